Context: an optimization exercise on an open-source flow, tuned for small area and a short achievable clock period. The choices shown serve that exercise and are no tape-out recipe.
RTL that was checked went through simulation tests only; none was proved equivalent to the original.
Runs are listed by start time; runs that overlapped did not see each other's results, and the first one shown may already differ from the original design.
Not every run is shown, and edits may drop behaviour that the tests do not exercise.
Only the layout flow was run in runs 1 and 3; the RTL was not checked for function there.
No activity file was given, so power comes from the tool's default toggle rates.

File: flow/design.v
module cpu (
    input clk,
    input reset,
    output reg [15:0] mem_addr,
    output reg [7:0] mem_data_write,
    input [7:0] mem_data_read,
    output reg mem_do_write,
    input [4:0] interrupts_enabled,
    input [4:0] interrupts_request,
    output reg [4:0] interrupts_ack,
    output cpu_is_halted,
    output [15:0] dbg_pc,
    output [15:0] dbg_sp,
    output [15:0] dbg_AF,
    output [15:0] dbg_BC,
    output [15:0] dbg_DE,
    output [15:0] dbg_HL,
    output dbg_instruction_retired,
    output reg [7:0] dbg_last_opcode
);
localparam RESET       = 0,
           HALTED      = 1,
           FETCH       = 2,
           DECODE      = 3,
           DECODE_CB1  = 4,
           DECODE_CB2  = 5,
           DECODE_CB3  = 6,
           DECODE_CB4  = 7,
           DECODE_IMM1 = 8,
           DECODE_IMM2 = 9,
           DECODE_IMM3 = 10,
           DECODE_IMM4 = 11,
           DECODE_IMM5 = 12,
           DECODE_IMM6 = 13,
           DECODE_IMM7 = 14,
           DECODE_IMM8 = 15,
           LOAD_MEM1   = 16,
           LOAD_MEM2   = 17,
           LOAD_MEM3   = 18,
           LOAD_MEM4   = 19,
           LOAD_MEM5   = 20,
           LOAD_MEM6   = 21,
           LOAD_MEM7   = 22,
           LOAD_MEM8   = 23,
           EXECUTE     = 24,
           STORE_MEM1  = 25,
           STORE_MEM2  = 26,
           STORE_MEM3  = 27,
           STORE_MEM4  = 28,
           STORE_MEM5  = 29,
           STORE_MEM6  = 30,
           STORE_MEM7  = 31,
           STORE_MEM8  = 32,
           STALL1      = 33,
           STALL2      = 34,
           STALL3      = 35,
           STALL4      = 36,
           STALL5      = 37,
           STALL6      = 38,
           STALL7      = 39,
           STALL8      = 40,
           WRITEBACK   = 41;
localparam ALU_NOP  = 0,
           ALU_ADD  = 1,
           ALU_ADC  = 2,
           ALU_SUB  = 3,
           ALU_SBC  = 4,
           ALU_AND  = 5,
           ALU_XOR  = 6,
           ALU_OR   = 7,
           ALU_RLC  = 8,
           ALU_RRC  = 9,
           ALU_RL   = 10,
           ALU_RR   = 11,
           ALU_SLA  = 12,
           ALU_SRA  = 13,
           ALU_SWAP = 14,
           ALU_SRL  = 15,
           ALU_DAA  = 16;
localparam DE_NONE   = 0,
           DE_CONST  = 1,
           DE_IMM8   = 2,
           DE_IMM16  = 3,
           DE_PC     = 4,
           DE_SP     = 5,
           DE_REG_A  = 6,
           DE_REG_B  = 7,
           DE_REG_C  = 8,
           DE_REG_D  = 9,
           DE_REG_E  = 10,
           DE_REG_H  = 11,
           DE_REG_L  = 12,
           DE_REG_AF = 13,
           DE_REG_BC = 14,
           DE_REG_DE = 15,
           DE_REG_HL = 16,
           DE_HLMEM  = 17,  
           DE_IO_C   = 18,
           DE_IO_IMM = 19;
localparam SP_OP_NONE = 0,
           SP_OP_INC2 = 1,
           SP_OP_DEC2 = 2;
localparam HL_OP_NONE = 0,
           HL_OP_INC  = 1,
           HL_OP_DEC  = 2;
reg [5:0] stage, next_stage;
reg halted;
reg interrupts_master_enabled;
wire has_pending_intr;
reg [15:0] pc, sp;
reg Z, N, H, C;
reg [7:0] reg_A, reg_B, reg_C, reg_D, reg_E, reg_H, reg_L;
wire [7:0] reg_F;
wire [3:0] reg_Fh;
reg decode_halt;
reg decode_instruction_not_implemented;
reg decode_16bit;
reg [4:0] decode_alu_op;
reg [4:0] decode_oper1, decode_oper2;
reg [15:0] decode_oper1_constval, decode_oper2_constval;
reg [1:0] decode_instr_length;
reg [4:0] decode_dest;
reg [7:0] decode_opcode, opc;
reg [3:0] decode_flags_mask;
reg [3:0] decode_flags_override_set, decode_flags_override_reset;
reg [1:0] decode_HL_op, decode_SP_op;
reg decode_cond;
reg decode_load_mem8, decode_load_mem16;
reg decode_store_mem8, decode_store_mem16;
reg [4:0] decode_store_addr_oper, decode_store_data_oper;
reg [15:0] decode_store_addr_constval, decode_store_data_constval;
reg decode_cb_prefix;
reg decode_intm_disable, decode_intm_enable;
reg [4:0] decode_intack;
reg decode_branch_taken;
reg decode_ret;
reg decode_push;
reg decode_arith16;
reg decode_stall_more;
reg [7:0] decode_cb_opcode;
reg [4:0] decode_cb_alu_op;
reg [4:0] decode_cb_oper1;
reg [4:0] decode_cb_oper2;
reg [7:0] decode_cb_oper2_constval;
reg [4:0] decode_cb_dest;
reg [3:0] decode_cb_flags_mask;
reg decode_cb_instruction_not_implemented;
reg decode_has_imm_operand, decode_has_imm16_operand;
reg decode_imm_operand_is_store_addr;
reg decode_imm_operand_is_oper2;
reg load_mem, load_mem16;
reg load_use_oper2;
reg load_from_iospace;
reg [15:0] load_mem_addr;
reg store_mem, store_mem16;
reg [15:0] store_mem_addr, store_mem_data;
reg store_mem_execout;
reg alu_16bit;
reg [4:0] alu_op;
reg [15:0] exec_oper1, exec_oper2;
reg [16:0] alu_out;  
wire alu_out_Z, alu_out_N, alu_out_H;
reg alu_out_C;
wire [7:0] alu_daa_add;
reg do_stall, do_stall8;
reg [4:0] wb_dest;
reg [15:0] wb_data;
reg [15:0] wb_pc;
reg [3:0] wb_flags, wb_flags_mask, wb_flags_override_set, wb_flags_override_reset;
reg [1:0] wb_HL_op, wb_SP_op;
reg wb_intm_disable, wb_intm_enable;
reg [4:0] wb_intack;
assign cpu_is_halted = halted;
assign dbg_pc = pc;
assign dbg_sp = sp;
assign dbg_AF = {reg_A, reg_F};
assign dbg_BC = {reg_B, reg_C};
assign dbg_DE = {reg_D, reg_E};
assign dbg_HL = {reg_H, reg_L};
assign dbg_instruction_retired = stage == WRITEBACK;
assign reg_Fh = {Z, N, H, C};
assign reg_F = {reg_Fh, 4'h0};
assign has_pending_intr = interrupts_master_enabled &
    |(interrupts_request & interrupts_enabled);
function [15:0] sext(input [7:0] val);
    sext = {{8{val[7]}}, val};
endfunction
always @(*)
    if (reset)
        next_stage = RESET;
    else
        case (stage)
            RESET:       next_stage = FETCH;
            HALTED:      next_stage = has_pending_intr ? FETCH :
                                      halted ? HALTED : FETCH;
            FETCH:       next_stage = DECODE;
            DECODE:      next_stage = decode_cb_prefix ? DECODE_CB1 :
                                      decode_has_imm_operand ? DECODE_IMM1 :
                                      load_mem ? LOAD_MEM1 : EXECUTE;
            DECODE_CB1:  next_stage = DECODE_CB2;
            DECODE_CB2:  next_stage = DECODE_CB3;
            DECODE_CB3:  next_stage = DECODE_CB4;
            DECODE_CB4:  next_stage = decode_has_imm_operand ? DECODE_IMM1 :
                                      load_mem ? LOAD_MEM1 : EXECUTE;
            DECODE_IMM1: next_stage = DECODE_IMM2;
            DECODE_IMM2: next_stage = DECODE_IMM3;
            DECODE_IMM3: next_stage = DECODE_IMM4;
            DECODE_IMM4: next_stage = decode_has_imm16_operand ? DECODE_IMM5 :
                                      (load_mem ? LOAD_MEM1 : EXECUTE);
            DECODE_IMM5: next_stage = DECODE_IMM6;
            DECODE_IMM6: next_stage = DECODE_IMM7;
            DECODE_IMM7: next_stage = DECODE_IMM8;
            DECODE_IMM8: next_stage = load_mem ? LOAD_MEM1 : EXECUTE;
            LOAD_MEM1:   next_stage = LOAD_MEM2;
            LOAD_MEM2:   next_stage = LOAD_MEM3;
            LOAD_MEM3:   next_stage = LOAD_MEM4;
            LOAD_MEM4:   next_stage = load_mem16 ? LOAD_MEM5 : EXECUTE;
            LOAD_MEM5:   next_stage = LOAD_MEM6;
            LOAD_MEM6:   next_stage = LOAD_MEM7;
            LOAD_MEM7:   next_stage = LOAD_MEM8;
            LOAD_MEM8:   next_stage = EXECUTE;
            EXECUTE:     next_stage = store_mem ? STORE_MEM1 :
                                      do_stall ? STALL1 : WRITEBACK;
            STORE_MEM1:  next_stage = STORE_MEM2;
            STORE_MEM2:  next_stage = STORE_MEM3;
            STORE_MEM3:  next_stage = STORE_MEM4;
            STORE_MEM4:  next_stage = store_mem16 ? STORE_MEM5 :
                                      do_stall ? STALL1 : WRITEBACK;
            STORE_MEM5:  next_stage = STORE_MEM6;
            STORE_MEM6:  next_stage = STORE_MEM7;
            STORE_MEM7:  next_stage = STORE_MEM8;
            STORE_MEM8:  next_stage = do_stall ? STALL1 : WRITEBACK;
            STALL1:      next_stage = STALL2;
            STALL2:      next_stage = STALL3;
            STALL3:      next_stage = STALL4;
            STALL4:      next_stage = do_stall8 ? STALL5 : WRITEBACK;
            STALL5:      next_stage = STALL6;
            STALL6:      next_stage = STALL7;
            STALL7:      next_stage = STALL8;
            STALL8:      next_stage = WRITEBACK;
            WRITEBACK:   next_stage = has_pending_intr ? FETCH :
                                      halted ? HALTED : FETCH;
            default:     next_stage = HALTED;
        endcase
function [4:0] decode_operand_reg8(input [2:0] operand_bits);
    case (operand_bits)
        3'b000: decode_operand_reg8 = DE_REG_B;
        3'b001: decode_operand_reg8 = DE_REG_C;
        3'b010: decode_operand_reg8 = DE_REG_D;
        3'b011: decode_operand_reg8 = DE_REG_E;
        3'b100: decode_operand_reg8 = DE_REG_H;
        3'b101: decode_operand_reg8 = DE_REG_L;
        3'b110: decode_operand_reg8 = DE_HLMEM;
        3'b111: decode_operand_reg8 = DE_REG_A;
    endcase
endfunction
function [4:0] decode_operand_reg16(input [1:0] operand_bits, input allow_AF);
    case (operand_bits)
        2'b00: decode_operand_reg16 = DE_REG_BC;
        2'b01: decode_operand_reg16 = DE_REG_DE;
        2'b10: decode_operand_reg16 = DE_REG_HL;
        2'b11: decode_operand_reg16 = allow_AF ? DE_REG_AF : DE_SP;
    endcase
endfunction
function decode_operand_cond(input [1:0] operand_bits);
    case (operand_bits)
        2'b00: decode_operand_cond = ~Z;
        2'b01: decode_operand_cond = Z;
        2'b10: decode_operand_cond = ~C;
        2'b11: decode_operand_cond = C;
    endcase
endfunction
function [2:0] get_pending_intr();
    casez (interrupts_request & interrupts_enabled)
        5'b????1: get_pending_intr = 0;
        5'b???10: get_pending_intr = 1;
        5'b??100: get_pending_intr = 2;
        5'b?1000: get_pending_intr = 3;
        5'b10000: get_pending_intr = 4;
        default: get_pending_intr = 0;
    endcase
endfunction
/*verilator lint_off LATCH*/
always @(*) begin
    decode_cb_prefix = 0;
    decode_alu_op = ALU_NOP;
    decode_oper1 = DE_REG_A;
    decode_oper2 = DE_NONE;
    decode_oper1_constval = 'hffff;
    decode_oper2_constval = 16'h0001;
    decode_dest = DE_NONE;
    decode_halt = 0;
    decode_instruction_not_implemented = 0;
    decode_flags_mask = 4'h0;
    decode_flags_override_reset = 4'h0;
    decode_flags_override_set = 4'h0;
    decode_16bit = 0;
    decode_HL_op = HL_OP_NONE;
    decode_SP_op = SP_OP_NONE;
    decode_load_mem8 = 0;
    decode_load_mem16 = 0;
    decode_store_mem8 = 0;
    decode_store_mem16 = 0;
    decode_store_addr_oper = DE_CONST;
    decode_store_data_oper = DE_CONST;
    decode_store_addr_constval = 16'hffff;
    decode_store_data_constval = 16'hffff;
    decode_intm_disable = 0;
    decode_intm_enable = 0;
    decode_intack = 0;
    decode_branch_taken = 0;
    decode_ret = 0;
    decode_push = 0;
    decode_arith16 = 0;
    decode_stall_more = 0;
    decode_cond = 0;
    decode_opcode = mem_data_read;
    opc = decode_opcode;
    if (has_pending_intr) begin
        decode_store_mem16 = 1;
        decode_store_addr_constval = sp - 2;
        decode_store_data_constval = pc;
        decode_SP_op = SP_OP_DEC2;
        decode_oper1 = DE_CONST;
        decode_oper1_constval = {8'h0, 2'b01, get_pending_intr(), 3'b0};
        decode_dest = DE_PC;
        decode_intack = 5'b1 << get_pending_intr();
    end else if (opc == 'h00) begin                  
        ;
    end else if (opc == 'h76) begin                  
        decode_halt = 1;
    end else if (opc == 'hf3) begin                  
        decode_intm_disable = 1;
    end else if (opc == 'hfb) begin                  
        decode_intm_enable = 1;
    end else if (opc == 'h37) begin                  
        decode_flags_override_set   = 4'b0001;
        decode_flags_override_reset = 4'b0110;
    end else if (opc == 'h3f) begin                  
        decode_flags_override_set   = C ? 4'b0000 : 4'b0001;
        decode_flags_override_reset = C ? 4'b0111 : 4'b0110;
    end else if ((opc & 'hcf) == 'h01) begin         
        decode_dest = decode_operand_reg16(opc[5:4], 0);
        decode_oper1 = DE_IMM16;
    end else if ((opc & 'hc7) == 'h06) begin         
        decode_oper1 = DE_IMM8;
        decode_dest = decode_operand_reg8(opc[5:3]);
    end else if ((opc & 'hc0) == 'h40) begin         
        decode_oper1 = decode_operand_reg8(opc[2:0]);
        decode_dest = decode_operand_reg8(opc[5:3]);
    end else if (opc == 'hf9) begin                  
        decode_oper1 = DE_REG_HL;
        decode_dest = DE_SP;
        decode_arith16 = 1;
    end else if ((opc & 'hef) == 'h0a) begin         
        decode_load_mem8 = 1;
        decode_oper1 = decode_operand_reg16(opc[5:4], 0);
        decode_dest = DE_REG_A;
    end else if (opc == 'h2a) begin                  
        decode_load_mem8 = 1;
        decode_oper1 = DE_REG_HL;
        decode_dest = DE_REG_A;
        decode_HL_op = HL_OP_INC;
    end else if (opc == 'h3a) begin                  
        decode_load_mem8 = 1;
        decode_oper1 = DE_REG_HL;
        decode_dest = DE_REG_A;
        decode_HL_op = HL_OP_DEC;
    end else if (opc == 'hf0) begin                  
        decode_load_mem8 = 1;
        decode_oper1 = DE_IO_IMM;
        decode_dest = DE_REG_A;
    end else if (opc == 'hf2) begin                  
        decode_load_mem8 = 1;
        decode_oper1 = DE_IO_C;
        decode_dest = DE_REG_A;
    end else if (opc == 'hfa) begin                  
        decode_load_mem8 = 1;
        decode_oper1 = DE_IMM16;
        decode_dest = DE_REG_A;
    end else if ((opc & 'hef) == 'h02) begin         
        decode_store_mem8 = 1;
        decode_store_addr_oper = decode_operand_reg16(opc[5:4], 0);
        decode_store_data_oper = DE_REG_A;
    end else if (opc == 'h22) begin                  
        decode_store_mem8 = 1;
        decode_store_addr_oper = DE_REG_HL;
        decode_store_data_oper = DE_REG_A;
        decode_HL_op = HL_OP_INC;
    end else if (opc == 'h32) begin                  
        decode_store_mem8 = 1;
        decode_store_addr_oper = DE_REG_HL;
        decode_store_data_oper = DE_REG_A;
        decode_HL_op = HL_OP_DEC;
    end else if (opc == 'hea) begin                  
        decode_store_mem8 = 1;
        decode_store_addr_oper = DE_IMM16;
        decode_store_data_oper = DE_REG_A;
    end else if (opc == 'he2) begin                  
        decode_store_mem8 = 1;
        decode_store_addr_oper = DE_IO_C;
        decode_store_data_oper = DE_REG_A;
    end else if (opc == 'he0) begin                  
        decode_store_mem8 = 1;
        decode_store_addr_oper = DE_IO_IMM;
        decode_store_data_oper = DE_REG_A;
    end else if (opc == 'h08) begin                  
        decode_store_mem16 = 1;
        decode_store_addr_oper = DE_IMM16;
        decode_store_data_oper = DE_SP;
    end else if ((opc & 'hcf) == 'hc5) begin         
        decode_store_mem16 = 1;
        decode_store_addr_constval = sp - 2;
        decode_store_data_oper = decode_operand_reg16(opc[5:4], 1);
        decode_SP_op = SP_OP_DEC2;
        decode_push = 1;
    end else if ((opc & 'hcf) == 'hc1) begin         
        decode_load_mem16 = 1;
        decode_oper1 = DE_SP;
        decode_dest = decode_operand_reg16(opc[5:4], 1);
        decode_SP_op = SP_OP_INC2;
    end else if (opc == 'hcd) begin                  
        decode_store_mem16 = 1;
        decode_store_addr_constval = sp - 2;
        decode_store_data_constval = pc + 3;
        decode_SP_op = SP_OP_DEC2;
        decode_oper1 = DE_IMM16;
        decode_dest = DE_PC;
        decode_branch_taken = 1;
    end else if ((opc & 'he7) == 'hc4) begin         
        decode_cond = decode_operand_cond(opc[4:3]);
        decode_store_mem16 = decode_cond;
        decode_store_addr_constval = sp - 2;
        decode_store_data_constval = pc + 3;
        decode_SP_op = decode_cond ? SP_OP_DEC2 : SP_OP_NONE;
        decode_oper1 = DE_IMM16;
        decode_dest = decode_cond ? DE_PC : DE_NONE;
        decode_branch_taken = decode_cond;
    end else if (opc == 'hc9) begin                  
        decode_load_mem16 = 1;
        decode_oper1 = DE_SP;
        decode_dest = DE_PC;
        decode_SP_op = SP_OP_INC2;
        decode_ret = 1;
    end else if ((opc & 'he7) == 'hc0) begin         
        decode_cond = decode_operand_cond(opc[4:3]);
        decode_load_mem16 = decode_cond;
        decode_oper1 = DE_SP;
        decode_dest = decode_cond ? DE_PC : DE_NONE;
        decode_SP_op = decode_cond ? SP_OP_INC2 : SP_OP_NONE;
        decode_ret = 1;
        decode_branch_taken = decode_cond;
    end else if (opc == 'hd9) begin                  
        decode_load_mem16 = 1;
        decode_oper1 = DE_SP;
        decode_dest = DE_PC;
        decode_SP_op = SP_OP_INC2;
        decode_intm_enable = 1;
        decode_branch_taken = 1;
    end else if ((opc & 'hc7) == 'hc7) begin         
        decode_store_mem16 = 1;
        decode_store_addr_constval = sp - 2;
        decode_store_data_constval = pc + 1;
        decode_SP_op = SP_OP_DEC2;
        decode_oper1 = DE_CONST;
        decode_oper1_constval = {10'h0, opc[5:3], 3'b000};
        decode_dest = DE_PC;
        decode_branch_taken = 1;
    end else if (opc == 'hc3) begin                  
        decode_oper1 = DE_IMM16;
        decode_dest = DE_PC;
        decode_branch_taken = 1;
    end else if (opc == 'he9) begin                  
        decode_oper1 = DE_REG_HL;
        decode_dest = DE_PC;
    end else if (opc == 'h18) begin                  
        decode_alu_op = ALU_ADD;
        decode_oper1 = DE_IMM8;
        decode_oper2 = DE_PC;
        decode_dest = DE_PC;
        decode_branch_taken = 1;
    end else if ((opc & 'he7) == 'hc2) begin         
        decode_oper1 = DE_IMM16;
        decode_cond = decode_operand_cond(opc[4:3]);
        decode_dest = decode_cond ? DE_PC : DE_NONE;
        decode_branch_taken = decode_cond;
    end else if ((opc & 'he7) == 'h20) begin         
        decode_alu_op = ALU_ADD;
        decode_oper1 = DE_IMM8;
        decode_oper2 = DE_PC;
        decode_cond = decode_operand_cond(opc[4:3]);
        decode_dest = decode_cond ? DE_PC : DE_NONE;
        decode_branch_taken = decode_cond;
    end else if (opc == 'h07) begin                  
        decode_alu_op = ALU_RLC;
        decode_oper1 = DE_REG_A;
        decode_dest = DE_REG_A;
        decode_flags_mask = 4'b1111;
        decode_flags_override_reset = 4'b1000;
    end else if (opc == 'h0f) begin                  
        decode_alu_op = ALU_RRC;
        decode_oper1 = DE_REG_A;
        decode_dest = DE_REG_A;
        decode_flags_mask = 4'b1111;
        decode_flags_override_reset = 4'b1000;
    end else if (opc == 'h17) begin                  
        decode_alu_op = ALU_RL;
        decode_oper1 = DE_REG_A;
        decode_dest = DE_REG_A;
        decode_flags_mask = 4'b1111;
        decode_flags_override_reset = 4'b1000;
    end else if (opc == 'h1f) begin                  
        decode_alu_op = ALU_RR;
        decode_oper1 = DE_REG_A;
        decode_dest = DE_REG_A;
        decode_flags_mask = 4'b1111;
        decode_flags_override_reset = 4'b1000;
    end else if (opc == 'h27) begin                  
        decode_alu_op = ALU_DAA;
        decode_oper1 = DE_REG_A;
        decode_dest = DE_REG_A;
        decode_flags_mask = 4'b1011;
        decode_flags_override_reset = 4'b0010;
    end else if (opc == 'h2f) begin                  
        decode_alu_op = ALU_XOR;
        decode_oper1 = DE_REG_A;
        decode_oper2 = DE_CONST;
        decode_oper2_constval = 'hff;
        decode_dest = DE_REG_A;
        decode_flags_mask = 4'b0110;
        decode_flags_override_set = 4'b0110;
    end else if ((opc & 'hc7) == 'h04) begin         
        decode_alu_op = ALU_ADD;
        decode_oper1 = decode_operand_reg8(opc[5:3]);
        decode_oper2 = DE_CONST;
        decode_dest = decode_operand_reg8(opc[5:3]);
        decode_flags_mask = 4'b1110;
    end else if ((opc & 'hc7) == 'h05) begin         
        decode_alu_op = ALU_SUB;
        decode_oper1 = decode_operand_reg8(opc[5:3]);
        decode_oper2 = DE_CONST;
        decode_dest = decode_operand_reg8(opc[5:3]);
        decode_flags_mask = 4'b1110;
    end else if ((opc & 'hf8) == 'h80) begin         
        decode_alu_op = ALU_ADD;
        decode_oper2 = decode_operand_reg8(opc[2:0]);
        decode_dest = DE_REG_A;
        decode_flags_mask = 4'b1111;
    end else if ((opc & 'hf8) == 'h88) begin         
        decode_alu_op = ALU_ADC;
        decode_oper2 = decode_operand_reg8(opc[2:0]);
        decode_dest = DE_REG_A;
        decode_flags_mask = 4'b1111;
    end else if ((opc & 'hf8) == 'h90) begin         
        decode_alu_op = ALU_SUB;
        decode_oper2 = decode_operand_reg8(opc[2:0]);
        decode_dest = DE_REG_A;
        decode_flags_mask = 4'b1111;
    end else if ((opc & 'hf8) == 'h98) begin         
        decode_alu_op = ALU_SBC;
        decode_oper2 = decode_operand_reg8(opc[2:0]);
        decode_dest = DE_REG_A;
        decode_flags_mask = 4'b1111;
    end else if ((opc & 'hf8) == 'ha0) begin         
        decode_alu_op = ALU_AND;
        decode_oper2 = decode_operand_reg8(opc[2:0]);
        decode_dest = DE_REG_A;
        decode_flags_mask = 4'b1111;
    end else if ((opc & 'hf8) == 'ha8) begin         
        decode_alu_op = ALU_XOR;
        decode_oper2 = decode_operand_reg8(opc[2:0]);
        decode_dest = DE_REG_A;
        decode_flags_mask = 4'b1111;
    end else if ((opc & 'hf8) == 'hb0) begin         
        decode_alu_op = ALU_OR;
        decode_oper2 = decode_operand_reg8(opc[2:0]);
        decode_dest = DE_REG_A;
        decode_flags_mask = 4'b1111;
    end else if ((opc & 'hf8) == 'hb8) begin         
        decode_alu_op = ALU_SUB;
        decode_oper2 = decode_operand_reg8(opc[2:0]);
        decode_flags_mask = 4'b1111;
    end else if (opc == 'hc6) begin                  
        decode_alu_op = ALU_ADD;
        decode_oper2 = DE_IMM8;
        decode_dest = DE_REG_A;
        decode_flags_mask = 4'b1111;
    end else if (opc == 'hd6) begin                  
        decode_alu_op = ALU_SUB;
        decode_oper2 = DE_IMM8;
        decode_dest = DE_REG_A;
        decode_flags_mask = 4'b1111;
    end else if (opc == 'he6) begin                  
        decode_alu_op = ALU_AND;
        decode_oper2 = DE_IMM8;
        decode_dest = DE_REG_A;
        decode_flags_mask = 4'b1111;
    end else if (opc == 'hf6) begin                  
        decode_alu_op = ALU_OR;
        decode_oper2 = DE_IMM8;
        decode_dest = DE_REG_A;
        decode_flags_mask = 4'b1111;
    end else if (opc == 'hce) begin                  
        decode_alu_op = ALU_ADC;
        decode_oper2 = DE_IMM8;
        decode_dest = DE_REG_A;
        decode_flags_mask = 4'b1111;
    end else if (opc == 'hde) begin                  
        decode_alu_op = ALU_SBC;
        decode_oper2 = DE_IMM8;
        decode_dest = DE_REG_A;
        decode_flags_mask = 4'b1111;
    end else if (opc == 'hee) begin                  
        decode_alu_op = ALU_XOR;
        decode_oper2 = DE_IMM8;
        decode_dest = DE_REG_A;
        decode_flags_mask = 4'b1111;
    end else if (opc == 'hfe) begin                  
        decode_alu_op = ALU_SUB;
        decode_oper2 = DE_IMM8;
        decode_flags_mask = 4'b1111;
    end else if ((opc & 'hcf) == 'h03) begin         
        decode_alu_op = ALU_ADD;
        decode_oper1 = decode_operand_reg16(opc[5:4], 0);
        decode_oper2 = DE_CONST;
        decode_dest = decode_operand_reg16(opc[5:4], 0);
        decode_arith16 = 1;
    end else if ((opc & 'hcf) == 'h0b) begin         
        decode_alu_op = ALU_SUB;
        decode_oper1 = decode_operand_reg16(opc[5:4], 0);
        decode_oper2 = DE_CONST;
        decode_dest = decode_operand_reg16(opc[5:4], 0);
        decode_arith16 = 1;
    end else if ((opc & 'hcf) == 'h09) begin         
        decode_alu_op = ALU_ADD;
        decode_16bit = 1;
        decode_oper1 = DE_REG_HL;
        decode_oper2 = decode_operand_reg16(opc[5:4], 0);
        decode_dest = DE_REG_HL;
        decode_flags_mask = 4'b0111;
        decode_arith16 = 1;
    end else if (opc == 'he8) begin                  
        decode_alu_op = ALU_ADD;
        decode_oper1 = DE_SP;
        decode_oper2 = DE_IMM8;
        decode_dest = DE_SP;
        decode_flags_mask = 4'b0111;
        decode_flags_override_reset = 4'b1000;
        decode_arith16 = 1;
        decode_stall_more = 1;  
    end else if (opc == 'hf8) begin                  
        decode_alu_op = ALU_ADD;
        decode_oper1 = DE_SP;
        decode_oper2 = DE_IMM8;
        decode_dest = DE_REG_HL;
        decode_flags_mask = 4'b0111;
        decode_flags_override_reset = 4'b1000;
        decode_arith16 = 1;
    end else if (opc == 'hcb) begin                  
        decode_cb_prefix = 1;
    end else
        decode_instruction_not_implemented = 1;
    decode_instr_length = (decode_oper1 == DE_IMM16 ||
                           decode_store_addr_oper == DE_IMM16) ? 3 : (
                          (decode_oper1 == DE_IMM8 ||
                           decode_oper2 == DE_IMM8 ||
                           decode_oper1 == DE_IO_IMM ||
                           decode_store_addr_oper == DE_IMM8 ||
                           decode_store_addr_oper == DE_IO_IMM ||
                           decode_cb_prefix) ? 2 :
                                               1);
end
always @(*) begin
    decode_cb_opcode = mem_data_read;
    decode_cb_alu_op = ALU_NOP;
    decode_cb_oper2 = DE_NONE;
    decode_cb_oper2_constval = 8'h01;
    decode_cb_instruction_not_implemented = 0;
    decode_cb_oper1 = decode_operand_reg8(decode_cb_opcode[2:0]);
    decode_cb_dest = decode_operand_reg8(decode_cb_opcode[2:0]);
    decode_cb_flags_mask = 4'b1111;
    if ((decode_cb_opcode & 'hf8) == 'h00) begin             
        decode_cb_alu_op = ALU_RLC;
    end else if ((decode_cb_opcode & 'hf8) == 'h08) begin    
        decode_cb_alu_op = ALU_RRC;
    end else if ((decode_cb_opcode & 'hf8) == 'h10) begin    
        decode_cb_alu_op = ALU_RL;
    end else if ((decode_cb_opcode & 'hf8) == 'h18) begin    
        decode_cb_alu_op = ALU_RR;
    end else if ((decode_cb_opcode & 'hf8) == 'h20) begin    
        decode_cb_alu_op = ALU_SLA;
    end else if ((decode_cb_opcode & 'hf8) == 'h28) begin    
        decode_cb_alu_op = ALU_SRA;
    end else if ((decode_cb_opcode & 'hf8) == 'h30) begin    
        decode_cb_alu_op = ALU_SWAP;
    end else if ((decode_cb_opcode & 'hf8) == 'h38) begin    
        decode_cb_alu_op = ALU_SRL;
    end else if ((decode_cb_opcode & 'hc0) == 'h40) begin    
        decode_cb_alu_op = ALU_AND;
        decode_cb_oper2 = DE_CONST;
        decode_cb_oper2_constval = 8'b1 << decode_cb_opcode[5:3];
        decode_cb_dest = DE_NONE;
        decode_cb_flags_mask = 4'b1110;
    end else if ((decode_cb_opcode & 'hc0) == 'h80) begin    
        decode_cb_alu_op = ALU_AND;
        decode_cb_oper2 = DE_CONST;
        decode_cb_oper2_constval = ~(8'b1 << decode_cb_opcode[5:3]);
        decode_cb_flags_mask = 4'b0000;
    end else if ((decode_cb_opcode & 'hc0) == 'hc0) begin    
        decode_cb_alu_op = ALU_OR;
        decode_cb_oper2 = DE_CONST;
        decode_cb_oper2_constval = 8'b1 << decode_cb_opcode[5:3];
        decode_cb_flags_mask = 4'b0000;
    end else
        decode_cb_instruction_not_implemented = 1;
end
function automatic [15:0] operand_mux(input [4:0] operand, input [15:0] const_value);
    case (operand)
        DE_NONE:   operand_mux = 'hffff;
        DE_CONST:  operand_mux = const_value;
        DE_IMM8:   operand_mux = 'hffff;  
        DE_IMM16:  operand_mux = 'hffff;  
        DE_PC:     operand_mux = pc + {14'b0, decode_instr_length};
        DE_SP:     operand_mux = sp;
        DE_REG_A:  operand_mux = sext(reg_A);
        DE_REG_B:  operand_mux = sext(reg_B);
        DE_REG_C:  operand_mux = sext(reg_C);
        DE_REG_D:  operand_mux = sext(reg_D);
        DE_REG_E:  operand_mux = sext(reg_E);
        DE_REG_H:  operand_mux = sext(reg_H);
        DE_REG_L:  operand_mux = sext(reg_L);
        DE_REG_AF: operand_mux = {reg_A, reg_F};
        DE_REG_BC: operand_mux = {reg_B, reg_C};
        DE_REG_DE: operand_mux = {reg_D, reg_E};
        DE_REG_HL: operand_mux = {reg_H, reg_L};
        DE_HLMEM:  operand_mux = {reg_H, reg_L};  
        DE_IO_C:   operand_mux = {8'hff, reg_C};
        DE_IO_IMM: operand_mux = 16'hff00;  
        default: begin
            operand_mux = 'hffff;
        end
    endcase
endfunction
always @(*)
    case (alu_op)
        ALU_NOP:  begin alu_out = {1'b0, exec_oper1}; end
        ALU_ADD:  begin alu_out = {1'b0, exec_oper1} + {1'b0, exec_oper2}; end
        ALU_ADC:  begin alu_out = {1'b0, exec_oper1} + {1'b0, exec_oper2} + {16'b0, C}; end
        ALU_SUB:  begin alu_out = {1'b0, exec_oper1} - {1'b0, exec_oper2}; end
        ALU_SBC:  begin alu_out = {1'b0, exec_oper1} - {1'b0, exec_oper2} - {16'b0, C}; end
        ALU_AND:  begin alu_out = {1'b0, exec_oper1} & {1'b0, exec_oper2}; end
        ALU_XOR:  begin alu_out = {1'b0, exec_oper1} ^ {1'b0, exec_oper2}; end
        ALU_OR:   begin alu_out = {1'b0, exec_oper1} | {1'b0, exec_oper2}; end
        ALU_RLC:  begin alu_out = {9'b0, exec_oper1[6:0], exec_oper1[7]}; end
        ALU_RRC:  begin alu_out = {9'b0, exec_oper1[0], exec_oper1[7:1]}; end
        ALU_RL:   begin alu_out = {9'b0, exec_oper1[6:0], C}; end
        ALU_RR:   begin alu_out = {9'b0, C, exec_oper1[7:1]}; end
        ALU_SLA:  begin alu_out = {9'b0, exec_oper1[6:0], 1'b0}; end
        ALU_SRA:  begin alu_out = {9'b0, exec_oper1[7], exec_oper1[7:1]}; end
        ALU_SWAP: begin alu_out = {9'b0, exec_oper1[3:0], exec_oper1[7:4]}; end
        ALU_SRL:  begin alu_out = {9'b0, 1'b0, exec_oper1[7:1]}; end
        ALU_DAA:  begin alu_out = {9'b0, exec_oper1[7:0] + (N ? -alu_daa_add : alu_daa_add)}; end
        default:  alu_out = 17'hFFFF;
    endcase
assign alu_daa_add = ((H || (!N && (exec_oper1 & 'h0f) > 'h09)) ? 8'h06 : 0) |
                     ((C || (!N && (exec_oper1 & 'hff) > 'h99)) ? 8'h60 : 0);
assign alu_out_Z = alu_16bit ? (alu_out[15:0] == 16'h0000) :
                               (alu_out[7:0] == 8'h00);
assign alu_out_N = alu_op == ALU_SUB || alu_op == ALU_SBC;
assign alu_out_H = alu_op == ALU_AND ||
                   ((alu_op == ALU_ADD || alu_op == ALU_ADC ||
                     alu_op == ALU_SUB || alu_op == ALU_SBC) &&
                    (alu_16bit ? exec_oper1[12] ^ exec_oper2[12] ^ alu_out[12]
                               : exec_oper1[4] ^ exec_oper2[4] ^ alu_out[4]));
always @(*)
    case (alu_op)
        ALU_ADD, ALU_ADC, ALU_SUB, ALU_SBC:
            alu_out_C = alu_16bit ? alu_out[16] :
                            (exec_oper1[8] ^ exec_oper2[8] ^ alu_out[8]);
        ALU_RLC, ALU_RL,
        ALU_SLA:
            alu_out_C = exec_oper1[7];
        ALU_RRC, ALU_RR,
        ALU_SRA, ALU_SRL:
            alu_out_C = exec_oper1[0];
        ALU_DAA:
            alu_out_C = C || (!N && (exec_oper1 & 'hff) > 'h99);
        default:
            alu_out_C = 0;
    endcase
always @(posedge clk) begin
    interrupts_ack <= 0;
    if (reset) begin
        stage <= RESET;
        halted <= 0;
            pc <= 16'h0000;
        sp <= 16'h0000;
        reg_A <= 8'h00;
        reg_B <= 8'h00;
        reg_C <= 8'h00;
        reg_D <= 8'h00;
        reg_E <= 8'h00;
        reg_H <= 8'h00;
        reg_L <= 8'h00;
        {Z, N, H, C} <= 4'h0;
        mem_do_write <= 0;
        mem_addr <= 0;
        interrupts_master_enabled <= 0;
    end else begin
        case (next_stage)
        FETCH: begin
            halted <= 0;
            mem_addr <= pc;
        end
        DECODE: begin
            if (decode_instruction_not_implemented) begin
                halted <= 1;
            end
            if (decode_halt)
                halted <= 1;
            dbg_last_opcode <= decode_opcode;
            alu_op <= decode_alu_op;
            alu_16bit <= decode_16bit;
            exec_oper1 <= operand_mux(decode_oper1, decode_oper1_constval);
            exec_oper2 <= operand_mux(decode_oper2, decode_oper2_constval);
            decode_has_imm_operand <= decode_oper1 == DE_IMM8 ||
                                      decode_oper1 == DE_IMM16 ||
                                      decode_oper1 == DE_IO_IMM ||
                                      decode_oper2 == DE_IMM8 ||
                                      decode_oper2 == DE_IMM16 ||
                                      decode_store_addr_oper == DE_IMM8 ||
                                      decode_store_addr_oper == DE_IMM16 ||
                                      decode_store_addr_oper == DE_IO_IMM;
            decode_has_imm16_operand <= decode_oper1 == DE_IMM16 ||
                                        decode_oper2 == DE_IMM16 ||
                                        decode_store_addr_oper == DE_IMM16;
            decode_imm_operand_is_store_addr <= decode_store_addr_oper == DE_IMM8 ||
                                                decode_store_addr_oper == DE_IMM16 ||
                                                decode_store_addr_oper == DE_IO_IMM;
            decode_imm_operand_is_oper2 <= decode_oper2 == DE_IMM8 ||
                                           decode_oper2 == DE_IMM16;
            load_mem <= decode_load_mem8 || decode_load_mem16 ||
                        decode_oper1 == DE_HLMEM || decode_oper2 == DE_HLMEM ||
                        decode_oper1 == DE_IO_IMM;
            load_mem16 <= decode_load_mem16;
            load_use_oper2 <= decode_oper2 == DE_HLMEM;
            load_from_iospace <= decode_oper1 == DE_IO_IMM;
            store_mem <= decode_store_mem8 || decode_store_mem16 ||
                         decode_dest == DE_HLMEM;
            store_mem16 <= decode_store_mem16;
            store_mem_addr <= operand_mux(decode_dest == DE_HLMEM ? DE_HLMEM : decode_store_addr_oper, decode_store_addr_constval);
            store_mem_data <= operand_mux(decode_store_data_oper, decode_store_data_constval);
            store_mem_execout <= decode_dest == DE_HLMEM;
            do_stall <= decode_branch_taken || decode_ret || decode_arith16 || decode_push;
            do_stall8 <= (decode_ret && decode_branch_taken) || decode_stall_more;
            wb_dest <= decode_dest;
            wb_pc <= pc + {14'b0, decode_instr_length};
            wb_flags_mask <= decode_flags_mask;
            wb_flags_override_set <= decode_flags_override_set;
            wb_flags_override_reset <= decode_flags_override_reset;
            wb_HL_op <= decode_HL_op;
            wb_SP_op <= decode_SP_op;
            wb_intm_disable <= decode_intm_disable;
            wb_intm_enable <= decode_intm_enable;
            wb_intack <= decode_intack;
        end
        DECODE_CB1: begin
            mem_addr <= pc + 16'h1;
        end
        DECODE_CB3: begin
            if (decode_cb_instruction_not_implemented) begin
                halted <= 1;
            end
            alu_op <= decode_cb_alu_op;
            exec_oper1 <= operand_mux(decode_cb_oper1, 16'hdead);
            exec_oper2 <= operand_mux(decode_cb_oper2, {8'h00, decode_cb_oper2_constval});
            wb_dest <= decode_cb_dest;
            wb_flags_mask <= decode_cb_flags_mask;
            load_mem <= decode_cb_oper1 == DE_HLMEM;
            load_mem16 <= 0;
            load_use_oper2 <= 0;
            load_from_iospace <= 0;
            store_mem <= decode_cb_dest == DE_HLMEM;
            store_mem_addr <= operand_mux(DE_HLMEM, 0);
            store_mem_execout <= 1;
        end
        DECODE_IMM1: begin
            mem_addr <= pc + 16'h1;
        end
        DECODE_IMM3: begin
            if (decode_imm_operand_is_store_addr)
                store_mem_addr[7:0] <= mem_data_read;
            else if (decode_imm_operand_is_oper2)
                exec_oper2 <= sext(mem_data_read);
            else
                exec_oper1 <= sext(mem_data_read);
        end
        DECODE_IMM5: begin
            mem_addr <= pc + 16'h2;
        end
        DECODE_IMM7: begin
            if (decode_imm_operand_is_store_addr)
                store_mem_addr[15:8] <= mem_data_read;
            else if (decode_imm_operand_is_oper2)
                exec_oper2[15:8] <= mem_data_read;
            else
                exec_oper1[15:8] <= mem_data_read;
        end
        LOAD_MEM1: begin
            if (load_use_oper2)
                mem_addr <= load_from_iospace ? {8'hff, exec_oper2[7:0]} : exec_oper2;
            else
                mem_addr <= load_from_iospace ? {8'hff, exec_oper1[7:0]} : exec_oper1;
        end
        LOAD_MEM3: begin
            load_mem_addr <= mem_addr;
            if (load_use_oper2)
                exec_oper2 <= sext(mem_data_read);
            else
                exec_oper1 <= sext(mem_data_read);
        end
        LOAD_MEM5: begin
            mem_addr <= load_mem_addr + 16'h1;
        end
        LOAD_MEM7: begin
            if (load_use_oper2)
                exec_oper2[15:8] <= mem_data_read;
            else
                exec_oper1[15:8] <= mem_data_read;
        end
        EXECUTE: begin
            wb_data <= alu_out[15:0];
            wb_flags <= {alu_out_Z, alu_out_N, alu_out_H, alu_out_C};
            if (store_mem_execout)
                store_mem_data <= alu_out[15:0];
        end
        STORE_MEM1: begin
            mem_addr <= store_mem_addr;
            mem_data_write <= store_mem_data[7:0];
            mem_do_write <= 1;
        end
        STORE_MEM2: begin
            mem_do_write <= 0;
        end
        STORE_MEM5: begin
            mem_addr <= store_mem_addr + 16'h1;
            mem_data_write <= store_mem_data[15:8];
            mem_do_write <= 1;
        end
        STORE_MEM6: begin
            mem_do_write <= 0;
        end
        WRITEBACK: begin
            pc <= wb_dest == DE_PC ? wb_data : wb_pc;
            mem_addr <= wb_dest == DE_PC ? wb_data : wb_pc;  
            {Z, N, H, C} <= ((reg_Fh & ~wb_flags_mask) |
                             (wb_flags & wb_flags_mask))
                            & ~wb_flags_override_reset
                            | wb_flags_override_set;
            interrupts_master_enabled <= wb_intm_disable ? 0 :
                                         wb_intm_enable  ? 1 :
                                         interrupts_master_enabled;
            interrupts_ack <= wb_intack;
            case (wb_dest)
                DE_SP:     sp <= wb_data;
                DE_REG_A:  reg_A <= wb_data[7:0];
                DE_REG_B:  reg_B <= wb_data[7:0];
                DE_REG_C:  reg_C <= wb_data[7:0];
                DE_REG_D:  reg_D <= wb_data[7:0];
                DE_REG_E:  reg_E <= wb_data[7:0];
                DE_REG_H:  reg_H <= wb_data[7:0];
                DE_REG_L:  reg_L <= wb_data[7:0];
                DE_REG_AF: {reg_A, Z, N, H, C} <= wb_data[15:4];
                DE_REG_BC: {reg_B, reg_C} <= wb_data;
                DE_REG_DE: {reg_D, reg_E} <= wb_data;
                DE_REG_HL: {reg_H, reg_L} <= wb_data;
            endcase
            case (wb_HL_op)
                HL_OP_INC: {reg_H, reg_L} <= {reg_H, reg_L} + 16'h0001;
                HL_OP_DEC: {reg_H, reg_L} <= {reg_H, reg_L} - 16'h0001;
            endcase
            case (wb_SP_op)
                SP_OP_INC2: sp <= sp + 16'h0002;
                SP_OP_DEC2: sp <= sp - 16'h0002;
            endcase
        end
        endcase  
        stage <= next_stage;
    end
end
endmodule
File: flow/run.sh
#!/bin/bash
# synth_recipe.tcl (not shown) runs the flow's synth.tcl, then flattens the netlist and writes it again
# the make line also repeats each setting of config.mk as NAME=value (left out here)
make -C /OpenROAD-flow-scripts/flow DESIGN_CONFIG=/design/flow/config.mk WORK_HOME=/design/flow/orfs CLKGATE_MAP_FILE= SYNTH_SCRIPT=/design/flow/synth_recipe.tcl finish
File: flow/config.mk
export PLATFORM = sky130hd
export DESIGN_NAME = cpu
export DESIGN_NICKNAME = cpu
export VERILOG_FILES = /design/flow/design.v
export SDC_FILE = /design/flow/constraint.sdc
export NUM_CORES = 4
export LEC_CHECK = 0
export CAP_MARGIN = 20
export CORE_MARGIN = 2
export CORE_UTILIZATION = 40
export SLEW_MARGIN = 20
File: flow/constraint.sdc
create_clock -name core_clock -period 12.0 [get_ports {clk}]
set_input_delay 2.4000 -clock core_clock [delete_from_list [all_inputs] [get_ports {clk}]]
set_output_delay 2.4000 -clock core_clock [all_outputs]
set_load 0.01 [all_outputs]
==> flow_summary.yaml, run 1 <==
critical_path:
  path_delay_family: "simple AND/OR/NAND/NOR gates"
  timing.rr.start: "interrupts_master_enabled"
  worstPathRequired_ps: 12310
  cp.buffers_inverters: 2
  crit_slowest_cell: "clkdlybuf4s50_1"
  cp.arrival_ps: 9710
  crit_path_end_kind: "register"
  crit_fanout: 15
  start_kind: "input pin"
  timing.rr.end: "exec_oper2[5]"
  crit_type: "input pin to register"
  reg2reg_depth: 18
  reg2reg_slack_ps: 5910
  path_cells: "clkdlybuf4s50_1 > inv_1 > ha_1 > nand2b_1 > o22ai_1 > or4_1 > nor3_4 > and3_1 > nand2_1 > o21ai_0 > a41oi_1 > ha_1 > fa_1 > nand2_1 > xnor2_1 > a32o_1 > a2111oi_0 > nand4_1 > a221o_1"
  critPathMaxStageDelay_ps: 900
status:
  status: "complete, no violations"
cells_and_area:
  stdcell_area_mm2: 0.03195
  drive_above_1_share_pct: 7.250
  instances_no_fill: 4637
  areaGrowthSynthToFinish_pct: 11.67
  fin_nets: 3763
  multiInputGateArea_mm2: 0.01909
  seq_area_mm2: 0.007757
  num-fill-cells: 7209
clock_tree:
  worst_skew_pair.late_latency_ps: 570
  root_buffer: "clkbuf_16"
  cts_buffers: 36
  cts.clk_slew.worst_paths_ps: 60
  cts.repair.resized: 0
  cts_hold_buf: 0
  tritoncts: "done"
  ctsLongestPathBuffers: 3
  cts_setup_buffers: 0
  htree_levels: 2
  cts_sinks: 299
sta:
  max_freq_mhz: 106.3
  whs_ps: 440.3
  rsz0062_at_grt: "false"
  finalCritPeriodShare_pct: 78.37
  finalClockSkew_ps: 30.19
  relSlewSlack_pct: 13.06
  fin_tns_setup_ps: 0
  setup_violations: 0
  period_needed_ps: 9404
  finalHoldViolations: 0
  final_max_slew_viol_count: 0
  worst-slew-pin-transition_ps: 1294
min_path:
  min_path_type: "register to register"
  hold_depth: 1
  hold-path-endpoint: "interrupts_ack[4]"
  hp-start: "wb_intack[4]"
grt:
  grt_max_degree: 75
  grt_overflow_total: 0
  first_global_vias: 30640
  grt_pass1_wl_mm: 230.1
  antenna_found_initial: 7
  grt_usage_pct: 42.78
route:
  drtPass1Iterations: 11
  ant_nets: 0
  vias: 33330
  drt_wl_total_mm: 163.7
  avgViaCountPerCell: 7.188
  wire_per_inst_um: 35.31
  drtIter0Drc: 5461
  drc: 0
pwr:
  total_power_w: 0.004666
  ir_drop_mv: 0.08517
  p_leak_nw: 11.18
  p_per_area_mw_per_mm2: 146.0
place:
  dp.cells: 4566
  dp_hpwl_mm: 120.2
  port_buffers: 151
  gp_congestion: 1.081
  placed_area_mm2: 0.03072
yosys:
  ys_seq_area_share_pct: 27.12
  synth_area_leaders: "edfxtp_1 (19%), dfxtp_1 (8.5%), nand2_1 (5.1%)"
  synthCells: 3703
  synth_seq_cells: 299
  synth.avg_cell_area_um2: 7.726
  yosys_warnings: 1
  netlist_area_mm2: 0.02861
  dominantRegCellSynth: "edfxtp_1"
  synth_edf_count: 177
  synth_top_area_cell: "edfxtp_1"
  yosysUniqueCellTypes: 123
  ys_async_sr_fraction_pct: 0
  synth_top_area_share_pct: 18.58
die:
  rows: 98
  die_w_um: 271.4
  start_util_pct: 40.23
  num_io_pins: 156
  core_area_mm2: 0.07112
  fp.dieH_um: 271.4
  die_area_mm2: 0.07368
job:
  cap_viol_max_count: 0
==> logic make-up (layout without fill, tap and decap cells) <==
family	count (synthesis)	in the layout	share of synthesized area, %
buf+inv	462	439	6.692
fa+ha+maj	89	89	3.989
mux	122	122	4.299
flops	299	299	27.12
compound gates	1206	1206	29.81
other cells	1	8	0.01311
xor+xnor	122	122	3.735
simple gates	1402	1402	24.35
==> cells in the final DEF, fill, tap and decap left out, drive strengths merged, types with 48 or more instances in the layout <==
master,count
mux2i,115
and2,49
nor3,113
clkdlybuf4s50,145
a222oi,80
a211oi,78
a22oi,62
and3,61
edfxtp,177
xnor2,75
nand2,389
buf,109
o21ai,194
dfxtp,122
ha,84
o211ai,50
nor2,384
a31oi,67
clkbuf,48
nand3,101
a21oi,274
a221oi,55
inv,118
==> cells in the mapped netlist (35+ instances only) <==
cell / count
a22oi_1: 62
a31oi_1: 66
xor2_1: 47
a211oi_1: 78
nand3_1: 101
o211ai_1: 50
a222oi_1: 80
nor3_1: 100
and3_1: 61
ha_1: 84
xnor2_1: 75
or3_1: 35
nand2_1: 387
nor2_1: 380
nand4_1: 45
nor4_1: 37
mux2i_1: 115
a21oi_1: 271
edfxtp_1: 177
and2_1: 45
inv_1: 114
clkbuf_1: 257
buf_2: 37
o21ai_0: 182
dfxtp_1: 122
a221oi_1: 55
nor2b_1: 35
==> per-stage QoR <==
step / worst slack [ps] / utilization [%]
3_3_place_gp: 2469 / 43.19
5_1_grt: 2422 / 44.91
4_1_cts: 2971 / 44.88
6_report: 2596 / 44.92
3_5_place_dp: 2417 / 43.19
2_1_floorplan: 1480 / -
==> report_power, final <==
group          switching (W)  leakage (nW)  internal [W]
clock network       0.000486         0.591      0.000657
registers           0.000181          2.57       0.00129
logic                0.00138          8.02      0.000663
total                0.00205          11.2       0.00262
==> worst max-delay path by stage <==
stage	from	end	cells after the start
after detailed placement	mem_data_read[1]	exec_oper1[6]	19
after floorplan	mem_data_read[0]	exec_oper1[10]	15
after global placement	mem_data_read[1]	exec_oper1[6]	19
after global routing	mem_data_read[1]	exec_oper1[6]	19
final	mem_data_read[1]	exec_oper1[6]	19
after CTS	mem_data_read[1]	exec_oper1[6]	19
==> layout make-up <==
class / count / share of cell area [%]
antenna: 4 / 0.03133
clock buffer: 48 / 3.258
clock inverter: 18 / 0.4974
inverter: 119 / 1.406
multi-input combinational: 2945 / 59.74
sequential: 299 / 24.28
tap: 950 / 3.721
timing repair buffer: 254 / 7.065
==> layer usage <==
| metal | up-vias | share of wire (%) | track usage, % |
|---|---|---|---|
| met5 | - | 0.063 | 0.7702 |
| li1 | 13940 | - | - |
| met3 | 695 | 13 | 13.50 |
| met2 | 2651 | 42 | 63.99 |
| met1 | 16030 | 37 | 53.04 |
| met4 | 9 | 8.0 | 27.49 |
==> run 2: changes to the inputs <==
==> flow/design.v (replaced) <==
module cpu (
    input clk,
    input reset,
    output reg [15:0] mem_addr,
    output reg [7:0] mem_data_write,
    input [7:0] mem_data_read,
    output reg mem_do_write,
    input [4:0] interrupts_enabled,
    input [4:0] interrupts_request,
    output reg [4:0] interrupts_ack,
    output cpu_is_halted,
    output [15:0] dbg_pc,
    output [15:0] dbg_sp,
    output [15:0] dbg_AF,
    output [15:0] dbg_BC,
    output [15:0] dbg_DE,
    output [15:0] dbg_HL,
    output dbg_instruction_retired,
    output reg [7:0] dbg_last_opcode
);
localparam S_IDLE = 4'd0,   
           S_FET  = 4'd1,
           S_DEC  = 4'd2,
           S_CB   = 4'd3,
           S_IML  = 4'd4,
           S_IMH  = 4'd5,
           S_LDL  = 4'd6,
           S_LDH  = 4'd7,
           S_EX   = 4'd8,
           S_STL  = 4'd9,
           S_STH  = 4'd10,
           S_PDL  = 4'd11,
           S_PDH  = 4'd12,
           S_WB   = 4'd13;
reg [3:0] st, nst;
reg [1:0] ph;
reg halted;
reg ime;
reg [15:0] pc, sp;
reg [7:0] rA, rB, rC, rD, rE, rH, rL;
reg fZ, fN, fH, fC;
reg [15:0] t;           
reg [4:0] ih;           
reg cbm;                
wire [7:0] op = dbg_last_opcode;
wire [7:0] cbop = t[15:8];
wire intr = |ih;
assign cpu_is_halted = halted;
assign dbg_pc = pc;
assign dbg_sp = sp;
assign dbg_AF = {rA, fZ, fN, fH, fC, 4'b0};
assign dbg_BC = {rB, rC};
assign dbg_DE = {rD, rE};
assign dbg_HL = {rH, rL};
assign dbg_instruction_retired = st == S_WB;
wire [4:0] irq = interrupts_request & interrupts_enabled;
wire pending = ime & |irq;
wire [4:0] irq_first = irq & (~irq + 5'd1);
wire op_halts = mem_data_read == 8'h76 || mem_data_read == 8'h10 ||
                mem_data_read == 8'hd3 || mem_data_read == 8'hdb ||
                mem_data_read == 8'hdd || mem_data_read == 8'he3 ||
                mem_data_read == 8'he4 || mem_data_read == 8'heb ||
                mem_data_read == 8'hec || mem_data_read == 8'hed ||
                mem_data_read == 8'hf4 || mem_data_read == 8'hfc ||
                mem_data_read == 8'hfd;
wire nrm = ~intr & ~cbm;
wire cbx = cbm;                  
wire intd = intr & ~cbm;         
reg cond;
always @(*)
    case (op[4:3])
        2'd0: cond = ~fZ;
        2'd1: cond = fZ;
        2'd2: cond = ~fC;
        default: cond = fC;
    endcase
wire o_ldrr_imm = (op & 8'hcf) == 8'h01;
wire o_st_a_rr  = (op & 8'hcf) == 8'h02;    
wire o_ld_a_rr  = (op & 8'hcf) == 8'h0a;    
wire o_inc16    = (op & 8'hcf) == 8'h03;
wire o_dec16    = (op & 8'hcf) == 8'h0b;
wire o_inc8     = (op & 8'hc7) == 8'h04;
wire o_dec8     = (op & 8'hc7) == 8'h05;
wire o_ld8_imm  = (op & 8'hc7) == 8'h06;
wire o_rota     = (op & 8'he7) == 8'h07;    
wire o_ldnnsp   = op == 8'h08;
wire o_addhl    = (op & 8'hcf) == 8'h09;
wire o_jr       = op == 8'h18;
wire o_jrcc     = (op & 8'he7) == 8'h20;
wire o_daa      = op == 8'h27;
wire o_cpl      = op == 8'h2f;
wire o_scf      = op == 8'h37;
wire o_ccf      = op == 8'h3f;
wire o_ldrr8    = op[7:6] == 2'b01 && op != 8'h76;
wire o_alu      = op[7:6] == 2'b10;
wire o_alui     = (op & 8'hc7) == 8'hc6;
wire o_retcc    = (op & 8'he7) == 8'hc0;
wire o_pop      = (op & 8'hcf) == 8'hc1;
wire o_jpcc     = (op & 8'he7) == 8'hc2;
wire o_jp       = op == 8'hc3;
wire o_callcc   = (op & 8'he7) == 8'hc4;
wire o_push     = (op & 8'hcf) == 8'hc5;
wire o_rst      = (op & 8'hc7) == 8'hc7;
wire o_ret      = op == 8'hc9;
wire o_reti     = op == 8'hd9;
wire o_call     = op == 8'hcd;
wire o_ldh_st   = op == 8'he0;
wire o_ldc_st   = op == 8'he2;
wire o_addsp    = op == 8'he8;
wire o_jphl     = op == 8'he9;
wire o_ldnn_st  = op == 8'hea;
wire o_ldh_ld   = op == 8'hf0;
wire o_ldc_ld   = op == 8'hf2;
wire o_di       = op == 8'hf3;
wire o_ldhlsp   = op == 8'hf8;
wire o_ldsphl   = op == 8'hf9;
wire o_ldnn_ld  = op == 8'hfa;
wire o_ei       = op == 8'hfb;
wire alu_imm_or_reg = o_alu | o_alui;
wire [2:0] alu_kind = op[5:3];    
wire call_t  = o_call | (o_callcc & cond);
wire ret_t   = o_ret | o_reti | (o_retcc & cond);
wire jp_t    = o_jp | (o_jpcc & cond);
wire jr_t    = o_jr | (o_jrcc & cond);
wire hl_src  = (o_ldrr8 | o_alu) & (op[2:0] == 3'd6) |
               (o_inc8 | o_dec8) & (op[5:3] == 3'd6);
wire hl_dst  = (o_ldrr8 | o_inc8 | o_dec8 | o_ld8_imm) & (op[5:3] == 3'd6);
wire n_imm16 = o_ldrr_imm | o_ldnnsp | o_jpcc | o_jp | o_callcc | o_call |
               o_ldnn_st | o_ldnn_ld;
wire n_imm   = n_imm16 | o_ld8_imm | o_jr | o_jrcc | o_alui | o_ldh_st |
               o_addsp | o_ldh_ld | o_ldhlsp;
wire n_ld16  = o_pop | ret_t;
wire n_ld    = n_ld16 | o_ld_a_rr | o_ldh_ld | o_ldc_ld | o_ldnn_ld | hl_src;
wire n_st16  = o_ldnnsp | o_push | call_t | o_rst;
wire n_st    = n_st16 | o_st_a_rr | o_ldh_st | o_ldc_st | o_ldnn_st | hl_dst;
wire n_pad   = call_t | o_retcc | o_ret | o_reti | o_rst | jp_t | jr_t |
               o_ldsphl | o_inc16 | o_dec16 | o_addhl | o_addsp | o_ldhlsp | o_push;
wire n_pad8  = (o_retcc & cond) | o_addsp;
wire cb_hl   = cbop[2:0] == 3'd6;
wire cb_bit  = cbop[7:6] == 2'b01;
wire d_imm   = nrm & n_imm;
wire d_imm16 = nrm & n_imm16;
wire d_ld    = nrm ? n_ld : (cbx & cb_hl);
wire d_ld16  = nrm & n_ld16;
wire d_st    = nrm ? n_st : intd | (cbx & cb_hl & ~cb_bit);
wire d_st16  = nrm ? n_st16 : intr;
wire d_pad   = nrm & n_pad;
wire d_pad8  = nrm & n_pad8;
reg [1:0] n_len;
always @(*)
    if (n_imm16) n_len = 2'd3;
    else if (n_imm | op == 8'hcb) n_len = 2'd2;
    else n_len = 2'd1;
wire [1:0] pc_inc = intr ? (cbm ? 2'd1 : 2'd0) : (cbm ? 2'd2 : n_len);
wire [15:0] pcn = pc + {14'b0, pc_inc};
reg [2:0] sidx;
always @(*)
    if (cbm) sidx = cbop[2:0];
    else if (o_inc8 | o_dec8) sidx = op[5:3];
    else sidx = op[2:0];
wire s_useT = sidx == 3'd6 | (nrm & (o_ld8_imm | o_alui | o_ld_a_rr | o_ldh_ld | o_ldc_ld | o_ldnn_ld));
reg [7:0] sv;
always @(*)
    if (s_useT) sv = t[7:0];
    else case (sidx)
        3'd0: sv = rB;
        3'd1: sv = rC;
        3'd2: sv = rD;
        3'd3: sv = rE;
        3'd4: sv = rH;
        3'd5: sv = rL;
        default: sv = rA;
    endcase
reg [15:0] rr;      
always @(*)
    case (op[5:4])
        2'd0: rr = {rB, rC};
        2'd1: rr = {rD, rE};
        2'd2: rr = {rH, rL};
        default: rr = sp;
    endcase
wire [7:0] daa_add = ((fH | (~fN & (rA[3:0] > 4'h9))) ? 8'h06 : 8'h00) |
                     ((fC | (~fN & (rA > 8'h99))) ? 8'h60 : 8'h00);
wire sub8 = (alu_imm_or_reg & (alu_kind == 3'd2 | alu_kind == 3'd3 | alu_kind == 3'd7)) | o_dec8;
wire [15:0] sext_t = {{8{t[7]}}, t[7:0]};
reg [15:0] ax, ay;
reg acin;
always @(*) begin
    ax = sp;
    ay = 16'hfffe;
    acin = 1'b0;
    if (nrm) begin
        if (o_inc16) begin ax = rr; ay = 16'h0001; end
        else if (o_dec16) begin ax = rr; ay = 16'hffff; end
        else if (o_addhl) begin ax = rr; ay = {rH, rL}; end
        else if (o_st_a_rr | o_ld_a_rr) begin
            ax = {rH, rL}; ay = op[4] ? 16'hffff : 16'h0001;
        end
        else if (o_pop | o_ret | o_reti | o_retcc) begin ax = sp; ay = 16'h0002; end
        else if (o_addsp | o_ldhlsp) begin ax = sp; ay = sext_t; end
        else if (o_jr | o_jrcc) begin ax = mem_addr; ay = sext_t; acin = 1'b1; end
        else if (alu_imm_or_reg) begin
            ax = {8'h00, rA};
            ay = {8'h00, sub8 ? ~sv : sv};
            acin = sub8 ^ (alu_kind[0] & ~alu_kind[2] & fC);
        end
        else if (o_inc8) begin ax = {8'h00, sv}; ay = 16'h0001; end
        else if (o_dec8) begin ax = {8'h00, sv}; ay = 16'h00ff; end
        else if (o_daa) begin
            ax = {8'h00, rA}; ay = {8'h00, fN ? ~daa_add : daa_add}; acin = fN;
        end
    end
end
wire [16:0] asum = {1'b0, ax} + {1'b0, ay} + {16'b0, acin};
wire c4  = ax[4] ^ ay[4] ^ asum[4];
wire c8  = ax[8] ^ ay[8] ^ asum[8];
wire c12 = ax[12] ^ ay[12] ^ asum[12];
wire c16 = asum[16];
wire [7:0] bmask = 8'b1 << cbop[5:3];
wire [7:0] sh_in = (nrm & o_rota) ? rA : sv;
wire [2:0] sh_kind = (nrm & o_rota) ? {1'b0, op[4:3]} : cbop[5:3];
reg [7:0] sh_out;
reg sh_c;
always @(*)
    case (sh_kind)
        3'd0: begin sh_out = {sh_in[6:0], sh_in[7]}; sh_c = sh_in[7]; end    
        3'd1: begin sh_out = {sh_in[0], sh_in[7:1]}; sh_c = sh_in[0]; end    
        3'd2: begin sh_out = {sh_in[6:0], fC}; sh_c = sh_in[7]; end          
        3'd3: begin sh_out = {fC, sh_in[7:1]}; sh_c = sh_in[0]; end          
        3'd4: begin sh_out = {sh_in[6:0], 1'b0}; sh_c = sh_in[7]; end        
        3'd5: begin sh_out = {sh_in[7], sh_in[7:1]}; sh_c = sh_in[0]; end    
        3'd6: begin sh_out = {sh_in[3:0], sh_in[7:4]}; sh_c = 1'b0; end      
        default: begin sh_out = {1'b0, sh_in[7:1]}; sh_c = sh_in[0]; end     
    endcase
reg [7:0] w8;
always @(*)
    if (cbm) begin
        case (cbop[7:6])
            2'b00: w8 = sh_out;
            2'b01: w8 = sv & bmask;
            2'b10: w8 = sv & ~bmask;
            default: w8 = sv | bmask;
        endcase
    end else if (o_rota) w8 = sh_out;
    else if (o_cpl) w8 = ~rA;
    else if (alu_imm_or_reg & alu_kind == 3'd4) w8 = rA & sv;
    else if (alu_imm_or_reg & alu_kind == 3'd5) w8 = rA ^ sv;
    else if (alu_imm_or_reg & alu_kind == 3'd6) w8 = rA | sv;
    else if (alu_imm_or_reg | o_inc8 | o_dec8 | o_daa) w8 = asum[7:0];
    else w8 = sv;
wire z8 = w8 == 8'h00;
reg [2:0] didx;
reg w8_en;
always @(*) begin
    didx = 3'd7;
    w8_en = 1'b0;
    if (cbm) begin
        didx = cbop[2:0];
        w8_en = ~cb_bit;
    end else if (nrm) begin
        if (o_ldrr8 | o_ld8_imm | o_inc8 | o_dec8) begin didx = op[5:3]; w8_en = 1'b1; end
        else if ((alu_imm_or_reg & alu_kind != 3'd7) | o_rota | o_daa | o_cpl |
                 o_ld_a_rr | o_ldh_ld | o_ldc_ld | o_ldnn_ld) w8_en = 1'b1;
    end
end
wire w16_T  = nrm & (o_ldrr_imm | o_pop);           
wire w16_ad = nrm & (o_inc16 | o_dec16);            
wire hl_ad  = nrm & (o_addhl | o_ldhlsp | ((o_st_a_rr | o_ld_a_rr) & op[5]));
wire sp_ad  = intr | (nrm & (o_push | call_t | o_rst | o_pop | ret_t | o_addsp));
wire sp_hl  = nrm & o_ldsphl;
reg [3:0] fnew;
always @(*) begin
    fnew = {fZ, fN, fH, fC};
    if (cbm) begin
        case (cbop[7:6])
            2'b00: fnew = {z8, 1'b0, 1'b0, sh_c};
            2'b01: fnew = {z8, 1'b0, 1'b1, fC};
            default: ;
        endcase
    end else if (nrm) begin
        if (alu_imm_or_reg) begin
            case (alu_kind)
                3'd4: fnew = {z8, 1'b0, 1'b1, 1'b0};
                3'd5, 3'd6: fnew = {z8, 1'b0, 1'b0, 1'b0};
                default: fnew = {z8, sub8, c4 ^ sub8, c8 ^ sub8};
            endcase
        end
        else if (o_inc8 | o_dec8) fnew = {z8, sub8, c4 ^ sub8, fC};
        else if (o_daa) fnew = {z8, fN, 1'b0, fC | (~fN & (rA > 8'h99))};
        else if (o_cpl) fnew = {fZ, 1'b1, 1'b1, fC};
        else if (o_scf) fnew = {fZ, 1'b0, 1'b0, 1'b1};
        else if (o_ccf) fnew = {fZ, 1'b0, 1'b0, ~fC};
        else if (o_rota) fnew = {1'b0, 1'b0, 1'b0, sh_c};
        else if (o_addhl) fnew = {fZ, 1'b0, c12, c16};
        else if (o_addsp | o_ldhlsp) fnew = {1'b0, 1'b0, c4, c8};
        else if (o_pop & op[5:4] == 2'd3) fnew = t[7:4];
    end
end
reg [15:0] npc;
always @(*)
    if (intd) npc = {9'b0, 1'b1, ih[4], ih[3] | ih[2], ih[3] | ih[1], 3'b0};
    else if (nrm & (jp_t | call_t | ret_t)) npc = t;
    else if (nrm & o_jphl) npc = {rH, rL};
    else if (nrm & jr_t) npc = asum[15:0];
    else if (nrm & o_rst) npc = {10'b0, op[5:3], 3'b0};
    else npc = pcn;
reg [15:0] addr_ls;
always @(*)
    if (cbm) addr_ls = {rH, rL};
    else if (intr) addr_ls = asum[15:0];    
    else if (hl_src | hl_dst | ((o_st_a_rr | o_ld_a_rr) & op[5])) addr_ls = {rH, rL};
    else if (o_st_a_rr | o_ld_a_rr) addr_ls = op[4] ? {rD, rE} : {rB, rC};
    else if (o_ldh_st | o_ldh_ld) addr_ls = {8'hff, t[7:0]};
    else if (o_ldc_st | o_ldc_ld) addr_ls = {8'hff, rC};
    else if (o_ldnn_st | o_ldnn_ld | o_ldnnsp) addr_ls = t;
    else if (o_pop | o_ret | o_reti | o_retcc) addr_ls = sp;
    else addr_ls = asum[15:0];    
reg [15:0] sdat;
always @(*)
    if (intr) sdat = cbm ? {cbop[7:6] == 2'b11 ? {8{t[7]}} : 8'h00, w8} : pcn;
    else if (cbm | hl_dst) sdat = {8'h00, w8};
    else if (o_ldnnsp) sdat = sp;
    else if (o_push) sdat = (op[5:4] == 2'd3) ? {rA, fZ, fN, fH, fC, 4'b0} : rr;
    else if (call_t | o_rst) sdat = pcn;
    else sdat = {8'h00, rA};
wire grp = st == S_CB || st == S_IML || st == S_IMH || st == S_LDL ||
           st == S_LDH || st == S_STL || st == S_STH || st == S_PDL || st == S_PDH;
wire ph3 = ph == 2'd3;
wire cb_go = op == 8'hcb && !pending;
always @(*) begin
    nst = st;
    case (st)
        S_IDLE: nst = (pending | ~halted) ? S_FET : S_IDLE;
        S_FET:  nst = S_DEC;
        S_DEC:  nst = cb_go ? S_CB : d_imm ? S_IML : d_ld ? S_LDL : S_EX;
        S_CB:   if (ph3) nst = d_ld ? S_LDL : S_EX;
        S_IML:  if (ph3) nst = d_imm16 ? S_IMH : d_ld ? S_LDL : S_EX;
        S_IMH:  if (ph3) nst = d_ld ? S_LDL : S_EX;
        S_LDL:  if (ph3) nst = d_ld16 ? S_LDH : S_EX;
        S_LDH:  if (ph3) nst = S_EX;
        S_EX:   nst = d_st ? S_STL : d_pad ? S_PDL : S_WB;
        S_STL:  if (ph3) nst = d_st16 ? S_STH : d_pad ? S_PDL : S_WB;
        S_STH:  if (ph3) nst = d_pad ? S_PDL : S_WB;
        S_PDL:  if (ph3) nst = d_pad8 ? S_PDH : S_WB;
        S_PDH:  if (ph3) nst = S_WB;
        S_WB:   nst = (pending | ~halted) ? S_FET : S_IDLE;
        default: nst = S_IDLE;
    endcase
end
wire to_wb  = nst == S_WB;
wire to_inc = (nst != st) && (nst == S_CB || nst == S_IML || nst == S_IMH ||
                              nst == S_LDH || nst == S_STH);
wire to_ldl = nst == S_LDL && st != S_LDL;
wire to_stl = nst == S_STL && st != S_STL;
wire to_sth = nst == S_STH && st != S_STH;
always @(posedge clk) begin
    interrupts_ack <= 5'b0;
    if (reset) begin
        st <= S_IDLE;
        ph <= 2'd0;
        halted <= 1'b0;
        pc <= 16'h0000;
        sp <= 16'h0000;
        rA <= 8'h00; rB <= 8'h00; rC <= 8'h00; rD <= 8'h00;
        rE <= 8'h00; rH <= 8'h00; rL <= 8'h00;
        {fZ, fN, fH, fC} <= 4'h0;
        mem_do_write <= 1'b0;
        mem_addr <= 16'h0000;
        ime <= 1'b0;
    end else begin
        st <= nst;
        ph <= grp ? ph + 2'd1 : 2'd0;
        mem_do_write <= to_stl | to_sth;
        if (st == S_FET) begin
            dbg_last_opcode <= mem_data_read;
            halted <= op_halts & ~pending;
            ih <= pending ? irq_first : 5'b0;
            cbm <= 1'b0;
        end
        if (nst == S_FET) halted <= 1'b0;
        if (st == S_DEC) cbm <= cb_go;
        if (ph == 2'd1 && (st == S_IML || st == S_LDL)) t[7:0] <= mem_data_read;
        if (ph == 2'd1 && (st == S_CB || st == S_IMH || st == S_LDH)) t[15:8] <= mem_data_read;
        if (to_inc) mem_addr <= mem_addr + 16'd1;
        if (to_ldl | to_stl) mem_addr <= addr_ls;
        if (to_stl) mem_data_write <= sdat[7:0];
        if (to_sth) mem_data_write <= sdat[15:8];
        if (to_wb) begin
            pc <= npc;
            mem_addr <= npc;
            interrupts_ack <= ih;
            {fZ, fN, fH, fC} <= fnew;
            if (nrm & o_di) ime <= 1'b0;
            if (nrm & (o_ei | o_reti)) ime <= 1'b1;
            if (w8_en) case (didx)
                3'd0: rB <= w8;
                3'd1: rC <= w8;
                3'd2: rD <= w8;
                3'd3: rE <= w8;
                3'd4: rH <= w8;
                3'd5: rL <= w8;
                3'd7: rA <= w8;
                default: ;
            endcase
            if (w16_T | w16_ad) case (op[5:4])
                2'd0: {rB, rC} <= w16_T ? t : asum[15:0];
                2'd1: {rD, rE} <= w16_T ? t : asum[15:0];
                2'd2: {rH, rL} <= w16_T ? t : asum[15:0];
                default: if (o_pop) rA <= t[15:8]; else sp <= w16_T ? t : asum[15:0];
            endcase
            if (hl_ad) {rH, rL} <= asum[15:0];
            if (sp_ad) sp <= asum[15:0];
            if (sp_hl) sp <= {rH, rL};
        end
    end
end
endmodule
==> flow_summary.yaml, run 2 <==
sta:
  worst-slew-pin-transition_ps: 1273
  relSlewSlack_pct: 14.23
  whs_ps: 451.2
  period_needed_ps: 9030
  finalClockSkew_ps: 20.00
  final_max_slew_viol_count: 0
  fin_tns_setup_ps: 0
  finalHoldViolations: 0
  rsz0062_at_grt: "false"
  max_freq_mhz: 110.7
  setup_violations: 0
  finalCritPeriodShare_pct: 75.25
yosys:
  synth_top_area_cell: "dfxtp_1"
  dominantRegCellSynth: "dfxtp_1"
  yosysUniqueCellTypes: 110
  ys_seq_area_share_pct: 20.89
  yosysMostFrequentCell: "nand2_1"
  synth_edf_count: 38
  synthCells: 2458
  synth_area_leaders: "dfxtp_1 (14%), a21oi_1 (6.7%), edfxtp_1 (6.7%)"
  synth_top_area_share_pct: 14.24
  synth_seq_cells: 160
  synth_common_cells: "nand2_1 (269), nor2_1 (267), a21oi_1 (228)"
  synth.avg_cell_area_um2: 6.979
  ys_async_sr_fraction_pct: 0
  netlist_area_mm2: 0.01715
  yosys_warnings: 1
critical_path:
  crit_path_end_kind: "register"
  worstPathRequired_ps: 12440
  crit_fanout: 27
  path_cells: "nor4b_4 > mux2i_2 > nand2_1 > o32ai_1 > a32oi_1 > a22oi_2 > a211oi_1 > o221ai_1 > a21oi_1 > o21a_1 > fa_1 > a211oi_1 > o21ai_0 > a2111oi_0 > nor2_1 > a41o_1 > o21ai_0 > nand2_1 > o21ai_0 > a21oi_1 > nor2_1 > a21oi_1 > a211oi_1"
  crit_type: "register to register"
  start_kind: "register"
  cp.arrival_ps: 9470
  crit_slowest_cell: "nor4b_4"
  critPathMaxStageDelay_ps: 1080
die:
  start_util_pct: 40.71
  die_w_um: 211.1
  die_area_mm2: 0.04456
  fp.dieH_um: 211.1
  core_area_mm2: 0.04213
  num_io_pins: 156
  rows: 75
grt:
  grt_max_degree: 72
  grt_usage_pct: 48.51
  grt_pass1_wl_mm: 153.1
  grt_overflow_total: 0
  first_global_vias: 20270
  antenna_found_initial: 8
route:
  drc: 0
  drt_wl_total_mm: 110.3
  drtPass1Iterations: 8
  drtIter0Drc: 3908
  avgViaCountPerCell: 7.391
  vias: 22540
  ant_nets: 0
  wire_per_inst_um: 36.15
clock_tree:
  cts.repair.resized: 0
  cts_hold_buf: 0
  cts.clk_slew.worst_paths_ps: 70
  cts_sinks: 160
  htree_levels: 4
  cts_buffers: 17
  ctsLongestPathBuffers: 2
  root_buffer: "clkbuf_16"
  worst_skew_pair.late_latency_ps: 530
  tritoncts: "done"
  cts_setup_buffers: 0
pwr:
  pwr-share-clk_pct: 23.4
  swShare_pct: 49.13
  ir_drop_mv: 0.08815
  p_per_area_mw_per_mm2: 125.8
  p_leak_nw: 6.786
  p_seq_share_pct: 26.6
  p_int_w: 0.001261
  switchingPower_w: 0.001218
  p_comb_share_pct: 50.0
cells_and_area:
  multiInputGateArea_mm2: 0.01252
  seq_area_mm2: 0.003583
  layout.cells.most_common: "nand2_1"
  drive_above_1_share_pct: 7.898
  num-fill-cells: 4336
  postLayoutCoreUtil_pct: 46.76
  fin_nets: 2558
  areaGrowthSynthToFinish_pct: 14.87
  most-common-layout-cells: "nand2_1 (269), nor2_1 (264), a21oi_1 (225)"
status:
  status: "complete, no violations"
place:
  port_buffers: 151
  dp_hpwl_mm: 81.61
  gp_congestion: 1.117
job:
  cap_viol_max_count: 0
min_path:
  min_path_type: "register to register"
## run 2: cell types whose count changed in the layout (fill, tap and decap cells not counted), moves of 34 or more
cell      delta
inv_1       -62
nand2_1    -118
a21oi_1     -46
mux2i_1     -67
a22oi_1     -47
nor2_1     -112
a222oi_1    -76
edfxtp_1   -139
ha_1        -43
xnor2_1     -34
## run 2: kinds of logic (layout without fill, tap and decap cells)
| group | Yosys count | after routing | synth area share (%) |
|---|---|---|---|
| multiplexers | 68 | 68 | 4.128 |
| XOR/XNOR | 64 | 64 | 3.268 |
| AO/OA/AOI/OAI | 974 | 974 | 37.67 |
| adder cells (fa/ha/maj) | 43 | 43 | 3.224 |
| AND/OR/NAND/NOR | 874 | 874 | 24.09 |
| flip-flops | 160 | 160 | 20.89 |
| buffers and inverters | 274 | 320 | 6.710 |
| other | 1 | 8 | 0.02186 |
## run 2: path summary, 6_finish.rpt
| kind | from | to | slack [ps] | cells past startpoint |
|---|---|---|---|---|
| worst max register to register | dbg_last_opcode[6] | sp[14] | 2970 | 23 |
| worst min register to register | ph[0] | ph[0] | 450 | 1 |
| worst max-delay path | dbg_last_opcode[6] | sp[14] | 2970 | 23 |
| worst min-delay path | ph[0] | ph[0] | 450 | 1 |
## run 2: critical path, delay by kind of cell, from the launching register on
| kind | cells | cell delay (ps) |
|---|---|---|
| muxes | 1 | 400 |
| and+or+nand+nor | 5 | 2050 |
| DFF | 1 | 770 |
| AOI/OAI and AO/OA | 16 | 5260 |
| adders and majority gates | 1 | 450 |
## run 2: cell type report
| class | count | share of cell area, % |
|---|---|---|
| Multi-Input combinational cell | 2027 | 63.53 |
| Sequential cell | 160 | 18.19 |
| Timing Repair Buffer | 233 | 10.82 |
| Tap cell | 539 | 3.423 |
| Clock buffer | 19 | 2.299 |
| Inverter | 56 | 1.067 |
| Clock inverter | 12 | 0.6287 |
| Antenna cell | 4 | 0.05080 |
## run 2: per-stage QoR
step           cells  setup WS [ps]  total power, W  area, um2
3_5_place_dp    3015           3403        0.001814      19100
5_1_grt         3047           2568        0.002523      19700
3_3_place_gp    3014           3552        0.001805      19070
2_1_floorplan   2461           5713        0.001348      17170
6_report        3050           2970        0.002478      19700
4_1_cts         3046           3335        0.002392      19680
## run 2: metal layers
layer	up-vias	wire length (um)	track usage [%]
met5	-	30	0
met4	4	8753	32.25
met3	460	16040	17.77
met2	1984	43650	67.67
met1	10750	41780	62.15
li1	9349	-	-
## run 2: power groups by stage
stage / clock network (W) / logic [W] / registers [W]
3_5_place_dp: 0 / 0.00115 / 0.000665
3_3_place_gp: 0 / 0.00114 / 0.000664
6_report: 0.000581 / 0.00124 / 0.000658
2_1_floorplan: 0 / 0.000716 / 0.000632
5_1_grt: 0.000600 / 0.00126 / 0.000660
4_1_cts: 0.000584 / 0.00115 / 0.000653
==> run 3: changes to the inputs <==
==> flow/design.v (replaced) <==
module cpu (
    input clk,
    input reset,
    output reg [15:0] mem_addr,
    output reg [7:0] mem_data_write,
    input [7:0] mem_data_read,
    output reg mem_do_write,
    input [4:0] interrupts_enabled,
    input [4:0] interrupts_request,
    output reg [4:0] interrupts_ack,
    output cpu_is_halted,
    output [15:0] dbg_pc,
    output [15:0] dbg_sp,
    output [15:0] dbg_AF,
    output [15:0] dbg_BC,
    output [15:0] dbg_DE,
    output [15:0] dbg_HL,
    output dbg_instruction_retired,
    output reg [7:0] dbg_last_opcode
);
localparam S_IDLE = 4'd0,   
           S_FET  = 4'd1,
           S_DEC  = 4'd2,
           S_CB   = 4'd3,
           S_IML  = 4'd4,
           S_IMH  = 4'd5,
           S_LDL  = 4'd6,
           S_LDH  = 4'd7,
           S_EX   = 4'd8,
           S_STL  = 4'd9,
           S_STH  = 4'd10,
           S_PDL  = 4'd11,
           S_PDH  = 4'd12,
           S_WB   = 4'd13;
reg [3:0] st, nst;
reg [1:0] ph;
reg halted;
reg ime;
reg [15:0] pc, sp;
reg [7:0] rA, rB, rC, rD, rE, rH, rL;
reg fZ, fN, fH, fC;
reg [15:0] t;           
reg [4:0] ih;           
reg cbm;                
wire [7:0] op = dbg_last_opcode;
wire [7:0] cbop = t[15:8];
wire intr = |ih;
assign cpu_is_halted = halted;
assign dbg_pc = pc;
assign dbg_sp = sp;
assign dbg_AF = {rA, fZ, fN, fH, fC, 4'b0};
assign dbg_BC = {rB, rC};
assign dbg_DE = {rD, rE};
assign dbg_HL = {rH, rL};
wire [4:0] irq = interrupts_request & interrupts_enabled;
wire pending = ime & |irq;
wire [4:0] irq_first = irq & (~irq + 5'd1);
wire op_halts = mem_data_read == 8'h76 || mem_data_read == 8'h10 ||
                mem_data_read == 8'hd3 || mem_data_read == 8'hdb ||
                mem_data_read == 8'hdd || mem_data_read == 8'he3 ||
                mem_data_read == 8'he4 || mem_data_read == 8'heb ||
                mem_data_read == 8'hec || mem_data_read == 8'hed ||
                mem_data_read == 8'hf4 || mem_data_read == 8'hfc ||
                mem_data_read == 8'hfd;
wire nrm = ~intr & ~cbm;
wire cbx = cbm;                  
wire intd = intr & ~cbm;         
reg cond;
always @(*)
    case (op[4:3])
        2'd0: cond = ~fZ;
        2'd1: cond = fZ;
        2'd2: cond = ~fC;
        default: cond = fC;
    endcase
wire o_ldrr_imm = (op & 8'hcf) == 8'h01;
wire o_st_a_rr  = (op & 8'hcf) == 8'h02;    
wire o_ld_a_rr  = (op & 8'hcf) == 8'h0a;    
wire o_inc16    = (op & 8'hcf) == 8'h03;
wire o_dec16    = (op & 8'hcf) == 8'h0b;
wire o_inc8     = (op & 8'hc7) == 8'h04;
wire o_dec8     = (op & 8'hc7) == 8'h05;
wire o_ld8_imm  = (op & 8'hc7) == 8'h06;
wire o_rota     = (op & 8'he7) == 8'h07;    
wire o_ldnnsp   = op == 8'h08;
wire o_addhl    = (op & 8'hcf) == 8'h09;
wire o_jr       = op == 8'h18;
wire o_jrcc     = (op & 8'he7) == 8'h20;
wire o_daa      = op == 8'h27;
wire o_cpl      = op == 8'h2f;
wire o_scf      = op == 8'h37;
wire o_ccf      = op == 8'h3f;
wire o_ldrr8    = op[7:6] == 2'b01 && op != 8'h76;
wire o_alu      = op[7:6] == 2'b10;
wire o_alui     = (op & 8'hc7) == 8'hc6;
wire o_retcc    = (op & 8'he7) == 8'hc0;
wire o_pop      = (op & 8'hcf) == 8'hc1;
wire o_jpcc     = (op & 8'he7) == 8'hc2;
wire o_jp       = op == 8'hc3;
wire o_callcc   = (op & 8'he7) == 8'hc4;
wire o_push     = (op & 8'hcf) == 8'hc5;
wire o_rst      = (op & 8'hc7) == 8'hc7;
wire o_ret      = op == 8'hc9;
wire o_reti     = op == 8'hd9;
wire o_call     = op == 8'hcd;
wire o_ldh_st   = op == 8'he0;
wire o_ldc_st   = op == 8'he2;
wire o_addsp    = op == 8'he8;
wire o_jphl     = op == 8'he9;
wire o_ldnn_st  = op == 8'hea;
wire o_ldh_ld   = op == 8'hf0;
wire o_ldc_ld   = op == 8'hf2;
wire o_di       = op == 8'hf3;
wire o_ldhlsp   = op == 8'hf8;
wire o_ldsphl   = op == 8'hf9;
wire o_ldnn_ld  = op == 8'hfa;
wire o_ei       = op == 8'hfb;
wire call_t  = o_call | (o_callcc & cond);
wire ret_t   = o_ret | o_reti | (o_retcc & cond);
wire jp_t    = o_jp | (o_jpcc & cond);
wire jr_t    = o_jr | (o_jrcc & cond);
wire hl_src  = (o_ldrr8 | o_alu) & (op[2:0] == 3'd6) |
               (o_inc8 | o_dec8) & (op[5:3] == 3'd6);
wire hl_dst  = (o_ldrr8 | o_inc8 | o_dec8 | o_ld8_imm) & (op[5:3] == 3'd6);
wire n_imm16 = o_ldrr_imm | o_ldnnsp | o_jpcc | o_jp | o_callcc | o_call |
               o_ldnn_st | o_ldnn_ld;
wire n_imm   = n_imm16 | o_ld8_imm | o_jr | o_jrcc | o_alui | o_ldh_st |
               o_addsp | o_ldh_ld | o_ldhlsp;
wire n_ld16  = o_pop | ret_t;
wire n_ld    = n_ld16 | o_ld_a_rr | o_ldh_ld | o_ldc_ld | o_ldnn_ld | hl_src;
wire n_st16  = o_ldnnsp | o_push | call_t | o_rst;
wire n_st    = n_st16 | o_st_a_rr | o_ldh_st | o_ldc_st | o_ldnn_st | hl_dst;
wire n_pad   = call_t | o_retcc | o_ret | o_reti | o_rst | jp_t | jr_t |
               o_ldsphl | o_inc16 | o_dec16 | o_addhl | o_addsp | o_ldhlsp | o_push;
wire n_pad8  = (o_retcc & cond) | o_addsp;
wire cb_hl   = cbop[2:0] == 3'd6;
wire cb_bit  = cbop[7:6] == 2'b01;
wire d_imm   = nrm & n_imm;
wire d_imm16 = nrm & n_imm16;
wire d_ld    = nrm ? n_ld : (cbx & cb_hl);
wire d_ld16  = nrm & n_ld16;
wire d_st    = nrm ? n_st : intd | (cbx & cb_hl & ~cb_bit);
wire d_st16  = nrm ? n_st16 : intr;
wire d_pad   = nrm & n_pad;
wire d_pad8  = nrm & n_pad8;
reg [1:0] n_len;
always @(*)
    if (n_imm16) n_len = 2'd3;
    else if (n_imm | op == 8'hcb) n_len = 2'd2;
    else n_len = 2'd1;
wire [1:0] pc_inc = intr ? (cbm ? 2'd1 : 2'd0) : (cbm ? 2'd2 : n_len);
reg [1:0] c_pcinc;
always @(posedge clk) c_pcinc <= pc_inc;
wire [15:0] pcn = pc + {14'b0, c_pcinc};
wire hlpm = (o_st_a_rr | o_ld_a_rr) & op[5];           
wire o_popret = o_pop | o_ret | o_reti | o_retcc;
wire alu8 = o_alu | o_alui;
wire [2:0] alu_kind = op[5:3];    
wire sub8 = (alu8 & (alu_kind == 3'd2 | alu_kind == 3'd3 | alu_kind == 3'd7)) | o_dec8;
reg [2:0] k_sidx;
always @(*)
    if (cbm) k_sidx = cbop[2:0];
    else if (o_inc8 | o_dec8) k_sidx = op[5:3];
    else k_sidx = op[2:0];
wire k_useT = k_sidx == 3'd6 | (nrm & (o_ld_a_rr | o_ldh_ld | o_ldc_ld | o_ldnn_ld));
wire k_xP  = nrm & (o_inc16 | o_dec16 | hlpm | o_addhl | o_addsp | o_ldhlsp | o_ldsphl | o_jphl);
wire k_xM  = nrm & (o_jr | o_jrcc);
wire k_xA  = nrm & (alu8 | o_daa);
wire k_x01 = nrm & o_inc8;
wire k_xFF = nrm & o_dec8;
wire k_xT  = nrm & (o_ldrr_imm | o_pop | jp_t | call_t | ret_t);
wire k_y01 = nrm & (o_inc16 | (hlpm & ~op[4]));
wire k_yM1 = nrm & (o_dec16 | (hlpm & op[4]));
wire k_yHL = nrm & o_addhl;
wire k_ySx = nrm & (o_addsp | o_ldhlsp | o_jr | o_jrcc);
wire k_ySv = nrm & (alu8 | o_inc8 | o_dec8);
wire k_yInv = nrm & ((alu8 & sub8) | (o_daa & fN));
wire k_daa6  = nrm & o_daa & (fH | (~fN & (rA[3:0] > 4'h9)));
wire k_daa60 = nrm & o_daa & (fC | (~fN & (rA > 8'h99)));
wire k_cin = nrm & ((o_jr | o_jrcc) | (o_daa & fN) |
                    (alu8 & (alu_kind == 3'd2 | alu_kind == 3'd7)) |
                    (alu8 & alu_kind == 3'd1 & fC) | (alu8 & alu_kind == 3'd3 & ~fC));
wire k_wSh   = (cbm & cbop[7:6] == 2'b00) | (nrm & o_rota);
wire k_wBand = cbm & cbop[7:6] == 2'b01;
wire k_wBres = cbm & cbop[7:6] == 2'b10;
wire k_wBset = cbm & cbop[7:6] == 2'b11;
wire k_wCpl  = nrm & o_cpl;
wire k_wAnd  = nrm & alu8 & alu_kind == 3'd4;
wire k_wXor  = nrm & alu8 & alu_kind == 3'd5;
wire k_wOr   = nrm & alu8 & alu_kind == 3'd6;
wire k_wSum  = nrm & ((alu8 & (alu_kind[2] == 1'b0 | alu_kind == 3'd7)) | o_inc8 | o_dec8 | o_daa);
wire [2:0] k_shk = cbm ? cbop[5:3] : {1'b0, op[4:3]};
reg [2:0] k_didx;
reg k_w8;
always @(*) begin
    k_didx = 3'd7;
    k_w8 = 1'b0;
    if (cbm) begin
        k_didx = cbop[2:0];
        k_w8 = ~cb_bit;
    end else if (nrm) begin
        if (o_ldrr8 | o_ld8_imm | o_inc8 | o_dec8) begin k_didx = op[5:3]; k_w8 = 1'b1; end
        else if ((alu8 & alu_kind != 3'd7) | o_rota | o_daa | o_cpl |
                 o_ld_a_rr | o_ldh_ld | o_ldc_ld | o_ldnn_ld) k_w8 = 1'b1;
    end
end
wire k_w16 = nrm & (o_ldrr_imm | o_pop | o_inc16 | o_dec16 | o_addhl | o_ldhlsp | hlpm |
                    o_addsp | o_ldsphl);
wire [1:0] k_w16i = (o_addhl | o_ldhlsp | hlpm) ? 2'd2 : (o_addsp | o_ldsphl) ? 2'd3 : op[5:4];
wire k_popaf = nrm & o_pop & op[5:4] == 2'd3;
wire k_weA  = (k_w8 & k_didx == 3'd7) | k_popaf;
wire k_weB  = (k_w8 & k_didx == 3'd0) | (k_w16 & k_w16i == 2'd0);
wire k_weC  = (k_w8 & k_didx == 3'd1) | (k_w16 & k_w16i == 2'd0);
wire k_weD  = (k_w8 & k_didx == 3'd2) | (k_w16 & k_w16i == 2'd1);
wire k_weE  = (k_w8 & k_didx == 3'd3) | (k_w16 & k_w16i == 2'd1);
wire k_weH  = (k_w8 & k_didx == 3'd4) | (k_w16 & k_w16i == 2'd2);
wire k_weL  = (k_w8 & k_didx == 3'd5) | (k_w16 & k_w16i == 2'd2);
wire k_weSP = k_w16 & k_w16i == 2'd3 & ~o_pop;
wire k_spst = intr | (nrm & (o_push | call_t | o_rst | o_pop | ret_t));
wire k_rb8  = k_w8 & ~hlpm;    
wire k_aw8  = k_w8;            
reg k_zZ8, k_zA, k_nA, k_hC4, k_hC12, k_hA, k_cC8, k_cSh, k_cC16, k_cA, k_hInv, k_cInv;
reg [3:0] k_fk;    
always @(*) begin
    k_zZ8 = 0; k_zA = 0; k_nA = 0; k_hC4 = 0; k_hC12 = 0; k_hA = 0;
    k_cC8 = 0; k_cSh = 0; k_cC16 = 0; k_cA = 0; k_hInv = 0; k_cInv = 0;
    k_fk = {fZ, fN, fH, fC};
    if (cbm) begin
        case (cbop[7:6])
            2'b00: begin k_zZ8 = 1; k_fk[2:1] = 2'b00; k_cSh = 1; end
            2'b01: begin k_zZ8 = 1; k_fk[2:1] = 2'b01; end
            default: ;
        endcase
    end else if (nrm) begin
        if (alu8) begin
            k_zZ8 = 1;
            case (alu_kind)
                3'd4: k_fk[2:0] = 3'b010;
                3'd5, 3'd6: k_fk[2:0] = 3'b000;
                default: begin k_fk[2] = sub8; k_hC4 = 1; k_hInv = sub8; k_cC8 = 1; k_cInv = sub8; end
            endcase
        end
        else if (o_inc8 | o_dec8) begin k_zZ8 = 1; k_fk[2] = sub8; k_hC4 = 1; k_hInv = sub8; end
        else if (o_daa) begin k_zZ8 = 1; k_fk[1] = 1'b0; k_fk[0] = fC | (~fN & (rA > 8'h99)); end
        else if (o_cpl) k_fk[2:1] = 2'b11;
        else if (o_scf) k_fk[2:0] = 3'b001;
        else if (o_ccf) k_fk[2:0] = {2'b00, ~fC};
        else if (o_rota) begin k_fk[3:1] = 3'b000; k_cSh = 1; end
        else if (o_addhl) begin k_fk[2] = 1'b0; k_hC12 = 1; k_cC16 = 1; end
        else if (o_addsp | o_ldhlsp) begin k_fk[3:2] = 2'b00; k_hC4 = 1; k_cC8 = 1; end
        else if (o_pop & op[5:4] == 2'd3) begin k_zA = 1; k_nA = 1; k_hA = 1; k_cA = 1; end
    end
end
wire k_npcS = nrm & (jp_t | call_t | ret_t | jr_t | o_jphl);
wire k_npcV = intd | (nrm & o_rst);
wire [7:0] k_vec = intd ? {1'b0, 1'b1, ih[4], ih[3] | ih[2], ih[3] | ih[1], 3'b0}
                        : {2'b00, op[5:3], 3'b0};
reg [2:0] c_sidx, c_shk;
reg c_useT, c_xP, c_xM, c_xA, c_x01, c_xFF, c_xT, c_y01, c_yM1, c_yHL, c_ySx, c_ySv, c_yInv,
    c_daa6, c_daa60, c_cin, c_wSh, c_wBand, c_wBres, c_wBset, c_wCpl, c_wAnd, c_wXor, c_wOr,
    c_wSum, c_weA, c_weB, c_weC, c_weD, c_weE, c_weH, c_weL, c_weSP, c_spst, c_rb8, c_aw8,
    c_zZ8, c_zA, c_nA, c_hC4, c_hC12, c_hA, c_cC8, c_cSh, c_cC16, c_cA, c_hInv, c_cInv,
    c_npcS, c_npcV;
reg [3:0] c_fk;
reg [7:0] c_vec;
always @(posedge clk) begin
    c_sidx <= k_sidx; c_shk <= k_shk; c_useT <= k_useT;
    c_xP <= k_xP; c_xM <= k_xM; c_xA <= k_xA; c_x01 <= k_x01; c_xFF <= k_xFF; c_xT <= k_xT;
    c_y01 <= k_y01; c_yM1 <= k_yM1; c_yHL <= k_yHL; c_ySx <= k_ySx; c_ySv <= k_ySv;
    c_yInv <= k_yInv; c_daa6 <= k_daa6; c_daa60 <= k_daa60; c_cin <= k_cin;
    c_wSh <= k_wSh; c_wBand <= k_wBand; c_wBres <= k_wBres; c_wBset <= k_wBset;
    c_wCpl <= k_wCpl; c_wAnd <= k_wAnd; c_wXor <= k_wXor; c_wOr <= k_wOr; c_wSum <= k_wSum;
    c_weA <= k_weA; c_weB <= k_weB; c_weC <= k_weC; c_weD <= k_weD; c_weE <= k_weE;
    c_weH <= k_weH; c_weL <= k_weL; c_weSP <= k_weSP; c_spst <= k_spst; c_rb8 <= k_rb8;
    c_aw8 <= k_aw8;
    c_zZ8 <= k_zZ8; c_zA <= k_zA; c_nA <= k_nA; c_hC4 <= k_hC4; c_hC12 <= k_hC12; c_hA <= k_hA;
    c_cC8 <= k_cC8; c_cSh <= k_cSh; c_cC16 <= k_cC16; c_cA <= k_cA; c_hInv <= k_hInv;
    c_cInv <= k_cInv; c_fk <= k_fk;
    c_npcS <= k_npcS; c_npcV <= k_npcV; c_vec <= k_vec;
end
reg [7:0] sv;
always @(*)
    if (c_useT) sv = t[7:0];
    else case (c_sidx)
        3'd0: sv = rB;
        3'd1: sv = rC;
        3'd2: sv = rD;
        3'd3: sv = rE;
        3'd4: sv = rH;
        3'd5: sv = rL;
        default: sv = rA;
    endcase
function [1:0] psel_of(input [7:0] x);
    if ((x & 8'hcf) == 8'hc1 || (x & 8'he7) == 8'hc0 || x == 8'hc9 || x == 8'hd9 ||
        x == 8'h08 || x == 8'he8 || x == 8'hf8)
        psel_of = 2'd3;
    else if ((x & 8'hcf) == 8'hc5 || (x & 8'hc7) == 8'h03 || (x & 8'hcf) == 8'h09 ||
             (x & 8'he7) == 8'h02)
        psel_of = x[5:4];
    else
        psel_of = 2'd2;
endfunction
reg [1:0] psel;
always @(posedge clk)
    if (st == S_FET) psel <= psel_of(mem_data_read);
reg [15:0] P;
always @(*)
    case (psel)
        2'd0: P = {rB, rC};
        2'd1: P = {rD, rE};
        2'd2: P = {rH, rL};
        default: P = sp;
    endcase
reg sp_dn;
always @(posedge clk) sp_dn <= intr | o_push | call_t | o_rst;
wire [15:0] spn = {sp[15:1] + (sp_dn ? 15'h7fff : 15'h0001), sp[0]};
wire [15:0] sext_t = {{8{t[7]}}, t[7:0]};
wire [7:0] daa_v = {1'b0, c_daa60, c_daa60, 2'b00, c_daa6, c_daa6, 1'b0};
wire [15:0] ax = ({16{c_xP}} & P) | ({16{c_xT}} & t) | ({16{c_xM}} & mem_addr) |
                 ({16{c_xA}} & {8'h00, rA}) | {8'h00, {7{c_xFF}}, c_xFF | c_x01};
wire [7:0] ay_lo8 = ({8{c_ySv}} & sv) | daa_v;
wire [15:0] ay = ({16{c_y01}} & 16'h0001) | {16{c_yM1}} | ({16{c_yHL}} & {rH, rL}) |
                 ({16{c_ySx}} & sext_t) | {8'h00, ay_lo8 ^ {8{c_yInv}}};
wire [16:0] asum = {1'b0, ax} + {1'b0, ay} + {16'b0, c_cin};
wire c4  = ax[4] ^ ay[4] ^ asum[4];
wire c8  = ax[8] ^ ay[8] ^ asum[8];
wire c12 = ax[12] ^ ay[12] ^ asum[12];
wire c16 = asum[16];
wire [7:0] bmask = 8'b1 << cbop[5:3];
reg [7:0] sh_out;
reg sh_c;
always @(*)
    case (c_shk)
        3'd0: begin sh_out = {sv[6:0], sv[7]}; sh_c = sv[7]; end    
        3'd1: begin sh_out = {sv[0], sv[7:1]}; sh_c = sv[0]; end    
        3'd2: begin sh_out = {sv[6:0], fC}; sh_c = sv[7]; end       
        3'd3: begin sh_out = {fC, sv[7:1]}; sh_c = sv[0]; end       
        3'd4: begin sh_out = {sv[6:0], 1'b0}; sh_c = sv[7]; end     
        3'd5: begin sh_out = {sv[7], sv[7:1]}; sh_c = sv[0]; end    
        3'd6: begin sh_out = {sv[3:0], sv[7:4]}; sh_c = 1'b0; end   
        default: begin sh_out = {1'b0, sv[7:1]}; sh_c = sv[0]; end  
    endcase
wire w8_other = ~(c_wSh | c_wBand | c_wBres | c_wBset | c_wCpl | c_wAnd | c_wXor | c_wOr | c_wSum);
wire [7:0] w8 = ({8{c_wSh}} & sh_out) | ({8{c_wBand}} & sv & bmask) |
                ({8{c_wBres}} & sv & ~bmask) | ({8{c_wBset}} & (sv | bmask)) |
                ({8{c_wCpl}} & ~rA) | ({8{c_wAnd}} & rA & sv) | ({8{c_wXor}} & (rA ^ sv)) |
                ({8{c_wOr}} & (rA | sv)) | ({8{c_wSum}} & asum[7:0]) | ({8{w8_other}} & sv);
wire z8 = w8 == 8'h00;
wire [15:0] rb = c_rb8 ? {w8, w8} : asum[15:0];
wire [3:0] fnew = {
    c_zZ8 ? z8 : c_zA ? asum[7] : c_fk[3],
    c_nA ? asum[6] : c_fk[2],
    c_hC4 ? c4 ^ c_hInv : c_hC12 ? c12 : c_hA ? asum[5] : c_fk[1],
    c_cC8 ? c8 ^ c_cInv : c_cSh ? sh_c : c_cC16 ? c16 : c_cA ? asum[4] : c_fk[0]};
wire [15:0] npc = c_npcS ? asum[15:0] : c_npcV ? {8'h00, c_vec} : pcn;
reg [15:0] am;
always @(*)
    if (cbm) am = P;
    else if (intr | o_push | call_t | o_rst) am = spn;
    else if (o_ldh_st | o_ldh_ld) am = {8'hff, t[7:0]};
    else if (o_ldc_st | o_ldc_ld) am = {8'hff, rC};
    else if (o_ldnn_st | o_ldnn_ld | o_ldnnsp) am = t;
    else am = P;
reg [15:0] sdat;
always @(*)
    if (intr) sdat = cbm ? {cbop[7:6] == 2'b11 ? {8{t[7]}} : 8'h00, w8} : pcn;
    else if (cbm | hl_dst) sdat = {8'h00, w8};
    else if (o_push & op[5:4] == 2'd3) sdat = {rA, fZ, fN, fH, fC, 4'b0};
    else if (o_push | o_ldnnsp) sdat = P;
    else if (call_t | o_rst) sdat = pcn;
    else sdat = {8'h00, rA};
wire cb_go = op == 8'hcb && !pending;
wire ph3 = ph == 2'd3;
reg c_ld, c_ld16, c_st, c_st16, c_pad, c_pad8, c_imm16;
always @(posedge clk) begin
    c_ld <= d_ld; c_ld16 <= d_ld16; c_st <= d_st; c_st16 <= d_st16;
    c_pad <= d_pad; c_pad8 <= d_pad8; c_imm16 <= d_imm16;
end
wire s_idle = st == S_IDLE, s_fet = st == S_FET, s_dec = st == S_DEC, s_cb = st == S_CB,
     s_iml = st == S_IML, s_imh = st == S_IMH, s_ldl = st == S_LDL, s_ldh = st == S_LDH,
     s_ex = st == S_EX, s_stl = st == S_STL, s_sth = st == S_STH, s_pdl = st == S_PDL,
     s_pdh = st == S_PDH, s_wb = st == S_WB;
wire grp = ~(s_idle | s_fet | s_dec | s_ex | s_wb);
wire go_fet = (s_idle | s_wb) & (pending | ~halted);
wire go_cb  = s_dec & cb_go;
wire go_iml = s_dec & d_imm;
wire go_ldl = (s_dec & ~d_imm & d_ld) |
              (ph3 & c_ld & (s_cb | (s_iml & ~c_imm16) | s_imh));
wire go_imh = ph3 & s_iml & c_imm16;
wire go_ldh = ph3 & s_ldl & c_ld16;
wire go_ex  = (s_dec & ~cb_go & ~d_imm & ~d_ld) |
              (ph3 & ((s_cb & ~c_ld) | (s_iml & ~c_imm16 & ~c_ld) | (s_imh & ~c_ld) |
                      (s_ldl & ~c_ld16) | s_ldh));
wire go_stl = s_ex & c_st;
wire go_sth = ph3 & s_stl & c_st16;
wire go_pdl = (s_ex & ~c_st & c_pad) | (ph3 & c_pad & ((s_stl & ~c_st16) | s_sth));
wire go_pdh = ph3 & s_pdl & c_pad8;
wire go_wb  = (s_ex & ~c_st & ~c_pad) |
              (ph3 & (((s_stl & ~c_st16) | s_sth) & ~c_pad | (s_pdl & ~c_pad8) | s_pdh));
wire go_idle = (s_idle | s_wb) & ~(pending | ~halted);
always @(*) begin
    nst = st;
    if (go_fet) nst = S_FET;
    if (s_fet) nst = S_DEC;
    if (go_cb) nst = S_CB;
    if (go_iml) nst = S_IML;
    if (go_imh) nst = S_IMH;
    if (go_ldl) nst = S_LDL;
    if (go_ldh) nst = S_LDH;
    if (go_ex) nst = S_EX;
    if (go_stl) nst = S_STL;
    if (go_sth) nst = S_STH;
    if (go_pdl) nst = S_PDL;
    if (go_pdh) nst = S_PDH;
    if (go_wb) nst = S_WB;
    if (go_idle) nst = S_IDLE;
end
wire to_wb  = go_wb;
wire to_inc = go_cb | go_iml | go_imh | go_ldh | go_sth;
wire to_ldl = go_ldl;
wire to_stl = go_stl;
wire to_sth = go_sth;
reg in_wb;
assign dbg_instruction_retired = in_wb;
always @(posedge clk) begin
    interrupts_ack <= 5'b0;
    if (reset) begin
        st <= S_IDLE;
        in_wb <= 1'b0;
        ph <= 2'd0;
        halted <= 1'b0;
        pc <= 16'h0000;
        sp <= 16'h0000;
        rA <= 8'h00; rB <= 8'h00; rC <= 8'h00; rD <= 8'h00;
        rE <= 8'h00; rH <= 8'h00; rL <= 8'h00;
        {fZ, fN, fH, fC} <= 4'h0;
        mem_do_write <= 1'b0;
        mem_addr <= 16'h0000;
        ime <= 1'b0;
    end else begin
        st <= nst;
        in_wb <= to_wb;
        ph <= grp ? ph + 2'd1 : 2'd0;
        mem_do_write <= to_stl | to_sth;
        if (st == S_FET) begin
            dbg_last_opcode <= mem_data_read;
            halted <= op_halts & ~pending;
            ih <= pending ? irq_first : 5'b0;
            cbm <= 1'b0;
        end
        if (nst == S_FET) halted <= 1'b0;
        if (st == S_DEC) cbm <= cb_go;
        if (ph == 2'd1 && (st == S_IML || st == S_LDL)) t[7:0] <= mem_data_read;
        if (ph == 2'd1 && (st == S_CB || st == S_IMH || st == S_LDH)) t[15:8] <= mem_data_read;
        if (to_inc) mem_addr <= mem_addr + 16'd1;
        if (to_ldl | to_stl) mem_addr <= am;
        if (to_stl) mem_data_write <= sdat[7:0];
        if (to_sth) mem_data_write <= sdat[15:8];
        if (to_wb) begin
            pc <= npc;
            mem_addr <= npc;
            interrupts_ack <= ih;
            {fZ, fN, fH, fC} <= fnew;
            if (nrm & o_di) ime <= 1'b0;
            if (nrm & (o_ei | o_reti)) ime <= 1'b1;
            if (c_weA) rA <= c_aw8 ? w8 : rb[15:8];
            if (c_weB) rB <= rb[15:8];
            if (c_weC) rC <= rb[7:0];
            if (c_weD) rD <= rb[15:8];
            if (c_weE) rE <= rb[7:0];
            if (c_weH) rH <= rb[15:8];
            if (c_weL) rL <= rb[7:0];
            if (c_weSP) sp <= rb;
            if (c_spst) sp <= spn;
        end
    end
end
endmodule
==> flow_summary.yaml, run 3 <==
status:
  status: "complete, no violations"
yosys:
  yosysUniqueCellTypes: 103
  synth_top_area_share_pct: 24.33
  synth.avg_cell_area_um2: 8.013
  yosysMostFrequentCell: "nand2_1"
  synth_area_leaders: "dfxtp_1 (24%), edfxtp_1 (7.6%), nand2_1 (5.8%)"
  yosys_warnings: 1
  synth_seq_cells: 233
  synth_common_cells: "nand2_1 (245), dfxtp_1 (193), nor2_1 (188)"
  synth_edf_count: 40
  synth_top_area_cell: "dfxtp_1"
  ys_seq_area_share_pct: 31.89
  synthCells: 1982
  netlist_area_mm2: 0.01588
  dominantRegCellSynth: "dfxtp_1"
  ys_async_sr_fraction_pct: 0
cells_and_area:
  most-common-layout-cells: "nand2_1 (245), dfxtp_1 (193), nor2_1 (187)"
  fin_nets: 2124
  drive_above_1_share_pct: 7.400
  antenna_cells: 0
  layout.cells.most_common: "nand2_1"
  postLayoutCoreUtil_pct: 48.09
  areaGrowthSynthToFinish_pct: 17.84
die:
  core_area_mm2: 0.03892
  start_util_pct: 40.81
  die_w_um: 203.3
  rows: 72
  num_io_pins: 156
  die_area_mm2: 0.04131
  fp.dieH_um: 203.3
critical_path:
  crit_path_end_kind: "register"
  crit_fanout: 21
  worstPathRequired_ps: 12520
  start_kind: "register"
  crit_type: "register to register"
  cp.arrival_ps: 6350
grt:
  grt_usage_pct: 37.69
  grt_max_degree: 60
  antenna_found_initial: 1
  grt_pass1_wl_mm: 114.2
  first_global_vias: 16200
  grt_overflow_total: 0
clock_tree:
  ctsLongestPathBuffers: 3
  cts_buffers: 28
  root_buffer: "clkbuf_16"
  cts.repair.resized: 0
  tritoncts: "done"
  cts_hold_buf: 0
  cts.clk_slew.worst_paths_ps: 60
  htree_levels: 1
  worst_skew_pair.late_latency_ps: 590
  cts_sinks: 233
  cts_setup_buffers: 0
sta:
  finalHoldViolations: 0
  finalCritPeriodShare_pct: 48.62
  relSlewSlack_pct: 25.10
  fin_tns_setup_ps: 0
  setup_violations: 0
  period_needed_ps: 5835
  finalClockSkew_ps: 23.04
  rsz0062_at_grt: "false"
  worst-slew-pin-transition_ps: 1123
  max_freq_mhz: 171.4
  final_max_slew_viol_count: 0
job:
  cap_viol_max_count: 0
pwr:
  ir_drop_mv: 0.09687
  p_per_area_mw_per_mm2: 148.3
  p_leak_nw: 6.839
place:
  dp_hpwl_mm: 60.45
  port_buffers: 151
  gp_congestion: 1.030
route:
  drtIter0Drc: 2031
  ant_nets: 0
  avgViaCountPerCell: 6.641
  wire_per_inst_um: 30.45
  drtPass1Iterations: 9
  drc: 0
  drt_wl_total_mm: 79.13
  vias: 17260
min_path:
  min_path_type: "register to register"
[run 3: changes by cell type after synthesis, moves of 34 or more]
cell / change
o22ai_1: -49
clkbuf_1: -83
a21oi_1: -78
nor2_1: -79
a211oi_1: -34
o21ai_0: -117
dfxtp_1: +71
[run 3: final cells by class]
class                           count  area [um2]
Fill cell                        3916       20200
Multi-Input combinational cell   1538        9960
Sequential cell                   233        5065
Timing Repair Buffer              183        1757
Clock buffer                       35       778.2
Tap cell                          518       648.1
Inverter                           75       281.5
Clock inverter                     17       225.2
[run 3: logic make-up after synthesis]
logic type,share of synthesized area [%]
simple gates,21.66
compound gates,27.57
flops,31.89
buf+inv,5.680
xor+xnor,3.853
mux,5.594
fa+ha+maj,3.734
other cells,0.02361
[run 3: metrics by stage]
stage               area [um2]  total power (W)  setup slack (ps)  cells  hold WS, ps
finish                   18710         0.002776              6165   2599        455.9
global route             18710         0.002881              5880   2599        477.3
CTS                      18700         0.002755              6269   2598        466.7
detailed placement       17690         0.001833              6276   2546        452.7
global placement         17680         0.001830              5748   2545        434.3
floorplan                15890         0.001502              7581   1985        421.5
[run 3: worst paths after layout]
| path | from | to | slack, ps | depth (start not counted) |
|---|---|---|---|---|
| worst max-delay path | c_sidx[0] | sp[5] | 6170 | 17 |
| worst min-delay path | ph[0] | ph[0] | 460 | 1 |
| worst max register to register | c_sidx[0] | sp[5] | 6170 | 17 |
| worst min register to register | ph[0] | ph[0] | 460 | 1 |
[run 3: critical path: stages, from the launching register on]
cell      delay (ps)
dfxtp_1          940
mux4_2           410
nor3b_1          170
a311oi_4         480
inv_1             80
a21oi_1          180
xnor2_1           80
a2111o_1         390
ha_1             300
a21o_1           180
a21oi_1          280
o21bai_1         100
a21oi_1          180
xnor2_1          410
a221oi_2         280
a21oi_1          950
a222oi_1         260
inv_1             90
[run 3: report_power, final]
part / internal, W / switching, W
combinational: 0.000321 / 0.000553
clock: 0.000551 / 0.000373
sequential: 0.000854 / 0.000125
[run 3: metal layers]
layer | routed length [um] | vias up | global-route usage (%)
met5 | 11 | - | 0
met4 | 5955 | 2 | 23.23
met3 | 8353 | 310 | 7.510
met1 | 30700 | 8244 | 48.43
li1 | - | 7495 | -
met2 | 34110 | 1209 | 58.25
==> run 4: changes to the inputs <==
--- a/flow/design.v
+++ b/flow/design.v
@@ -255,8 +255,8 @@
 wire k_npcV = intd | (nrm & o_rst);
 wire [7:0] k_vec = intd ? {1'b0, 1'b1, ih[4], ih[3] | ih[2], ih[3] | ih[1], 3'b0}
                         : {2'b00, op[5:3], 3'b0};
-reg [2:0] c_sidx, c_shk;
-reg c_useT, c_xP, c_xM, c_xA, c_x01, c_xFF, c_xT, c_y01, c_yM1, c_yHL, c_ySx, c_ySv, c_yInv,
+reg [2:0] c_shk;
+reg c_xP, c_xM, c_xA, c_x01, c_xFF, c_xT, c_y01, c_yM1, c_yHL, c_ySx, c_ySv, c_yInv,
     c_daa6, c_daa60, c_cin, c_wSh, c_wBand, c_wBres, c_wBset, c_wCpl, c_wAnd, c_wXor, c_wOr,
     c_wSum, c_weA, c_weB, c_weC, c_weD, c_weE, c_weH, c_weL, c_weSP, c_spst, c_rb8, c_aw8,
     c_zZ8, c_zA, c_nA, c_hC4, c_hC12, c_hA, c_cC8, c_cSh, c_cC16, c_cA, c_hInv, c_cInv,
@@ -264,7 +264,7 @@
 reg [3:0] c_fk;
 reg [7:0] c_vec;
 always @(posedge clk) begin
-    c_sidx <= k_sidx; c_shk <= k_shk; c_useT <= k_useT;
+    c_shk <= k_shk;
     c_xP <= k_xP; c_xM <= k_xM; c_xA <= k_xA; c_x01 <= k_x01; c_xFF <= k_xFF; c_xT <= k_xT;
     c_y01 <= k_y01; c_yM1 <= k_yM1; c_yHL <= k_yHL; c_ySx <= k_ySx; c_ySv <= k_ySv;
     c_yInv <= k_yInv; c_daa6 <= k_daa6; c_daa60 <= k_daa60; c_cin <= k_cin;
@@ -278,18 +278,19 @@
     c_cInv <= k_cInv; c_fk <= k_fk;
     c_npcS <= k_npcS; c_npcV <= k_npcV; c_vec <= k_vec;
 end
-reg [7:0] sv;
+reg [7:0] sv_c, sv;
 always @(*)
-    if (c_useT) sv = t[7:0];
-    else case (c_sidx)
-        3'd0: sv = rB;
-        3'd1: sv = rC;
-        3'd2: sv = rD;
-        3'd3: sv = rE;
-        3'd4: sv = rH;
-        3'd5: sv = rL;
-        default: sv = rA;
+    if (k_useT) sv_c = t[7:0];
+    else case (k_sidx)
+        3'd0: sv_c = rB;
+        3'd1: sv_c = rC;
+        3'd2: sv_c = rD;
+        3'd3: sv_c = rE;
+        3'd4: sv_c = rH;
+        3'd5: sv_c = rL;
+        default: sv_c = rA;
     endcase
+always @(posedge clk) sv <= sv_c;
 function [1:0] psel_of(input [7:0] x);
     if ((x & 8'hcf) == 8'hc1 || (x & 8'he7) == 8'hc0 || x == 8'hc9 || x == 8'hd9 ||
         x == 8'h08 || x == 8'he8 || x == 8'hf8)
==> flow/flow/run.sh (new file) <==
#!/bin/bash
# The standard layout (standard.sh, unchanged synthesis), with the
# resizer's setup repair aiming at a larger slack than the ORFS default, so
# that it sizes and buffers the critical paths although the 12 ns clock is met.
set -euo pipefail
bash standard.sh SETUP_SLACK_MARGIN=8 finish > orfs_make.log 2>&1
==> flow/standard.sh (new file) <==
#!/bin/bash
# synth_recipe.tcl (not shown) runs the flow's synth.tcl, then flattens the netlist and writes it again
# the make line also repeats each setting of config.mk as NAME=value (left out here)
make -C /OpenROAD-flow-scripts/flow DESIGN_CONFIG=/design/flow/config.mk WORK_HOME=/design/flow/orfs CLKGATE_MAP_FILE= SYNTH_SCRIPT=/design/flow/synth_recipe.tcl "${@:-finish}"
--- a/flow/config.mk
+++ b/flow/config.mk
@@ -8,4 +8,6 @@
 export CAP_MARGIN = 20
 export CORE_MARGIN = 2
 export CORE_UTILIZATION = 40
+export CTS_CLUSTER_DIAMETER = 100
+export CTS_CLUSTER_SIZE = 30
 export SLEW_MARGIN = 20
removed: flow/run.sh
==> flow_summary.yaml, run 4 <==
status:
  status: "complete, no violations"
cells_and_area:
  seq_area_mm2: 0.005281
  multiInputGateArea_mm2: 0.01057
  drive_above_1_share_pct: 14.65
  layout.cells.most_common: "nor2_1"
  areaGrowthSynthToFinish_pct: 20.56
  postLayoutCoreUtil_pct: 48.86
  fin_nets: 2230
  most-common-layout-cells: "nor2_1 (223), nand2_1 (208), a21oi_1 (161)"
  num-fill-cells: 3926
yosys:
  synth_top_area_share_pct: 24.49
  netlist_area_mm2: 0.01610
  yosysUniqueCellTypes: 90
  synthCells: 2062
  synth_area_leaders: "dfxtp_1 (24%), edfxtp_1 (7.5%), a21oi_1 (5.3%)"
  yosys_warnings: 1
  synth_edf_count: 40
  ys_async_sr_fraction_pct: 0
  yosysMostFrequentCell: "nor2_1"
  ys_seq_area_share_pct: 31.95
  synth_top_area_cell: "dfxtp_1"
  dominantRegCellSynth: "dfxtp_1"
  synth_seq_cells: 237
  synth.avg_cell_area_um2: 7.809
  synth_common_cells: "nor2_1 (225), nand2_1 (209), dfxtp_1 (197)"
pwr:
  ir_drop_mv: 0.1119
  p_per_area_mw_per_mm2: 145.3
  p_leak_nw: 7.110
  total_power_w: 0.002821
route:
  drc: 0
  drtPass1Iterations: 8
  avgViaCountPerCell: 6.688
  drtIter0Drc: 2653
  drt_wl_total_mm: 82.27
  ant_nets: 0
  vias: 18040
  wire_per_inst_um: 30.51
critical_path:
  critPathMaxStageDelay_ps: 600
  crit_path_end_kind: "output port"
  path_cells: "clkdlybuf4s50_1"
  crit_type: "register to output port"
  cp.buffers_inverters: 1
  crit_slowest_cell: "clkdlybuf4s50_1"
  path_delay_family: "buffers and inverters"
  cp.arrival_ps: 1620
  crit_fanout: 4
  worstPathRequired_ps: 9600
  start_kind: "register"
die:
  core_area_mm2: 0.03973
  rows: 73
  die_w_um: 204.6
  start_util_pct: 40.53
  num_io_pins: 156
  die_area_mm2: 0.04188
  fp.dieH_um: 204.6
clock_tree:
  cts_sinks: 237
  htree_levels: 1
  ctsLongestPathBuffers: 3
  root_buffer: "clkbuf_16"
  tritoncts: "done"
  cts.clk_slew.worst_paths_ps: 110
  cts_buffers: 12
  cts_hold_buf: 0
  worst_skew_pair.late_latency_ps: 530
sta:
  relSlewSlack_pct: 22.57
  finalHoldViolations: 0
  fin_tns_setup_ps: 0
  finalCritPeriodShare_pct: 33.54
  worst_slack_ps: 7976
  setup_violations: 0
  whs_ps: 463.9
  worst-slew-pin-transition_ps: 1151
  final_max_slew_viol_count: 0
  max_freq_mhz: 248.5
  finalClockSkew_ps: 26.89
  rsz0062_at_grt: "true"
  period_needed_ps: 4024
place:
  gp_congestion: 1.058
  port_buffers: 151
  dp_hpwl_mm: 61.48
  pre_cts_ws_ps: 6717
grt:
  grt_pass1_wl_mm: 116.3
  grt_usage_pct: 38.02
  antenna_found_initial: 1
  grt_overflow_total: 0
  first_global_vias: 16730
  grt_max_degree: 70
min_path:
  min_path_type: "register to register"
job:
  cap_viol_max_count: 0
-- run 4: logic make-up (layout without fill, tap and decap cells) --
| group | Yosys count | in the layout | synth area share, % |
|---|---|---|---|
| compound gates | 669 | 669 | 27.49 |
| xor+xnor | 53 | 53 | 2.883 |
| fa+ha+maj | 45 | 45 | 3.683 |
| buf+inv | 225 | 330 | 5.734 |
| flops | 237 | 237 | 31.95 |
| mux | 69 | 69 | 5.820 |
| other cells | 1 | 5 | 0.02329 |
| simple gates | 763 | 764 | 22.42 |
-- run 4: final timing paths --
path | end | from | cells after the start | slack (ps)
max | dbg_sp[8] | sp[8] | 1 | 7980
min | ph[0] | ph[0] | 1 | 460
max reg2reg | mem_addr[14] | psel[1] | 13 | 7980
min reg2reg | ph[0] | ph[0] | 1 | 460
-- run 4: layer usage --
| metal | track usage, % | up-vias | share of wire (%) |
|---|---|---|---|
| li1 | - | 7846 | - |
| met1 | 51.83 | 8691 | 40 |
| met2 | 56.41 | 1246 | 42 |
| met3 | 8.670 | 255 | 12 |
| met4 | 18.48 | 0 | 5.9 |
| met5 | 0 | - | 0 |
-- run 4: layout make-up --
class	instances	area share, %
diodes	1	0.01289
clock buffers	17	1.856
clock inverters	3	0.1353
inverters	80	1.547
multi-input cells	1604	54.46
flip-flops and latches	237	27.20
well taps	525	3.384
repair buffers	230	11.40
-- run 4: metrics by stage --
step / std cells / area (um2)
after floorplan: 2065 / 16140
after global placement: 2629 / 17940
after detailed placement: 2629 / 17940
after CTS: 2678 / 18940
after global routing: 2696 / 19410
final: 2697 / 19410
-- run 4: power by group --
part / internal, W / switching, W / total (W)
sequential: 0.000903 / 0.000175 / 0.00108
combinational: 0.000466 / 0.000770 / 0.00124
clock: 0.000216 / 0.000290 / 0.000507
-- run 4: repair_timing --
action / 4_1_cts / 5_1_grt
endpoints found under the setup margin: 186 / 130
setup buffers: 27 / 17
hold endpoints to repair: 0 / 0
gates resized for setup: 147 / 90
gates cloned: 2 / 1
pin swaps: 12 / 30
==> run 5: changes to the inputs <==
--- a/flow/design.v
+++ b/flow/design.v
@@ -165,7 +165,7 @@
 wire k_useT = k_sidx == 3'd6 | (nrm & (o_ld_a_rr | o_ldh_ld | o_ldc_ld | o_ldnn_ld));
 wire k_xP  = nrm & (o_inc16 | o_dec16 | hlpm | o_addhl | o_addsp | o_ldhlsp | o_ldsphl | o_jphl);
 wire k_xM  = nrm & (o_jr | o_jrcc);
-wire k_xA  = nrm & (alu8 | o_daa);
+wire k_xA  = nrm & (alu8 | o_daa | o_cpl);
 wire k_x01 = nrm & o_inc8;
 wire k_xFF = nrm & o_dec8;
 wire k_xT  = nrm & (o_ldrr_imm | o_pop | jp_t | call_t | ret_t);
@@ -173,7 +173,7 @@
 wire k_yM1 = nrm & (o_dec16 | (hlpm & op[4]));
 wire k_yHL = nrm & o_addhl;
 wire k_ySx = nrm & (o_addsp | o_ldhlsp | o_jr | o_jrcc);
-wire k_ySv = nrm & (alu8 | o_inc8 | o_dec8);
+wire k_yZ  = nrm & (o_ldrr_imm | o_pop | jp_t | call_t | ret_t | o_ldsphl | o_jphl);
 wire k_yInv = nrm & ((alu8 & sub8) | (o_daa & fN));
 wire k_daa6  = nrm & o_daa & (fH | (~fN & (rA[3:0] > 4'h9)));
 wire k_daa60 = nrm & o_daa & (fC | (~fN & (rA > 8'h99)));
@@ -189,6 +189,7 @@
 wire k_wXor  = nrm & alu8 & alu_kind == 3'd5;
 wire k_wOr   = nrm & alu8 & alu_kind == 3'd6;
 wire k_wSum  = nrm & ((alu8 & (alu_kind[2] == 1'b0 | alu_kind == 3'd7)) | o_inc8 | o_dec8 | o_daa);
+wire k_wT    = nrm & o_ld_a_rr & op[5];    
 wire [2:0] k_shk = cbm ? cbop[5:3] : {1'b0, op[4:3]};
 reg [2:0] k_didx;
 reg k_w8;
@@ -256,18 +257,13 @@
 wire [7:0] k_vec = intd ? {1'b0, 1'b1, ih[4], ih[3] | ih[2], ih[3] | ih[1], 3'b0}
                         : {2'b00, op[5:3], 3'b0};
 reg [2:0] c_shk;
-reg c_xP, c_xM, c_xA, c_x01, c_xFF, c_xT, c_y01, c_yM1, c_yHL, c_ySx, c_ySv, c_yInv,
-    c_daa6, c_daa60, c_cin, c_wSh, c_wBand, c_wBres, c_wBset, c_wCpl, c_wAnd, c_wXor, c_wOr,
+reg c_cin, c_wT, c_wSh, c_wBand, c_wBres, c_wBset, c_wCpl, c_wAnd, c_wXor, c_wOr,
     c_wSum, c_weA, c_weB, c_weC, c_weD, c_weE, c_weH, c_weL, c_weSP, c_spst, c_rb8, c_aw8,
     c_zZ8, c_zA, c_nA, c_hC4, c_hC12, c_hA, c_cC8, c_cSh, c_cC16, c_cA, c_hInv, c_cInv,
     c_npcS, c_npcV;
-reg [3:0] c_fk;
-reg [7:0] c_vec;
 always @(posedge clk) begin
     c_shk <= k_shk;
-    c_xP <= k_xP; c_xM <= k_xM; c_xA <= k_xA; c_x01 <= k_x01; c_xFF <= k_xFF; c_xT <= k_xT;
-    c_y01 <= k_y01; c_yM1 <= k_yM1; c_yHL <= k_yHL; c_ySx <= k_ySx; c_ySv <= k_ySv;
-    c_yInv <= k_yInv; c_daa6 <= k_daa6; c_daa60 <= k_daa60; c_cin <= k_cin;
+    c_cin <= k_cin; c_wT <= k_wT;
     c_wSh <= k_wSh; c_wBand <= k_wBand; c_wBres <= k_wBres; c_wBset <= k_wBset;
     c_wCpl <= k_wCpl; c_wAnd <= k_wAnd; c_wXor <= k_wXor; c_wOr <= k_wOr; c_wSum <= k_wSum;
     c_weA <= k_weA; c_weB <= k_weB; c_weC <= k_weC; c_weD <= k_weD; c_weE <= k_weE;
@@ -275,10 +271,10 @@
     c_aw8 <= k_aw8;
     c_zZ8 <= k_zZ8; c_zA <= k_zA; c_nA <= k_nA; c_hC4 <= k_hC4; c_hC12 <= k_hC12; c_hA <= k_hA;
     c_cC8 <= k_cC8; c_cSh <= k_cSh; c_cC16 <= k_cC16; c_cA <= k_cA; c_hInv <= k_hInv;
-    c_cInv <= k_cInv; c_fk <= k_fk;
-    c_npcS <= k_npcS; c_npcV <= k_npcV; c_vec <= k_vec;
+    c_cInv <= k_cInv;
+    c_npcS <= k_npcS; c_npcV <= k_npcV;
 end
-reg [7:0] sv_c, sv;
+reg [7:0] sv_c;
 always @(*)
     if (k_useT) sv_c = t[7:0];
     else case (k_sidx)
@@ -290,7 +286,6 @@
         3'd5: sv_c = rL;
         default: sv_c = rA;
     endcase
-always @(posedge clk) sv <= sv_c;
 function [1:0] psel_of(input [7:0] x);
     if ((x & 8'hcf) == 8'hc1 || (x & 8'he7) == 8'hc0 || x == 8'hc9 || x == 8'hd9 ||
         x == 8'h08 || x == 8'he8 || x == 8'hf8)
@@ -316,12 +311,24 @@
 always @(posedge clk) sp_dn <= intr | o_push | call_t | o_rst;
 wire [15:0] spn = {sp[15:1] + (sp_dn ? 15'h7fff : 15'h0001), sp[0]};
 wire [15:0] sext_t = {{8{t[7]}}, t[7:0]};
-wire [7:0] daa_v = {1'b0, c_daa60, c_daa60, 2'b00, c_daa6, c_daa6, 1'b0};
-wire [15:0] ax = ({16{c_xP}} & P) | ({16{c_xT}} & t) | ({16{c_xM}} & mem_addr) |
-                 ({16{c_xA}} & {8'h00, rA}) | {8'h00, {7{c_xFF}}, c_xFF | c_x01};
-wire [7:0] ay_lo8 = ({8{c_ySv}} & sv) | daa_v;
-wire [15:0] ay = ({16{c_y01}} & 16'h0001) | {16{c_yM1}} | ({16{c_yHL}} & {rH, rL}) |
-                 ({16{c_ySx}} & sext_t) | {8'h00, ay_lo8 ^ {8{c_yInv}}};
+wire [7:0] daa_v = {1'b0, k_daa60, k_daa60, 2'b00, k_daa6, k_daa6, 1'b0};
+wire [15:0] ax_c = ({16{k_xP}} & P) | ({16{k_xT}} & t) | ({16{k_xM}} & mem_addr) |
+                   ({16{k_xA}} & {8'h00, rA}) | {8'h00, {7{k_xFF}}, k_xFF | k_x01};
+reg [15:0] ay_c;
+always @(*)
+    if (k_y01) ay_c = 16'h0001;
+    else if (k_yM1) ay_c = 16'hffff;
+    else if (k_yHL) ay_c = {rH, rL};
+    else if (k_ySx) ay_c = sext_t;
+    else if (k_yZ) ay_c = 16'h0000;
+    else ay_c = {8'h00, (o_daa & nrm ? daa_v : sv_c) ^ {8{k_yInv}}};
+reg [15:0] ax, ay;
+always @(posedge clk) begin
+    ax <= ax_c;
+    ay <= ay_c;
+end
+wire [7:0] sv = ay[7:0];
+wire [7:0] av = ax[7:0];
 wire [16:0] asum = {1'b0, ax} + {1'b0, ay} + {16'b0, c_cin};
 wire c4  = ax[4] ^ ay[4] ^ asum[4];
 wire c8  = ax[8] ^ ay[8] ^ asum[8];
@@ -341,19 +348,19 @@
         3'd6: begin sh_out = {sv[3:0], sv[7:4]}; sh_c = 1'b0; end   
         default: begin sh_out = {1'b0, sv[7:1]}; sh_c = sv[0]; end  
     endcase
-wire w8_other = ~(c_wSh | c_wBand | c_wBres | c_wBset | c_wCpl | c_wAnd | c_wXor | c_wOr | c_wSum);
-wire [7:0] w8 = ({8{c_wSh}} & sh_out) | ({8{c_wBand}} & sv & bmask) |
+wire w8_other = ~(c_wT | c_wSh | c_wBand | c_wBres | c_wBset | c_wCpl | c_wAnd | c_wXor | c_wOr | c_wSum);
+wire [7:0] w8 = ({8{c_wT}} & t[7:0]) | ({8{c_wSh}} & sh_out) | ({8{c_wBand}} & sv & bmask) |
                 ({8{c_wBres}} & sv & ~bmask) | ({8{c_wBset}} & (sv | bmask)) |
-                ({8{c_wCpl}} & ~rA) | ({8{c_wAnd}} & rA & sv) | ({8{c_wXor}} & (rA ^ sv)) |
-                ({8{c_wOr}} & (rA | sv)) | ({8{c_wSum}} & asum[7:0]) | ({8{w8_other}} & sv);
+                ({8{c_wCpl}} & ~av) | ({8{c_wAnd}} & av & sv) | ({8{c_wXor}} & (av ^ sv)) |
+                ({8{c_wOr}} & (av | sv)) | ({8{c_wSum}} & asum[7:0]) | ({8{w8_other}} & sv);
 wire z8 = w8 == 8'h00;
 wire [15:0] rb = c_rb8 ? {w8, w8} : asum[15:0];
 wire [3:0] fnew = {
-    c_zZ8 ? z8 : c_zA ? asum[7] : c_fk[3],
-    c_nA ? asum[6] : c_fk[2],
-    c_hC4 ? c4 ^ c_hInv : c_hC12 ? c12 : c_hA ? asum[5] : c_fk[1],
-    c_cC8 ? c8 ^ c_cInv : c_cSh ? sh_c : c_cC16 ? c16 : c_cA ? asum[4] : c_fk[0]};
-wire [15:0] npc = c_npcS ? asum[15:0] : c_npcV ? {8'h00, c_vec} : pcn;
+    c_zZ8 ? z8 : c_zA ? asum[7] : k_fk[3],
+    c_nA ? asum[6] : k_fk[2],
+    c_hC4 ? c4 ^ c_hInv : c_hC12 ? c12 : c_hA ? asum[5] : k_fk[1],
+    c_cC8 ? c8 ^ c_cInv : c_cSh ? sh_c : c_cC16 ? c16 : c_cA ? asum[4] : k_fk[0]};
+wire [15:0] npc = c_npcS ? asum[15:0] : c_npcV ? {8'h00, k_vec} : pcn;
 reg [15:0] am;
 always @(*)
     if (cbm) am = P;
==> flow/flow/run.sh (replaced) <==
#!/bin/bash
# The standard layout (standard.sh: unchanged synthesis, placement, CTS,
# routing), with two settings changed:
#  - the resizer's setup repair aims at a larger slack than the ORFS default,
#    so that it sizes and buffers the critical paths although 12 ns is met;
#  - the port buffers are buf_2 cells (ORFS otherwise picks a 10 um2 delay
#    buffer); every input and output port is still buffered.
# make's output goes to orfs_make.log; each ORFS step logs to orfs/logs/.
set -euo pipefail
bash standard.sh SETUP_SLACK_MARGIN=8.3 \
    "BUFFER_PORTS_ARGS=-buffer_cell sky130_fd_sc_hd__buf_2" \
    finish > orfs_make.log 2>&1
--- a/flow/config.mk
+++ b/flow/config.mk
@@ -7,7 +7,7 @@
 export LEC_CHECK = 0
 export CAP_MARGIN = 20
 export CORE_MARGIN = 2
-export CORE_UTILIZATION = 40
-export CTS_CLUSTER_DIAMETER = 100
-export CTS_CLUSTER_SIZE = 30
+export CORE_UTILIZATION = 55
+export CTS_CLUSTER_DIAMETER = 60
+export CTS_CLUSTER_SIZE = 20
 export SLEW_MARGIN = 20
==> flow_summary.yaml, run 5 <==
cells_and_area:
  stdcell_area_mm2: 0.01863
  drive_above_1_share_pct: 18.29
  most-common-layout-cells: "nand2_1 (220), nor2_1 (215), dfxtp_1 (185)"
  layout.cells.most_common: "nand2_1"
  fin_nets: 2197
  areaGrowthSynthToFinish_pct: 15.53
die:
  die_w_um: 175.2
  num_io_pins: 156
  fp.dieH_um: 175.2
  start_util_pct: 56.04
  die_area_mm2: 0.03071
  rows: 62
  core_area_mm2: 0.02878
route:
  drtPass1Iterations: 12
  avgViaCountPerCell: 7.112
  wire_per_inst_um: 28.09
  ant_nets: 0
  drtIter0Drc: 3025
  vias: 18030
  drt_wl_total_mm: 71.20
  drc: 0
clock_tree:
  worst_skew_pair.late_latency_ps: 560
  ctsLongestPathBuffers: 3
  tritoncts: "done"
  cts_sinks: 240
  cts_hold_buf: 0
  cts.clk_slew.worst_paths_ps: 70
  htree_levels: 1
  root_buffer: "clkbuf_16"
  cts_buffers: 24
sta:
  finalHoldViolations: 0
  setup_violations: 0
  fin_tns_setup_ps: 0
  final_max_slew_viol_count: 0
  relSlewSlack_pct: 21.02
  finalCritPeriodShare_pct: 31.86
  max_freq_mhz: 261.6
  rsz0062_at_grt: "true"
  worst-slew-pin-transition_ps: 1185
  finalClockSkew_ps: 18.65
  period_needed_ps: 3823
grt:
  grt_max_degree: 64
  top_usage_layer: "met2"
  first_global_vias: 16010
  grtUsageMet1_pct: 60.09
  grt_use_met2_pct: 66.17
  grt_pass1_wl_mm: 103.7
  grt_overflow_total: 0
  grt_usage_pct: 44.68
  grt_use_met3_pct: 12.12
  antenna_found_initial: 3
yosys:
  synth_edf_count: 40
  synth.avg_cell_area_um2: 8.020
  ys_async_sr_fraction_pct: 0
  synthAdderAreaFrac_pct: 3.739
  synth_xor_area_share_pct: 3.413
  synth_top_area_share_pct: 24.83
  ys_seq_area_share_pct: 32.27
  netlist_area_mm2: 0.01613
  synth_area_leaders: "dfxtp_1 (25%), edfxtp_1 (7.4%), nand2_1 (5.3%)"
  synth_top_area_cell: "dfxtp_1"
  synth_common_cells: "nand2_1 (226), nor2_1 (220), dfxtp_1 (200)"
  yosys.area_share.simple_pct: 21.38
  yosysMostFrequentCell: "nand2_1"
  dominantRegCellSynth: "dfxtp_1"
  yosysUniqueCellTypes: 103
  synth_top_family_by_area: "compound AO/OA/AOI/OAI gates"
  yosys_warnings: 1
  synth_seq_cells: 240
  synthCells: 2011
  synth_compound_area_share_pct: 27.70
  synth_mux_area_share_pct: 5.919
place:
  port_buffers: 151
  gp_congestion: 1.090
  dp_hpwl_mm: 52.22
  placed_area_mm2: 0.01706
critical_path:
  worstPathRequired_ps: 12410
  crit_type: "input pin to register"
  crit_fanout: 5
  cp.arrival_ps: 4240
  start_kind: "input pin"
  crit_path_end_kind: "register"
pwr:
  p_per_area_mw_per_mm2: 154.3
  ir_drop_mv: 0.1217
  p_leak_nw: 7.313
job:
  cap_viol_max_count: 0
min_path:
  min_path_type: "register to register"
status:
  status: "complete, no violations"
[run 5: kinds of logic (layout without fill, tap and decap cells)]
family / count (synthesis) / count (layout)
adder cells (fa/ha/maj): 46 / 46
flip-flops: 240 / 240
multiplexers: 73 / 73
AO/OA/AOI/OAI: 649 / 649
XOR/XNOR: 62 / 62
AND/OR/NAND/NOR: 736 / 736
other: 1 / 6
buffers and inverters: 204 / 339
[run 5: critical path, stage by stage]
cell       delay, ps
buf_6             70
a222oi_1          80
buf_4            150
a31o_4           220
nor2b_4          130
nand2_2          110
nand2_2           70
a2111oi_4        440
buf_6            220
buf_4            130
a21oi_2           30
a22oi_2          120
nor2_1            60
[run 5: area by class of cell]
type | count | area, um2
Inverter | 68 | 259.0
Multi-Input combinational cell | 1570 | 10290
Clock buffer | 27 | 633.1
Tap cell | 384 | 480.5
Antenna cell | 2 | 5.005
Fill cell | 2539 | 10150
Clock inverter | 16 | 211.5
Timing Repair Buffer | 228 | 1531
Sequential cell | 240 | 5224
[run 5: what timing repair did]
item | CTS | global route
resized for setup | 34 | 43
gates cloned | 5 | 1
endpoints found under the setup margin | 67 | 66
buffers inserted | 26 | 14
pin swaps | 6 | 13
[run 5: per-stage QoR]
step	hold WS (ps)	setup slack (ps)	cells	utilization, %	power [W]
global route	482.0	8089	2533	64.72	0.002957
detailed placement	446.5	7337	2444	59.27	0.001937
CTS	463.6	8259	2518	63.69	0.002772
global placement	432.6	7417	2444	59.27	0.001923
finish	459.0	8177	2535	64.74	0.002875
floorplan	421.5	8067	2014	-	0.001604
[run 5: layer usage]
layer	part of all wire, %	up-vias
met5	0.015	-
met4	6.8	2
met1	37	8454
li1	-	7730
met2	42	1488
met3	14	355
[run 5: path summary, 6_finish.rpt]
path	startpoint	end	slack [ps]	depth (start not counted)
max	interrupts_enabled[0]	mem_addr[1]	8180	13
min	ph[0]	ph[0]	460	1
max reg2reg	dbg_last_opcode[1]	mem_addr[12]	8340	10
min reg2reg	ph[0]	ph[0]	460	1
[run 5: power by group]
group / switching, W / leakage, nW / internal [W] / total, W
Clock: 0.000398 / 0.411 / 0.000414 / 0.000812
Combinational: 0.000698 / 4.91 / 0.000380 / 0.00108
Sequential: 0.000109 / 1.99 / 0.000877 / 0.000986
==> run 6: changes to the inputs <==
--- a/flow/design.v
+++ b/flow/design.v
@@ -377,7 +377,8 @@
     else if (o_push | o_ldnnsp) sdat = P;
     else if (call_t | o_rst) sdat = pcn;
     else sdat = {8'h00, rA};
-wire cb_go = op == 8'hcb && !pending;
+reg opcb;    
+wire cb_go = opcb & ~pending;
 wire ph3 = ph == 2'd3;
 reg c_ld, c_ld16, c_st, c_st16, c_pad, c_pad8, c_imm16;
 always @(posedge clk) begin
@@ -389,14 +390,12 @@
      s_ex = st == S_EX, s_stl = st == S_STL, s_sth = st == S_STH, s_pdl = st == S_PDL,
      s_pdh = st == S_PDH, s_wb = st == S_WB;
 wire grp = ~(s_idle | s_fet | s_dec | s_ex | s_wb);
-wire go_fet = (s_idle | s_wb) & (pending | ~halted);
-wire go_cb  = s_dec & cb_go;
 wire go_iml = s_dec & d_imm;
 wire go_ldl = (s_dec & ~d_imm & d_ld) |
               (ph3 & c_ld & (s_cb | (s_iml & ~c_imm16) | s_imh));
 wire go_imh = ph3 & s_iml & c_imm16;
 wire go_ldh = ph3 & s_ldl & c_ld16;
-wire go_ex  = (s_dec & ~cb_go & ~d_imm & ~d_ld) |
+wire go_ex  = (s_dec & ~opcb & ~d_imm & ~d_ld) |
               (ph3 & ((s_cb & ~c_ld) | (s_iml & ~c_imm16 & ~c_ld) | (s_imh & ~c_ld) |
                       (s_ldl & ~c_ld16) | s_ldh));
 wire go_stl = s_ex & c_st;
@@ -405,12 +404,9 @@
 wire go_pdh = ph3 & s_pdl & c_pad8;
 wire go_wb  = (s_ex & ~c_st & ~c_pad) |
               (ph3 & (((s_stl & ~c_st16) | s_sth) & ~c_pad | (s_pdl & ~c_pad8) | s_pdh));
-wire go_idle = (s_idle | s_wb) & ~(pending | ~halted);
 always @(*) begin
     nst = st;
-    if (go_fet) nst = S_FET;
     if (s_fet) nst = S_DEC;
-    if (go_cb) nst = S_CB;
     if (go_iml) nst = S_IML;
     if (go_imh) nst = S_IMH;
     if (go_ldl) nst = S_LDL;
@@ -421,10 +417,11 @@
     if (go_pdl) nst = S_PDL;
     if (go_pdh) nst = S_PDH;
     if (go_wb) nst = S_WB;
-    if (go_idle) nst = S_IDLE;
+    if (s_idle | s_wb) nst = (pending | ~halted) ? S_FET : S_IDLE;
+    if (s_dec & opcb) nst = pending ? S_EX : S_CB;
 end
 wire to_wb  = go_wb;
-wire to_inc = go_cb | go_iml | go_imh | go_ldh | go_sth;
+wire to_inc = go_iml | go_imh | go_ldh | go_sth;    
 wire to_ldl = go_ldl;
 wire to_stl = go_stl;
 wire to_sth = go_sth;
@@ -454,13 +451,14 @@
             dbg_last_opcode <= mem_data_read;
             halted <= op_halts & ~pending;
             ih <= pending ? irq_first : 5'b0;
+            opcb <= mem_data_read == 8'hcb;
             cbm <= 1'b0;
         end
-        if (nst == S_FET) halted <= 1'b0;
+        if (s_idle | s_wb) halted <= halted & ~pending;
         if (st == S_DEC) cbm <= cb_go;
         if (ph == 2'd1 && (st == S_IML || st == S_LDL)) t[7:0] <= mem_data_read;
         if (ph == 2'd1 && (st == S_CB || st == S_IMH || st == S_LDH)) t[15:8] <= mem_data_read;
-        if (to_inc) mem_addr <= mem_addr + 16'd1;
+        if (to_inc | (s_dec & opcb & ~pending)) mem_addr <= mem_addr + 16'd1;
         if (to_ldl | to_stl) mem_addr <= am;
         if (to_stl) mem_data_write <= sdat[7:0];
         if (to_sth) mem_data_write <= sdat[15:8];
==> flow_summary.yaml, run 6 <==
status:
  status: "complete, no violations"
pwr:
  p_comb_share_pct: 40.5
  ir_drop_mv: 0.1474
  swShare_pct: 43.28
  switchingPower_w: 0.001333
  pwr-share-clk_pct: 25.7
  p_seq_share_pct: 33.8
  p_leak_nw: 7.390
  p_per_area_mw_per_mm2: 166.6
  p_int_w: 0.001747
clock_tree:
  root_buffer: "clkbuf_16"
  htree_levels: 1
  worst_skew_pair.late_latency_ps: 560
  cts_sinks: 241
  cts.clk_slew.worst_paths_ps: 80
  cts_hold_buf: 0
  cts_buffers: 23
  ctsLongestPathBuffers: 3
  tritoncts: "done"
die:
  die_w_um: 174.3
  fp.dieH_um: 174.3
  rows: 62
  core_area_mm2: 0.02863
  num_io_pins: 156
  die_area_mm2: 0.03037
  start_util_pct: 55.70
route:
  avgViaCountPerCell: 7.211
  vias: 17990
  drc: 0
  drtIter0Drc: 3063
  drt_wl_total_mm: 71.70
  ant_nets: 0
  wire_per_inst_um: 28.74
  drtPass1Iterations: 7
critical_path:
  crit_path_end_kind: "register"
  crit_slowest_cell: "o41ai_1"
  worstPathRequired_ps: 12430
  cp.arrival_ps: 4130
  path_cells: "buf_12 > buf_4 > buf_4 > o41ai_1 > o21a_2 > mux2_2 > a22oi_1 > a21oi_1 > a21oi_1 > a21oi_1 > mux2i_1 > a21oi_1"
  crit_top_cell: "a21oi_1"
  start_kind: "register"
  critPathMaxStageDelay_ps: 670
  crit_fanout: 11
  crit_type: "register to register"
grt:
  grt_max_degree: 54
  grt_pass1_wl_mm: 105.1
  grt_usage_pct: 45.51
  first_global_vias: 16220
  grt_overflow_total: 0
  antenna_found_initial: 1
min_path:
  min_path_type: "register to register"
yosys:
  synth_top_area_cell: "dfxtp_1"
  yosysUniqueCellTypes: 91
  ys_async_sr_fraction_pct: 0
  yosysMostFrequentCell: "dfxtp_1"
  ys_seq_area_share_pct: 32.83
  synth_edf_count: 41
  yosys_warnings: 1
  netlist_area_mm2: 0.01595
  synth_area_leaders: "dfxtp_1 (25%), edfxtp_1 (7.7%), a21oi_1 (5.3%)"
  synth_top_area_share_pct: 25.11
  dominantRegCellSynth: "dfxtp_1"
  synthCells: 1973
  synth.avg_cell_area_um2: 8.082
  synth_seq_cells: 241
  synth_common_cells: "dfxtp_1 (200), nand2_1 (188), nor2_1 (171)"
cells_and_area:
  multiInputGateArea_mm2: 0.01014
  antenna_cells: 0
  num-fill-cells: 2457
  fin_nets: 2160
  areaGrowthSynthToFinish_pct: 15.95
  layout.cells.most_common: "dfxtp_1"
  instances_no_fill: 2495
  most-common-layout-cells: "dfxtp_1 (188), nand2_1 (185), nor2_1 (167), a21oi_1 (167), buf_2 (150)"
  seq_area_mm2: 0.005250
  drive_above_1_share_pct: 17.48
sta:
  finalHoldViolations: 0
  fin_tns_setup_ps: 0
  rsz0062_at_grt: "true"
  finalCritPeriodShare_pct: 30.88
  final_max_slew_viol_count: 0
  period_needed_ps: 3706
  setup_violations: 0
  finalClockSkew_ps: 38.57
  worst-slew-pin-transition_ps: 1038
  relSlewSlack_pct: 30.10
  max_freq_mhz: 269.9
place:
  gp_congestion: 1.037
  port_buffers: 151
  dp.cells: 2410
  dp_hpwl_mm: 52.38
job:
  cap_viol_max_count: 0
## run 6: routing by layer
layer,up-vias,routed length [um],GRT usage [%]
met5,-,10,0
met3,324,10140,11.70
met2,1576,30140,67.72
met4,2,4837,23.91
met1,8397,26570,60.78
li1,7693,-,-
## run 6: power by group through the flow
stage / logic (W) / clock network [W] / registers [W]
6_report: 0.00125 / 0.000793 / 0.00104
2_1_floorplan: 0.000758 / 0 / 0.000984
4_1_cts: 0.00115 / 0.000788 / 0.00104
3_3_place_gp: 0.00108 / 0 / 0.00106
3_5_place_dp: 0.00108 / 0 / 0.00106
5_1_grt: 0.00131 / 0.000819 / 0.00104
## run 6: worst max-delay path, delay by kind of cell (launching register included)
family / cells / cell delay, ps
compound gates: 7 / 2130
mux: 2 / 500
buf+inv: 3 / 470
flops: 1 / 450
## run 6: per-stage QoR
| step | cell area, um2 | power, W | setup WS [ps] | hold slack, ps | utilization [%] |
|---|---|---|---|---|---|
| floorplan | 16060 | 0.001742 | 8264 | 421.5 | - |
| global placement | 16980 | 0.002133 | 7426 | 436.2 | 59.31 |
| detailed placement | 16980 | 0.002142 | 7368 | 448.4 | 59.31 |
| CTS | 18260 | 0.002977 | 8198 | 458.2 | 63.77 |
| global route | 18490 | 0.003169 | 8210 | 479.9 | 64.59 |
| finish | 18490 | 0.003080 | 8294 | 461.6 | 64.59 |
## run 6: worst paths after layout
check	startpoint	endpoint	slack (ps)	cells past startpoint
hold reg to reg	ph[0]	ph[0]	460	1
hold / removal	ph[0]	ph[0]	460	1
setup reg to reg	dbg_last_opcode[1]	ay[7]	8290	12
setup / recovery	dbg_last_opcode[1]	ay[7]	8290	12
## run 6: final cells by class
type	instances	share of cell area, %
repair buffers	227	8.391
multi-input cells	1535	54.82
flip-flops and latches	241	28.40
well taps	384	2.599
inverters	67	1.381
clock inverters	16	1.259
clock buffers	25	3.154
## run 6: what timing repair did
item                                   CTS  global route
endpoints found under the hold margin    0             0
setup endpoints to repair               77            84
buffers inserted                        26             9
gates resized for setup                 35            30
cloned                                   5             2
pin swaps                                1             1
## run 6: logic make-up after synthesis
family	synth area share [%]
other	0.02352
flip-flops	32.83
AO/OA/AOI/OAI	29.34
multiplexers	5.367
adder cells (fa/ha/maj)	3.719
AND/OR/NAND/NOR	20.50
XOR/XNOR	3.076
buffers and inverters	5.147
==> run 7: changes to the inputs <==
--- a/flow/design.v
+++ b/flow/design.v
@@ -263,7 +263,7 @@
     c_npcS, c_npcV;
 always @(posedge clk) begin
     c_shk <= k_shk;
-    c_cin <= k_cin; c_wT <= k_wT;
+    c_cin <= k_cin & ~incmode; c_wT <= k_wT;
     c_wSh <= k_wSh; c_wBand <= k_wBand; c_wBres <= k_wBres; c_wBset <= k_wBset;
     c_wCpl <= k_wCpl; c_wAnd <= k_wAnd; c_wXor <= k_wXor; c_wOr <= k_wOr; c_wSum <= k_wSum;
     c_weA <= k_weA; c_weB <= k_weB; c_weC <= k_weC; c_weD <= k_weD; c_weE <= k_weE;
@@ -312,11 +312,12 @@
 wire [15:0] spn = {sp[15:1] + (sp_dn ? 15'h7fff : 15'h0001), sp[0]};
 wire [15:0] sext_t = {{8{t[7]}}, t[7:0]};
 wire [7:0] daa_v = {1'b0, k_daa60, k_daa60, 2'b00, k_daa6, k_daa6, 1'b0};
-wire [15:0] ax_c = ({16{k_xP}} & P) | ({16{k_xT}} & t) | ({16{k_xM}} & mem_addr) |
+wire incmode;
+wire [15:0] ax_c = incmode ? mem_addr : ({16{k_xP}} & P) | ({16{k_xT}} & t) | ({16{k_xM}} & mem_addr) |
                    ({16{k_xA}} & {8'h00, rA}) | {8'h00, {7{k_xFF}}, k_xFF | k_x01};
 reg [15:0] ay_c;
 always @(*)
-    if (k_y01) ay_c = 16'h0001;
+    if (incmode | k_y01) ay_c = 16'h0001;
     else if (k_yM1) ay_c = 16'hffff;
     else if (k_yHL) ay_c = {rH, rL};
     else if (k_ySx) ay_c = sext_t;
@@ -380,6 +381,9 @@
 reg opcb;    
 wire cb_go = opcb & ~pending;
 wire ph3 = ph == 2'd3;
+assign incmode = (st == S_FET) |
+                 (ph == 2'd2 & ((st == S_IML & c_imm16) | (st == S_LDL & c_ld16) |
+                                (st == S_STL & c_st16)));
 reg c_ld, c_ld16, c_st, c_st16, c_pad, c_pad8, c_imm16;
 always @(posedge clk) begin
     c_ld <= d_ld; c_ld16 <= d_ld16; c_st <= d_st; c_st16 <= d_st16;
@@ -458,7 +462,7 @@
         if (st == S_DEC) cbm <= cb_go;
         if (ph == 2'd1 && (st == S_IML || st == S_LDL)) t[7:0] <= mem_data_read;
         if (ph == 2'd1 && (st == S_CB || st == S_IMH || st == S_LDH)) t[15:8] <= mem_data_read;
-        if (to_inc | (s_dec & opcb & ~pending)) mem_addr <= mem_addr + 16'd1;
+        if (to_inc | (s_dec & opcb & ~pending)) mem_addr <= asum[15:0];
         if (to_ldl | to_stl) mem_addr <= am;
         if (to_stl) mem_data_write <= sdat[7:0];
         if (to_sth) mem_data_write <= sdat[15:8];
==> flow_summary.yaml, run 7 <==
status:
  status: "complete, no violations"
yosys:
  ys_seq_area_share_pct: 32.78
  yosysMostFrequentCell: "nand2_1"
  synth_area_leaders: "dfxtp_1 (25%), edfxtp_1 (7.7%), nand2_1 (5.9%)"
  synth_seq_cells: 241
  synth_top_area_share_pct: 25.07
  yosys_warnings: 1
  synth_edf_count: 41
  netlist_area_mm2: 0.01597
  yosysUniqueCellTypes: 99
  synth_top_area_cell: "dfxtp_1"
  synthCells: 2037
  dominantRegCellSynth: "dfxtp_1"
  synth_common_cells: "nand2_1 (250), nor2_1 (214), dfxtp_1 (200)"
  ys_async_sr_fraction_pct: 0
  synth.avg_cell_area_um2: 7.839
critical_path:
  crit_type: "register to register"
  critPathMaxStageDelay_ps: 770
  reg2reg_depth: 10
  timing.rr.start: "ay[3]"
  crit_slowest_cell: "xnor2_1"
  start_kind: "register"
  crit_fanout: 6
  timing.rr.end: "fH"
  reg2reg_slack_ps: 8120
  path_cells: "inv_1 > ha_1 > o21ai_0 > o21bai_1 > a21oi_1 > xnor2_1 > a221oi_1 > a211oi_2 > a21oi_1 > a211oi_1"
  crit_path_end_kind: "register"
  cp.arrival_ps: 4350
  worstPathRequired_ps: 12470
  path_delay_family: "compound AO/OA/AOI/OAI gates"
  setup.worst_path.start: "ay[3]"
  cp.buffers_inverters: 1
  crit_top_cell: "a21oi_1"
min_path:
  min_path_type: "register to register"
  hold_depth: 1
  hold-path-endpoint: "ph[0]"
  hp-start: "ph[0]"
sta:
  finalCritPeriodShare_pct: 32.30
  worst_slack_ps: 8124
  finalClockSkew_ps: 20.83
  final_max_slew_viol_count: 0
  relSlewSlack_pct: 19.54
  period_needed_ps: 3876
  fin_tns_setup_ps: 0
  worst-slew-pin-transition_ps: 1194
  max_freq_mhz: 258.0
  rsz0062_at_grt: "true"
  setup_violations: 0
  finalHoldViolations: 0
pwr:
  p_seq_share_pct: 31.7
  swShare_pct: 45.27
  p_leak_nw: 7.339
  p_int_w: 0.001790
  pwr-share-clk_pct: 25.3
  switchingPower_w: 0.001481
  p_comb_share_pct: 43.1
  p_per_area_mw_per_mm2: 176.1
  ir_drop_mv: 0.1326
cells_and_area:
  most-common-layout-cells: "nand2_1 (248), nor2_1 (210), dfxtp_1 (189)"
  postLayoutCoreUtil_pct: 64.88
  fin_nets: 2220
  drive_above_1_share_pct: 17.40
  areaGrowthSynthToFinish_pct: 16.31
  layout.cells.most_common: "nand2_1"
  stdcell_area_mm2: 0.01857
route:
  drc: 0
  drt_wl_total_mm: 73.45
  vias: 18330
  drtIter0Drc: 3425
  ant_nets: 0
  wire_per_inst_um: 28.71
  drtPass1Iterations: 9
  avgViaCountPerCell: 7.167
die:
  die_area_mm2: 0.03041
  die_w_um: 174.4
  start_util_pct: 55.78
  rows: 62
  core_area_mm2: 0.02863
  num_io_pins: 156
  fp.dieH_um: 174.4
clock_tree:
  cts_buffers: 24
  tritoncts: "done"
  cts_sinks: 241
  ctsLongestPathBuffers: 3
  root_buffer: "clkbuf_16"
  cts_hold_buf: 0
  cts.clk_slew.worst_paths_ps: 80
  worst_skew_pair.late_latency_ps: 560
  htree_levels: 1
grt:
  first_global_vias: 16290
  antenna_found_initial: 6
  grt_max_degree: 74
  grt_pass1_wl_mm: 105.7
  grt_usage_pct: 46.09
  grt_overflow_total: 0
place:
  placed_area_mm2: 0.01690
  pre_cts_ws_ps: 7786
  gp_congestion: 1.073
  dp_hpwl_mm: 52.98
  port_buffers: 151
job:
  cap_viol_max_count: 0
## run 7: cell types whose count changed after synthesis, moves of 10 or more
cell,change
nor3_1,-16
a221o_1,-22
and3_1,-15
a21o_1,-10
nand2_1,+62
a211oi_1,+22
nor2_1,+43
## run 7: worst max-delay path by stage
stage / cells past startpoint / end / slack [ps]
2_1_floorplan: 8 / mem_addr[11] / 8220
3_3_place_gp: 8 / mem_addr[2] / 7840
3_5_place_dp: 8 / mem_addr[5] / 7790
4_1_cts: 2 / dbg_last_opcode[2] / 8300
5_1_grt: 9 / mem_addr[3] / 8210
6_report: 10 / fH / 8120
## run 7: kinds of logic after synthesis
group	after synthesis	synth area share (%)
AO/OA/AOI/OAI	691	28.72
XOR/XNOR	46	2.523
adder cells (fa/ha/maj)	46	3.777
buffers and inverters	207	5.321
flip-flops	241	32.78
multiplexers	58	5.070
other	1	0.02348
AND/OR/NAND/NOR	747	21.78
## run 7: final cells by class
class	count	area, um2
Antenna cell	2	5.005
Clock buffer	27	654.4
Clock inverter	16	201.4
Fill cell	2504	10050
Inverter	65	244.0
Multi-Input combinational cell	1593	10170
Sequential cell	241	5249
Tap cell	384	480.5
Timing Repair Buffer	230	1563
## run 7: worst register-to-register path, stage by stage, from the launching register on
cell	delay [ps]
dfxtp_1	640
inv_1	130
ha_1	440
o21ai_0	180
o21bai_1	170
a21oi_1	100
xnor2_1	770
a221oi_1	410
a211oi_2	630
a21oi_1	110
a211oi_1	240
## run 7: power groups by stage
stage	clock network, W	registers [W]	logic, W
2_1_floorplan	0	0.000985	0.000807
3_3_place_gp	0	0.00106	0.00119
6_report	0.000826	0.00104	0.00141
5_1_grt	0.000856	0.00104	0.00146
4_1_cts	0.000822	0.00103	0.00126
3_5_place_dp	0	0.00106	0.00119
## run 7: repair_timing
action | CTS | global route
cloned | 4 | 2
setup buffers | 17 | 28
resized for setup | 23 | 46
setup endpoints to repair | 57 | 72
pin swaps | 0 | 13
## run 7: per-stage QoR
step           cells  power [W]  hold WS (ps)
6_report        2558   0.003271         475.4
5_1_grt         2556   0.003354         523.3
4_1_cts         2525   0.003111         471.7
3_5_place_dp    2461   0.002253         453.7
3_3_place_gp    2461   0.002246         444.1
2_1_floorplan   2040   0.001792         433.2
## run 7: layer usage
layer	vias up	global-route usage (%)	part of all wire, %
met2	1628	66.12	40
met4	4	25.77	7.4
li1	7799	-	-
met3	368	13.56	15
met1	8535	61.87	37
met5	-	0	0.029
==> run 8: changes to the inputs <==
--- a/flow/design.v
+++ b/flow/design.v
@@ -161,8 +161,10 @@
 always @(*)
     if (cbm) k_sidx = cbop[2:0];
     else if (o_inc8 | o_dec8) k_sidx = op[5:3];
+    else if (o_addhl) k_sidx = 3'd5;       
     else k_sidx = op[2:0];
-wire k_useT = k_sidx == 3'd6 | (nrm & (o_ld_a_rr | o_ldh_ld | o_ldc_ld | o_ldnn_ld));
+wire k_useT = k_sidx == 3'd6 | (nrm & (o_ld_a_rr | o_ldh_ld | o_ldc_ld | o_ldnn_ld |
+                                      o_addsp | o_ldhlsp | o_jr | o_jrcc));
 wire k_xP  = nrm & (o_inc16 | o_dec16 | hlpm | o_addhl | o_addsp | o_ldhlsp | o_ldsphl | o_jphl);
 wire k_xM  = nrm & (o_jr | o_jrcc);
 wire k_xA  = nrm & (alu8 | o_daa | o_cpl);
@@ -313,16 +315,20 @@
 wire [15:0] sext_t = {{8{t[7]}}, t[7:0]};
 wire [7:0] daa_v = {1'b0, k_daa60, k_daa60, 2'b00, k_daa6, k_daa6, 1'b0};
 wire incmode;
-wire [15:0] ax_c = incmode ? mem_addr : ({16{k_xP}} & P) | ({16{k_xT}} & t) | ({16{k_xM}} & mem_addr) |
-                   ({16{k_xA}} & {8'h00, rA}) | {8'h00, {7{k_xFF}}, k_xFF | k_x01};
-reg [15:0] ay_c;
-always @(*)
-    if (incmode | k_y01) ay_c = 16'h0001;
-    else if (k_yM1) ay_c = 16'hffff;
-    else if (k_yHL) ay_c = {rH, rL};
-    else if (k_ySx) ay_c = sext_t;
-    else if (k_yZ) ay_c = 16'h0000;
-    else ay_c = {8'h00, (o_daa & nrm ? daa_v : sv_c) ^ {8{k_yInv}}};
+wire xm = k_xM | incmode;
+wire xo = ~incmode;
+wire [15:0] ax_c = ({16{xm}} & mem_addr) | ({16{k_xP & xo}} & P) | ({16{k_xT & xo}} & t) |
+                   ({16{k_xA & xo}} & {8'h00, rA}) |
+                   {8'h00, {7{k_xFF & xo}}, (k_xFF | k_x01) & xo};
+wire y_c01  = incmode | k_y01;
+wire y_cFF  = xo & k_yM1;
+wire y_daa  = xo & nrm & o_daa;
+wire y_sv   = xo & ~k_y01 & ~k_yM1 & ~k_yZ & ~(nrm & o_daa);
+wire y_svInv = nrm & alu8 & sub8;
+wire [7:0] ay_lo = ({8{y_sv}} & (sv_c ^ {8{y_svInv}})) | ({8{y_daa}} & (daa_v ^ {8{fN}})) |
+                   {7'b0, y_c01} | {8{y_cFF}};
+wire [7:0] ay_hi = {8{y_cFF}} | ({8{xo & k_yHL}} & rH) | ({8{xo & k_ySx}} & {8{t[7]}});
+wire [15:0] ay_c = {ay_hi, ay_lo};
 reg [15:0] ax, ay;
 always @(posedge clk) begin
     ax <= ax_c;
@@ -362,22 +368,37 @@
     c_hC4 ? c4 ^ c_hInv : c_hC12 ? c12 : c_hA ? asum[5] : k_fk[1],
     c_cC8 ? c8 ^ c_cInv : c_cSh ? sh_c : c_cC16 ? c16 : c_cA ? asum[4] : k_fk[0]};
 wire [15:0] npc = c_npcS ? asum[15:0] : c_npcV ? {8'h00, k_vec} : pcn;
-reg [15:0] am;
-always @(*)
-    if (cbm) am = P;
-    else if (intr | o_push | call_t | o_rst) am = spn;
-    else if (o_ldh_st | o_ldh_ld) am = {8'hff, t[7:0]};
-    else if (o_ldc_st | o_ldc_ld) am = {8'hff, rC};
-    else if (o_ldnn_st | o_ldnn_ld | o_ldnnsp) am = t;
-    else am = P;
-reg [15:0] sdat;
-always @(*)
-    if (intr) sdat = cbm ? {cbop[7:6] == 2'b11 ? {8{t[7]}} : 8'h00, w8} : pcn;
-    else if (cbm | hl_dst) sdat = {8'h00, w8};
-    else if (o_push & op[5:4] == 2'd3) sdat = {rA, fZ, fN, fH, fC, 4'b0};
-    else if (o_push | o_ldnnsp) sdat = P;
-    else if (call_t | o_rst) sdat = pcn;
-    else sdat = {8'h00, rA};
+wire k_amSP  = ~cbm & (intr | o_push | call_t | o_rst);
+wire k_amIOt = ~cbm & ~intr & (o_ldh_st | o_ldh_ld);
+wire k_amIOC = ~cbm & ~intr & (o_ldc_st | o_ldc_ld);
+wire k_amT   = ~cbm & ~intr & (o_ldnn_st | o_ldnn_ld | o_ldnnsp);
+reg c_amSP, c_amIOt, c_amIOC, c_amT, opF2;
+always @(posedge clk) begin
+    c_amSP <= k_amSP; c_amIOt <= k_amIOt; c_amIOC <= k_amIOC; c_amT <= k_amT;
+end
+wire in_dec = st == S_DEC;
+wire a_SP  = ~in_dec & c_amSP;
+wire a_IOt = ~in_dec & c_amIOt;
+wire a_IOC = in_dec ? opF2 : c_amIOC;
+wire a_T   = ~in_dec & c_amT;
+wire a_P   = ~(a_SP | a_IOt | a_IOC | a_T);
+wire [15:0] am = ({16{a_P}} & P) | ({16{a_SP}} & spn) | ({16{a_T}} & t) |
+                 {{8{a_IOt | a_IOC}}, ({8{a_IOt}} & t[7:0]) | ({8{a_IOC}} & rC)};
+wire k_sdw8 = cbm | (~intr & hl_dst);
+wire k_sdpc = intd | (nrm & (call_t | o_rst));
+wire k_sdaf = nrm & o_push & op[5:4] == 2'd3;
+wire k_sdP  = nrm & ((o_push & op[5:4] != 2'd3) | o_ldnnsp);
+wire k_sdhy = intr & cbm & cbop[7:6] == 2'b11;
+reg sd_w8, sd_pc, sd_af, sd_P, sd_hy;
+always @(posedge clk) begin
+    sd_w8 <= k_sdw8; sd_pc <= k_sdpc; sd_af <= k_sdaf; sd_P <= k_sdP; sd_hy <= k_sdhy;
+end
+wire sd_A  = ~(sd_w8 | sd_pc | sd_af | sd_P);
+wire [7:0] sd_lo = ({8{sd_w8}} & w8) | ({8{sd_pc}} & pcn[7:0]) |
+                   ({8{sd_af}} & {fZ, fN, fH, fC, 4'b0}) | ({8{sd_P}} & P[7:0]) |
+                   ({8{sd_A}} & rA);
+wire [7:0] sd_hi = ({8{sd_hy}} & {8{t[7]}}) |
+                   ({8{sd_pc}} & pcn[15:8]) | ({8{sd_af}} & rA) | ({8{sd_P}} & P[15:8]);
 reg opcb;    
 wire cb_go = opcb & ~pending;
 wire ph3 = ph == 2'd3;
@@ -456,6 +477,7 @@
             halted <= op_halts & ~pending;
             ih <= pending ? irq_first : 5'b0;
             opcb <= mem_data_read == 8'hcb;
+            opF2 <= mem_data_read == 8'hf2;
             cbm <= 1'b0;
         end
         if (s_idle | s_wb) halted <= halted & ~pending;
@@ -464,8 +486,8 @@
         if (ph == 2'd1 && (st == S_CB || st == S_IMH || st == S_LDH)) t[15:8] <= mem_data_read;
         if (to_inc | (s_dec & opcb & ~pending)) mem_addr <= asum[15:0];
         if (to_ldl | to_stl) mem_addr <= am;
-        if (to_stl) mem_data_write <= sdat[7:0];
-        if (to_sth) mem_data_write <= sdat[15:8];
+        if (to_stl) mem_data_write <= sd_lo;
+        if (to_sth) mem_data_write <= sd_hi;
         if (to_wb) begin
             pc <= npc;
             mem_addr <= npc;
==> flow_summary.yaml, run 8 <==
clock_tree:
  cts_hold_buf: 0
  cts_sinks: 251
  root_buffer: "clkbuf_16"
  worst_skew_pair.late_latency_ps: 560
  ctsLongestPathBuffers: 3
  tritoncts: "done"
  htree_levels: 1
  cts_buffers: 24
  cts.clk_slew.worst_paths_ps: 70
min_path:
  min_path_type: "register to register"
  hold_depth: 1
  hp-start: "ih[1]"
  hold-path-endpoint: "interrupts_ack[1]"
critical_path:
  cp.arrival_ps: 1300
  path_cells: "buf_2"
  worstPathRequired_ps: 9600
  timing.rr.start: "sp[1]"
  start_kind: "register"
  cp.buffers_inverters: 1
  timing.rr.end: "mem_addr[15]"
  critPathMaxStageDelay_ps: 550
  reg2reg_slack_ps: 8420
  cp.depth: 1
  path_delay_family: "flip-flops"
  crit_path_end_kind: "output port"
  crit_fanout: 12
  crit_slowest_cell: "dfxtp_2"
  crit_type: "register to output port"
  reg2reg_depth: 10
yosys:
  dominantRegCellSynth: "dfxtp_1"
  synth_top_area_share_pct: 26.45
  synth_top_area_cell: "dfxtp_1"
  yosysMostFrequentCell: "dfxtp_1"
  synth_edf_count: 42
  synth_mux_area_share_pct: 6.669
  netlist_area_mm2: 0.01582
  yosysUniqueCellTypes: 94
  ys_seq_area_share_pct: 34.43
  synth_compound_area_share_pct: 26.49
  ys_async_sr_fraction_pct: 0
  yosys_warnings: 1
  synth_area_leaders: "dfxtp_1 (26%), edfxtp_1 (8.0%), nor2_1 (4.8%)"
  yosys.area_share.simple_pct: 20.92
  synth.avg_cell_area_um2: 8.395
  synth_xor_area_share_pct: 2.603
  synth_common_cells: "dfxtp_1 (209), nor2_1 (202), nand2_1 (192)"
  synth_seq_cells: 251
  synthCells: 1884
  synth_top_family_by_area: "compound AO/OA/AOI/OAI gates"
  synthAdderAreaFrac_pct: 3.813
route:
  drtIter0Drc: 2443
  wire_per_inst_um: 28.40
  drtPass1Iterations: 7
  drt_wl_total_mm: 67.61
  ant_nets: 0
  vias: 16860
  drc: 0
  avgViaCountPerCell: 7.079
grt:
  grt_usage_pct: 43.33
  grt_pass1_wl_mm: 98.95
  grt_max_degree: 76
  grt_overflow_total: 0
  antenna_found_initial: 2
  first_global_vias: 15340
cells_and_area:
  drive_above_1_share_pct: 17.28
  areaGrowthSynthToFinish_pct: 14.15
  fin_nets: 2043
  layout.cells.most_common: "nor2_1"
  most-common-layout-cells: "nor2_1 (199), dfxtp_1 (198), nand2_1 (191)"
status:
  status: "complete, no violations"
place:
  dp_hpwl_mm: 49.41
  port_buffers: 151
  pre_cts_ws_ps: 7536
  gp_congestion: 1.019
die:
  num_io_pins: 156
  start_util_pct: 55.40
  rows: 62
  fp.dieH_um: 173.6
  die_w_um: 173.6
  die_area_mm2: 0.03013
  core_area_mm2: 0.02855
pwr:
  p_per_area_mw_per_mm2: 171.6
  ir_drop_mv: 0.1389
  p_leak_nw: 7.042
sta:
  worst_slack_ps: 8305
  finalClockSkew_ps: 26.84
  finalCritPeriodShare_pct: 30.79
  setup_violations: 0
  finalHoldViolations: 0
  worst-slew-pin-transition_ps: 1013
  max_freq_mhz: 270.6
  period_needed_ps: 3695
  final_max_slew_viol_count: 0
  rsz0062_at_grt: "true"
  fin_tns_setup_ps: 0
  relSlewSlack_pct: 32.25
job:
  cap_viol_max_count: 0
==> run 8: cell types whose count changed in the layout (fill, tap and decap cells not counted), sizes merged, moves of 12 or more <==
cell    delta
nand3     -14
nor2      -12
a21o      +13
nand2     -60
o21ai     -82
a31oi     -13
buf       -25
a221oi    +13
a21oi     -37
a221o     +17
==> run 8: cells by family (layout without fill, tap and decap cells) <==
| logic type | Yosys count | after routing |
|---|---|---|
| mux | 74 | 74 |
| simple gates | 687 | 687 |
| other cells | 1 | 5 |
| flops | 251 | 251 |
| buf+inv | 196 | 305 |
| compound gates | 582 | 582 |
| xor+xnor | 47 | 47 |
| fa+ha+maj | 46 | 46 |
==> run 8: power breakdown <==
group	internal (W)	switching [W]	leakage, nW
clock	0.000425	0.000402	0.415
sequential	0.000933	0.000138	2.08
combinational	0.000417	0.000783	4.55
==> run 8: worst reg2reg max path, stage by stage, from the launching register on <==
cell and delay, ps:
dfxtp_1 490, inv_1 180, fa_1 500, nor2b_1 160, o31a_1 210, o31ai_1 110
o21ai_0 410, a2111oi_0 230, or3_1 460, a211oi_1 530, o32ai_1 150
==> run 8: worst max path at each step <==
| stage | start | to |
|---|---|---|
| 2_1_floorplan | interrupts_request[1] | mem_addr[6] |
| 3_3_place_gp | dbg_last_opcode[2] | ay[2] |
| 3_5_place_dp | dbg_last_opcode[2] | ay[7] |
| 4_1_cts | sp_dn | mem_addr[15] |
| 5_1_grt | sp_dn | mem_addr[15] |
| 6_report | fC | dbg_AF[4] |
==> run 8: per-stage QoR <==
| stage | cells | instance area [um2] | util [%] | total power, W | hold slack [ps] |
|---|---|---|---|---|---|
| after floorplan | 1887 | 15850 | - | 0.001759 | 433.2 |
| after global placement | 2306 | 16720 | 58.56 | 0.002161 | 451.8 |
| after detailed placement | 2306 | 16720 | 58.56 | 0.002169 | 458.9 |
| after CTS | 2374 | 17920 | 62.76 | 0.003016 | 477.2 |
| after global routing | 2380 | 18050 | 63.24 | 0.003188 | 498.8 |
| final | 2381 | 18050 | 63.25 | 0.003099 | 472.6 |
==> run 8: cell type report <==
type | count | area (um2)
diodes | 1 | 2.502
clock buffers | 29 | 670.6
clock inverters | 15 | 182.7
fillers | 2563 | 10490
inverters | 56 | 210.2
multi-input cells | 1440 | 9717
flip-flops and latches | 251 | 5459
well taps | 384 | 480.5
repair buffers | 205 | 1333
==> run 8: what timing repair did <==
| action | in CTS | in global routing |
|---|---|---|
| cloned | 4 | 1 |
| setup buffers | 20 | 5 |
| pin swaps | 1 | 1 |
| setup endpoints to repair | 28 | 66 |
| gates resized for setup | 22 | 20 |
==> run 8: per-layer routing <==
metal  part of all wire, %  vias to the layer above  global-route usage [%]  routed length, um
li1                      -                     7281                       -                  -
met1                    38                     7887                   59.74              25910
met2                    41                     1385                   63.60              27750
met3                    14                      300                   9.430               9140
met4                   7.1                        2                   23.14               4796
met5                 0.019                        -                       0                 13
==> run 9: changes to the inputs <==
--- a/flow/design.v
+++ b/flow/design.v
@@ -453,6 +453,19 @@
 reg in_wb;
 assign dbg_instruction_retired = in_wb;
 always @(posedge clk) begin
+    if (st == S_FET) begin
+        ih <= pending ? irq_first : 5'b0;
+        opcb <= mem_data_read == 8'hcb;
+        opF2 <= mem_data_read == 8'hf2;
+        cbm <= 1'b0;
+    end
+    if (st == S_DEC) cbm <= cb_go;
+    if (ph == 2'd1 && (st == S_IML || st == S_LDL)) t[7:0] <= mem_data_read;
+    if (ph == 2'd1 && (st == S_CB || st == S_IMH || st == S_LDH)) t[15:8] <= mem_data_read;
+    if (to_stl) mem_data_write <= sd_lo;
+    if (to_sth) mem_data_write <= sd_hi;
+end
+always @(posedge clk) begin
     interrupts_ack <= 5'b0;
     if (reset) begin
         st <= S_IDLE;
@@ -475,19 +488,10 @@
         if (st == S_FET) begin
             dbg_last_opcode <= mem_data_read;
             halted <= op_halts & ~pending;
-            ih <= pending ? irq_first : 5'b0;
-            opcb <= mem_data_read == 8'hcb;
-            opF2 <= mem_data_read == 8'hf2;
-            cbm <= 1'b0;
         end
         if (s_idle | s_wb) halted <= halted & ~pending;
-        if (st == S_DEC) cbm <= cb_go;
-        if (ph == 2'd1 && (st == S_IML || st == S_LDL)) t[7:0] <= mem_data_read;
-        if (ph == 2'd1 && (st == S_CB || st == S_IMH || st == S_LDH)) t[15:8] <= mem_data_read;
         if (to_inc | (s_dec & opcb & ~pending)) mem_addr <= asum[15:0];
         if (to_ldl | to_stl) mem_addr <= am;
-        if (to_stl) mem_data_write <= sd_lo;
-        if (to_sth) mem_data_write <= sd_hi;
         if (to_wb) begin
             pc <= npc;
             mem_addr <= npc;
==> flow_summary.yaml, run 9 <==
sta:
  setup_violations: 0
  period_needed_ps: 3712
  finalHoldViolations: 0
  max_freq_mhz: 269.4
  worst-slew-pin-transition_ps: 1129
  finalCritPeriodShare_pct: 30.93
  rsz0062_at_grt: "true"
  final_max_slew_viol_count: 0
  finalClockSkew_ps: 18.77
  relSlewSlack_pct: 24.12
  fin_tns_setup_ps: 0
route:
  drt_wl_total_mm: 68.83
  avgViaCountPerCell: 7.113
  drtPass1Iterations: 9
  vias: 17240
  wire_per_inst_um: 28.41
  ant_nets: 0
  drtIter0Drc: 2881
  drc: 0
clock_tree:
  cts_sinks: 251
  ctsLongestPathBuffers: 3
  tritoncts: "done"
  root_buffer: "clkbuf_16"
  htree_levels: 1
  cts.clk_slew.worst_paths_ps: 80
  cts_buffers: 22
  worst_skew_pair.late_latency_ps: 550
critical_path:
  cp.arrival_ps: 4120
  path_cells: "nand2_1 > o32a_1 > o22ai_4 > buf_4 > and2_1 > mux2i_1 > nor2_1"
  worstPathRequired_ps: 12410
  start_kind: "register"
  timing.rr.end: "rB[0]"
  reg2reg_slack_ps: 8290
  timing.rr.start: "st[3]"
  path_delay_family: "compound AO/OA/AOI/OAI gates"
  crit_slowest_cell: "o22ai_4"
  critPathMaxStageDelay_ps: 750
  reg2reg_depth: 7
  crit_type: "register to register"
  cp.buffers_inverters: 1
  crit_fanout: 29
  crit_path_end_kind: "register"
grt:
  grt_usage_pct: 43.48
  grt_max_degree: 85
  antenna_found_initial: 4
  grt_overflow_total: 0
  grt_pass1_wl_mm: 100.6
  first_global_vias: 15560
pwr:
  p_leak_nw: 7.297
  pwr-share-clk_pct: 24.2
  switchingPower_w: 0.001457
  p_per_area_mw_per_mm2: 179.8
  p_seq_share_pct: 33.4
  p_comb_share_pct: 42.5
  swShare_pct: 44.04
  ir_drop_mv: 0.1616
  total_power_w: 0.003308
  p_int_w: 0.001851
cells_and_area:
  drive_above_1_share_pct: 17.67
  instances_no_fill: 2423
  fin_nets: 2087
  areaGrowthSynthToFinish_pct: 14.89
  num-fill-cells: 2487
  layout.cells.most_common: "nand2_1"
  stdcell_area_mm2: 0.01840
  most-common-layout-cells: "nand2_1 (232), dfxtp_1 (200), nor2_1 (159)"
  postLayoutCoreUtil_pct: 64.09
min_path:
  hold-path-endpoint: "ph[0]"
  hp-start: "ph[0]"
  hold_depth: 1
  min_path_type: "register to register"
place:
  port_buffers: 151
  dp.cells: 2341
  placed_area_mm2: 0.01692
  gp_congestion: 1.081
  dp_hpwl_mm: 49.25
yosys:
  ys_seq_area_share_pct: 34.01
  synth_top_area_share_pct: 26.13
  synth_common_cells: "nand2_1 (238), dfxtp_1 (209), nor2_1 (165)"
  synth_area_leaders: "dfxtp_1 (26%), edfxtp_1 (7.9%), nand2_1 (5.6%)"
  synth_seq_cells: 251
  netlist_area_mm2: 0.01601
  ys_async_sr_fraction_pct: 0
  synth_edf_count: 42
  synthCells: 1916
  yosysUniqueCellTypes: 105
  yosysMostFrequentCell: "nand2_1"
  synth_top_area_cell: "dfxtp_1"
  dominantRegCellSynth: "dfxtp_1"
  synth.avg_cell_area_um2: 8.357
  yosys_warnings: 1
die:
  core_area_mm2: 0.02870
  start_util_pct: 55.78
  die_area_mm2: 0.03049
  die_w_um: 174.6
  rows: 62
  num_io_pins: 156
  fp.dieH_um: 174.6
job:
  cap_viol_max_count: 0
status:
  status: "complete, no violations"
==> run 9: kinds of logic after synthesis <==
group	synth area share, %
and+or+nand+nor	20.98
xor gates and xnor gates	3.063
buffers and inverters	5.548
other	0.02342
AOI/OAI and AO/OA	26.78
adders and majority gates	3.767
DFF	34.01
muxes	5.829
==> run 9: power groups by stage <==
stage | combinational, W | clock [W] | sequential, W
2_1_floorplan | 0.000892 | 0 | 0.00103
5_1_grt | 0.00147 | 0.000823 | 0.00111
3_3_place_gp | 0.00123 | 0 | 0.00112
4_1_cts | 0.00130 | 0.000791 | 0.00110
6_report | 0.00141 | 0.000799 | 0.00110
3_5_place_dp | 0.00123 | 0 | 0.00112
==> run 9: stage by stage <==
stage / setup WS, ps / hold WS [ps]
5_1_grt: 8164 / 520.3
6_report: 8288 / 476.4
3_5_place_dp: 7592 / 470.6
3_3_place_gp: 7601 / 452.0
2_1_floorplan: 8250 / 433.2
4_1_cts: 8305 / 487.8
==> run 9: worst reg2reg max path: cells and delay by family, from the launching register on <==
family / cells / cell delay [ps]
mux: 1 / 260
simple gates: 3 / 880
compound gates: 2 / 1200
flops: 1 / 710
buf+inv: 1 / 530
==> run 9: worst max-delay path by stage <==
stage / cells past startpoint / to / start / slack (ps)
floorplan: 8 / mem_addr[8] / interrupts_request[1] / 8250
global placement: 9 / mem_addr[0] / interrupts_request[0] / 7600
detailed placement: 9 / mem_addr[0] / interrupts_request[0] / 7590
CTS: 2 / dbg_last_opcode[2] / dbg_last_opcode[2] / 8310
global route: 7 / rB[5] / st[3] / 8160
finish: 7 / rB[0] / st[3] / 8290
==> run 9: routing by layer <==
layer | global-route usage, % | wire [um] | vias up
met1 | 58.75 | 25900 | 8055
li1 | - | - | 7394
met3 | 10.81 | 9857 | 309
met4 | 20.14 | 4162 | 2
met5 | 0 | 32 | -
met2 | 65.67 | 28880 | 1475
==> run 9: repair_timing <==
item | CTS | global route
cloned | 7 | 1
pin swaps | 2 | 3
setup endpoints to repair | 48 | 77
resized for setup | 31 | 20
hold buffers | 0 | 0
setup buffers | 17 | 15
==> run 9: layout make-up <==
type | count | area (um2) | area share [%]
repair buffers | 215 | 1515 | 8.236
multi-input cells | 1467 | 9903 | 53.83
clock buffers | 24 | 579.3 | 3.149
inverters | 65 | 244.0 | 1.326
clock inverters | 15 | 212.7 | 1.156
well taps | 384 | 480.5 | 2.612
diodes | 2 | 5.005 | 0.02721
flip-flops and latches | 251 | 5456 | 29.66
==> run 10: changes to the inputs <==
--- a/flow/design.v
+++ b/flow/design.v
@@ -453,19 +453,6 @@
 reg in_wb;
 assign dbg_instruction_retired = in_wb;
 always @(posedge clk) begin
-    if (st == S_FET) begin
-        ih <= pending ? irq_first : 5'b0;
-        opcb <= mem_data_read == 8'hcb;
-        opF2 <= mem_data_read == 8'hf2;
-        cbm <= 1'b0;
-    end
-    if (st == S_DEC) cbm <= cb_go;
-    if (ph == 2'd1 && (st == S_IML || st == S_LDL)) t[7:0] <= mem_data_read;
-    if (ph == 2'd1 && (st == S_CB || st == S_IMH || st == S_LDH)) t[15:8] <= mem_data_read;
-    if (to_stl) mem_data_write <= sd_lo;
-    if (to_sth) mem_data_write <= sd_hi;
-end
-always @(posedge clk) begin
     interrupts_ack <= 5'b0;
     if (reset) begin
         st <= S_IDLE;
@@ -488,10 +475,19 @@
         if (st == S_FET) begin
             dbg_last_opcode <= mem_data_read;
             halted <= op_halts & ~pending;
+            ih <= pending ? irq_first : 5'b0;
+            opcb <= mem_data_read == 8'hcb;
+            opF2 <= mem_data_read == 8'hf2;
+            cbm <= 1'b0;
         end
         if (s_idle | s_wb) halted <= halted & ~pending;
+        if (st == S_DEC) cbm <= cb_go;
+        if (ph == 2'd1 && (st == S_IML || st == S_LDL)) t[7:0] <= mem_data_read;
+        if (ph == 2'd1 && (st == S_CB || st == S_IMH || st == S_LDH)) t[15:8] <= mem_data_read;
         if (to_inc | (s_dec & opcb & ~pending)) mem_addr <= asum[15:0];
         if (to_ldl | to_stl) mem_addr <= am;
+        if (to_stl) mem_data_write <= sd_lo;
+        if (to_sth) mem_data_write <= sd_hi;
         if (to_wb) begin
             pc <= npc;
             mem_addr <= npc;
--- a/flow/config.mk
+++ b/flow/config.mk
@@ -7,7 +7,7 @@
 export LEC_CHECK = 0
 export CAP_MARGIN = 20
 export CORE_MARGIN = 2
-export CORE_UTILIZATION = 55
+export CORE_UTILIZATION = 62
 export CTS_CLUSTER_DIAMETER = 60
 export CTS_CLUSTER_SIZE = 20
 export SLEW_MARGIN = 20
==> flow_summary.yaml, run 10 <==
critical_path:
  critPathMaxStageDelay_ps: 640
  setup.worst_path.start: "dbg_last_opcode[7]"
  cp.arrival_ps: 4100
  worstPathRequired_ps: 12380
  crit_slowest_cell: "a211oi_1"
  crit_fanout: 16
  timing.rr.end: "mem_addr[3]"
  cp.buffers_inverters: 1
  start_kind: "register"
  path_cells: "buf_4 > and2_0 > nand2_1 > a221o_1 > a21o_4 > o31a_1 > a211oi_1 > o311a_1 > nor3_1"
  reg2reg_depth: 9
  crit_type: "register to register"
  cp-endpoint: "mem_addr[3]"
  reg2reg_slack_ps: 8280
  crit_path_end_kind: "register"
  timing.rr.start: "dbg_last_opcode[7]"
  path_delay_family: "compound AO/OA/AOI/OAI gates"
  cp.depth: 9
pwr:
  p_per_area_mw_per_mm2: 167.3
  p_int_w: 0.001699
  p_seq_share_pct: 36.0
  ir_drop_mv: 0.1657
  switchingPower_w: 0.001281
  total_power_w: 0.002979
  swShare_pct: 42.98
  pwr-share-clk_pct: 24.2
  p_comb_share_pct: 39.8
  p_leak_nw: 6.957
yosys:
  synth_common_cells: "dfxtp_1 (209), nor2_1 (202), nand2_1 (192)"
  ys_seq_area_share_pct: 34.43
  synthCells: 1884
  synth_top_area_cell: "dfxtp_1"
  synth_edf_count: 42
  synth_seq_cells: 251
  synth.avg_cell_area_um2: 8.395
  synth_mux_area_share_pct: 6.669
  synth_area_leaders: "dfxtp_1 (26%), edfxtp_1 (8.0%), nor2_1 (4.8%)"
  synth_compound_area_share_pct: 26.49
  yosysMostFrequentCell: "dfxtp_1"
  synth_xor_area_share_pct: 2.603
  yosys.area_share.simple_pct: 20.92
  synth_top_area_share_pct: 26.45
  yosysUniqueCellTypes: 94
  dominantRegCellSynth: "dfxtp_1"
  ys_async_sr_fraction_pct: 0
  yosys_warnings: 1
  netlist_area_mm2: 0.01582
  synth_top_family_by_area: "compound AO/OA/AOI/OAI gates"
  synthAdderAreaFrac_pct: 3.813
sta:
  fin_tns_setup_ps: 0
  worst-slew-pin-transition_ps: 1164
  finalHoldViolations: 0
  relSlewSlack_pct: 22.14
  period_needed_ps: 3722
  setup_violations: 0
  max_freq_mhz: 268.7
  finalCritPeriodShare_pct: 31.02
  rsz0062_at_grt: "true"
  final_max_slew_viol_count: 0
  finalClockSkew_ps: 17.34
clock_tree:
  cts.clk_slew.worst_paths_ps: 80
  htree_levels: 1
  cts_buffers: 22
  ctsLongestPathBuffers: 3
  tritoncts: "done"
  cts_sinks: 251
  root_buffer: "clkbuf_16"
  worst_skew_pair.late_latency_ps: 540
die:
  num_io_pins: 156
  die_area_mm2: 0.02680
  start_util_pct: 62.99
  core_area_mm2: 0.02511
  fp.dieH_um: 163.7
  rows: 58
  die_w_um: 163.7
route:
  wire_per_inst_um: 28.35
  drtPass1Iterations: 8
  ant_nets: 0
  drc: 0
  drtIter0Drc: 3053
  vias: 17150
  drt_wl_total_mm: 65.80
  avgViaCountPerCell: 7.387
cells_and_area:
  areaGrowthSynthToFinish_pct: 12.59
  num-fill-cells: 1950
  stdcell_area_mm2: 0.01781
  postLayoutCoreUtil_pct: 70.92
  most-common-layout-cells: "nor2_1 (199), dfxtp_1 (199), nand2_1 (191)"
  drive_above_1_share_pct: 16.84
  instances_no_fill: 2321
  fin_nets: 2039
grt:
  grt_overflow_total: 0
  grt_pass1_wl_mm: 95.35
  first_global_vias: 15180
  antenna_found_initial: 1
  grt_max_degree: 91
  grt_usage_pct: 47.26
status:
  status: "complete, no violations"
min_path:
  hold_depth: 1
  min_path_type: "register to register"
place:
  placed_area_mm2: 0.01665
  dp.cells: 2253
  dp_hpwl_mm: 47.70
  port_buffers: 151
  gp_congestion: 1.056
job:
  cap_viol_max_count: 0
run 10: cell types whose count changed after synthesis, sizes merged, moves of 17 or more:
cell and change:
nor2 +38, buf -17, clkbuf +20, o21ai -23, nand3 +21, nand2 -47
run 10: worst min path at each step:
stage                        end  start  slack [ps]
6_report       interrupts_ack[1]  ih[1]         460
5_1_grt        interrupts_ack[1]  ih[1]         480
4_1_cts        interrupts_ack[1]  ih[1]         460
3_5_place_dp   interrupts_ack[1]  ih[1]         450
3_3_place_gp               ph[0]  ph[0]         450
2_1_floorplan              ph[0]  ph[0]         430
run 10: layer usage:
metal	wire [um]	vias up	GRT usage [%]	share of wire, %
met5	17	-	0	0.026
li1	-	7249	-	-
met1	23710	7955	62.76	36
met4	4331	2	23.72	6.6
met2	27310	1601	70.05	41
met3	10440	339	14.04	16
run 10: area by class of cell:
cell class | instances | area (um2) | area share (%)
timing repair buffer | 203 | 1297 | 7.286
tap | 330 | 412.9 | 2.319
clock inverter | 15 | 146.4 | 0.8221
multi-input combinational | 1440 | 9717 | 54.57
inverter | 56 | 210.2 | 1.180
clock buffer | 24 | 558.0 | 3.134
sequential | 251 | 5460 | 30.66
antenna | 2 | 5.005 | 0.02811
run 10: what timing repair did:
action | in CTS | in global routing
gates resized for setup | 21 | 26
hold buffers | 0 | 0
setup buffers | 10 | 11
setup endpoints to repair | 32 | 57
pin swaps | 0 | 3
gates cloned | 2 | 2
run 10: worst reg2reg max path, cell delays in order (launching register included):
cell and delay [ps]:
edfxtp_1 470, buf_4 260, and2_0 420, nand2_1 320
a221o_1 400, a21o_4 260, o31a_1 510, a211oi_1 640
o311a_1 230, nor3_1 50
run 10: kinds of logic (layout without fill, tap and decap cells):
logic type / after synthesis / after routing
and+or+nand+nor: 687 / 687
AOI/OAI and AO/OA: 582 / 582
DFF: 251 / 251
buffers and inverters: 196 / 298
muxes: 74 / 74
xor gates and xnor gates: 47 / 47
adders and majority gates: 46 / 46
other: 1 / 6
run 10: power by group through the flow:
| stage | registers [W] | clock network, W | logic (W) |
|---|---|---|---|
| 6_report | 0.00107 | 0.000720 | 0.00119 |
| 3_3_place_gp | 0.00109 | 0 | 0.00105 |
| 3_5_place_dp | 0.00109 | 0 | 0.00106 |
| 4_1_cts | 0.00106 | 0.000710 | 0.00110 |
| 2_1_floorplan | 0.00102 | 0 | 0.000742 |
| 5_1_grt | 0.00108 | 0.000742 | 0.00123 |
run 10: stage by stage:
step                      worst slack, ps  hold slack, ps
after floorplan                      8301           433.2
after global placement               7688           450.4
after detailed placement             7697           452.8
after CTS                            8267           464.0
after global routing                 8261           475.7
final                                8278           459.4
==> run 11: changes to the inputs <==
--- a/flow/design.v
+++ b/flow/design.v
@@ -399,6 +399,30 @@
                    ({8{sd_A}} & rA);
 wire [7:0] sd_hi = ({8{sd_hy}} & {8{t[7]}}) |
                    ({8{sd_pc}} & pcn[15:8]) | ({8{sd_af}} & rA) | ({8{sd_P}} & P[15:8]);
+function fetch_imm(input [7:0] x);
+    fetch_imm = (x & 8'hcf) == 8'h01 || x == 8'h08 || (x & 8'he7) == 8'hc2 || x == 8'hc3 ||
+                (x & 8'he7) == 8'hc4 || x == 8'hcd || x == 8'hea || x == 8'hfa ||
+                (x & 8'hc7) == 8'h06 || x == 8'h18 || (x & 8'he7) == 8'h20 ||
+                (x & 8'hc7) == 8'hc6 || x == 8'he0 || x == 8'he8 || x == 8'hf0 || x == 8'hf8;
+endfunction
+function fetch_ld(input [7:0] x, input z, input c);
+    reg cc;
+    begin
+        case (x[4:3])
+            2'd0: cc = ~z;
+            2'd1: cc = z;
+            2'd2: cc = ~c;
+            default: cc = c;
+        endcase
+        fetch_ld = (x & 8'hcf) == 8'hc1 || x == 8'hc9 || x == 8'hd9 ||
+                   ((x & 8'he7) == 8'hc0 && cc) ||
+                   (x & 8'hcf) == 8'h0a || x == 8'hf0 || x == 8'hf2 || x == 8'hfa ||
+                   (x[7:6] == 2'b01 && x[2:0] == 3'd6 && x != 8'h76) ||
+                   (x[7:6] == 2'b10 && x[2:0] == 3'd6) ||
+                   (((x & 8'hc7) == 8'h04 || (x & 8'hc7) == 8'h05) && x[5:3] == 3'd6);
+    end
+endfunction
+reg f_imm, f_ld;
 reg opcb;    
 wire cb_go = opcb & ~pending;
 wire ph3 = ph == 2'd3;
@@ -415,12 +439,12 @@
      s_ex = st == S_EX, s_stl = st == S_STL, s_sth = st == S_STH, s_pdl = st == S_PDL,
      s_pdh = st == S_PDH, s_wb = st == S_WB;
 wire grp = ~(s_idle | s_fet | s_dec | s_ex | s_wb);
-wire go_iml = s_dec & d_imm;
-wire go_ldl = (s_dec & ~d_imm & d_ld) |
+wire go_iml = s_dec & f_imm;
+wire go_ldl = (s_dec & ~f_imm & f_ld) |
               (ph3 & c_ld & (s_cb | (s_iml & ~c_imm16) | s_imh));
 wire go_imh = ph3 & s_iml & c_imm16;
 wire go_ldh = ph3 & s_ldl & c_ld16;
-wire go_ex  = (s_dec & ~opcb & ~d_imm & ~d_ld) |
+wire go_ex  = (s_dec & ~opcb & ~f_imm & ~f_ld) |
               (ph3 & ((s_cb & ~c_ld) | (s_iml & ~c_imm16 & ~c_ld) | (s_imh & ~c_ld) |
                       (s_ldl & ~c_ld16) | s_ldh));
 wire go_stl = s_ex & c_st;
@@ -478,6 +502,8 @@
             ih <= pending ? irq_first : 5'b0;
             opcb <= mem_data_read == 8'hcb;
             opF2 <= mem_data_read == 8'hf2;
+            f_imm <= ~pending & fetch_imm(mem_data_read);
+            f_ld <= ~pending & fetch_ld(mem_data_read, fZ, fC);
             cbm <= 1'b0;
         end
         if (s_idle | s_wb) halted <= halted & ~pending;
--- a/flow/config.mk
+++ b/flow/config.mk
@@ -7,7 +7,7 @@
 export LEC_CHECK = 0
 export CAP_MARGIN = 20
 export CORE_MARGIN = 2
-export CORE_UTILIZATION = 62
+export CORE_UTILIZATION = 55
 export CTS_CLUSTER_DIAMETER = 60
 export CTS_CLUSTER_SIZE = 20
 export SLEW_MARGIN = 20
==> flow_summary.yaml, run 11 <==
status:
  status: "complete, no violations"
yosys:
  ys_async_sr_fraction_pct: 0
  synth.avg_cell_area_um2: 8.302
  ys_seq_area_share_pct: 33.71
  synth_top_area_share_pct: 25.62
  yosys_warnings: 1
  netlist_area_mm2: 0.01633
  yosysMostFrequentCell: "dfxtp_1"
  synth_edf_count: 44
  synth_common_cells: "dfxtp_1 (209), nand2_1 (208), a21oi_1 (171)"
  synthCells: 1967
  synth_area_leaders: "dfxtp_1 (26%), edfxtp_1 (8.1%), a21oi_1 (5.2%)"
  synth_top_area_cell: "dfxtp_1"
  synth_seq_cells: 253
  dominantRegCellSynth: "dfxtp_1"
  yosysUniqueCellTypes: 113
sta:
  fin_tns_setup_ps: 0
  final_max_slew_viol_count: 0
  setup_violations: 0
  rsz0062_at_grt: "true"
  finalHoldViolations: 0
  period_needed_ps: 3694
  relSlewSlack_pct: 26.37
  max_freq_mhz: 270.7
  finalCritPeriodShare_pct: 30.78
  worst-slew-pin-transition_ps: 1095
  finalClockSkew_ps: 18.88
clock_tree:
  cts.clk_slew.worst_paths_ps: 70
  htree_levels: 1
  cts_buffers: 25
  cts_hold_buf: 0
  cts_sinks: 253
  root_buffer: "clkbuf_16"
  worst_skew_pair.late_latency_ps: 550
  ctsLongestPathBuffers: 3
  tritoncts: "done"
pwr:
  total_power_w: 0.003061
  p_comb_share_pct: 37.2
  pwr-share-clk_pct: 27.2
  swShare_pct: 42.58
  switchingPower_w: 0.001303
  p_seq_share_pct: 35.6
  p_leak_nw: 7.145
  ir_drop_mv: 0.2089
  p_per_area_mw_per_mm2: 167.0
  p_int_w: 0.001757
critical_path:
  crit_fanout: 5
  worstPathRequired_ps: 9600
  cp.arrival_ps: 1290
  critPathMaxStageDelay_ps: 540
  reg2reg_depth: 7
  path_cells: "buf_2"
  cp.buffers_inverters: 1
  crit_path_end_kind: "output port"
  cp.depth: 1
  path_delay_family: "flip-flops"
  crit_slowest_cell: "dfxtp_1"
  crit_type: "register to output port"
  start_kind: "register"
die:
  core_area_mm2: 0.02940
  rows: 63
  fp.dieH_um: 176.3
  die_w_um: 176.3
  start_util_pct: 55.54
  die_area_mm2: 0.03109
  num_io_pins: 156
cells_and_area:
  drive_above_1_share_pct: 17.37
  num-fill-cells: 2640
  multiInputGateArea_mm2: 0.01002
  most-common-layout-cells: "nand2_1 (205), dfxtp_1 (194), a21oi_1 (167)"
  fin_nets: 2109
  areaGrowthSynthToFinish_pct: 12.22
  stdcell_area_mm2: 0.01833
  instances_no_fill: 2453
  layout.cells.most_common: "nand2_1"
  seq_area_mm2: 0.005524
route:
  drt_wl_total_mm: 68.15
  vias: 17100
  wire_per_inst_um: 27.78
  ant_nets: 0
  avgViaCountPerCell: 6.973
  drtIter0Drc: 2578
  drc: 0
  drtPass1Iterations: 9
grt:
  first_global_vias: 15640
  grt_pass1_wl_mm: 99.53
  grt_overflow_total: 0
  grt_usage_pct: 42.66
  grt_max_degree: 70
  antenna_found_initial: 1
place:
  port_buffers: 151
  dp.cells: 2386
  gp_congestion: 1.046
  placed_area_mm2: 0.01710
  dp_hpwl_mm: 49.96
job:
  cap_viol_max_count: 0
min_path:
  min_path_type: "register to register"
  hold_depth: 1
==> run 11: cell count changes after synthesis, moves of 10 or more <==
cell | before | now
a31oi_1 | 22 | 36
clkbuf_1 | 103 | 68
buf_2 | 19 | 33
inv_1 | 55 | 67
nor2_1 | 202 | 167
a211oi_1 | 57 | 37
nand2_1 | 192 | 208
o21ai_0 | 71 | 115
a22oi_1 | 29 | 18
buf_4 | 9 | 25
xor2_1 | 16 | 27
nand4_1 | 15 | 5
a21oi_1 | 126 | 171
==> run 11: cell families after synthesis <==
logic type               after synthesis  share of synthesized area, %
buffers and inverters                211                         5.968
flip-flops                           253                         33.71
AND/OR/NAND/NOR                      687                         20.97
multiplexers                          62                         5.149
AO/OA/AOI/OAI                        651                         27.47
other                                  1                       0.02296
adder cells (fa/ha/maj)               47                         3.754
XOR/XNOR                              55                         2.950
==> run 11: layout make-up <==
type                    instances  share of cell area [%]
diodes                          2                 0.02731
clock buffers                  26                   3.489
clock inverters                18                   1.208
inverters                      68                   1.393
multi-input cells            1506                   54.66
flip-flops and latches        253                   30.14
well taps                     390                   2.663
repair buffers                190                   6.418
==> run 11: repair_timing <==
| action | CTS | global route |
|---|---|---|
| endpoints found under the setup margin | 24 | 49 |
| gates resized for setup | 25 | 17 |
| pin swaps | 0 | 3 |
| buffers inserted | 8 | 10 |
| cloned | 2 | 1 |
| hold endpoints to repair | 0 | 0 |
==> run 11: final timing paths <==
path,start,to,slack [ps]
max,fH,dbg_AF[5],8310
min,ph[0],ph[0],470
max reg2reg,st[1],mem_addr[12],8340
min reg2reg,ph[0],ph[0],470
==> run 11: metrics by stage <==
step,setup slack [ps],hold WS [ps],utilization [%]
after floorplan,8126,433.2,-
after global placement,7682,447.6,58.17
after detailed placement,7649,464.8,58.17
after CTS,8117,481.8,61.80
after global routing,8300,500.2,62.31
final,8306,474.6,62.33
==> run 11: per-layer routing <==
| layer | GRT usage, % | wire length, um | vias up | share of wire, % |
|---|---|---|---|---|
| met5 | 0 | 12 | - | 0.018 |
| met4 | 22.59 | 4672 | 2 | 6.9 |
| met3 | 10.03 | 8593 | 260 | 13 |
| met2 | 62.27 | 28220 | 1225 | 41 |
| met1 | 58.51 | 26650 | 8131 | 39 |
| li1 | - | - | 7486 | - |
==> run 11: power groups by stage <==
stage / clock (W) / sequential, W / combinational (W)
finish: 0.000833 / 0.00109 / 0.00114
floorplan: 0 / 0.00102 / 0.000749
CTS: 0.000829 / 0.00108 / 0.00107
global route: 0.000864 / 0.00110 / 0.00119
detailed placement: 0 / 0.00111 / 0.00103
global placement: 0 / 0.00111 / 0.00102
==> run 12: changes to the inputs <==
--- a/flow/config.mk
+++ b/flow/config.mk
@@ -7,7 +7,7 @@
 export LEC_CHECK = 0
 export CAP_MARGIN = 20
 export CORE_MARGIN = 2
-export CORE_UTILIZATION = 55
+export CORE_UTILIZATION = 62
 export CTS_CLUSTER_DIAMETER = 60
 export CTS_CLUSTER_SIZE = 20
 export SLEW_MARGIN = 20
==> flow_summary.yaml, run 12 <==
clock_tree:
  root_buffer: "clkbuf_16"
  cts.clk_slew.worst_paths_ps: 80
  cts_sinks: 253
  worst_skew_pair.late_latency_ps: 550
  cts_hold_buf: 0
  ctsLongestPathBuffers: 3
  htree_levels: 1
  cts_buffers: 22
  tritoncts: "done"
route:
  wl_met2_mm: 28.13
  drtPass1Iterations: 9
  vias: 17700
  wire_per_inst_um: 28.65
  drtIter0Drc: 3060
  met1_length_mm: 24.54
  top_layer: "met5"
  ant_nets: 0
  drt_wl_total_mm: 68.85
  routed-wl-met3_mm: 10.78
  drc: 0
  avgViaCountPerCell: 7.365
sta:
  worst-slew-pin-transition_ps: 1271
  final_max_slew_viol_count: 0
  rsz0062_at_grt: "false"
  fin_tns_setup_ps: 0
  max_freq_mhz: 266.8
  finalClockSkew_ps: 20.45
  relSlewSlack_pct: 14.64
  setup_violations: 0
  finalHoldViolations: 0
  whs_ps: 477.5
  period_needed_ps: 3749
  finalCritPeriodShare_pct: 31.24
yosys:
  synth_top_family_by_area: "compound AO/OA/AOI/OAI gates"
  synth_seq_cells: 253
  synth_common_cells: "dfxtp_1 (209), nand2_1 (208), a21oi_1 (171)"
  synth_top_area_cell: "dfxtp_1"
  yosys_warnings: 1
  yosysUniqueCellTypes: 113
  synth_edf_count: 44
  yosys.area_share.simple_pct: 20.97
  yosysMostFrequentCell: "dfxtp_1"
  ys_async_sr_fraction_pct: 0
  dominantRegCellSynth: "dfxtp_1"
  synth_top_area_share_pct: 25.62
  synth_compound_area_share_pct: 27.47
  synthCells: 1967
  netlist_area_mm2: 0.01633
  synth_mux_area_share_pct: 5.149
  synth_area_leaders: "dfxtp_1 (26%), edfxtp_1 (8.1%), a21oi_1 (5.2%)"
  synth_xor_area_share_pct: 2.950
  ys_seq_area_share_pct: 33.71
  synthAdderAreaFrac_pct: 3.754
  synth.avg_cell_area_um2: 8.302
cells_and_area:
  drive_above_1_share_pct: 17.38
  areaGrowthSynthToFinish_pct: 12.17
  num-fill-cells: 2091
  seq_area_mm2: 0.005524
  multiInputGateArea_mm2: 0.01002
  fin_nets: 2116
  instances_no_fill: 2403
  layout.cells.most_common: "nand2_1"
  most-common-layout-cells: "nand2_1 (205), dfxtp_1 (194), a21oi_1 (167)"
grt:
  grt_overflow_total: 0
  antenna_found_initial: 2
  grt_usage_pct: 47.56
  first_global_vias: 15990
  grt_pass1_wl_mm: 101.1
  grt_max_degree: 71
critical_path:
  path_delay_family: "flip-flops"
  path_cells: "buf_2"
  critPathMaxStageDelay_ps: 580
  crit_fanout: 4
  cp.buffers_inverters: 1
  crit_path_end_kind: "output port"
  crit_type: "register to output port"
  crit_slowest_cell: "dfxtp_1"
  worstPathRequired_ps: 9600
  start_kind: "register"
  cp.arrival_ps: 1350
die:
  rows: 59
  die_area_mm2: 0.02765
  core_area_mm2: 0.02598
  start_util_pct: 62.85
  die_w_um: 166.3
  num_io_pins: 156
  fp.dieH_um: 166.3
job:
  cap_viol_max_count: 0
pwr:
  p_leak_nw: 7.161
  p_per_area_mw_per_mm2: 165.9
  ir_drop_mv: 0.1509
status:
  status: "complete, no violations"
place:
  port_buffers: 151
  dp.cells: 2332
  gp_congestion: 1.069
  dp_hpwl_mm: 49.15
min_path:
  min_path_type: "register to register"
run 12: cell counts after synthesis:
Identical to the previous run, type by type.
run 12: report_power, final:
group	total, W	internal [W]	switching [W]
sequential	0.00109	0.000940	0.000151
clock	0.000774	0.000392	0.000382
combinational	0.00117	0.000400	0.000774
run 12: area by class of cell:
cell class / count / share of cell area [%]
Sequential cell: 253 / 30.16
Antenna cell: 2 / 0.02732
Clock buffer: 24 / 3.163
Clock inverter: 15 / 1.004
Timing Repair Buffer: 200 / 7.268
Multi-Input combinational cell: 1506 / 54.70
Tap cell: 335 / 2.288
Inverter: 68 / 1.393
run 12: worst register-to-register path: cells and delay by family (launching register included):
kind                     cells  cell delay, ps
AO/OA/AOI/OAI                6            1360
XOR/XNOR                     1             740
adder cells (fa/ha/maj)      1             460
buffers and inverters        1             160
flip-flops                   1             490
multiplexers                 1             390
run 12: cells by family after synthesis:
family	count (synthesis)
compound gates	651
other cells	1
fa+ha+maj	47
buf+inv	211
simple gates	687
mux	62
flops	253
xor+xnor	55
run 12: final timing paths:
check / from / end / slack (ps) / cells past startpoint
worst min register to register: mem_addr[10] / mem_addr[10] / 480 / 2
worst min-delay path: mem_addr[10] / mem_addr[10] / 480 / 2
worst max-delay path: mem_addr[14] / mem_addr[14] / 8250 / 1
worst max register to register: ay[3] / sp[5] / 8320 / 10
run 12: per-layer routing:
layer  vias to the layer above  global-route usage (%)
li1                       7476                       -
met5                         -                       0
met2                      1664                   70.02
met3                       399                   14.37
met4                         2                   25.41
met1                      8158                   62.96
run 12: timing repair:
| action | 4_1_cts | 5_1_grt |
|---|---|---|
| cloned | 2 | 4 |
| endpoints found under the setup margin | 38 | 56 |
| buffers inserted | 7 | 17 |
| hold endpoints to repair | 0 | 0 |
| pin swaps | 0 | 3 |
| resized for setup | 23 | 23 |
run 12: per-stage QoR:
step                      cell area, um2  power, W  worst slack, ps  utilization (%)
after floorplan                    16440  0.001769             8126                -
after detailed placement           17040  0.002135             7666            65.59
after global routing               18310  0.003115             8274            70.47
after CTS                          18000  0.002910             8150            69.26
after global placement             17040  0.002117             7701            65.59
final                              18320  0.003039             8251            70.49

## afterwards: timing with drivers on the ports
How much do the figures lean on ideal ports? The routed layouts below were timed once more, with nothing changed but the port constraints. Step 1 assumes that a clkbuf_16 drives the clock port and a buf_2 every other input. Step 2 adds t to the input delays and takes it off the output delays; t is the mean of the earliest and latest rising clock arrival at the registers after step 1. Input paths then give back, and output paths get back, about the clock's delay inside the block. Slacks: ideal / step 1 / step 2; pairs: ideal / step 1.
run	t (ns)	slack for setup (ns)	worst hold slack (ns)	slew at the worst register clock pin (ns)	worst slew at a driven data input, ns
run 1	0.633	2.596 / 2.644 / 2.011	0.440 / 0.440 / 0.440	0.07 / 0.07	0.03
run 2	0.580	2.970 / 2.970 / 2.970	0.451 / 0.451 / 0.451	0.08 / 0.08	0.04
run 3	0.637	6.165 / 6.165 / 6.165	0.456 / 0.456 / 0.456	0.07 / 0.07	0.04
run 4	0.577	7.976 / 7.913 / 7.513	0.464 / 0.464 / 0.464	0.12 / 0.12	0.04
run 5	0.605	8.177 / 8.192 / 7.587	0.459 / 0.459 / 0.459	0.09 / 0.09	0.04
run 6	0.593	8.294 / 8.248 / 7.777	0.462 / 0.462 / 0.462	0.08 / 0.08	0.03
run 7	0.603	8.124 / 8.124 / 7.763	0.475 / 0.475 / 0.475	0.09 / 0.09	0.04
run 8	0.607	8.305 / 8.249 / 7.801	0.473 / 0.473 / 0.473	0.09 / 0.09	0.04
run 9	0.595	8.288 / 8.241 / 7.805	0.476 / 0.476 / 0.476	0.08 / 0.08	0.03
run 10	0.585	8.278 / 8.240 / 7.858	0.459 / 0.459 / 0.459	0.08 / 0.08	0.03
run 11	0.592	8.306 / 8.253 / 7.831	0.475 / 0.475 / 0.475	0.08 / 0.08	0.03
run 12	0.589	8.251 / 8.199 / 7.830	0.477 / 0.477 / 0.477	0.08 / 0.08	0.04
After both steps setup and hold are still met in every run listed. For run 5, which loses most, drivers alone change the setup slack by +0.015 ns; drivers and shift together by -0.590 ns.
